From an optimization exercise on the open Yosys and OpenROAD flow, aimed at a short achievable clock period and few clock cycles; shortcuts taken in it are not production practice. At most, simulation tests tie the RTL to the original design; equivalence was not proved. Order is by start time. A run may have started before the one above it ended, and the first run may already hold edits. Not every run is shown, and edits may drop behaviour that the tests do not exercise. The RTL of runs 1 and 2 was laid out without a check of its function. Power is estimated from default activity; no workload was simulated.

$ cat design/flow/design.v
module ARM(input clk,rst,
           output [31:0] imem_addr,
           input [31:0] imem_rdata,
           output [31:0] dmem_addr,dmem_wdata,
           output dmem_we,
           input [31:0] dmem_rdata);
  function cpass(input [3:0] c, input [3:0] f);
    reg n,z,cf,v;
    begin
      {n,z,cf,v}=f;
      case(c)
        4'd0: cpass=z;
        4'd1: cpass=!z;
        4'd2: cpass=cf;
        4'd3: cpass=!cf;
        4'd4: cpass=n;
        4'd5: cpass=!n;
        4'd6: cpass=v;
        4'd7: cpass=!v;
        4'd8: cpass=cf&!z;
        4'd9: cpass=!cf|z;
        4'd10: cpass=(n==v);
        4'd11: cpass=(n!=v);
        4'd12: cpass=!z&(n==v);
        4'd13: cpass=z|(n!=v);
        4'd14: cpass=1'b1;
        default: cpass=1'b0;
      endcase
    end
  endfunction
  reg [31:0] pc;
  reg        d_valid,d_pred;
  reg [31:0] d_ir,d_pc,d_pc4;
  reg        e_valid,e_wb,e_setf,e_ld,e_br,e_guess;
  reg [3:0]  e_cond,e_rd;
  reg        e_mov,e_mvn,e_arith,e_sub,e_cinc,e_and,e_orr,e_eor;
  reg [31:0] e_a,e_b;
  reg        e_fwd_a,e_fwd_b;
  reg [31:0] e_alt,e_bpc,e_tgt;
  reg [31:0] last_res;
  reg [31:0] m_addr,m_wdata;
  reg        m_we;
  reg [3:0]  flags;                
  reg [31:0] rf [0:14];
  reg [3:0]  btb_v;
  reg [31:0] btb_pc [0:3];
  reg [31:0] btb_tg [0:3];
  reg [1:0]  btb_ptr;
  assign imem_addr=pc;
  assign dmem_addr=m_addr;
  assign dmem_wdata=m_wdata;
  assign dmem_we=m_we;
  wire e_pass=cpass(e_cond,flags);
  wire e_wr=e_valid&e_wb&e_pass&(e_rd!=4'd15);
  wire e_sf=e_valid&e_setf&e_pass;
  wire [31:0] A=e_fwd_a ? last_res : e_a;
  wire [31:0] B=e_fwd_b ? last_res : e_b;
  wire [31:0] Bx=e_sub ? ~B : B;
  wire        cin=e_cinc ? flags[1] : e_sub;
  wire [32:0] sum={1'b0,A}+{1'b0,Bx}+{32'd0,cin};
  reg  [31:0] res;
  always @(*) begin
    res=32'd0;
    if(e_mov) res=B;
    if(e_mvn) res=~B;
    if(e_arith) res=sum[31:0];
    if(e_and) res=A&B;
    if(e_orr) res=A|B;
    if(e_eor) res=A^B;
  end
  wire nf=res[31];
  wire zf=(res==32'd0);
  wire cf=e_arith ? (sum[32]^e_sub) : flags[1];
  wire vf=e_arith ? ((A[31]==Bx[31])&(A[31]!=sum[31])) : flags[0];
  wire [31:0] e_final=e_ld ? dmem_rdata : res;
  wire e_mispred=e_valid&e_br&(e_pass!=e_guess);
  wire [3:0]  d_cond=d_ir[31:28];
  wire [1:0]  d_mode=d_ir[27:26];
  wire        d_I=d_ir[25];
  wire [3:0]  d_opc=d_ir[24:21];
  wire        d_S=d_ir[20];
  wire [3:0]  d_rn=d_ir[19:16];
  wire [3:0]  d_rd=d_ir[15:12];
  wire [11:0] d_opnd=d_ir[11:0];
  wire [3:0]  d_rm=d_opnd[3:0];
  wire [4:0]  d_sh=d_opnd[11:7];
  wire op_mov=(d_opc==4'b1101),op_mvn=(d_opc==4'b1111),op_add=(d_opc==4'b0100),
       op_adc=(d_opc==4'b0101),op_sub=(d_opc==4'b0010),op_sbc=(d_opc==4'b0110),
       op_and=(d_opc==4'b0000),op_orr=(d_opc==4'b1100),op_eor=(d_opc==4'b0001),
       op_cmp=(d_opc==4'b1010),op_tst=(d_opc==4'b1000);
  wire is_dp=(d_mode==2'b00)&(op_mov|op_mvn|op_add|op_adc|op_sub|op_sbc|op_and|op_orr|op_eor|op_cmp|op_tst);
  wire is_mem=(d_mode==2'b01)&(d_opc==4'b0100);
  wire is_ld=is_mem&d_S;
  wire is_st=is_mem&!d_S;
  wire is_br=(d_mode==2'b10);
  wire dp_wb=is_dp&!op_cmp&!op_tst;
  wire dp_setf=is_dp&(d_S|op_cmp|op_tst);
  wire shifted=is_dp&!d_I&!d_opnd[4]&(d_sh!=5'd0);
  wire needs_flags=(d_cond!=4'd14)&(d_cond!=4'd15);
  wire [31:0] rv_n=(d_rn==4'd15) ? 32'd0 : rf[d_rn];
  wire [31:0] rv_m=(d_rm==4'd15) ? 32'd0 : rf[d_rm];
  wire [31:0] rv_d=(d_rd==4'd15) ? 32'd0 : rf[d_rd];
  wire dep_n=e_wr&(d_rn==e_rd);
  wire dep_m=e_wr&(d_rm==e_rd);
  wire dep_d=e_wr&(d_rd==e_rd);
  wire stall=d_valid&((is_mem&dep_n)|(shifted&dep_m)|(is_st&needs_flags&e_sf));
  wire [4:0]  rot={d_opnd[11:8],1'b0};
  wire [63:0] immx={32'd0,24'd0,d_opnd[7:0]};
  wire [63:0] immr={immx[31:0],immx[31:0]}>>rot;
  wire [63:0] rorx={rv_m,rv_m}>>d_sh;
  reg  [31:0] shv;
  always @(*) begin
    case(d_opnd[6:5])
      2'b00: shv=rv_m<<d_sh;
      2'b01: shv=rv_m>>d_sh;
      2'b10: shv=$signed(rv_m)>>>d_sh;
      default: shv=rorx[31:0];
    endcase
  end
  wire [31:0] op2=d_I ? immr[31:0] : (shifted ? shv : rv_m);
  wire        fwd_b=!d_I&!shifted&dep_m;
  wire [31:0] addr=rv_n+{{20{d_opnd[11]}},d_opnd};
  wire [31:0] sdata=dep_d ? e_final : rv_d;
  wire [31:0] d_tgt=d_pc4+{{6{d_ir[23]}},d_ir[23:0],2'b00};
  wire br_known=!needs_flags|!e_sf;
  wire br_take=cpass(d_cond,flags);
  wire br_guess=br_known ? br_take : (d_pred|d_ir[23]);
  wire d_br=d_valid&is_br;
  wire d_redirect=d_br&(br_guess!=d_pred);
  wire [31:0] d_newpc=br_guess ? d_tgt : d_pc4;
  wire [3:0] hit;
  assign hit[0]=btb_v[0]&(btb_pc[0]==pc);
  assign hit[1]=btb_v[1]&(btb_pc[1]==pc);
  assign hit[2]=btb_v[2]&(btb_pc[2]==pc);
  assign hit[3]=btb_v[3]&(btb_pc[3]==pc);
  wire f_hit=|hit;
  wire [31:0] f_tgt=({32{hit[0]}}&btb_tg[0])|({32{hit[1]}}&btb_tg[1])|
                     ({32{hit[2]}}&btb_tg[2])|({32{hit[3]}}&btb_tg[3]);
  wire [31:0] pc4=pc+32'd4;
  wire d_ins=d_br&!e_mispred&br_known&br_take&!d_pred;
  wire e_ins=e_valid&e_br&e_pass&!e_guess_btb;
  reg  e_guess_btb;
  wire btb_ins=d_ins|e_ins;
  wire [31:0] ins_pc=d_ins ? d_pc : e_bpc;
  wire [31:0] ins_tg=d_ins ? d_tgt : e_tgt;
  integer i;
  always @(posedge clk or posedge rst) begin
    if(rst) begin
      btb_v<=4'd0;
      btb_ptr<=2'd0;
    end else if(btb_ins) begin
      btb_v[btb_ptr]<=1'b1;
      btb_ptr<=btb_ptr+2'd1;
    end
  end
  always @(posedge clk) begin
    if(btb_ins) begin
      btb_pc[btb_ptr]<=ins_pc;
      btb_tg[btb_ptr]<=ins_tg;
    end
  end
  always @(posedge clk or posedge rst) begin
    if(rst) begin
      pc<=32'd0;
      d_valid<=1'b0;
      e_valid<=1'b0;
      m_we<=1'b0;
      flags<=4'd0;
    end else begin
      if(e_mispred) begin
        pc<=e_alt;
        d_valid<=1'b0;
      end else if(d_redirect) begin
        pc<=d_newpc;
        d_valid<=1'b0;
      end else if(!stall) begin
        pc<=f_hit ? f_tgt : pc4;
        d_valid<=1'b1;
      end
      e_valid<=d_valid&!stall&!e_mispred&(is_dp|is_mem|is_br);
      m_we<=d_valid&!stall&!e_mispred&is_st&cpass(d_cond,flags);
      if(e_sf) flags<={nf,zf,cf,vf};
    end
  end
  always @(posedge clk) begin
    if(!stall) begin
      d_ir<=imem_rdata;
      d_pc<=pc;
      d_pc4<=pc4;
      d_pred<=f_hit;
    end
    e_cond<=d_cond;
    e_rd<=d_rd;
    e_wb<=dp_wb|is_ld;
    e_setf<=dp_setf;
    e_ld<=is_ld;
    e_br<=is_br&!br_known;
    e_guess<=br_guess;
    e_guess_btb<=d_pred;
    e_alt<=br_guess ? d_pc4 : d_tgt;
    e_bpc<=d_pc;
    e_tgt<=d_tgt;
    e_mov<=op_mov;
    e_mvn<=op_mvn;
    e_arith<=op_add|op_adc|op_sub|op_sbc|op_cmp;
    e_sub<=op_sub|op_sbc|op_cmp;
    e_cinc<=op_adc|op_sbc;
    e_and<=op_and|op_tst;
    e_orr<=op_orr;
    e_eor<=op_eor;
    e_a<=rv_n;
    e_b<=op2;
    e_fwd_a<=dep_n;
    e_fwd_b<=fwd_b;
    m_addr<=addr;
    m_wdata<=sdata;
    last_res<=e_final;
  end
  always @(posedge clk or posedge rst) begin
    if(rst) begin
      for(i=0;i<15;i=i+1) rf[i]<=i;
    end else if(e_wr) begin
      rf[e_rd]<=e_final;
    end
  end
endmodule
$ cat design/flow/run.sh
#!/bin/bash
# synth_recipe.tcl (not shown) runs the flow's synth.tcl, then flattens the netlist and writes it again
# the make line also repeats each setting of config.mk as NAME=value (left out here)
make -C /OpenROAD-flow-scripts/flow DESIGN_CONFIG=/design/flow/config.mk WORK_HOME=/design/flow/orfs CLKGATE_MAP_FILE= SYNTH_SCRIPT=/design/flow/synth_recipe.tcl finish
$ cat design/flow/config.mk
export PLATFORM = sky130hd
export DESIGN_NAME = ARM
export DESIGN_NICKNAME = ARM
export VERILOG_FILES = /design/flow/design.v
export SDC_FILE = /design/flow/constraint.sdc
export NUM_CORES = 4
export LEC_CHECK = 0
export CAP_MARGIN = 20
export CORE_MARGIN = 2
export CORE_UTILIZATION = 40
export PLACE_DENSITY = 0.6
export SLEW_MARGIN = 20
$ cat design/flow/constraint.sdc
create_clock -name core_clock -period 12.0 [get_ports {clk}]
set_input_delay 2.4000 -clock core_clock [delete_from_list [all_inputs] [get_ports {clk}]]
set_output_delay 2.4000 -clock core_clock [all_outputs]
set_load 0.01 [all_outputs]
==> notes.md, run 1 <==
- The design draws 14.26 mW.
- The clock arrives with 0.03604 ns of skew.
- The number of cells in the finished layout apart from fillers is 8943.
- The count of yosys warnings during synthesis is 2.
- The quantity of I/O buffers inserted on ports is 162.
- The routed via count divided by cell count is 6.710.
- The initial standard-cell utilization of the core is 40.19%.
- The relative area change from synthesis to final layout is 13.37%.
- Yosys instantiated no cell more often than sky130_fd_sc_hd__nand2_1.
- The commonest cells after synthesis are sky130_fd_sc_hd__nand2_1 (820), sky130_fd_sc_hd__o21ai_0 (649), sky130_fd_sc_hd__dfrtp_1 (497).
- The number of instances in the synthesized netlist is 6730.
- The net count reported at finish is 6897.
- For this block, the initial DRC count from the detailed router was 10800.
- The maximum level of the CTS H-tree is 4.
- Data on the critical path arrives at its endpoint at 7.03 ns.
- The post-route fraction of the period consumed by the critical path is 52.90%.
- More flip-flops sit in one register than any other, and that register is rf.
- The tightest min-delay check is of the flip-flop to flip-flop type.
- In the final routed layout, each cell accounts on average for 33.82 um.
- The distinct cell type count after synthesis is 104.
- The number of global-route vias before repair was 56670.
- Global routing used 36.06% of the available tracks.
- After global routing the overflow that remains totals 0.
- The count of final hold-check violations was 0.
- At the later pin of the worst-skew pair, clock insertion delay measures 0.84 ns.
- The setup path with the least slack is of type flip-flop to flip-flop.
- In this run the deepest clock path goes through 3 buffers.
- Counting every sink on the clock net gives 1144.
- On the final layout, the worst hold slack is 0.3641 ns.
- The register with the most flip-flops in the layout has 480 of them.
- The most used flip-flop cell after synthesis is sky130_fd_sc_hd__dfrtp_1.
- After detailed routing, the number of remaining DRC violations is 0.
- Counting flops and latches in the post-synthesis netlist gives 1144.
- The smallest clock period supported by the final layout is computed as 6.349 ns.
- The total negative slack is 0 ns.
- The flow ran to the end and the layout has no timing, DRC or antenna violations.
- The count of maximum capacitance violations is 0.
- The worst setup path is launched from a flip-flop.
- The synthesized design contains 343 enable-type register cells.
- The number of antenna violations at the first check in global routing is 20.
- The maximum vdd ir drop is 0.0002167 V.
- TritonCTS built the clock tree.
- The power density over the cells is 195.1 mW/mm^2.
- The number of iterations in the first detailed-routing pass is 13.
- The count of nets left with antenna violations once routing finished came out at 0.
- The number of buffers created by CTS is 132.
- The share of the synthesized area in the top cell type is 19.29%.
- The placeable core region is 0.1604 mm^2.
- A synthesized cell averages 9.578 um^2.
- Headroom to the max-slew limit came out at 8.948%.
- STA classifies the critical path endpoint as a flip-flop.
- For this design, the CTS-stage hold fixing added 0 buffers.
- Cells with a size suffix above 1 make up 11.51% of the layout.
- Setup repair after global routing left no endpoint under its margin.
- The actual transition at the worst max-transition pin is 1.360 ns.
- The maximum net fanout on the critical path is 33.
- The number of cell rows is 147.
- The clock tree root driver cell is sky130_fd_sc_hd__clkbuf_16.
- The area enclosed by the die boundary is 0.1644 mm^2.
- The data required time of the critical path is 12.68 ns.
- Summed over all instances, the cell type with the most area after synthesis is sky130_fd_sc_hd__dfrtp_1.
- The wire length of the first global-routing pass is 427600 um.
- The largest registers in the layout are rf: 480 flops, btb_pc: 126 flops, btb_tg: 122 flops.
- After clock tree synthesis, the clock-pin slew on the worst setup and hold paths is 0.06 ns.
- After synthesis, the cell types taking the most area are sky130_fd_sc_hd__dfrtp_1 (19%), sky130_fd_sc_hd__edfxtp_1 (16%), sky130_fd_sc_hd__dfxtp_1 (8.6%), sky130_fd_sc_hd__o21ai_0 (5.0%), sky130_fd_sc_hd__a22oi_1 (4.9%).
- The post-synthesis sequential area ratio is 44.98%.
- Setup slack on the critical path of the routed design comes to 5.651 ns.
- The total leakage power is 29.44 nW.
- The die is 405.4 um wide.
- Before CTS, the worst setup slack after placement is 5.951 ns.
- The post-DP HPWL is 194300 um.
- The count of buffers added by post-CTS timing repair for setup is 0.
- The routed wire length is 302400 um.
- The final setup violation count is 0.
- The die is 405.4 um tall.
- Summing every instance area after synthesis gives 0.06446 mm^2.
- The count of boundary I/O pins is 163.
- The number of gates resized after CTS was 0.
- The detailed-route via count is 60010.
- The pin count of the biggest net entering global routing is 157.
- The share of flip-flops with an asynchronous set or reset after synthesis is 45.89%.
- The weighted congestion reported at the end of routability-driven placement is 1.024.
- After detailed placement, the design holds a cell count of 8692.
- The number of max-slew violations in the final report is 0.
- The fmax is 157.5 MHz.
==> stage by stage <==
step,cell area (um^2),utilization (%)
6_report,73080,45.57
5_1_grt,73070,45.56
4_1_cts,73040,45.54
3_5_place_dp,68410,42.65
3_3_place_gp,68400,42.65
2_1_floorplan,64470,-
==> layout make-up <==
type,count,area (um^2)
Fill cell,15180,87300
Multi-Input combinational cell,4841,32850
Sequential cell,1144,29000
Clock buffer,180,3686
Timing Repair Buffer,357,3161
Tap cell,2160,2703
Clock inverter,65,948.4
Inverter,190,719.4
Antenna cell,6,15.01
==> final timing paths <==
path	from	endpoint	slack [ns]	cells past startpoint
min	d_pc[22]	e_bpc[22]	0.36	0
max in group asynchronous	rst	rf[2][28]	7.53	5
min in group asynchronous	rst	rf[2][10]	2.04	2
min reg2reg	d_pc[22]	e_bpc[22]	0.36	0
max reg2reg	d_ir[18]	m_addr[31]	5.65	18
max	d_ir[18]	m_addr[31]	5.65	18
==> cell families after synthesis <==
logic type,share of synthesized area (%)
multiplexers,8.012
adder cells (fa/ha/maj),3.249
flip-flops,44.98
AND/OR/NAND/NOR,12.61
AO/OA/AOI/OAI,22.63
XOR/XNOR,3.791
buffers and inverters,4.718
==> power breakdown <==
part	switching, mW	internal (mW)
sequential	0.767	4.90
clock	1.85	2.48
combinational	2.69	1.57
==> routing by layer <==
metal,up-vias,global-route usage (%),share of wire [%]
met2,4601,51.06,41
met5,-,0.4460,0.088
met4,22,20.74,7.1
met1,29230,47.60,39
li1,24980,-,-
met3,1176,12.39,13
==> cell usage in the layout (no fill, tap or decap), drive strengths merged, types with 39 or more instances in the layout <==
master,instances
ha,161
nand4,94
nand2b,57
o221ai,55
nand2,821
mux2i,312
xnor2,147
a21o,48
a222oi,71
clkdlybuf4s50,162
nor4,40
nand3,172
nor3,68
mux2,135
a22oi,422
a21oi,318
inv,195
dfxtp,276
xor2,132
nor2b,48
dfrtp,497
buf,195
nor2,286
a22o,40
clkinv,39
o21ai,659
edfxtp,343
a221oi,57
a211oi,39
clkbuf,180
o211ai,57
a31oi,52
==> worst max-delay path, stage by stage (launching register included) <==
cell and delay (ns):
sky130_fd_sc_hd__edfxtp_1 0.57, sky130_fd_sc_hd__nand4_1 0.18, sky130_fd_sc_hd__buf_4 0.58, sky130_fd_sc_hd__nand2_1 0.15, sky130_fd_sc_hd__buf_4 0.38, sky130_fd_sc_hd__a21oi_1 0.22
sky130_fd_sc_hd__nand4_1 0.10, sky130_fd_sc_hd__o221a_2 0.32, sky130_fd_sc_hd__ha_1 0.37, sky130_fd_sc_hd__a2111oi_0 0.46, sky130_fd_sc_hd__a21boi_0 0.22, sky130_fd_sc_hd__o211a_1 0.40
sky130_fd_sc_hd__o41ai_1 0.89, sky130_fd_sc_hd__o21ai_0 0.37, sky130_fd_sc_hd__a41o_1 0.35, sky130_fd_sc_hd__o31a_1 0.26, sky130_fd_sc_hd__o21a_1 0.18, sky130_fd_sc_hd__nor2_1 0.11
sky130_fd_sc_hd__xnor2_1 0.07
==> run 2, diff against run 1 <==
--- a/design/flow/design.v
+++ b/design/flow/design.v
@@ -31,6 +31,8 @@
   reg [31:0] pc;
   reg        d_valid,d_pred;
   reg [31:0] d_ir,d_pc,d_pc4;
+  reg [15:0] d_noh,d_moh,d_doh;      
+  reg        rst_q;                  
   reg        e_valid,e_wb,e_setf,e_ld,e_br,e_guess;
   reg [3:0]  e_cond,e_rd;
   reg        e_mov,e_mvn,e_arith,e_sub,e_cinc,e_and,e_orr,e_eor;
@@ -97,9 +99,16 @@
   wire dp_setf=is_dp&(d_S|op_cmp|op_tst);
   wire shifted=is_dp&!d_I&!d_opnd[4]&(d_sh!=5'd0);
   wire needs_flags=(d_cond!=4'd14)&(d_cond!=4'd15);
-  wire [31:0] rv_n=(d_rn==4'd15) ? 32'd0 : rf[d_rn];
-  wire [31:0] rv_m=(d_rm==4'd15) ? 32'd0 : rf[d_rm];
-  wire [31:0] rv_d=(d_rd==4'd15) ? 32'd0 : rf[d_rd];
+  reg  [31:0] rv_n,rv_m,rv_d;
+  integer k;
+  always @(*) begin
+    rv_n=32'd0; rv_m=32'd0; rv_d=32'd0;
+    for(k=0;k<15;k=k+1) begin
+      rv_n=rv_n|({32{d_noh[k]}}&rf[k]);
+      rv_m=rv_m|({32{d_moh[k]}}&rf[k]);
+      rv_d=rv_d|({32{d_doh[k]}}&rf[k]);
+    end
+  end
   wire dep_n=e_wr&(d_rn==e_rd);
   wire dep_m=e_wr&(d_rm==e_rd);
   wire dep_d=e_wr&(d_rd==e_rd);
@@ -188,6 +197,9 @@
       d_pc<=pc;
       d_pc4<=pc4;
       d_pred<=f_hit;
+      d_noh<=16'd1<<imem_rdata[19:16];
+      d_moh<=16'd1<<imem_rdata[3:0];
+      d_doh<=16'd1<<imem_rdata[15:12];
     end
     e_cond<=d_cond;
     e_rd<=d_rd;
@@ -217,7 +229,11 @@
     last_res<=e_final;
   end
   always @(posedge clk or posedge rst) begin
-    if(rst) begin
+    if(rst) rst_q<=1'b1;
+    else rst_q<=1'b0;
+  end
+  always @(posedge clk) begin
+    if(rst_q) begin
       for(i=0;i<15;i=i+1) rf[i]<=i;
     end else if(e_wr) begin
       rf[e_rd]<=e_final;
--- a/design/flow/config.mk
+++ b/design/flow/config.mk
@@ -5,6 +5,7 @@
 export SDC_FILE = /design/flow/constraint.sdc
 export NUM_CORES = 4
 export LEC_CHECK = 0
+export ABC_CLOCK_PERIOD_IN_PS = 2000
 export CAP_MARGIN = 20
 export CORE_MARGIN = 2
 export CORE_UTILIZATION = 40
==> notes.md, run 2 <==
- The data required time of the critical path is 12.52 ns.
- The flow ran to the end and the layout has no timing, DRC or antenna violations.
- The count of hold buffers inserted by post-cts repair is 0.
- The clock tree from TritonCTS is yes.
- The synthesized area per cell is 10.58 um^2.
- In the layout the commonest cells are sky130_fd_sc_hd__edfxtp_1 (868), sky130_fd_sc_hd__nor2_1 (724), sky130_fd_sc_hd__a22oi_1 (511).
- The root buffer cell chosen for the clock tree is sky130_fd_sc_hd__clkbuf_16.
- The worst register-to-register path has a depth of 16.
- For this run, the leading register cell type out of synthesis is sky130_fd_sc_hd__edfxtp_1.
- Power spread over the standard cell area amounts to 187.9 mW/mm^2.
- The maximum net fanout on the critical path is 32.
- The part of the power in registers is 42.3%.
- The area growth from synthesis to layout is 14.08%.
- Counting both buffers and inverters, the worst setup path holds a total of 2.
- Hold timing on the final database bottoms out at a slack of 0.3582 ns.
- The capturing element of the worst setup path is rf[1][28].
- 163 I/O pins were placed.
- Setup slack on the worst reg-to-reg path comes out at 6.17 ns.
- The clock passes through at most 3 buffers.
- Yosys attributes the largest share of cell area to sky130_fd_sc_hd__edfxtp_1 (42%), sky130_fd_sc_hd__dfxtp_1 (8.8%), sky130_fd_sc_hd__a22oi_1 (6.1%), sky130_fd_sc_hd__nor2_1 (4.4%), sky130_fd_sc_hd__ha_1 (3.2%).
- TritonCTS created 134 clock buffers.
- The weighted congestion reported at the end of routability-driven placement is 1.016.
- The maximum level of the CTS H-tree is 4.
- The global route total overflow is 0.
- The number of iterations in the first detailed-routing pass is 13.
- Headroom to the max-slew limit came out at 22.20%.
- The slack of the critical path is 6.174 ns.
- In the synthesized netlist, the number of instances is 5903.
- Counting instances in the post-synthesis netlist gives the leading cell types as sky130_fd_sc_hd__edfxtp_1 (868), sky130_fd_sc_hd__nor2_1 (728), sky130_fd_sc_hd__a22oi_1 (511).
- The delay of the slowest cell on the worst path is 0.78 ns.
- The top register by number of flip-flops is rf.
- For this run, the number of Yosys warnings is 1.
- The number of antenna violations at the first check in global routing is 24.
- Derived from the worst setup path, the maximum achievable clock frequency is 171.6 MHz.
- The number of global-route vias before repair is 52010.
- Synthesis instantiated 96 different standard cells from the library.
- The net count reported at finish is 6169.
- The count of final hold-check violations is 0.
- The worst register-to-register path ends at rf[1][28].
- The leading cell type by number of instances after synthesis is sky130_fd_sc_hd__edfxtp_1.
- The dominant delay contributor by cell family on the critical path is compound AO/OA/AOI/OAI gates.
- After floorplanning, the core was sized to cover 0.1546 mm^2.
- The net switching power of the design is 4.582 mW.
- Sequential cells were found to cover 52.44% of the synthesized design area.
- The signal on the critical path passes through buf_4, mux2i_1, xor2_1, fa_1, inv_1, fa_1, a211oi_1, o21ai_0, nand3_1, o21ai_1, a2111oi_2, o21ai_0, a21o_1, a31o_2, mux2i_2, nor2_1.
- The largest registers in the layout are rf: 480 flops, btb_pc: 128 flops, btb_tg: 120 flops.
- The switching share of power is 34.23%.
- The setup path with the least slack is of type flip-flop to flip-flop.
- The count of nets left with antenna violations after detail routing is 0.
- The clock-pin slew on the worst setup and hold paths is 0.06 ns.
- The fraction of layout cells with a size suffix above 1 is 10.20%.
- The count of instances resized after the clock tree is built is 0.
- The cell depth of the worst setup path is 16.
- sky130_fd_sc_hd__edfxtp_1 takes more of the synthesized area than any other cell.
- Measured along the x axis, the die boundary spans 399.1 um.
- The final layout contains routed wiring with a total length of 280700 um.
- The actual transition at the worst max-transition pin is 1.163 ns.
- The floorplan step defined a die boundary enclosing 0.1593 mm^2.
- Summed over all cells, the static leakage comes to 26.02 nW.
- Port buffering added 162 buffers.
- The number of cells in the finished layout apart from fillers is 8102.
- Setup repair after global routing left no endpoint under its margin.
- The number of placed instances, taps included, is 7844.
- The clock period minus final worst setup slack is 5.826 ns.
- The pin count of the biggest net entering global routing is 82.
- Clock latency on the worst-skew pair, taken at its later pin, is 0.82 ns.
- The reg-to-reg startpoint is e_fwd_b.
- The overall global routing resource usage is 34.17%.
- The share of synthesized area in the top cell type comes to 41.74%.
- The synthesized design contains 868 enable-type register cells.
- Post-CTS timing repair inserted 0 buffers for setup.
- The total negative slack is 0 ns.
- Between clock sinks in the finished design, the worst skew comes to 0.06425 ns.
- The post-route fraction of the period consumed by the critical path is 48.55%.
- The total power draw is 13.39 mW.
- The number of cell rows is 144.
- The clock net in this run drives a total of 1190 sinks.
- The final setup violation count is 0.
- The clock network is responsible for 31.5% of the overall power.
- The initial utilization of the core area, before any placement, comes to 40.39%.
- The first global-routing pass estimated 389300 um of wire.
- The class of the worst hold path is flip-flop to flip-flop.
- After legalization and detailed placement, the total HPWL measured 171600 um.
- The die is 399.1 um tall.
- In this run, the combinational gates consume 26.2% of the power.
- The worst setup slack after placement is 6.143 ns.
- The flip-flop count of the largest register after layout is 480.
- Detailed routing inserted a total of 55430 vias.
- The maximum vdd ir drop is 0.0001680 V.
- The cell-internal power is 8.804 mW.
- The library cell used most frequently in the layout, excluding fill and tap cells, is sky130_fd_sc_hd__edfxtp_1.
- Dividing the detail-routed wire length by the instance count gives 34.64 um.
- In this run the worst setup path begins at e_fwd_b.
- After detailed routing, the number of remaining DRC violations is 0.
- Synthesis inferred 1190 register bits.
- The cell type of the slowest stage on the worst timing path is sky130_fd_sc_hd__mux2i_2.
- The count of maximum capacitance violations is 0.
- The routed via count divided by cell count is 6.842.
- The cell area that synthesis handed to floorplanning was 0.06244 mm^2.
- The worst setup path is captured at a flip-flop.
- The number of max-slew violations in the final report is 0.
- The share of flip-flops with an asynchronous set or reset after synthesis is 3.866%.
- In this run, the number of DRC markers left after iteration 0 of detailed routing was 11150.
- The sort of element at the start of the critical path is a flip-flop.
- At the worst endpoint, the arrival time is 6.35 ns.
==> run 2: changes by cell type in the layout (fill, tap and decap cells not counted), sizes merged, moves of 69 or more <==
cell,delta
nand2,-425
a22oi,+89
a21oi,-69
mux2i,-127
o21ai,-444
edfxtp,+525
nor2,+442
dfrtp,-452
==> run 2: worst min path at each step <==
stage / from / endpoint / slack, ns / cells past startpoint
5_1_grt: d_pc[3] / e_bpc[3] / 0.37 / 0
3_3_place_gp: d_pc[29] / e_bpc[29] / 0.35 / 0
3_5_place_dp: d_pc[8] / e_bpc[8] / 0.35 / 0
2_1_floorplan: d_pc[10] / e_bpc[10] / 0.34 / 0
6_report: d_pc[26] / e_bpc[26] / 0.36 / 0
4_1_cts: d_pc[26] / e_bpc[26] / 0.36 / 0
==> run 2: layout make-up <==
type / count / area [um^2]
clock buffer: 181 / 3672
antenna: 9 / 22.52
clock inverter: 66 / 862.1
inverter: 160 / 605.6
multi-input combinational: 4110 / 27780
sequential: 1190 / 32750
tap: 2044 / 2557
timing repair buffer: 342 / 2988
fill: 14250 / 83350
==> run 2: power groups by stage <==
stage	Clock [mW]	Combinational (mW)	Sequential, mW
finish	4.22	3.51	5.66
CTS	4.24	3.42	5.65
global placement	0	3.36	5.72
global route	4.40	3.74	5.71
detailed placement	0	3.39	5.73
floorplan	0	2.16	5.48
==> run 2: worst reg2reg max path, stage by stage, from the launching register on <==
cell	delay, ns
sky130_fd_sc_hd__dfxtp_2	0.31
sky130_fd_sc_hd__buf_4	0.54
sky130_fd_sc_hd__mux2i_1	0.49
sky130_fd_sc_hd__xor2_1	0.23
sky130_fd_sc_hd__fa_1	0.24
sky130_fd_sc_hd__inv_1	0.07
sky130_fd_sc_hd__fa_1	0.48
sky130_fd_sc_hd__a211oi_1	0.30
sky130_fd_sc_hd__o21ai_0	0.23
sky130_fd_sc_hd__nand3_1	0.15
sky130_fd_sc_hd__o21ai_1	0.17
sky130_fd_sc_hd__a2111oi_2	0.73
sky130_fd_sc_hd__o21ai_0	0.26
sky130_fd_sc_hd__a21o_1	0.20
sky130_fd_sc_hd__a31o_2	0.25
sky130_fd_sc_hd__mux2i_2	0.78
sky130_fd_sc_hd__nor2_1	0.13
==> run 2: per-layer routing <==
layer	wire [um]	vias up	global-route usage, %
met5	131	-	0.1513
met4	18680	20	17.98
met3	42680	1221	12.82
met2	112000	4916	47.48
met1	107200	26790	45.97
li1	-	22490	-
==> run 2: logic make-up after synthesis <==
logic type,Yosys count,synth area share (%)
AO/OA/AOI/OAI,1595,18.34
multiplexers,294,5.474
other,1,0.006006
buffers and inverters,603,3.685
adder cells (fa/ha/maj),165,3.354
flip-flops,1190,52.44
AND/OR/NAND/NOR,1775,12.76
XOR/XNOR,280,3.939
==> run 2: per-stage QoR <==
| step | area [um^2] | utilization [%] |
|---|---|---|
| floorplan | 62440 | - |
| global placement | 66620 | 43.10 |
| detailed placement | 66640 | 43.10 |
| CTS | 71170 | 46.04 |
| global route | 71210 | 46.07 |
| finish | 71240 | 46.08 |
==> run 3, diff against run 2 <==
==> design/flow/design.v (replaced) <==
module ARM(input clk,rst,
           output [31:0] imem_addr,
           input [31:0] imem_rdata,
           output [31:0] dmem_addr,dmem_wdata,
           output dmem_we,
           input [31:0] dmem_rdata);
  function cpass(input [3:0] c, input [3:0] f);
    reg n,z,cf,v;
    begin
      {n,z,cf,v}=f;
      case(c)
        4'd0: cpass=z;
        4'd1: cpass=!z;
        4'd2: cpass=cf;
        4'd3: cpass=!cf;
        4'd4: cpass=n;
        4'd5: cpass=!n;
        4'd6: cpass=v;
        4'd7: cpass=!v;
        4'd8: cpass=cf&!z;
        4'd9: cpass=!cf|z;
        4'd10: cpass=(n==v);
        4'd11: cpass=(n!=v);
        4'd12: cpass=!z&(n==v);
        4'd13: cpass=z|(n!=v);
        4'd14: cpass=1'b1;
        default: cpass=1'b0;
      endcase
    end
  endfunction
  reg [31:0] pc;
  reg        d_valid,d_bpend,d_guess;
  reg [31:0] d_ir,d_pc4;
  reg [15:0] d_noh,d_moh,d_doh;      
  reg        d_byp_n,d_byp_m,d_byp_d;  
  reg        d_mt_n,d_mt_m,d_mt_d;   
  reg        rst_q;                  
  reg        e_valid,e_wb,e_setf,e_ld,e_br,e_guess;
  reg [3:0]  e_cond,e_rd;
  reg        e_inv,e_cinc,e_sub,e_arith,e_mov,e_and,e_orr,e_eor;
  reg [31:0] e_a,e_b;                
  reg        e_fwd_a,e_fwd_b;
  reg [31:0] e_alt;
  reg [31:0] m_addr,m_wdata;
  reg        m_we;
  reg [3:0]  flags;                  
  reg [31:0] w_res;                  
  reg [3:0]  w_rd;
  reg        w_wr;
  reg [31:0] rf [0:14];
  assign imem_addr=pc;
  assign dmem_addr=m_addr;
  assign dmem_wdata=m_wdata;
  assign dmem_we=m_we;
  wire e_pass=cpass(e_cond,flags);
  wire e_wr=e_valid&e_wb&e_pass&(e_rd!=4'd15);
  wire e_sf=e_valid&e_setf&e_pass;
  wire [31:0] A=e_fwd_a ? w_res : e_a;
  wire [31:0] Bx=e_fwd_b ? (w_res^{32{e_inv}}) : e_b;
  wire        cin=e_cinc ? flags[1] : e_sub;
  wire [32:0] sum={1'b0,A}+{1'b0,Bx}+{32'd0,cin};
  wire [31:0] lres=({32{e_mov}}&Bx)|({32{e_and}}&(A&Bx))|
                   ({32{e_orr}}&(A|Bx))|({32{e_eor}}&(A^Bx));
  wire [31:0] res=e_arith ? sum[31:0] : lres;
  wire [31:0] zp=A^Bx;
  wire [31:0] zk={A[30:0]|Bx[30:0],cin};
  wire        z_sum=&(zp^~zk);
  wire nf=res[31];
  wire zf=e_arith ? z_sum : ~|lres;
  wire cf=e_arith ? (sum[32]^e_sub) : flags[1];
  wire vf=e_arith ? ((A[31]==Bx[31])&(A[31]!=sum[31])) : flags[0];
  wire [31:0] e_final=e_ld ? dmem_rdata : res;
  wire e_mispred=e_valid&e_br&(e_pass!=e_guess);
  wire [3:0]  d_cond=d_ir[31:28];
  wire [1:0]  d_mode=d_ir[27:26];
  wire        d_I=d_ir[25];
  wire [3:0]  d_opc=d_ir[24:21];
  wire        d_S=d_ir[20];
  wire [3:0]  d_rn=d_ir[19:16];
  wire [3:0]  d_rd=d_ir[15:12];
  wire [11:0] d_opnd=d_ir[11:0];
  wire [3:0]  d_rm=d_opnd[3:0];
  wire [4:0]  d_sh=d_opnd[11:7];
  wire op_mov=(d_opc==4'b1101),op_mvn=(d_opc==4'b1111),op_add=(d_opc==4'b0100),
       op_adc=(d_opc==4'b0101),op_sub=(d_opc==4'b0010),op_sbc=(d_opc==4'b0110),
       op_and=(d_opc==4'b0000),op_orr=(d_opc==4'b1100),op_eor=(d_opc==4'b0001),
       op_cmp=(d_opc==4'b1010),op_tst=(d_opc==4'b1000);
  wire is_dp=(d_mode==2'b00)&(op_mov|op_mvn|op_add|op_adc|op_sub|op_sbc|op_and|op_orr|op_eor|op_cmp|op_tst);
  wire is_mem=(d_mode==2'b01)&(d_opc==4'b0100);
  wire is_ld=is_mem&d_S;
  wire is_st=is_mem&!d_S;
  wire dp_wb=is_dp&!op_cmp&!op_tst;
  wire dp_setf=is_dp&(d_S|op_cmp|op_tst);
  wire shifted=is_dp&!d_I&!d_opnd[4]&(d_sh!=5'd0);
  wire needs_flags=(d_cond!=4'd14)&(d_cond!=4'd15);
  wire inv_b=op_sub|op_sbc|op_cmp|op_mvn;
  reg  [31:0] rf_n,rf_m,rf_d;
  integer k;
  always @(*) begin
    rf_n=32'd0; rf_m=32'd0; rf_d=32'd0;
    for(k=0;k<15;k=k+1) begin
      rf_n=rf_n|({32{d_noh[k]}}&rf[k]);
      rf_m=rf_m|({32{d_moh[k]}}&rf[k]);
      rf_d=rf_d|({32{d_doh[k]}}&rf[k]);
    end
  end
  wire [31:0] rv_n=rf_n|({32{d_byp_n}}&w_res);
  wire [31:0] rv_m=rf_m|({32{d_byp_m}}&w_res);
  wire [31:0] rv_d=rf_d|({32{d_byp_d}}&w_res);
  wire dep_n=d_mt_n&e_pass;
  wire dep_m=d_mt_m&e_pass;
  wire dep_d=d_mt_d&e_pass;
  wire stall=d_valid&((is_mem&dep_n)|(shifted&dep_m)|(is_st&needs_flags&e_sf));
  wire [4:0]  rot={d_opnd[11:8],1'b0};
  wire [63:0] immx={32'd0,24'd0,d_opnd[7:0]};
  wire [63:0] immr={immx[31:0],immx[31:0]}>>rot;
  wire [63:0] rorx={rv_m,rv_m}>>d_sh;
  reg  [31:0] shv;
  always @(*) begin
    case(d_opnd[6:5])
      2'b00: shv=rv_m<<d_sh;
      2'b01: shv=rv_m>>d_sh;
      2'b10: shv=$signed(rv_m)>>>d_sh;
      default: shv=rorx[31:0];
    endcase
  end
  wire [31:0] op2=d_I ? immr[31:0] : (shifted ? shv : rv_m);
  wire        fwd_b=!d_I&!shifted&dep_m;
  wire [12:0] a_lo={1'b0,rv_n[11:0]}+{1'b0,d_opnd};
  wire [19:0] a_hi=rv_n[31:12];
  wire [19:0] a_hi_p=a_hi+20'd1;
  wire [19:0] a_hi_m=a_hi-20'd1;
  wire [19:0] a_top;
  CSel #(20) a_sel(.s(d_opnd[11]),.c(a_lo[12]),.x(a_hi),.p(a_hi_p),.m(a_hi_m),.y(a_top));
  wire [31:0] addr={a_top,a_lo[11:0]};
  wire [31:0] sdata=dep_d ? e_final : rv_d;
  wire [31:0] d_tgt=d_pc4+{{6{d_ir[23]}},d_ir[23:0],2'b00};
  wire d_br=d_valid&d_bpend;
  wire d_take=cpass(d_cond,flags);
  wire d_redirect=d_br&!e_sf&(d_take!=d_guess);
  wire [31:0] d_newpc=d_take ? d_tgt : d_pc4;
  wire [31:0] pc4=pc+32'd4;
  wire [3:0]  f_cond=imem_rdata[31:28];
  wire        f_isbr=(imem_rdata[27:26]==2'b10);
  wire        d_sf=d_valid&dp_setf;
  wire        f_known=(f_cond==4'd14)|(f_cond==4'd15)|!(d_sf|e_sf);
  wire        f_guess=f_known ? cpass(f_cond,flags) : imem_rdata[23];
  wire        f_short=(imem_rdata[23:7]==17'd0)|(imem_rdata[23:7]==17'h1ffff);
  wire [21:0] h=pc[31:10];
  wire        hq=&pc[9:2];
  wire [21:0] h_p1=h+22'd1;
  wire [21:0] h_p2=h+22'd2;
  wire [21:0] h_m1=h-22'd1;
  wire [21:0] pc4_hi,pc4_hi_p,pc4_hi_m;
  Mux2 #(22) h_sel0(.s(hq),.a(h_p1),.b(h),.y(pc4_hi));
  Mux2 #(22) h_sel1(.s(hq),.a(h_p2),.b(h_p1),.y(pc4_hi_p));
  Mux2 #(22) h_sel2(.s(hq),.a(h),.b(h_m1),.y(pc4_hi_m));
  wire [8:0]  f_lo={1'b0,pc4[9:2]}+{1'b0,imem_rdata[7:0]};
  wire [21:0] f_hi;
  CSel #(22) f_sel(.s(imem_rdata[7]),.c(f_lo[8]),.x(pc4_hi),.p(pc4_hi_p),.m(pc4_hi_m),.y(f_hi));
  wire [31:0] f_tgt={f_hi,f_lo[7:0],pc4[1:0]};
  wire [3:0]  nx_rn=stall ? d_rn : imem_rdata[19:16];
  wire [3:0]  nx_rm=stall ? d_rm : imem_rdata[3:0];
  wire [3:0]  nx_rd=stall ? d_rd : imem_rdata[15:12];
  wire        nx_byp_n=e_wr&(e_rd==nx_rn);
  wire        nx_byp_m=e_wr&(e_rd==nx_rm);
  wire        nx_byp_d=e_wr&(e_rd==nx_rd);
  wire        d_wpot=d_valid&!stall&(dp_wb|is_ld)&(d_rd!=4'd15);
  wire        nx_mt_n=d_wpot&(d_rd==imem_rdata[19:16]);
  wire        nx_mt_m=d_wpot&(d_rd==imem_rdata[3:0]);
  wire        nx_mt_d=d_wpot&(d_rd==imem_rdata[15:12]);
  wire f_take=!e_mispred&!d_redirect&!stall&f_isbr&f_short&f_guess;
  wire [31:0] pc_other=e_mispred ? e_alt : (d_redirect ? d_newpc : (stall ? pc : pc4));
  wire [31:0] pc_next;
  Mux2 #(32) pc_mux(.s(f_take),.a(f_tgt),.b(pc_other),.y(pc_next));
  always @(posedge clk or posedge rst) begin
    if(rst) begin
      pc<=32'd0;
      d_valid<=1'b0;
      e_valid<=1'b0;
      m_we<=1'b0;
      flags<=4'd0;
      w_wr<=1'b0;
    end else begin
      pc<=pc_next;
      if(e_mispred|d_redirect) d_valid<=1'b0;
      else if(!stall) d_valid<=1'b1;
      e_valid<=d_valid&!stall&!e_mispred&(is_dp|is_mem|(d_bpend&e_sf));
      m_we<=d_valid&!stall&!e_mispred&is_st&cpass(d_cond,flags);
      if(e_sf) flags<={nf,zf,cf,vf};
      w_wr<=e_wr;
    end
  end
  always @(posedge clk) begin
    if(!stall) begin
      d_ir<=imem_rdata;
      d_pc4<=pc4;
      d_bpend<=f_isbr&(!f_known|!f_short);
      d_guess<=f_short&f_guess;
    end
    d_noh<=(16'd1<<nx_rn)&{16{!nx_byp_n}};
    d_moh<=(16'd1<<nx_rm)&{16{!nx_byp_m}};
    d_doh<=(16'd1<<nx_rd)&{16{!nx_byp_d}};
    d_byp_n<=nx_byp_n;
    d_byp_m<=nx_byp_m;
    d_byp_d<=nx_byp_d;
    d_mt_n<=nx_mt_n;
    d_mt_m<=nx_mt_m;
    d_mt_d<=nx_mt_d;
    e_cond<=d_cond;
    e_rd<=d_rd;
    e_wb<=dp_wb|is_ld;
    e_setf<=dp_setf;
    e_ld<=is_ld;
    e_br<=d_bpend;
    e_guess<=d_guess;
    e_alt<=d_guess ? d_pc4 : d_tgt;
    e_inv<=inv_b;
    e_cinc<=op_adc|op_sbc;
    e_sub<=op_sub|op_sbc|op_cmp;
    e_arith<=op_add|op_adc|op_sub|op_sbc|op_cmp;
    e_mov<=op_mov|op_mvn;
    e_and<=op_and|op_tst;
    e_orr<=op_orr;
    e_eor<=op_eor;
    e_a<=rv_n;
    e_b<=op2^{32{inv_b}};
    e_fwd_a<=dep_n;
    e_fwd_b<=fwd_b;
    m_addr<=addr;
    m_wdata<=sdata;
    w_res<=e_final;
    w_rd<=e_rd;
  end
  integer i;
  always @(posedge clk or posedge rst) begin
    if(rst) rst_q<=1'b1;
    else rst_q<=1'b0;
  end
  always @(posedge clk) begin
    if(rst_q) begin
      for(i=0;i<15;i=i+1) rf[i]<=i;
    end else if(w_wr) begin
      rf[w_rd]<=w_res;
    end
  end
endmodule
module Mux2 #(parameter W=32) (input s, input [W-1:0] a, b, output [W-1:0] y);
  assign y=s ? a : b;
endmodule
module CSel #(parameter W=20) (input s, c, input [W-1:0] x, p, m, output [W-1:0] y);
  assign y=s ? (c ? x : m) : (c ? p : x);
endmodule
==> design/flow/flow/run.sh (new file) <==
#!/bin/bash
# The standard layout (standard.sh: unchanged synthesis, same clock and
# constraints). ORFS's timing repair is asked to leave a larger setup slack, and
# the port buffers are buf_4 cells instead of the default delay buffers.
set -euo pipefail
bash standard.sh SETUP_SLACK_MARGIN=8.5 "BUFFER_PORTS_ARGS=-buffer_cell sky130_fd_sc_hd__buf_4" finish > standard_flow.log 2>&1
==> design/flow/standard.sh (new file) <==
#!/bin/bash
# synth_recipe.tcl (not shown) runs the flow's synth.tcl, then flattens the netlist and writes it again
# the make line also repeats each setting of config.mk as NAME=value (left out here)
make -C /OpenROAD-flow-scripts/flow DESIGN_CONFIG=/design/flow/config.mk WORK_HOME=/design/flow/orfs CLKGATE_MAP_FILE= SYNTH_SCRIPT=/design/flow/synth_recipe.tcl "${@:-finish}"
--- a/design/flow/config.mk
+++ b/design/flow/config.mk
@@ -11,3 +11,5 @@
 export CORE_UTILIZATION = 40
 export PLACE_DENSITY = 0.6
 export SLEW_MARGIN = 20
+export SYNTH_HIERARCHICAL = 1
+export SYNTH_MINIMUM_KEEP_SIZE = 0
removed: design/flow/run.sh
==> notes.md, run 3 <==
- The run finished with no timing, DRC or antenna violations.
- The maximum vdd ir drop is 0.0001292 V.
- The x dimension of the die is 379.8 um.
- The worst path uses 33.91% of the clock period.
- The final setup violation count is 0.
- The post-layout instance area is 0.07228 mm^2.
- Along the worst path, the maximum fanout reaches 6.
- In this run, the combinational gates consume 39.4% of the power.
- The first detailed-routing pass took 13 iterations.
- The count of yosys warnings during synthesis is 7.
- The leading cell type by number of instances after synthesis is sky130_fd_sc_hd__edfxtp_1.
- The number of max-slew violations in the final report is 0.
- The number of global-route vias before repair was 51460.
- The combined area of all synthesized cells is 0.05649 mm^2.
- After legalization and detailed placement, the total HPWL measured 165300 um.
- The share of flip-flops with an asynchronous set or reset after synthesis is 4.784%.
- The die covers 0.1442 mm^2.
- The clock passes through at most 3 buffers.
- The count of final hold-check violations is 0.
- TritonCTS built the clock tree.
- The number of cell rows is 137.
- For this design the static power due to leakage is 27.17 nW.
- STA classifies the critical path startpoint as an input port.
- The floorplan step set the die height to 379.8 um.
- The initial standard-cell utilization of the core is 40.38%.
- The class of the worst hold path is flip-flop to flip-flop.
- For this run, the register share of the synthesized area comes to 40.41%.
- For the final routed database, the setup TNS stands at 0 ns.
- The global route total overflow is 0.
- The library cell used most frequently in the layout, excluding fill and tap cells, is sky130_fd_sc_hd__edfxtp_1.
- Entering global routing, the biggest net connects 77 pins.
- Counting flops with a built-in enable in the synthesized netlist gives 546.
- The synthesized area per cell is 9.844 um^2.
- The top register by number of flip-flops is rf.
- The worst clock skew on the final layout is 0.08644 ns.
- The filler cells instantiated in the layout total 12290.
- The routed via count divided by cell count is 7.149.
- The worst pin sits at a relative slew slack of 10.99%.
- The count of maximum capacitance violations is 0.
- The commonest register cell after synthesis is sky130_fd_sc_hd__edfxtp_1.
- The first global-routing pass estimated 399100 um of wire.
- STA classifies the critical path endpoint as a flip-flop.
- For the worst setup path, the data arrival time is 4.69 ns.
- The part of the power in registers is 34.3%.
- The fraction of layout cells with a size suffix above 1 is 29.66%.
- The clock period minus final worst setup slack is 4.070 ns.
- During placement, the flow inserted port buffers numbering 162.
- The final layout contains routed wiring with a total length of 309900 um.
- After synthesis the netlist holds a flip-flop and latch count of 857.
- The fmax is 245.7 MHz.
- The placeable core region is 0.1399 mm^2.
- After layout, the worst setup slack is 7.930 ns.
- The detailed router's first-iteration violation count is 12310.
- The clock tree root driver cell is sky130_fd_sc_hd__clkbuf_16.
- The overall global routing resource usage is 38.49%.
- The critical path is of the input port to flip-flop type.
- The commonest cells after synthesis are sky130_fd_sc_hd__edfxtp_1 (546), sky130_fd_sc_hd__and2_1 (472), sky130_fd_sc_hd__nand2_1 (376).
- Including well taps, the total number of placed cells is 7383.
- The switching share of power is 37.82%.
- The relative contribution of the clock network to total power is 26.4%.
- In this run the cell area measured after placement is 0.05890 mm^2.
- In this run the power spent charging and discharging nets is 4.501 mW.
- Setup repair after global routing could not meet its margin everywhere.
- The library cell with the largest summed area after synthesis is sky130_fd_sc_hd__edfxtp_1.
- The congestion estimate from routability-driven global placement came to 1.016.
- The flip-flop count of the largest register after layout is 480.
- The count of boundary I/O pins is 163.
- The distinct cell type count after synthesis is 99.
- The DRC violations left is 0.
- The number of instances in the synthesized netlist is 5738.
- Timing analysis after detailed placement gives a worst setup slack of 6.315 ns.
- Detailed routing inserted a total of 57790 vias.
- The data required time of the critical path is 12.63 ns.
- The actual transition at the worst max-transition pin is 1.330 ns.
- The tightest hold path in the finished design has a slack of 0.3755 ns.
- The relative area change from synthesis to final layout is 27.96%.
- The share of the synthesized area in the top cell type is 29.03%.
- Internal power comes to 7.400 mW.
- The maximum level of the CTS H-tree is 3.
- The net count reported at finish is 6283.
- The number of antenna violations at the first check in global routing is 40.
- The TritonCTS sink count is 857.
- The clock latency of the later-clocked register in the worst-skew pair is 0.78 ns.
- The number of clock buffers added by TritonCTS is 98.
- Clock-pin slew was measured on the worst setup and hold paths at 0.06 ns.
- Sorting the synthesized cells by area gives the leading types as sky130_fd_sc_hd__edfxtp_1 (29%), sky130_fd_sc_hd__dfxtp_1 (9.6%), sky130_fd_sc_hd__and2_1 (5.2%), sky130_fd_sc_hd__a221oi_1 (4.5%), sky130_fd_sc_hd__mux2i_1 (4.5%).
- Dividing total power by cell area gives a power density of 164.6 mW/mm^2.
- The top cell types in the final layout, fill and taps aside, are sky130_fd_sc_hd__edfxtp_1 (546), sky130_fd_sc_hd__buf_4 (483), sky130_fd_sc_hd__and2_1 (467).
- The finished layout holds 8084 standard cells, fillers aside.
- The post-detailed-route wirelength per cell is 38.34 um.
- The count of nets left with antenna violations after detail routing is 0.
- Buffers inserted to repair hold after CTS numbered 0.
## run 3: changes by cell type in the layout (fill, tap and decap cells not counted), moves of 95 or more
cell	before	now
sky130_fd_sc_hd__and2_1	21	467
sky130_fd_sc_hd__buf_4	176	483
sky130_fd_sc_hd__a222oi_1	96	0
sky130_fd_sc_hd__clkdlybuf4s50_1	162	0
sky130_fd_sc_hd__dfxtp_1	271	124
sky130_fd_sc_hd__a22o_1	73	265
sky130_fd_sc_hd__nand3_1	187	92
sky130_fd_sc_hd__edfxtp_1	868	546
sky130_fd_sc_hd__a22oi_1	511	266
sky130_fd_sc_hd__a221oi_1	78	238
sky130_fd_sc_hd__nor2_1	724	241
sky130_fd_sc_hd__buf_6	4	152
## run 3: cell type report
type | instances | area [um^2] | share of cell area, %
clock buffers | 135 | 2774 | 3.838
repair buffers | 777 | 8673 | 12.00
inverters | 168 | 664.4 | 0.9191
repair inverters | 2 | 20.02 | 0.02770
clock inverters | 51 | 514.2 | 0.7114
well taps | 1876 | 2347 | 3.247
flip-flops and latches | 857 | 23180 | 32.07
diodes | 31 | 77.57 | 0.1073
multi-input cells | 4187 | 34030 | 47.08
## run 3: cells by family (layout without fill, tap and decap cells)
family / count (synthesis) / after routing / synth area share [%]
simple gates: 1705 / 1710 / 15.89
compound gates: 1573 / 1573 / 20.54
flops: 857 / 857 / 40.41
buf+inv: 699 / 1133 / 5.644
mux: 445 / 445 / 9.496
xor+xnor: 332 / 332 / 5.161
fa+ha+maj: 126 / 126 / 2.857
other cells: 1 / 32 / 0.006639
## run 3: critical path: stages
cell and delay [ns]:
sky130_fd_sc_hd__buf_12 0.10, sky130_fd_sc_hd__ha_4 0.16, sky130_fd_sc_hd__fa_2 0.35, sky130_fd_sc_hd__a21o_1 0.17
sky130_fd_sc_hd__a21oi_2 0.14, sky130_fd_sc_hd__o21bai_1 0.11, sky130_fd_sc_hd__a21oi_2 0.16, sky130_fd_sc_hd__nor2b_1 0.08
sky130_fd_sc_hd__o21ai_2 0.20, sky130_fd_sc_hd__nand2b_4 0.12, sky130_fd_sc_hd__buf_12 0.16, sky130_fd_sc_hd__buf_16 0.15
sky130_fd_sc_hd__mux2i_1 0.12, sky130_fd_sc_hd__mux2_4 0.26
## run 3: per-stage QoR
| stage | power (mW) | utilization [%] |
|---|---|---|
| 2_1_floorplan | 6.253 | - |
| 3_3_place_gp | 7.432 | 42.11 |
| 3_5_place_dp | 7.473 | 42.11 |
| 4_1_cts | 11.32 | 48.48 |
| 5_1_grt | 12.21 | 51.63 |
| 6_report | 11.90 | 51.68 |
## run 3: metal layers
metal	wire (um)	GRT usage, %	vias up
li1	-	-	22470
met1	108700	49.16	27600
met2	117900	51.98	5877
met3	53170	17.48	1801
met4	29710	24.79	38
met5	505	0	-
## run 3: timing repair
| item | CTS | global route |
|---|---|---|
| cloned | 32 | 32 |
| pin swaps | 99 | 174 |
| gates resized for setup | 763 | 382 |
| setup buffers | 221 | 199 |
| endpoints found under the setup margin | 349 | 310 |
## run 3: worst paths after layout
check / start / end / slack, ns / cells past startpoint
max in group asynchronous: rst / flags[2] / 9.58 / 3
setup reg to reg: d_noh[13] / m_addr[30] / 7.96 / 12
setup / recovery: imem_rdata[0] / pc[31] / 7.93 / 14
min in group asynchronous: rst / pc[6] / 1.85 / 3
hold reg to reg: d_pc4[0] / e_alt[0] / 0.38 / 0
hold / removal: d_pc4[0] / e_alt[0] / 0.38 / 0
## run 3: power by group through the flow
stage | sequential, mW | clock, mW | combinational [mW]
floorplan | 3.80 | 0 | 2.46
global placement | 4.16 | 0 | 3.28
detailed placement | 4.15 | 0 | 3.32
CTS | 4.03 | 3.12 | 4.18
global route | 4.09 | 3.23 | 4.88
finish | 4.08 | 3.14 | 4.69
Testbench counts for the RTL of run 3, summed over its fixed seeds: cycles 24,737.
==> run 4, diff against run 3 <==
--- a/design/flow/design.v
+++ b/design/flow/design.v
@@ -1,3 +1,25 @@
+module EStage(input [31:0] A, B,                 
+              input cin, arith, sub, mov, and_, orr, eor, ld, c_old, v_old,
+              input [31:0] rdata,
+              input dep_a, dep_b, inv_b, dep_d,
+              input [31:0] rv_n, op2, rv_d,
+              output [31:0] res_out, a_next, b_next, sdata,
+              output nf, zf, cf, vf);
+  wire [32:0] sum={1'b0,A}+{1'b0,B}+{32'd0,cin};
+  wire [31:0] lres=({32{mov}}&B)|({32{and_}}&(A&B))|({32{orr}}&(A|B))|({32{eor}}&(A^B));
+  wire [31:0] res=arith ? sum[31:0] : lres;
+  wire [31:0] zp=A^B;
+  wire [31:0] zk={A[30:0]|B[30:0],cin};
+  wire        z_sum=&(zp^~zk);
+  assign nf=res[31];
+  assign zf=arith ? z_sum : ~|lres;
+  assign cf=arith ? (sum[32]^sub) : c_old;
+  assign vf=arith ? ((A[31]==B[31])&(A[31]!=sum[31])) : v_old;
+  assign res_out=ld ? rdata : res;
+  assign a_next=dep_a ? res_out : rv_n;
+  assign b_next=(dep_b ? res_out : op2)^{32{inv_b}};
+  assign sdata=dep_d ? res_out : rv_d;
+endmodule
 module ARM(input clk,rst,
            output [31:0] imem_addr,
            input [31:0] imem_rdata,
@@ -37,9 +59,8 @@
   reg        rst_q;                  
   reg        e_valid,e_wb,e_setf,e_ld,e_br,e_guess;
   reg [3:0]  e_cond,e_rd;
-  reg        e_inv,e_cinc,e_sub,e_arith,e_mov,e_and,e_orr,e_eor;
+  reg        e_inv,e_cin,e_sub,e_arith,e_mov,e_and,e_orr,e_eor;
   reg [31:0] e_a,e_b;                
-  reg        e_fwd_a,e_fwd_b;
   reg [31:0] e_alt;
   reg [31:0] m_addr,m_wdata;
   reg        m_we;
@@ -55,21 +76,13 @@
   wire e_pass=cpass(e_cond,flags);
   wire e_wr=e_valid&e_wb&e_pass&(e_rd!=4'd15);
   wire e_sf=e_valid&e_setf&e_pass;
-  wire [31:0] A=e_fwd_a ? w_res : e_a;
-  wire [31:0] Bx=e_fwd_b ? (w_res^{32{e_inv}}) : e_b;
-  wire        cin=e_cinc ? flags[1] : e_sub;
-  wire [32:0] sum={1'b0,A}+{1'b0,Bx}+{32'd0,cin};
-  wire [31:0] lres=({32{e_mov}}&Bx)|({32{e_and}}&(A&Bx))|
-                   ({32{e_orr}}&(A|Bx))|({32{e_eor}}&(A^Bx));
-  wire [31:0] res=e_arith ? sum[31:0] : lres;
-  wire [31:0] zp=A^Bx;
-  wire [31:0] zk={A[30:0]|Bx[30:0],cin};
-  wire        z_sum=&(zp^~zk);
-  wire nf=res[31];
-  wire zf=e_arith ? z_sum : ~|lres;
-  wire cf=e_arith ? (sum[32]^e_sub) : flags[1];
-  wire vf=e_arith ? ((A[31]==Bx[31])&(A[31]!=sum[31])) : flags[0];
-  wire [31:0] e_final=e_ld ? dmem_rdata : res;
+  wire [31:0] e_final,a_next,b_next,sdata;
+  wire        nf,zf,cf,vf;
+  EStage e_stage(.A(e_a),.B(e_b),.cin(e_cin),.arith(e_arith),.sub(e_sub),.mov(e_mov),
+                 .and_(e_and),.orr(e_orr),.eor(e_eor),.ld(e_ld),.c_old(flags[1]),.v_old(flags[0]),
+                 .rdata(dmem_rdata),.dep_a(dep_n),.dep_b(fwd_b),.inv_b(inv_b),.dep_d(dep_d),
+                 .rv_n(rv_n),.op2(op2),.rv_d(rv_d),.res_out(e_final),.a_next(a_next),
+                 .b_next(b_next),.sdata(sdata),.nf(nf),.zf(zf),.cf(cf),.vf(vf));
   wire e_mispred=e_valid&e_br&(e_pass!=e_guess);
   wire [3:0]  d_cond=d_ir[31:28];
   wire [1:0]  d_mode=d_ir[27:26];
@@ -126,39 +139,51 @@
   end
   wire [31:0] op2=d_I ? immr[31:0] : (shifted ? shv : rv_m);
   wire        fwd_b=!d_I&!shifted&dep_m;
-  wire [12:0] a_lo={1'b0,rv_n[11:0]}+{1'b0,d_opnd};
+  wire [12:0] a_lo;
+  AddC #(12) a_add(.a(rv_n[11:0]),.b(d_opnd),.ci(1'b0),.s(a_lo[11:0]),.co(a_lo[12]));
   wire [19:0] a_hi=rv_n[31:12];
-  wire [19:0] a_hi_p=a_hi+20'd1;
-  wire [19:0] a_hi_m=a_hi-20'd1;
+  wire [19:0] a_hi_p,a_hi_m;
+  wire        a_unused0,a_unused1;
+  AddC #(20) a_inc(.a(a_hi),.b(20'd0),.ci(1'b1),.s(a_hi_p),.co(a_unused0));
+  AddC #(20) a_dec(.a(a_hi),.b(20'hfffff),.ci(1'b0),.s(a_hi_m),.co(a_unused1));
   wire [19:0] a_top;
   CSel #(20) a_sel(.s(d_opnd[11]),.c(a_lo[12]),.x(a_hi),.p(a_hi_p),.m(a_hi_m),.y(a_top));
   wire [31:0] addr={a_top,a_lo[11:0]};
-  wire [31:0] sdata=dep_d ? e_final : rv_d;
-  wire [31:0] d_tgt=d_pc4+{{6{d_ir[23]}},d_ir[23:0],2'b00};
+  wire [31:0] d_tgt;
+  wire        d_unused;
+  AddC #(32) d_add(.a(d_pc4),.b({{6{d_ir[23]}},d_ir[23:0],2'b00}),.ci(1'b0),.s(d_tgt),.co(d_unused));
   wire d_br=d_valid&d_bpend;
   wire d_take=cpass(d_cond,flags);
   wire d_redirect=d_br&!e_sf&(d_take!=d_guess);
   wire [31:0] d_newpc=d_take ? d_tgt : d_pc4;
-  wire [31:0] pc4=pc+32'd4;
+  wire [31:0] pc4;
+  wire        pc4_unused;
+  AddC #(30) pc_inc(.a(pc[31:2]),.b(30'd0),.ci(1'b1),.s(pc4[31:2]),.co(pc4_unused));
+  assign pc4[1:0]=pc[1:0];
   wire [3:0]  f_cond=imem_rdata[31:28];
   wire        f_isbr=(imem_rdata[27:26]==2'b10);
   wire        d_sf=d_valid&dp_setf;
   wire        f_known=(f_cond==4'd14)|(f_cond==4'd15)|!(d_sf|e_sf);
-  wire        f_guess=f_known ? cpass(f_cond,flags) : imem_rdata[23];
+  wire [15:0] f_pass;
+  genvar gc;
+  generate for(gc=0;gc<16;gc=gc+1) begin : g_pass
+    assign f_pass[gc]=cpass(gc,flags);
+  end endgenerate
+  wire        f_ok=!e_mispred&!d_redirect&!stall;
+  wire        f_guess,f_take;
+  FTake f_dec(.ok(f_ok),.known(!(d_sf|e_sf)),.pass(f_pass),.cond(f_cond),.mode(imem_rdata[27:26]),
+              .back(imem_rdata[23]),.guess(f_guess),.take(f_take));
   wire        f_short=(imem_rdata[23:7]==17'd0)|(imem_rdata[23:7]==17'h1ffff);
   wire [21:0] h=pc[31:10];
   wire        hq=&pc[9:2];
-  wire [21:0] h_p1=h+22'd1;
-  wire [21:0] h_p2=h+22'd2;
-  wire [21:0] h_m1=h-22'd1;
-  wire [21:0] pc4_hi,pc4_hi_p,pc4_hi_m;
-  Mux2 #(22) h_sel0(.s(hq),.a(h_p1),.b(h),.y(pc4_hi));
+  wire [21:0] h_p1,h_p2,h_m1;
+  wire        h_unused0,h_unused1,h_unused2;
+  AddC #(22) h_inc1(.a(h),.b(22'd0),.ci(1'b1),.s(h_p1),.co(h_unused0));
+  AddC #(22) h_inc2(.a(h),.b(22'd1),.ci(1'b1),.s(h_p2),.co(h_unused1));
+  AddC #(22) h_dec1(.a(h),.b(22'h3fffff),.ci(1'b0),.s(h_m1),.co(h_unused2));
+  wire [21:0] pc4_hi_p,pc4_hi_m;
   Mux2 #(22) h_sel1(.s(hq),.a(h_p2),.b(h_p1),.y(pc4_hi_p));
   Mux2 #(22) h_sel2(.s(hq),.a(h),.b(h_m1),.y(pc4_hi_m));
-  wire [8:0]  f_lo={1'b0,pc4[9:2]}+{1'b0,imem_rdata[7:0]};
-  wire [21:0] f_hi;
-  CSel #(22) f_sel(.s(imem_rdata[7]),.c(f_lo[8]),.x(pc4_hi),.p(pc4_hi_p),.m(pc4_hi_m),.y(f_hi));
-  wire [31:0] f_tgt={f_hi,f_lo[7:0],pc4[1:0]};
   wire [3:0]  nx_rn=stall ? d_rn : imem_rdata[19:16];
   wire [3:0]  nx_rm=stall ? d_rm : imem_rdata[3:0];
   wire [3:0]  nx_rd=stall ? d_rd : imem_rdata[15:12];
@@ -169,26 +194,31 @@
   wire        nx_mt_n=d_wpot&(d_rd==imem_rdata[19:16]);
   wire        nx_mt_m=d_wpot&(d_rd==imem_rdata[3:0]);
   wire        nx_mt_d=d_wpot&(d_rd==imem_rdata[15:12]);
-  wire f_take=!e_mispred&!d_redirect&!stall&f_isbr&f_short&f_guess;
   wire [31:0] pc_other=e_mispred ? e_alt : (d_redirect ? d_newpc : (stall ? pc : pc4));
   wire [31:0] pc_next;
-  Mux2 #(32) pc_mux(.s(f_take),.a(f_tgt),.b(pc_other),.y(pc_next));
+  FNext f_next(.take(f_take),.short(f_short),.off(imem_rdata[7:0]),.pc4(pc4),.hi_p(pc4_hi_p),
+               .hi_m(pc4_hi_m),.other(pc_other),.next(pc_next));
   always @(posedge clk or posedge rst) begin
     if(rst) begin
-      pc<=32'd0;
       d_valid<=1'b0;
       e_valid<=1'b0;
-      m_we<=1'b0;
       flags<=4'd0;
       w_wr<=1'b0;
     end else begin
-      pc<=pc_next;
       if(e_mispred|d_redirect) d_valid<=1'b0;
       else if(!stall) d_valid<=1'b1;
       e_valid<=d_valid&!stall&!e_mispred&(is_dp|is_mem|(d_bpend&e_sf));
-      m_we<=d_valid&!stall&!e_mispred&is_st&cpass(d_cond,flags);
       if(e_sf) flags<={nf,zf,cf,vf};
       w_wr<=e_wr;
+    end
+  end
+  always @(posedge clk) begin
+    if(rst) begin
+      pc<=32'd0;
+      m_we<=1'b0;
+    end else begin
+      pc<=pc_next;
+      m_we<=d_valid&!stall&!e_mispred&is_st&cpass(d_cond,flags);
     end
   end
   always @(posedge clk) begin
@@ -216,17 +246,15 @@
     e_guess<=d_guess;
     e_alt<=d_guess ? d_pc4 : d_tgt;
     e_inv<=inv_b;
-    e_cinc<=op_adc|op_sbc;
+    e_cin<=(op_adc|op_sbc) ? (e_sf ? cf : flags[1]) : (op_sub|op_cmp);
     e_sub<=op_sub|op_sbc|op_cmp;
     e_arith<=op_add|op_adc|op_sub|op_sbc|op_cmp;
     e_mov<=op_mov|op_mvn;
     e_and<=op_and|op_tst;
     e_orr<=op_orr;
     e_eor<=op_eor;
-    e_a<=rv_n;
-    e_b<=op2^{32{inv_b}};
-    e_fwd_a<=dep_n;
-    e_fwd_b<=fwd_b;
+    e_a<=a_next;
+    e_b<=b_next;
     m_addr<=addr;
     m_wdata<=sdata;
     w_res<=e_final;
@@ -245,9 +273,31 @@
     end
   end
 endmodule
+module AddC #(parameter W=32) (input [W-1:0] a, b, input ci, output [W-1:0] s, output co);
+  assign {co,s}={1'b0,a}+{1'b0,b}+{{W{1'b0}},ci};
+endmodule
 module Mux2 #(parameter W=32) (input s, input [W-1:0] a, b, output [W-1:0] y);
   assign y=s ? a : b;
 endmodule
 module CSel #(parameter W=20) (input s, c, input [W-1:0] x, p, m, output [W-1:0] y);
   assign y=s ? (c ? x : m) : (c ? p : x);
 endmodule
+module FTake(input ok, known, input [15:0] pass, input [3:0] cond, input [1:0] mode,
+             input back, output guess, take);
+  assign guess=(cond==4'd14)|((cond!=4'd15)&(known ? pass[cond] : back));
+  assign take=ok&(mode==2'b10)&guess;
+endmodule
+module FNext(input take, short, input [7:0] off, input [31:0] pc4,
+             input [21:0] hi_p, hi_m, input [31:0] other, output [31:0] next);
+  wire [8:0]  lo={1'b0,pc4[9:2]}+{1'b0,off};
+  wire [21:0] hi_c1=off[7] ? pc4[31:10] : hi_p;
+  wire [21:0] hi_c0=off[7] ? hi_m : pc4[31:10];
+  wire        ts=take&short;
+  wire [31:0] base=take ? pc4 : other;
+  wire        s1=ts&lo[8];
+  wire        s0=ts&!lo[8];
+  wire        sb=!ts;
+  assign next[31:10]=({22{s1}}&hi_c1)|({22{s0}}&hi_c0)|({22{sb}}&base[31:10]);
+  assign next[9:2]=ts ? lo[7:0] : base[9:2];
+  assign next[1:0]=base[1:0];
+endmodule
==> notes.md, run 4 <==
- The count of boundary I/O pins is 163.
- The first global-routing pass estimated 444000 um of wire.
- The overall global routing resource usage is 38.05%.
- The pre-antenna-repair detailed-routing pass consisted of 14 iterations.
- The sort of element at the end of the critical path is a flip-flop.
- In the final timing run, aggregate negative setup slack is 0 ns.
- Of the cells placed in the final design, the portion with a size suffix greater than 1 is 28.43%.
- The worst slew margin relative to its limit is 26.09%.
- The count of maximum capacitance violations is 0.
- The data required time of the critical path is 12.62 ns.
- The post-route fraction of the period consumed by the critical path is 32.15%.
- The startpoint of the most critical hold path is d_bpend.
- The power density over the cells is 178.5 mW/mm^2.
- The cell type of the slowest stage on the worst timing path is sky130_fd_sc_hd__mux4_2.
- After detailed routing, the number of vias per cell comes to 7.017.
- The initial standard-cell utilization of the core is 40.31%.
- The quantity of I/O buffers inserted on ports is 162.
- The routed wire length is 326600 um.
- The number of cells in the finished layout apart from fillers is 9299.
- The sort of element at the start of the critical path is a flip-flop.
- The die is 400.8 um wide.
- The worst path arrival time is 4.48 ns.
- The detailed-route via count is 65260.
- The worst setup path is of the flip-flop to flip-flop kind.
- Traced cell by cell, the critical path runs through clkbuf_16, a22oi_1, nand2_1, or4_4, mux4_2, or2_4, a32oi_4, nor2_2, a2111oi_4, a21oi_4, nor2b_2, a31oi_1, xnor2_1.
- In this run the remaining antenna-violating nets after routing total 0.
- Along the worst hold path, the cell count comes to 0.
- The DRC violations left is 0.
- Clock skew on the completed layout was measured at 0.06629 ns.
- The delay of the slowest cell on the worst path is 0.61 ns.
- Once layout is done, the placed cells without fillers occupy 0.08010 mm^2.
- The weighted congestion reported at the end of routability-driven placement is 1.056.
- The buffering stage count on the worst path with inverters included is 1.
- The total leakage power is 30.79 nW.
- The combined area of all synthesized cells is 0.06297 mm^2.
- The top register by number of flip-flops is rf.
- The part of the power in registers is 27.9%.
- The relative area change from synthesis to final layout is 27.20%.
- The number of antenna violations at the first check in global routing is 30.
- Net switching is 42.17% of the power.
- Counting cells, the worst reg-to-reg path comes to 13.
- The count of yosys warnings during synthesis is 7.
- The number of max-slew violations in the final report is 0.
- The number of instances in the synthesized netlist is 6578.
- The area of placed instances is 0.06633 mm^2.
- The most frequent standard cell in the layout excluding fill and tap cells is sky130_fd_sc_hd__edfxtp_1.
- The total power draw is 14.30 mW.
- The clock tree from TritonCTS is yes.
- In the layout the commonest cells are sky130_fd_sc_hd__edfxtp_1 (546), sky130_fd_sc_hd__buf_4 (483), sky130_fd_sc_hd__and2_1 (477).
- The worst hold path belongs to the class flip-flop to flip-flop.
- After synthesis, the mean cell area works out to 9.573 um^2.
- The pin count of the biggest net entering global routing is 68.
- Subtracting the final worst setup slack from the clock period gives 3.858 ns.
- The number of cell rows is 145.
- Including well taps, the total number of placed cells is 8580.
- Counting buffers and inverters, the worst setup path is 13 cells deep.
- The global route total overflow is 0.
- After the last flow step, the layout net total stands at 7461.
- The count of final hold-check violations is 0.
- Clock tree synthesis found a total of 854 sinks.
- In the final routed layout, each cell accounts on average for 35.12 um.
- The area enclosed by the die boundary is 0.1606 mm^2.
- The count of hold buffers inserted by post-cts repair is 0.
- The fraction of the core area covered by cells at the end of the flow is 51.28%.
- The share of total power dissipated in combinational logic is 50.1%.
- At the later pin of the worst-skew pair, clock insertion delay measures 0.79 ns.
- The worst register-to-register path begins at d_moh[14].
- The number of buffers created by CTS is 98.
- At the pin with the least slew margin, the transition time is 1.109 ns.
- The final setup violation count is 0.
- Setup repair after global routing could not meet its margin everywhere.
- The flip-flop count of the largest register after layout is 480.
- The start point of the critical path is d_moh[14].
- In this run the power spent charging and discharging nets is 6.029 mW.
- The internal power of the cells totals 8.269 mW.
- From bottom edge to top edge, the die measures 400.8 um.
- Across the VDD grid, the largest voltage drop is 0.0001581 V.
- The number of global-route vias before repair came to 59700.
- Clock-pin slew was measured on the worst setup and hold paths at 0.06 ns.
- Along the worst path, the maximum fanout reaches 7.
- The clock network accounts for 22.0% of the total power.
- The flow ran to the end and the layout has no timing, DRC or antenna violations.
- The detailed router's first-iteration violation count is 10910.
- Derived from the worst setup path, the maximum achievable clock frequency is 259.2 MHz.
- The total area inside the core boundary comes to 0.1562 mm^2.
- In this design, the largest share of critical-path delay is due to compound AO/OA/AOI/OAI gates.
- Counting along the longest clock path gives a buffer depth of 3.
- After legalization and detailed placement, the total HPWL measured 185600 um.
- The H-tree generated during clock tree synthesis spans 3 levels.
- The clock tree root driver cell is sky130_fd_sc_hd__clkbuf_16.
run 4: through the flow:
step | hold slack [ns] | worst slack [ns]
floorplan | 0.3290 | 7.711
global placement | 0.4245 | 6.665
detailed placement | 0.4145 | 6.577
CTS | 0.4277 | 8.270
global route | 0.4299 | 8.051
finish | 0.4226 | 8.142
run 4: layout make-up:
type	instances	area, um^2
Antenna cell	24	60.06
Clock buffer	125	2668
Clock inverter	60	643.1
Fill cell	13830	76110
Inverter	176	696.9
Multi-Input combinational cell	5194	41420
Sequential cell	854	22950
Tap cell	2058	2575
Timing Repair Buffer	806	9059
Timing Repair inverter	2	32.53
run 4: timing repair:
action,in CTS,in global routing
pin swaps,151,189
endpoints found under the setup margin,330,322
setup buffers,258,188
gates resized for setup,772,449
gates cloned,47,17
run 4: power by group through the flow:
stage / registers [mW] / clock network, mW / logic, mW
global route: 4.01 / 3.26 / 7.51
floorplan: 3.83 / 0 / 3.91
detailed placement: 4.07 / 0 / 5.45
CTS: 3.95 / 3.15 / 6.42
finish: 3.98 / 3.15 / 7.16
global placement: 4.07 / 0 / 5.42
run 4: layer usage:
layer  vias to the layer above  part of all wire (%)  track usage (%)
met5                         -                  0.15            1.011
li1                      26360                     -                -
met4                        34                   8.1            22.27
met3                      1712                    16            17.43
met1                     31270                    36            47.90
met2                      5882                    39            52.94
run 4: final timing paths:
check	to	slack (ns)
max in group asynchronous	flags[0]	9.40
min reg2reg	e_br	0.42
max	e_b[26]	8.14
min	e_br	0.42
max reg2reg	e_b[26]	8.14
min in group asynchronous	w_wr	2.05
Testbench counts for the RTL of run 4, summed over its fixed seeds: cycles 24,737.
==> run 5, diff against run 4 <==
--- a/design/flow/design.v
+++ b/design/flow/design.v
@@ -3,8 +3,9 @@
               input [31:0] rdata,
               input dep_a, dep_b, inv_b, dep_d,
               input [31:0] rv_n, op2, rv_d,
+              input sets, input [3:0] flags, input [3:0] next_cond,
               output [31:0] res_out, a_next, b_next, sdata,
-              output nf, zf, cf, vf);
+              output nf, zf, cf, vf, next_pass);
   wire [32:0] sum={1'b0,A}+{1'b0,B}+{32'd0,cin};
   wire [31:0] lres=({32{mov}}&B)|({32{and_}}&(A&B))|({32{orr}}&(A|B))|({32{eor}}&(A^B));
   wire [31:0] res=arith ? sum[31:0] : lres;
@@ -16,10 +17,51 @@
   assign cf=arith ? (sum[32]^sub) : c_old;
   assign vf=arith ? ((A[31]==B[31])&(A[31]!=sum[31])) : v_old;
   assign res_out=ld ? rdata : res;
+  wire ps00,ps01,ps10,ps11,pl;
+  wire v0=(A[31]==B[31])&A[31];
+  wire v1=(A[31]==B[31])&!A[31];
+  Cond c00(.c(next_cond),.f({1'b0,z_sum,sub,v0}),.y(ps00));
+  Cond c01(.c(next_cond),.f({1'b0,z_sum,!sub,v0}),.y(ps01));
+  Cond c10(.c(next_cond),.f({1'b1,z_sum,sub,v1}),.y(ps10));
+  Cond c11(.c(next_cond),.f({1'b1,z_sum,!sub,v1}),.y(ps11));
+  Cond cl(.c(next_cond),.f(sets ? {lres[31],~|lres,c_old,v_old} : flags),.y(pl));
+  wire [1:0] top={sum[31],sum[32]};
+  wire ps=(top==2'd0) ? ps00 : (top==2'd1) ? ps01 : (top==2'd2) ? ps10 : ps11;
+  assign next_pass=(sets&arith) ? ps : pl;
   assign a_next=dep_a ? res_out : rv_n;
   assign b_next=(dep_b ? res_out : op2)^{32{inv_b}};
   assign sdata=dep_d ? res_out : rv_d;
 endmodule
+module ZPre(input [31:0] A, B, input cin, arith, mov, and_, orr, eor, output z);
+  wire [31:0] p=A^B;
+  wire [31:0] k={A[30:0]|B[30:0],cin};
+  wire        z_sum=&(p^~k);
+  wire [31:0] l=({32{mov}}&B)|({32{and_}}&(A&B))|({32{orr}}&(A|B))|({32{eor}}&p);
+  assign z=arith ? z_sum : ~|l;
+endmodule
+module Cond(input [3:0] c, input [3:0] f, output reg y);
+  wire n=f[3],z=f[2],cf=f[1],v=f[0];
+  always @(*) begin
+    case(c)
+      4'd0: y=z;
+      4'd1: y=!z;
+      4'd2: y=cf;
+      4'd3: y=!cf;
+      4'd4: y=n;
+      4'd5: y=!n;
+      4'd6: y=v;
+      4'd7: y=!v;
+      4'd8: y=cf&!z;
+      4'd9: y=!cf|z;
+      4'd10: y=(n==v);
+      4'd11: y=(n!=v);
+      4'd12: y=!z&(n==v);
+      4'd13: y=z|(n!=v);
+      4'd14: y=1'b1;
+      default: y=1'b0;
+    endcase
+  end
+endmodule
 module ARM(input clk,rst,
            output [31:0] imem_addr,
            input [31:0] imem_rdata,
@@ -62,6 +104,7 @@
   reg        e_inv,e_cin,e_sub,e_arith,e_mov,e_and,e_orr,e_eor;
   reg [31:0] e_a,e_b;                
   reg [31:0] e_alt;
+  reg        e_zpre,e_zok;           
   reg [31:0] m_addr,m_wdata;
   reg        m_we;
   reg [3:0]  flags;                  
@@ -73,16 +116,17 @@
   assign dmem_addr=m_addr;
   assign dmem_wdata=m_wdata;
   assign dmem_we=m_we;
-  wire e_pass=cpass(e_cond,flags);
+  reg  e_pass;                       
   wire e_wr=e_valid&e_wb&e_pass&(e_rd!=4'd15);
   wire e_sf=e_valid&e_setf&e_pass;
   wire [31:0] e_final,a_next,b_next,sdata;
-  wire        nf,zf,cf,vf;
+  wire        nf,zf,cf,vf,pass_next;
   EStage e_stage(.A(e_a),.B(e_b),.cin(e_cin),.arith(e_arith),.sub(e_sub),.mov(e_mov),
                  .and_(e_and),.orr(e_orr),.eor(e_eor),.ld(e_ld),.c_old(flags[1]),.v_old(flags[0]),
                  .rdata(dmem_rdata),.dep_a(dep_n),.dep_b(fwd_b),.inv_b(inv_b),.dep_d(dep_d),
-                 .rv_n(rv_n),.op2(op2),.rv_d(rv_d),.res_out(e_final),.a_next(a_next),
-                 .b_next(b_next),.sdata(sdata),.nf(nf),.zf(zf),.cf(cf),.vf(vf));
+                 .rv_n(rv_n),.op2(op2),.rv_d(rv_d),.sets(e_sf),.flags(flags),.next_cond(d_cond),
+                 .res_out(e_final),.a_next(a_next),.b_next(b_next),.sdata(sdata),
+                 .nf(nf),.zf(zf),.cf(cf),.vf(vf),.next_pass(pass_next));
   wire e_mispred=e_valid&e_br&(e_pass!=e_guess);
   wire [3:0]  d_cond=d_ir[31:28];
   wire [1:0]  d_mode=d_ir[27:26];
@@ -154,8 +198,16 @@
   AddC #(32) d_add(.a(d_pc4),.b({{6{d_ir[23]}},d_ir[23:0],2'b00}),.ci(1'b0),.s(d_tgt),.co(d_unused));
   wire d_br=d_valid&d_bpend;
   wire d_take=cpass(d_cond,flags);
-  wire d_redirect=d_br&!e_sf&(d_take!=d_guess);
-  wire [31:0] d_newpc=d_take ? d_tgt : d_pc4;
+  wire d_zcond=(d_cond[3:1]==3'd0);
+  wire d_known=!e_sf|(d_zcond&e_zok);
+  wire d_take_k=e_sf ? (e_zpre^d_cond[0]) : d_take;
+  wire d_redirect=d_br&d_known&(d_take_k!=d_guess);
+  wire [31:0] d_newpc=d_take_k ? d_tgt : d_pc4;
+  wire [31:0] z_b=(d_I ? immr[31:0] : rv_m)^{32{inv_b}};
+  wire        z_pre;
+  ZPre z_dec(.A(rv_n),.B(z_b),.cin(op_sub|op_cmp),.arith(op_add|op_sub|op_cmp),.mov(op_mov|op_mvn),
+             .and_(op_and|op_tst),.orr(op_orr),.eor(op_eor),.z(z_pre));
+  wire        z_ok=!shifted&!(!op_mov&!op_mvn&dep_n)&!fwd_b&!op_adc&!op_sbc;
   wire [31:0] pc4;
   wire        pc4_unused;
   AddC #(30) pc_inc(.a(pc[31:2]),.b(30'd0),.ci(1'b1),.s(pc4[31:2]),.co(pc4_unused));
@@ -207,7 +259,7 @@
     end else begin
       if(e_mispred|d_redirect) d_valid<=1'b0;
       else if(!stall) d_valid<=1'b1;
-      e_valid<=d_valid&!stall&!e_mispred&(is_dp|is_mem|(d_bpend&e_sf));
+      e_valid<=d_valid&!stall&!e_mispred&(is_dp|is_mem|(d_bpend&!d_known));
       if(e_sf) flags<={nf,zf,cf,vf};
       w_wr<=e_wr;
     end
@@ -238,6 +290,7 @@
     d_mt_m<=nx_mt_m;
     d_mt_d<=nx_mt_d;
     e_cond<=d_cond;
+    e_pass<=pass_next;
     e_rd<=d_rd;
     e_wb<=dp_wb|is_ld;
     e_setf<=dp_setf;
@@ -255,6 +308,8 @@
     e_eor<=op_eor;
     e_a<=a_next;
     e_b<=b_next;
+    e_zpre<=z_pre;
+    e_zok<=z_ok;
     m_addr<=addr;
     m_wdata<=sdata;
     w_res<=e_final;
==> notes.md, run 5 <==
- Setup repair after global routing could not meet its margin everywhere.
- The sort of element at the start of the critical path is a flip-flop.
- The filler cell count in the final layout is 14640.
- The number of cell rows is 148.
- Setup violations remaining at the end of the flow were counted as 0.
- The clock-pin slew on the worst setup and hold paths is 0.07 ns.
- The count of final hold-check violations is 0.
- The worst clock skew on the final layout is 0.06657 ns.
- The slack of the critical path is 8.114 ns.
- The flow ran to the end and the layout has no timing, DRC or antenna violations.
- The layer flagged by global routing as most heavily used is met2.
- The actual transition at the worst max-transition pin is 1.303 ns.
- For this run, the number of Yosys warnings is 8.
- The quantity of I/O buffers inserted on ports is 162.
- The design draws 14.45 mW.
- In the final layout, the share of cells above drive strength 1 is 27.58%.
- For this design the top-level I/O count stands at 163.
- After routing, the total negative slack on setup checks comes to 0 ns.
- In this run the static leakage power is 32.94 nW.
- The maximum vdd ir drop is 0.0001510 V.
- The total overflow left after global routing is 0.
- The clock tree from TritonCTS is yes.
- The post-detailed-route wirelength per cell is 35.50 um.
- The number of max-slew violations in the final report is 0.
- The die height is 409.9 um.
- The maximum clock path buffer count is 3.
- The wire length of the first global-routing pass is 480100 um.
- The count of nets left with antenna violations after detail routing is 0.
- Dividing the synthesized area by the synthesized cell count gives 9.362 um^2.
- The post-DP HPWL is 199200 um.
- The worst path arrival time is 4.50 ns.
- The TritonCTS sink count is 853.
- Static timing analysis puts the maximum clock frequency at 257.4 MHz.
- The category of the most critical setup path is flip-flop to flip-flop.
- The worst setup path is captured at a flip-flop.
- The placed instances occupy a cell area of 0.06961 mm^2.
- The flip-flop count of the largest register after layout is 480.
- The top cell types in the final layout, fill and taps aside, are sky130_fd_sc_hd__edfxtp_1 (546), sky130_fd_sc_hd__nand2_1 (515), sky130_fd_sc_hd__buf_4 (496).
- The count of maximum capacitance violations is 0.
- The weighted congestion reported at the end of routability-driven placement is 1.052.
- Global routing used 39.42% of the available tracks.
- The clock period minus final worst setup slack is 3.886 ns.
- The post-layout instance area is 0.08415 mm^2.
- The number of global-route vias before repair is 64100.
- The worst slew margin relative to its limit is 13.13%.
- Relative to the synthesized area, the layout overhead comes to 27.70%.
- The first routing iteration left 13690 violations.
- The total area of sequential cells is 0.02290 mm^2.
- At the end of the flow the core is filled with cells to 51.58%.
- Leaving out fill and tap cells, the most frequent cell in the layout is sky130_fd_sc_hd__edfxtp_1.
- The post-route fraction of the period consumed by the critical path is 32.38%.
- The routed wire length is 351500 um.
- The clock reaches the later pin of the worst-skew pair after 0.78 ns.
- Final hold analysis gives a worst-case slack of 0.4437 ns.
- The DRC violations left is 0.
- In the global route stage, met2 resource usage came out at 54.48%.
- The data required time of the critical path is 12.62 ns.
- Of all nets on the critical path, the largest fanout is 9.
- After the flow finishes, the layout carries non-filler instances totaling 9900.
- The initial standard-cell utilization of the core is 40.39%.
- After technology mapping, the gate count stands at 7039.
- Summing over every cut layer, the via total after detailed routing is 69440.
- The x dimension of the die is 409.9 um.
- Summing all multi-input logic gate instances after layout gives 0.04470 mm^2.
- The clock tree root driver cell is sky130_fd_sc_hd__clkbuf_16.
- The die covers 0.1680 mm^2.
- The synthesized netlist occupies a cell area of 0.06590 mm^2.
- Global routing used 50.23% of the available met1 tracks.
- The net count reported at finish is 8005.
- The number of buffers created by CTS is 101.
- The placeable core region is 0.1631 mm^2.
- In the routed layout, each cell is associated on average with a via count of 7.014.
- In this run the worst hold path is classified as flip-flop to flip-flop.
- In this run, placement finished with an instance count of 9169.
- The number of iterations in the first detailed-routing pass is 13.
- Global routing used 16.80% of the available met3 tracks.
- Counting flops per register, the top entry is rf.
- CTS built an H-tree with a depth of 3.
- The number of antenna violations at the first check in global routing is 30.
- For this design the ratio of total power to cell area is 171.7 mW/mm^2.
- The pin count of the biggest net entering global routing is 69.
- The worst setup slack after placement is 6.300 ns.
[run 5: routing by layer]
layer	wire (um)	share of wire, %
met1	126900	36
met2	137800	39
met3	55930	16
met4	30470	8.7
met5	359	0.10
[run 5: final timing paths]
path	depth (start not counted)	from	end	slack, ns
max reg2reg	14	d_moh[4]	e_b[24]	8.11
min	0	d_bpend	e_br	0.44
max in group asynchronous	2	rst	flags[3]	9.42
min in group asynchronous	2	rst	w_wr	2.07
min reg2reg	0	d_bpend	e_br	0.44
max	14	d_moh[4]	e_b[24]	8.11
[run 5: area by class of cell]
| cell class | instances | area share, % |
|---|---|---|
| Inverter | 235 | 1.131 |
| Clock inverter | 47 | 0.6200 |
| Clock buffer | 142 | 3.553 |
| Multi-Input combinational cell | 5588 | 53.12 |
| Timing Repair inverter | 3 | 0.03866 |
| Tap cell | 2175 | 3.234 |
| Timing Repair Buffer | 829 | 11.00 |
| Sequential cell | 853 | 27.22 |
| Antenna cell | 28 | 0.08326 |
[run 5: what timing repair did]
item,4_1_cts,5_1_grt
gates resized for setup,897,422
buffers inserted,309,142
gates cloned,45,18
pin swaps,187,200
hold buffers,0,0
hold endpoints to repair,0,0
setup endpoints to repair,293,227
[run 5: worst max-delay path, stage by stage, from the launching register on]
cell and delay (ns):
sky130_fd_sc_hd__dfxtp_4 0.42, sky130_fd_sc_hd__buf_12 0.20, sky130_fd_sc_hd__a22oi_1 0.19, sky130_fd_sc_hd__nand4_1 0.21
sky130_fd_sc_hd__nor3_4 0.30, sky130_fd_sc_hd__buf_4 0.26, sky130_fd_sc_hd__mux2i_1 0.15, sky130_fd_sc_hd__mux2i_2 0.30
sky130_fd_sc_hd__a21oi_1 0.13, sky130_fd_sc_hd__a221o_2 0.44, sky130_fd_sc_hd__o311a_1 0.32, sky130_fd_sc_hd__a311o_1 0.42
sky130_fd_sc_hd__nor2_1 0.14, sky130_fd_sc_hd__a21oi_1 0.07, sky130_fd_sc_hd__xor2_1 0.17
[run 5: where the power goes]
part / leakage, nW / internal (mW) / switching, mW / total [mW]
combinational: 23.0 / 2.96 / 4.19 / 7.16
sequential: 8.23 / 3.54 / 0.448 / 3.99
clock: 1.71 / 1.90 / 1.40 / 3.30
Testbench counts for the RTL of run 5, summed over its fixed seeds: cycles 24,230.
==> run 6, diff against run 5 <==
--- a/design/flow/design.v
+++ b/design/flow/design.v
@@ -94,7 +94,12 @@
   endfunction
   reg [31:0] pc;
   reg        d_valid,d_bpend,d_guess;
-  reg [31:0] d_ir,d_pc4;
+  reg [31:0] d_ir,d_pc,d_pc4;
+  reg        d_ismem,d_shifted;      
+  reg        d_zstatic,d_auses,d_rmop,d_setf;  
+  reg        d_fal,d_fz;             
+  reg        d_fold;                 
+  reg [3:0]  d_fcond;                
   reg [15:0] d_noh,d_moh,d_doh;      
   reg        d_byp_n,d_byp_m,d_byp_d;  
   reg        d_mt_n,d_mt_m,d_mt_d;   
@@ -104,6 +109,13 @@
   reg        e_inv,e_cin,e_sub,e_arith,e_mov,e_and,e_orr,e_eor;
   reg [31:0] e_a,e_b;                
   reg [31:0] e_alt;
+  reg        e_fold;
+  reg [3:0]  e_fcond;
+  reg [3:0]  btb_v;
+  reg [31:0] btb_tag [0:3];          
+  reg [31:0] btb_tgt [0:3];
+  reg [3:0]  btb_cond [0:3];
+  reg [1:0]  btb_ptr;
   reg        e_zpre,e_zok;           
   reg [31:0] m_addr,m_wdata;
   reg        m_we;
@@ -127,7 +139,8 @@
                  .rv_n(rv_n),.op2(op2),.rv_d(rv_d),.sets(e_sf),.flags(flags),.next_cond(d_cond),
                  .res_out(e_final),.a_next(a_next),.b_next(b_next),.sdata(sdata),
                  .nf(nf),.zf(zf),.cf(cf),.vf(vf),.next_pass(pass_next));
-  wire e_mispred=e_valid&e_br&(e_pass!=e_guess);
+  wire e_ftaken=(e_fcond==4'd14)|(e_sf ? (e_zpre^e_fcond[0]) : cpass(e_fcond,flags));
+  wire e_mispred=e_valid&((e_br&(e_pass!=e_guess))|(e_fold&!e_ftaken));
   wire [3:0]  d_cond=d_ir[31:28];
   wire [1:0]  d_mode=d_ir[27:26];
   wire        d_I=d_ir[25];
@@ -167,7 +180,7 @@
   wire dep_n=d_mt_n&e_pass;
   wire dep_m=d_mt_m&e_pass;
   wire dep_d=d_mt_d&e_pass;
-  wire stall=d_valid&((is_mem&dep_n)|(shifted&dep_m)|(is_st&needs_flags&e_sf));
+  wire stall=d_valid&e_pass&((d_ismem&d_mt_n)|(d_shifted&d_mt_m));
   wire [4:0]  rot={d_opnd[11:8],1'b0};
   wire [63:0] immx={32'd0,24'd0,d_opnd[7:0]};
   wire [63:0] immr={immx[31:0],immx[31:0]}>>rot;
@@ -201,13 +214,27 @@
   wire d_zcond=(d_cond[3:1]==3'd0);
   wire d_known=!e_sf|(d_zcond&e_zok);
   wire d_take_k=e_sf ? (e_zpre^d_cond[0]) : d_take;
-  wire d_redirect=d_br&d_known&(d_take_k!=d_guess);
-  wire [31:0] d_newpc=d_take_k ? d_tgt : d_pc4;
+  wire d_redirect_b=d_br&d_known&(d_take_k!=d_guess);
+  wire d_fk=d_fal|!d_setf|(d_fz&z_ok);
+  wire d_unfold=d_valid&d_fold&!d_fk&!stall;
+  wire d_redirect=d_redirect_b|d_unfold;
+  wire [31:0] d_newpc=(d_take_k&!d_unfold) ? d_tgt : d_pc4;
+  wire [31:0] d_pc8;
+  wire        d_pc8_unused;
+  AddC #(30) d_inc(.a(d_pc4[31:2]),.b(30'd0),.ci(1'b1),.s(d_pc8[31:2]),.co(d_pc8_unused));
+  assign d_pc8[1:0]=d_pc4[1:0];
+  wire d_isbr=(d_mode==2'b10);
+  wire d_btaken=d_bpend ? (d_known&d_take_k) : d_guess;
+  wire [31:0] d_pcm4;
+  wire        d_pcm4_unused;
+  AddC #(30) d_dec(.a(d_pc[31:2]),.b(30'h3fffffff),.ci(1'b0),.s(d_pcm4[31:2]),.co(d_pcm4_unused));
+  assign d_pcm4[1:0]=d_pc[1:0];
+  wire btb_ins=d_valid&d_isbr&!e_mispred&d_btaken&((d_cond[3:1]==3'd0)|(d_cond==4'd14));
   wire [31:0] z_b=(d_I ? immr[31:0] : rv_m)^{32{inv_b}};
   wire        z_pre;
   ZPre z_dec(.A(rv_n),.B(z_b),.cin(op_sub|op_cmp),.arith(op_add|op_sub|op_cmp),.mov(op_mov|op_mvn),
              .and_(op_and|op_tst),.orr(op_orr),.eor(op_eor),.z(z_pre));
-  wire        z_ok=!shifted&!(!op_mov&!op_mvn&dep_n)&!fwd_b&!op_adc&!op_sbc;
+  wire        z_ok=d_zstatic&!(d_auses&d_mt_n&e_pass)&!(d_rmop&d_mt_m&e_pass);
   wire [31:0] pc4;
   wire        pc4_unused;
   AddC #(30) pc_inc(.a(pc[31:2]),.b(30'd0),.ci(1'b1),.s(pc4[31:2]),.co(pc4_unused));
@@ -222,6 +249,22 @@
     assign f_pass[gc]=cpass(gc,flags);
   end endgenerate
   wire        f_ok=!e_mispred&!d_redirect&!stall;
+  wire [3:0]  f_hitv;
+  assign f_hitv[0]=btb_v[0]&(btb_tag[0]==pc);
+  assign f_hitv[1]=btb_v[1]&(btb_tag[1]==pc);
+  assign f_hitv[2]=btb_v[2]&(btb_tag[2]==pc);
+  assign f_hitv[3]=btb_v[3]&(btb_tag[3]==pc);
+  wire        f_hit=|f_hitv;
+  wire [31:0] f_btgt=({32{f_hitv[0]}}&btb_tgt[0])|({32{f_hitv[1]}}&btb_tgt[1])|
+                     ({32{f_hitv[2]}}&btb_tgt[2])|({32{f_hitv[3]}}&btb_tgt[3]);
+  wire [3:0]  f_bcond=({4{f_hitv[0]}}&btb_cond[0])|({4{f_hitv[1]}}&btb_cond[1])|
+                      ({4{f_hitv[2]}}&btb_cond[2])|({4{f_hitv[3]}}&btb_cond[3]);
+  wire        f_fold=f_ok&f_hit&!f_isbr;
+  wire [3:0]  f_opc=imem_rdata[24:21];
+  wire        f_dp=(imem_rdata[27:26]==2'b00)&((f_opc==4'b1101)|(f_opc==4'b1111)|(f_opc==4'b0100)|
+                   (f_opc==4'b0101)|(f_opc==4'b0010)|(f_opc==4'b0110)|(f_opc==4'b0000)|
+                   (f_opc==4'b1100)|(f_opc==4'b0001)|(f_opc==4'b1010)|(f_opc==4'b1000));
+  wire        f_shifted=f_dp&!imem_rdata[25]&!imem_rdata[4]&(imem_rdata[11:7]!=5'd0);
   wire        f_guess,f_take;
   FTake f_dec(.ok(f_ok),.known(!(d_sf|e_sf)),.pass(f_pass),.cond(f_cond),.mode(imem_rdata[27:26]),
               .back(imem_rdata[23]),.guess(f_guess),.take(f_take));
@@ -248,8 +291,8 @@
   wire        nx_mt_d=d_wpot&(d_rd==imem_rdata[15:12]);
   wire [31:0] pc_other=e_mispred ? e_alt : (d_redirect ? d_newpc : (stall ? pc : pc4));
   wire [31:0] pc_next;
-  FNext f_next(.take(f_take),.short(f_short),.off(imem_rdata[7:0]),.pc4(pc4),.hi_p(pc4_hi_p),
-               .hi_m(pc4_hi_m),.other(pc_other),.next(pc_next));
+  FNext f_next(.take(f_take),.short(f_short),.fold(f_fold),.off(imem_rdata[7:0]),.pc4(pc4),
+               .hi_p(pc4_hi_p),.hi_m(pc4_hi_m),.other(pc_other),.ftgt(f_btgt),.next(pc_next));
   always @(posedge clk or posedge rst) begin
     if(rst) begin
       d_valid<=1'b0;
@@ -259,7 +302,7 @@
     end else begin
       if(e_mispred|d_redirect) d_valid<=1'b0;
       else if(!stall) d_valid<=1'b1;
-      e_valid<=d_valid&!stall&!e_mispred&(is_dp|is_mem|(d_bpend&!d_known));
+      e_valid<=d_valid&!stall&!e_mispred&(is_dp|is_mem|(d_bpend&!d_known)|(d_fold&d_fk));
       if(e_sf) flags<={nf,zf,cf,vf};
       w_wr<=e_wr;
     end
@@ -270,13 +313,24 @@
       m_we<=1'b0;
     end else begin
       pc<=pc_next;
-      m_we<=d_valid&!stall&!e_mispred&is_st&cpass(d_cond,flags);
+      m_we<=d_valid&!stall&!e_mispred&is_st&pass_next;
     end
   end
   always @(posedge clk) begin
     if(!stall) begin
       d_ir<=imem_rdata;
+      d_pc<=pc;
       d_pc4<=pc4;
+      d_fold<=f_hit&!f_isbr;
+      d_ismem<=(imem_rdata[27:26]==2'b01)&(imem_rdata[24:21]==4'b0100);
+      d_shifted<=f_shifted;
+      d_zstatic<=!f_shifted&(f_opc!=4'b0101)&(f_opc!=4'b0110);
+      d_auses<=(f_opc!=4'b1101)&(f_opc!=4'b1111);
+      d_rmop<=!imem_rdata[25]&!f_shifted;
+      d_setf<=f_dp&(imem_rdata[20]|(f_opc==4'b1010)|(f_opc==4'b1000));
+      d_fal<=(f_bcond==4'd14);
+      d_fz<=(f_bcond[3:1]==3'd0);
+      d_fcond<=f_bcond;
       d_bpend<=f_isbr&(!f_known|!f_short);
       d_guess<=f_short&f_guess;
     end
@@ -297,7 +351,9 @@
     e_ld<=is_ld;
     e_br<=d_bpend;
     e_guess<=d_guess;
-    e_alt<=d_guess ? d_pc4 : d_tgt;
+    e_alt<=d_fold ? d_pc8 : (d_guess ? d_pc4 : d_tgt);
+    e_fold<=d_fold&d_fk;
+    e_fcond<=d_fcond;
     e_inv<=inv_b;
     e_cin<=(op_adc|op_sbc) ? (e_sf ? cf : flags[1]) : (op_sub|op_cmp);
     e_sub<=op_sub|op_sbc|op_cmp;
@@ -316,6 +372,34 @@
     w_rd<=e_rd;
   end
   integer i;
+  reg        ins_q;
+  reg [31:0] ins_tag,ins_tgt;
+  reg [3:0]  ins_cond;
+  wire       ins_dup=(btb_v[0]&(btb_tag[0]==ins_tag))|(btb_v[1]&(btb_tag[1]==ins_tag))|
+                     (btb_v[2]&(btb_tag[2]==ins_tag))|(btb_v[3]&(btb_tag[3]==ins_tag));
+  always @(posedge clk or posedge rst) begin
+    if(rst) begin
+      ins_q<=1'b0;
+      btb_v<=4'd0;
+      btb_ptr<=2'd0;
+    end else begin
+      ins_q<=btb_ins;
+      if(ins_q&!ins_dup) begin
+        btb_v[btb_ptr]<=1'b1;
+        btb_ptr<=btb_ptr+2'd1;
+      end
+    end
+  end
+  always @(posedge clk) begin
+    ins_tag<=d_pcm4;
+    ins_tgt<=d_tgt;
+    ins_cond<=d_cond;
+    if(ins_q&!ins_dup) begin
+      btb_tag[btb_ptr]<=ins_tag;
+      btb_tgt[btb_ptr]<=ins_tgt;
+      btb_cond[btb_ptr]<=ins_cond;
+    end
+  end
   always @(posedge clk or posedge rst) begin
     if(rst) rst_q<=1'b1;
     else rst_q<=1'b0;
@@ -342,8 +426,8 @@
   assign guess=(cond==4'd14)|((cond!=4'd15)&(known ? pass[cond] : back));
   assign take=ok&(mode==2'b10)&guess;
 endmodule
-module FNext(input take, short, input [7:0] off, input [31:0] pc4,
-             input [21:0] hi_p, hi_m, input [31:0] other, output [31:0] next);
+module FNext(input take, short, fold, input [7:0] off, input [31:0] pc4,
+             input [21:0] hi_p, hi_m, input [31:0] other, ftgt, output [31:0] next);
   wire [8:0]  lo={1'b0,pc4[9:2]}+{1'b0,off};
   wire [21:0] hi_c1=off[7] ? pc4[31:10] : hi_p;
   wire [21:0] hi_c0=off[7] ? hi_m : pc4[31:10];
@@ -351,8 +435,8 @@
   wire [31:0] base=take ? pc4 : other;
   wire        s1=ts&lo[8];
   wire        s0=ts&!lo[8];
-  wire        sb=!ts;
-  assign next[31:10]=({22{s1}}&hi_c1)|({22{s0}}&hi_c0)|({22{sb}}&base[31:10]);
-  assign next[9:2]=ts ? lo[7:0] : base[9:2];
-  assign next[1:0]=base[1:0];
+  wire        sb=!ts&!fold;
+  assign next[31:10]=({22{s1}}&hi_c1)|({22{s0}}&hi_c0)|({22{fold}}&ftgt[31:10])|({22{sb}}&base[31:10]);
+  assign next[9:2]=({8{ts}}&lo[7:0])|({8{fold}}&ftgt[9:2])|({8{sb}}&base[9:2]);
+  assign next[1:0]=fold ? ftgt[1:0] : base[1:0];
 endmodule
==> notes.md, run 6 <==
- The logic depth of the worst register-to-register path is 16.
- The clock tree from TritonCTS is yes.
- The relative area change from synthesis to final layout is 23.99%.
- The clock latency of the later-clocked register in the worst-skew pair is 0.83 ns.
- The count of yosys warnings during synthesis is 8.
- The routed via count divided by cell count is 6.711.
- The wire length of the first global-routing pass is 551400 um.
- The cell depth of the worst setup path is 13.
- The fraction of layout cells with a size suffix above 1 is 23.69%.
- The number of max-slew violations in the final report came to 0.
- For this block, the initial DRC count from the detailed router was 13620.
- The top register by number of flip-flops is rf.
- The initialized floorplan defines 168 standard-cell rows.
- The TritonCTS sink count is 1248.
- The clock tree root driver cell is sky130_fd_sc_hd__clkbuf_16.
- The count of nets left with antenna violations after detail routing is 0.
- The actual transition at the worst max-transition pin is 1.228 ns.
- The quantity of I/O buffers inserted on ports is 162.
- The routed layout has 80500 vias.
- The fraction of the core area covered by cells at the end of the flow is 49.89%.
- In the layout the commonest cells are sky130_fd_sc_hd__edfxtp_1 (861), sky130_fd_sc_hd__buf_4 (550), sky130_fd_sc_hd__and2_1 (508).
- In this run the number of H-tree levels came out at 4.
- For this run, the slowest stage of the critical path takes 0.54 ns.
- The number of antenna violations at the first check in global routing is 48.
- The worst slew margin relative to its limit is 18.10%.
- The worst path in the final design needs a cycle of 4.008 ns, including I/O delays and setup.
- The final hold slack is 0.3238 ns.
- The post-detailed-route wirelength per cell is 33.95 um.
- Summed over all nets, the half-perimeter wirelength after detailed placement is 242400 um.
- The count of maximum capacitance violations is 0.
- Averaged over all synthesized cells, the footprint is 10.06 um^2.
- Setup violations remaining at the end of the flow were counted as 0.
- Among the stages of the critical path, the cell type that occurs most often is sky130_fd_sc_hd__buf_12.
- The count of final hold-check violations came to 0.
- After routing, the total negative slack on setup checks comes to 0 ns.
- The post-route fraction of the period consumed by the critical path is 33.40%.
- The maximum clock path buffer count is 3.
- The depth of the worst hold-timing path is 0.
- The sort of element at the start of the critical path is an input port.
- The DRC violations left is 0.
- The worst clock skew on the final layout is 0.03900 ns.
- The combined area of all synthesized cells is 0.08424 mm^2.
- The worst setup path is of the input port to flip-flop kind.
- From bottom edge to top edge, the die measures 462.9 um.
- Global routing consumed, over all layers together, 35.37% of the routing resources.
- The first detailed-routing pass took 9 iterations.
- The sort of element at the end of the critical path is a flip-flop.
- The clock-pin slew on the worst setup and hold paths is 0.06 ns.
- The flow ran to the end and the layout has no timing, DRC or antenna violations.
- VDD sags by at most 0.0001665 V.
- The class of the worst hold path is flip-flop to flip-flop.
- The number of hold buffers added after CTS was 0.
- In this run the count of I/O pins placed on the die edge is 163.
- The net count of the finished layout is 9494.
- The initial utilization of the core area, before any placement, comes to 40.23%.
- The region available for standard cell placement spans 0.2094 mm^2.
- The fmax is 249.5 MHz.
- The total leakage power is 39.86 nW.
- The x dimension of the die is 462.9 um.
- Among all stages on the critical path, the largest delay is contributed by sky130_fd_sc_hd__or4_4.
- The area enclosed by the die boundary is 0.2143 mm^2.
- The total overflow left after global routing is 0.
- The dominant delay contributor by cell family on the critical path is simple AND/OR/NAND/NOR gates.
- The number of buffers and inverters on the critical path is 4.
- The power density over the cells is 193.5 mW/mm^2.
- At the worst endpoint, the arrival time is 4.66 ns.
- The number of instances in the synthesized netlist is 8375.
- The pin count of the biggest net entering global routing is 76.
- Along the worst path, the maximum fanout reaches 6.
- In the final layout, the registers with the most flip-flops are rf: 480 flops, btb_tag: 128 flops, btb_tgt: 128 flops.
- The number of global-route vias before repair is 73330.
- Leaving out fill and tap cells, the most frequent cell in the layout is sky130_fd_sc_hd__edfxtp_1.
- STA puts the critical path data required time at 12.66 ns.
- Summed over all layers, the routed wires come to 407300 um.
- The number of buffers created by CTS is 145.
- Setup repair after global routing could not meet its margin everywhere.
- At the end of routability-driven placement, the weighted congestion stood at 1.037.
- The signal on the critical path passes through buf_6, or4_4, nor2_4, nand4_1, o21ai_4, nor2b_4, buf_12, buf_12, buf_16, a21oi_2, nor2_1, a221o_1, nor2b_1.
- The flip-flop count of the largest register after layout is 480.
run 6: repair_timing:
| action | in CTS | in global routing |
|---|---|---|
| setup buffers | 287 | 190 |
| setup endpoints to repair | 422 | 326 |
| pin swaps | 150 | 183 |
| resized for setup | 822 | 513 |
| gates cloned | 33 | 20 |
run 6: final timing paths:
check / slack (ns) / to / startpoint
worst min register to register: 0.32 / e_fcond[0] / d_fcond[0]
worst min-delay path: 0.32 / e_fcond[0] / d_fcond[0]
worst max register to register: 8.06 / pc[20] / pc[2]
worst max-delay path: 7.99 / pc[28] / imem_rdata[10]
max in group asynchronous: 9.76 / flags[2] / rst
min in group asynchronous: 1.91 / w_wr / rst
run 6: cell type report:
class / instances / area (um^2)
timing repair inverter: 4 / 25.02
clock buffer: 195 / 4119
tap: 2805 / 3510
multi-input combinational: 6507 / 51290
timing repair buffer: 871 / 9470
fill: 18940 / 104900
clock inverter: 70 / 894.6
inverter: 255 / 1023
sequential: 1248 / 34010
antenna: 40 / 100.1
run 6: worst reg2reg max path, stage by stage, from the launching register on:
cell and delay, ns:
sky130_fd_sc_hd__dfxtp_4 0.39, sky130_fd_sc_hd__fa_2 0.37, sky130_fd_sc_hd__fa_2 0.41, sky130_fd_sc_hd__a21oi_4 0.16
sky130_fd_sc_hd__o211ai_1 0.20, sky130_fd_sc_hd__a31o_2 0.33, sky130_fd_sc_hd__o21ai_2 0.28, sky130_fd_sc_hd__o21ai_0 0.19
sky130_fd_sc_hd__xor2_2 0.21, sky130_fd_sc_hd__and2_1 0.17, sky130_fd_sc_hd__a211oi_1 0.22, sky130_fd_sc_hd__a221oi_1 0.12
sky130_fd_sc_hd__nor2b_1 0.17, sky130_fd_sc_hd__a21oi_2 0.10, sky130_fd_sc_hd__nor2_1 0.05, sky130_fd_sc_hd__a221o_1 0.27
sky130_fd_sc_hd__nor2b_1 0.14
run 6: stage by stage:
stage / std cells / area [um^2] / power [mW] / setup slack [ns]
6_report: 12000 / 104400 / 20.21 / 7.992
5_1_grt: 11970 / 104400 / 20.93 / 7.912
4_1_cts: 11750 / 99940 / 19.39 / 8.030
3_5_place_dp: 11160 / 88680 / 13.76 / 6.612
3_3_place_gp: 11160 / 88660 / 13.70 / 6.570
2_1_floorplan: 8611 / 85230 / 11.14 / 7.567
run 6: layer usage:
metal | vias to the layer above | share of wire [%] | track usage (%)
met5 | - | 0.18 | 0.5570
met4 | 32 | 7.2 | 19.50
met3 | 1775 | 14 | 12.83
met2 | 6345 | 40 | 49.73
met1 | 39190 | 39 | 46.77
li1 | 33160 | - | -
run 6: power breakdown:
part | switching, mW | internal, mW
registers | 0.754 | 5.33
logic | 5.56 | 3.85
clock network | 1.96 | 2.76
Testbench counts for the RTL of run 6, summed over its fixed seeds: cycles 22,873.
==> run 7, diff against run 6 <==
--- a/design/flow/design.v
+++ b/design/flow/design.v
@@ -3,9 +3,9 @@
               input [31:0] rdata,
               input dep_a, dep_b, inv_b, dep_d,
               input [31:0] rv_n, op2, rv_d,
-              input sets, input [3:0] flags, input [3:0] next_cond,
+              input sets, input [3:0] flags, input [3:0] next_cond, input st_ok,
               output [31:0] res_out, a_next, b_next, sdata,
-              output nf, zf, cf, vf, next_pass);
+              output nf, zf, cf, vf, next_pass, we_next);
   wire [32:0] sum={1'b0,A}+{1'b0,B}+{32'd0,cin};
   wire [31:0] lres=({32{mov}}&B)|({32{and_}}&(A&B))|({32{orr}}&(A|B))|({32{eor}}&(A^B));
   wire [31:0] res=arith ? sum[31:0] : lres;
@@ -28,6 +28,7 @@
   wire [1:0] top={sum[31],sum[32]};
   wire ps=(top==2'd0) ? ps00 : (top==2'd1) ? ps01 : (top==2'd2) ? ps10 : ps11;
   assign next_pass=(sets&arith) ? ps : pl;
+  assign we_next=st_ok&next_pass;          
   assign a_next=dep_a ? res_out : rv_n;
   assign b_next=(dep_b ? res_out : op2)^{32{inv_b}};
   assign sdata=dep_d ? res_out : rv_d;
@@ -98,6 +99,8 @@
   reg        d_ismem,d_shifted;      
   reg        d_zstatic,d_auses,d_rmop,d_setf;  
   reg        d_fal,d_fz;             
+  reg [31:0] d_immr;                 
+  reg        d_long;                 
   reg        d_fold;                 
   reg [3:0]  d_fcond;                
   reg [15:0] d_noh,d_moh,d_doh;      
@@ -132,13 +135,15 @@
   wire e_wr=e_valid&e_wb&e_pass&(e_rd!=4'd15);
   wire e_sf=e_valid&e_setf&e_pass;
   wire [31:0] e_final,a_next,b_next,sdata;
-  wire        nf,zf,cf,vf,pass_next;
+  wire        nf,zf,cf,vf,pass_next,we_next;
+  wire        st_ok;
   EStage e_stage(.A(e_a),.B(e_b),.cin(e_cin),.arith(e_arith),.sub(e_sub),.mov(e_mov),
                  .and_(e_and),.orr(e_orr),.eor(e_eor),.ld(e_ld),.c_old(flags[1]),.v_old(flags[0]),
                  .rdata(dmem_rdata),.dep_a(dep_n),.dep_b(fwd_b),.inv_b(inv_b),.dep_d(dep_d),
                  .rv_n(rv_n),.op2(op2),.rv_d(rv_d),.sets(e_sf),.flags(flags),.next_cond(d_cond),
                  .res_out(e_final),.a_next(a_next),.b_next(b_next),.sdata(sdata),
-                 .nf(nf),.zf(zf),.cf(cf),.vf(vf),.next_pass(pass_next));
+                 .st_ok(st_ok),
+                 .nf(nf),.zf(zf),.cf(cf),.vf(vf),.next_pass(pass_next),.we_next(we_next));
   wire e_ftaken=(e_fcond==4'd14)|(e_sf ? (e_zpre^e_fcond[0]) : cpass(e_fcond,flags));
   wire e_mispred=e_valid&((e_br&(e_pass!=e_guess))|(e_fold&!e_ftaken));
   wire [3:0]  d_cond=d_ir[31:28];
@@ -181,9 +186,7 @@
   wire dep_m=d_mt_m&e_pass;
   wire dep_d=d_mt_d&e_pass;
   wire stall=d_valid&e_pass&((d_ismem&d_mt_n)|(d_shifted&d_mt_m));
-  wire [4:0]  rot={d_opnd[11:8],1'b0};
-  wire [63:0] immx={32'd0,24'd0,d_opnd[7:0]};
-  wire [63:0] immr={immx[31:0],immx[31:0]}>>rot;
+  assign st_ok=d_valid&!stall&!e_mispred&is_st&!rst;
   wire [63:0] rorx={rv_m,rv_m}>>d_sh;
   reg  [31:0] shv;
   always @(*) begin
@@ -194,7 +197,7 @@
       default: shv=rorx[31:0];
     endcase
   end
-  wire [31:0] op2=d_I ? immr[31:0] : (shifted ? shv : rv_m);
+  wire [31:0] op2=d_I ? d_immr : (shifted ? shv : rv_m);
   wire        fwd_b=!d_I&!shifted&dep_m;
   wire [12:0] a_lo;
   AddC #(12) a_add(.a(rv_n[11:0]),.b(d_opnd),.ci(1'b0),.s(a_lo[11:0]),.co(a_lo[12]));
@@ -214,11 +217,12 @@
   wire d_zcond=(d_cond[3:1]==3'd0);
   wire d_known=!e_sf|(d_zcond&e_zok);
   wire d_take_k=e_sf ? (e_zpre^d_cond[0]) : d_take;
-  wire d_redirect_b=d_br&d_known&(d_take_k!=d_guess);
+  wire d_want=d_known ? d_take_k : d_guess;
+  wire d_redirect_b=d_br&((d_want!=d_guess)|(d_long&d_want));
   wire d_fk=d_fal|!d_setf|(d_fz&z_ok);
   wire d_unfold=d_valid&d_fold&!d_fk&!stall;
   wire d_redirect=d_redirect_b|d_unfold;
-  wire [31:0] d_newpc=(d_take_k&!d_unfold) ? d_tgt : d_pc4;
+  wire [31:0] d_newpc=(d_want&!d_unfold) ? d_tgt : d_pc4;
   wire [31:0] d_pc8;
   wire        d_pc8_unused;
   AddC #(30) d_inc(.a(d_pc4[31:2]),.b(30'd0),.ci(1'b1),.s(d_pc8[31:2]),.co(d_pc8_unused));
@@ -230,7 +234,7 @@
   AddC #(30) d_dec(.a(d_pc[31:2]),.b(30'h3fffffff),.ci(1'b0),.s(d_pcm4[31:2]),.co(d_pcm4_unused));
   assign d_pcm4[1:0]=d_pc[1:0];
   wire btb_ins=d_valid&d_isbr&!e_mispred&d_btaken&((d_cond[3:1]==3'd0)|(d_cond==4'd14));
-  wire [31:0] z_b=(d_I ? immr[31:0] : rv_m)^{32{inv_b}};
+  wire [31:0] z_b=(d_I ? d_immr : rv_m)^{32{inv_b}};
   wire        z_pre;
   ZPre z_dec(.A(rv_n),.B(z_b),.cin(op_sub|op_cmp),.arith(op_add|op_sub|op_cmp),.mov(op_mov|op_mvn),
              .and_(op_and|op_tst),.orr(op_orr),.eor(op_eor),.z(z_pre));
@@ -248,7 +252,7 @@
   generate for(gc=0;gc<16;gc=gc+1) begin : g_pass
     assign f_pass[gc]=cpass(gc,flags);
   end endgenerate
-  wire        f_ok=!e_mispred&!d_redirect&!stall;
+  wire        f_ok=!e_mispred&!d_redirect&!stall&!rst;
   wire [3:0]  f_hitv;
   assign f_hitv[0]=btb_v[0]&(btb_tag[0]==pc);
   assign f_hitv[1]=btb_v[1]&(btb_tag[1]==pc);
@@ -268,6 +272,9 @@
   wire        f_guess,f_take;
   FTake f_dec(.ok(f_ok),.known(!(d_sf|e_sf)),.pass(f_pass),.cond(f_cond),.mode(imem_rdata[27:26]),
               .back(imem_rdata[23]),.guess(f_guess),.take(f_take));
+  wire [4:0]  f_rot={imem_rdata[11:8],1'b0};
+  wire [63:0] f_immx={32'd0,24'd0,imem_rdata[7:0]};
+  wire [63:0] f_immr={f_immx[31:0],f_immx[31:0]}>>f_rot;
   wire        f_short=(imem_rdata[23:7]==17'd0)|(imem_rdata[23:7]==17'h1ffff);
   wire [21:0] h=pc[31:10];
   wire        hq=&pc[9:2];
@@ -289,9 +296,9 @@
   wire        nx_mt_n=d_wpot&(d_rd==imem_rdata[19:16]);
   wire        nx_mt_m=d_wpot&(d_rd==imem_rdata[3:0]);
   wire        nx_mt_d=d_wpot&(d_rd==imem_rdata[15:12]);
-  wire [31:0] pc_other=e_mispred ? e_alt : (d_redirect ? d_newpc : (stall ? pc : pc4));
+  wire [31:0] pc_other=rst ? 32'd0 : (e_mispred ? e_alt : (d_redirect ? d_newpc : (stall ? pc : pc4)));
   wire [31:0] pc_next;
-  FNext f_next(.take(f_take),.short(f_short),.fold(f_fold),.off(imem_rdata[7:0]),.pc4(pc4),
+  FNext f_next(.take(f_take),.fold(f_fold),.off(imem_rdata[7:0]),.pc4(pc4),
                .hi_p(pc4_hi_p),.hi_m(pc4_hi_m),.other(pc_other),.ftgt(f_btgt),.next(pc_next));
   always @(posedge clk or posedge rst) begin
     if(rst) begin
@@ -308,13 +315,8 @@
     end
   end
   always @(posedge clk) begin
-    if(rst) begin
-      pc<=32'd0;
-      m_we<=1'b0;
-    end else begin
-      pc<=pc_next;
-      m_we<=d_valid&!stall&!e_mispred&is_st&pass_next;
-    end
+    pc<=pc_next;                     
+    m_we<=we_next;                   
   end
   always @(posedge clk) begin
     if(!stall) begin
@@ -332,7 +334,9 @@
       d_fz<=(f_bcond[3:1]==3'd0);
       d_fcond<=f_bcond;
       d_bpend<=f_isbr&(!f_known|!f_short);
-      d_guess<=f_short&f_guess;
+      d_guess<=f_guess;
+      d_long<=f_isbr&!f_short;
+      d_immr<=f_immr[31:0];
     end
     d_noh<=(16'd1<<nx_rn)&{16{!nx_byp_n}};
     d_moh<=(16'd1<<nx_rm)&{16{!nx_byp_m}};
@@ -426,12 +430,12 @@
   assign guess=(cond==4'd14)|((cond!=4'd15)&(known ? pass[cond] : back));
   assign take=ok&(mode==2'b10)&guess;
 endmodule
-module FNext(input take, short, fold, input [7:0] off, input [31:0] pc4,
+module FNext(input take, fold, input [7:0] off, input [31:0] pc4,
              input [21:0] hi_p, hi_m, input [31:0] other, ftgt, output [31:0] next);
   wire [8:0]  lo={1'b0,pc4[9:2]}+{1'b0,off};
   wire [21:0] hi_c1=off[7] ? pc4[31:10] : hi_p;
   wire [21:0] hi_c0=off[7] ? hi_m : pc4[31:10];
-  wire        ts=take&short;
+  wire        ts=take;
   wire [31:0] base=take ? pc4 : other;
   wire        s1=ts&lo[8];
   wire        s0=ts&!lo[8];
==> notes.md, run 7 <==
- In this run the cell area of the synthesized design comes to 0.08541 mm^2.
- The routed wire length is 420400 um.
- The post-DP HPWL is 248700 um.
- The root buffer cell chosen for the clock tree is sky130_fd_sc_hd__clkbuf_16.
- The first detailed-routing pass took 13 iterations.
- The floorplan has 169 rows.
- TritonCTS built the clock tree.
- The number of global-route vias before repair is 76570.
- Counting the buffers created by CTS gives 148.
- The number of antenna violations at the first check in global routing came to 45.
- The fmax is 259.3 MHz.
- The count of boundary I/O pins is 163.
- The synthesized area per cell is 10.07 um^2.
- The TritonCTS sink count is 1281.
- Measured along the x axis, the die boundary spans 466.1 um.
- The fraction of layout cells with a size suffix above 1 is 23.99%.
- Counting flops per register, the top entry is rf.
- The completed layout was analyzed and its total power is 19.86 mW.
- The net count reported at finish is 9611.
- Once the floorplan was initialized, standard cells occupied 40.27% of the core.
- The power density over the cells is 187.4 mW/mm^2.
- The DRC violations left is 0.
- The quantity of I/O buffers inserted on ports is 162.
- STA puts the critical path data required time at 12.76 ns.
- The flow ran to the end and the layout has no timing, DRC or antenna violations.
- Data on the critical path arrives at its endpoint at 4.61 ns.
- The final setup violation count is 0.
- The worst setup path is launched from a flip-flop.
- Across all hold checks on the routed design, the worst slack comes to 0.3444 ns.
- The sort of element at the end of the critical path is a flip-flop.
- The count of final hold-check violations is 0.
- For this design the static power due to leakage is 40.94 nW.
- After layout, the worst path uses 32.14% of the clock period.
- The number of instances in the synthesized netlist is 8478.
- The largest registers in the layout are rf: 480 flops, btb_tag: 128 flops, btb_tgt: 128 flops.
- The category of the most critical setup path is flip-flop to flip-flop.
- In the final routed layout, each cell accounts on average for 34.64 um.
- The first global-routing pass estimated 566200 um of wire.
- The clock latency of the later-clocked register in the worst-skew pair is 0.87 ns.
- The die is 466.1 um tall.
- The overall global routing resource usage is 36.08%.
- The detailed router finished its first iteration with 14510 violations.
- Entering global routing, the biggest net connects 65 pins.
- The Yosys step of the flow raised 8 warnings.
- The clock passes through at most 3 buffers.
- The number of max-slew violations in the final report is 0.
- The maximum net fanout on the critical path is 63.
- The maximum level of the CTS H-tree is 4.
- The routed via count divided by cell count is 6.737.
- After floorplanning, the core was sized to cover 0.2121 mm^2.
- Subtracting the final worst setup slack from the clock period gives 3.856 ns.
- The area growth from synthesis to layout is 24.10%.
- The detail route stage leaves a number of antenna-violating nets equal to 0.
- The final route contains 81770 vias.
- The die covers 0.2172 mm^2.
- The count of maximum capacitance violations is 0.
- Setup repair after global routing could not meet its margin everywhere.
- The total negative slack is 0 ns.
- The actual transition at the worst max-transition pin is 1.167 ns.
- In the layout the commonest cells are sky130_fd_sc_hd__edfxtp_1 (894), sky130_fd_sc_hd__buf_4 (571), sky130_fd_sc_hd__nand2_1 (564).
- The flip-flop count of the largest register after layout is 480.
- The weighted congestion reported at the end of routability-driven placement is 1.034.
- The min-delay analysis places its worst path in the category flip-flop to flip-flop.
- Clock-pin slew was measured on the worst setup and hold paths at 0.06 ns.
- The global route total overflow is 0.
- The maximum vdd ir drop is 0.0001622 V.
- On the final layout, the worst clock skew is 0.06245 ns.
- Headroom to the max-slew limit came out at 21.37%.
- The library cell used most frequently in the layout, excluding fill and tap cells, is sky130_fd_sc_hd__edfxtp_1.
- After clock tree synthesis, the flow added hold-fix buffers numbering 0.
run 7: repair_timing:
action                     in CTS  in global routing
setup endpoints to repair     339                324
resized for setup             814                495
buffers inserted              326                178
pin swaps                     129                230
gates cloned                   29                 20
run 7: power breakdown:
group	internal, mW	switching [mW]	total (mW)
clock	2.69	2.10	4.79
combinational	3.66	5.18	8.85
sequential	5.46	0.769	6.23
run 7: path summary, 6_finish.rpt:
kind	from	endpoint	slack, ns	depth (start not counted)
max reg2reg	d_ir[25]	e_zpre	8.14	11
min in group asynchronous	rst	ins_q	1.63	2
max	d_ir[25]	e_zpre	8.14	11
min	d_fcond[2]	e_fcond[2]	0.34	0
min reg2reg	d_fcond[2]	e_fcond[2]	0.34	0
max in group asynchronous	rst	flags[3]	9.99	2
run 7: cell type report:
cell class,count,area (um^2)
Clock buffer,193,4015
Timing Repair Buffer,904,9644
Fill cell,18880,106100
Clock inverter,84,1046
Sequential cell,1281,35030
Inverter,259,1028
Antenna cell,40,100.1
Tap cell,2821,3530
Timing Repair inverter,1,8.758
Multi-Input combinational cell,6554,51590
run 7: metrics by stage:
| stage | utilization [%] | cell area [um^2] | setup slack (ns) | std cells |
|---|---|---|---|---|
| after floorplan | - | 86500 | 7.960 | 8714 |
| after global placement | 42.45 | 90030 | 6.779 | 11270 |
| after detailed placement | 42.45 | 90030 | 6.812 | 11270 |
| after CTS | 47.93 | 101700 | 8.133 | 11900 |
| after global routing | 49.95 | 105900 | 8.138 | 12110 |
| final | 49.98 | 106000 | 8.144 | 12140 |
run 7: worst max-delay path, stage by stage, from the launching register on:
cell and delay (ns):
sky130_fd_sc_hd__edfxtp_1 0.69, sky130_fd_sc_hd__clkinv_1 0.13, sky130_fd_sc_hd__buf_4 0.35, sky130_fd_sc_hd__o21ai_0 1.01, sky130_fd_sc_hd__xnor2_1 0.27, sky130_fd_sc_hd__inv_1 0.12, sky130_fd_sc_hd__ha_1 0.18, sky130_fd_sc_hd__nand4_1 0.08
sky130_fd_sc_hd__or4_1 0.52, sky130_fd_sc_hd__o21ai_1 0.13, sky130_fd_sc_hd__nand4_1 0.11, sky130_fd_sc_hd__o21ai_2 0.12
run 7: metal layers:
metal / up-vias / track usage, % / wire length (um)
met5: - / 0.04392 / 414
met4: 30 / 25.63 / 38450
met3: 2059 / 12.41 / 56390
met2: 6599 / 52.92 / 173400
met1: 39570 / 44.12 / 151700
li1: 33510 / - / -
Testbench counts for the RTL of run 7, summed over its fixed seeds: cycles 22,873.
==> run 8, diff against run 7 <==
--- a/design/flow/design.v
+++ b/design/flow/design.v
@@ -94,6 +94,7 @@
     end
   endfunction
   reg [31:0] pc;
+  reg [31:0] pc_o;                   
   reg        d_valid,d_bpend,d_guess;
   reg [31:0] d_ir,d_pc,d_pc4;
   reg        d_ismem,d_shifted;      
@@ -127,7 +128,7 @@
   reg [3:0]  w_rd;
   reg        w_wr;
   reg [31:0] rf [0:14];
-  assign imem_addr=pc;
+  assign imem_addr=pc_o;
   assign dmem_addr=m_addr;
   assign dmem_wdata=m_wdata;
   assign dmem_we=m_we;
@@ -272,6 +273,9 @@
   wire        f_guess,f_take;
   FTake f_dec(.ok(f_ok),.known(!(d_sf|e_sf)),.pass(f_pass),.cond(f_cond),.mode(imem_rdata[27:26]),
               .back(imem_rdata[23]),.guess(f_guess),.take(f_take));
+  wire        f_guess_o,f_take_o;
+  FTake f_dec_o(.ok(f_ok),.known(!(d_sf|e_sf)),.pass(f_pass),.cond(f_cond),.mode(imem_rdata[27:26]),
+                .back(imem_rdata[23]),.guess(f_guess_o),.take(f_take_o));
   wire [4:0]  f_rot={imem_rdata[11:8],1'b0};
   wire [63:0] f_immx={32'd0,24'd0,imem_rdata[7:0]};
   wire [63:0] f_immr={f_immx[31:0],f_immx[31:0]}>>f_rot;
@@ -300,6 +304,9 @@
   wire [31:0] pc_next;
   FNext f_next(.take(f_take),.fold(f_fold),.off(imem_rdata[7:0]),.pc4(pc4),
                .hi_p(pc4_hi_p),.hi_m(pc4_hi_m),.other(pc_other),.ftgt(f_btgt),.next(pc_next));
+  wire [31:0] pc_next_o;
+  FNext f_next_o(.take(f_take_o),.fold(f_fold),.off(imem_rdata[7:0]),.pc4(pc4),
+                 .hi_p(pc4_hi_p),.hi_m(pc4_hi_m),.other(pc_other),.ftgt(f_btgt),.next(pc_next_o));
   always @(posedge clk or posedge rst) begin
     if(rst) begin
       d_valid<=1'b0;
@@ -316,6 +323,7 @@
   end
   always @(posedge clk) begin
     pc<=pc_next;                     
+    pc_o<=pc_next_o;
     m_we<=we_next;                   
   end
   always @(posedge clk) begin
==> notes.md, run 8 <==
- The tree is rooted in a sky130_fd_sc_hd__clkbuf_16.
- The count of nets left with antenna violations after detail routing is 0.
- The worst setup path is launched from a flip-flop.
- The first TritonRoute pass finished after 11 iterations.
- The clock latency of the later-clocked register in the worst-skew pair is 0.87 ns.
- The cell family contributing the most delay on the critical path is flip-flops.
- Synthesis produced a netlist whose cell count is 8725.
- The class of the worst hold path is flip-flop to flip-flop.
- The delay of the slowest cell on the worst path is 0.41 ns.
- The synthesized netlist occupies a cell area of 0.08788 mm^2.
- Together, buffers and inverters on the worst path number 1.
- The internal reg-to-reg setup slack is 8.29 ns.
- The clock-pin slew on the worst setup and hold paths is 0.07 ns.
- TritonCTS built the clock tree.
- In this run, CTS created clock tree buffers numbering 152.
- The run finished with no timing, DRC or antenna violations.
- In the routed layout, each cell is associated on average with a via count of 6.766.
- The count of final hold-check violations came to 0.
- On the final layout, the worst hold slack is 0.3491 ns.
- rf holds more flip-flops than any other register.
- The post-route fraction of the period consumed by the critical path is 31.59%.
- The detailed-route via count is 83970.
- The total leakage power is 42.57 nW.
- The quantity of I/O buffers inserted on ports is 162.
- The first global-routing pass estimated 585300 um of wire.
- For hold timing, the worst endpoint is e_fcond[2].
- The slowest stage of the critical path is the sky130_fd_sc_hd__dfxtp_4 cell.
- Counting I/O delays and the setup requirement, the final critical path takes 3.791 ns.
- Leaving out fill and tap cells, the most frequent cells in the layout are sky130_fd_sc_hd__edfxtp_1 (894), sky130_fd_sc_hd__nand2_1 (564), sky130_fd_sc_hd__buf_4 (555).
- The overall global routing resource usage is 36.27%.
- The reg-to-reg startpoint is d_noh[6].
- The data required time of the critical path is 9.60 ns.
- The global route total overflow is 0.
- The number of cell rows is 172.
- The worst slew margin relative to its limit is 18.58%.
- The maximum net fanout on the critical path is 1.
- Traced cell by cell, the critical path runs through buf_6.
- The relative contribution of the clock network to total power is 23.5%.
- The internal power of the cells totals 12.53 mW.
- The critical path is of the flip-flop to primary output type.
- The number of antenna violations at the first check in global routing came to 34.
- The count of maximum capacitance violations is 0.
- The logic depth of the worst register-to-register path is 15.
- The depth of the worst hold-timing path is 0.
- Data on the critical path arrives at its endpoint at 1.39 ns.
- The final setup violation count is 0.
- Counting along the longest clock path gives a buffer depth of 3.
- The total negative slack is 0 ns.
- After filler insertion, the fill cell instance count of the layout stands at 19530.
- Dividing the detail-routed wire length by the instance count gives 34.78 um.
- After legalization and detailed placement, the total HPWL measured 260200 um.
- The net switching power of the design is 8.599 mW.
- The synthesized area per cell is 10.07 um^2.
- The register with the most flip-flops in the layout has 480 of them.
- The switching share of power is 40.69%.
- After detailed routing, the number of remaining DRC violations is 0.
- The relative area change from synthesis to final layout is 25.55%.
- The die height is 472.7 um.
- The post-route netlist has 25.86% of its cells at a drive strength greater than 1.
- The count of boundary I/O pins is 163.
- The area enclosed by the die boundary is 0.2235 mm^2.
- The total area of sequential cells is 0.03572 mm^2.
- Clock tree synthesis found a total of 1313 sinks.
- In this run the power density over the cells is 191.5 mW/mm^2.
- The number of global-route vias before repair came to 77830.
- The placeable core region is 0.2191 mm^2.
- The routed wire length is 431600 um.
- IR analysis of the VDD net gives a maximum drop of 0.0001358 V.
- The largest registers in the layout are rf: 480 flops, btb_tag: 128 flops, btb_tgt: 128 flops.
- The number of max-slew violations in the final report is 0.
- Entering global routing, the biggest net connects 91 pins.
- The worst clock skew on the final layout is 0.06269 ns.
- The share of total power dissipated in sequential elements is 31.0%.
- The worst hold path begins at d_fcond[2].
- The first routing iteration left 14080 violations.
- The x dimension of the die is 472.7 um.
- The Yosys step of the flow raised 8 warnings.
- The net count of the finished layout is 9851.
- The library cell used most frequently in the layout, excluding fill and tap cells, is sky130_fd_sc_hd__edfxtp_1.
- Once the floorplan was initialized, standard cells occupied 40.11% of the core.
- The endpoint identified for the worst register-to-register timing path is m_addr[26].
- STA classifies the critical path endpoint as a primary output.
- The multi-input combinational cells in the finished layout cover a total of 0.05471 mm^2.
- Setup repair after global routing could not meet its margin everywhere.
- The actual transition at the worst max-transition pin is 1.221 ns.
- The H-tree was split into 4 levels.
- Combinational logic burns 45.5% of the power.
- The congestion estimate from routability-driven global placement came to 1.010.
- The fmax is 263.8 MHz.
run 8: layer usage:
layer  global-route usage, %  part of all wire, %
met1                   44.43                   36
met2                   53.32                   42
met3                   12.39                   13
met4                   25.45                  9.3
met5                 0.06489                0.027
run 8: layout make-up:
| cell class | instances | area share, % |
|---|---|---|
| multi-input combinational | 6751 | 49.59 |
| inverter | 260 | 0.9208 |
| timing repair buffer | 902 | 9.003 |
| antenna | 27 | 0.06124 |
| clock buffer | 191 | 3.671 |
| tap | 2871 | 3.256 |
| sequential | 1313 | 32.37 |
| clock inverter | 95 | 1.125 |
run 8: worst max-delay path by stage:
stage | startpoint | to | slack [ns] | cells after the start
CTS | pc_o[12] | imem_addr[12] | 8.18 | 1
detailed placement | rst | pc_o[7] | 6.45 | 8
finish | pc_o[12] | imem_addr[12] | 8.21 | 1
global placement | rst | pc_o[7] | 6.54 | 8
global route | pc_o[12] | imem_addr[12] | 8.21 | 1
floorplan | rst | pc[7] | 7.95 | 12
run 8: through the flow:
| step | std cells | worst slack (ns) | cell area, um^2 | power, mW | util [%] |
|---|---|---|---|---|---|
| after floorplan | 8963 | 7.953 | 89140 | 11.61 | - |
| after global placement | 11540 | 6.544 | 92510 | 14.21 | 42.23 |
| after detailed placement | 11540 | 6.455 | 92570 | 14.28 | 42.25 |
| after CTS | 12160 | 8.182 | 105000 | 20.08 | 47.94 |
| after global routing | 12390 | 8.209 | 110300 | 21.85 | 50.34 |
| final | 12410 | 8.209 | 110300 | 21.13 | 50.36 |
run 8: timing repair:
| item | CTS | global route |
|---|---|---|
| hold endpoints to repair | 0 | 0 |
| pin swaps | 168 | 279 |
| gates resized for setup | 899 | 613 |
| endpoints found under the setup margin | 466 | 289 |
| hold buffers | 0 | 0 |
| cloned | 30 | 26 |
| setup buffers | 301 | 200 |
run 8: power by group through the flow:
stage | sequential [mW] | clock, mW | combinational (mW)
global route | 6.59 | 5.15 | 10.1
CTS | 6.51 | 4.98 | 8.59
detailed placement | 6.55 | 0 | 7.73
finish | 6.55 | 4.97 | 9.61
floorplan | 6.06 | 0 | 5.55
global placement | 6.54 | 0 | 7.67
Testbench counts for the RTL of run 8, summed over its fixed seeds: cycles 22,873.
==> run 9, diff against run 8 <==
--- a/design/flow/design.v
+++ b/design/flow/design.v
@@ -104,6 +104,10 @@
   reg        d_long;                 
   reg        d_fold;                 
   reg [3:0]  d_fcond;                
+  reg        d_fpred;                
+  reg [1:0]  d_fidx;                 
+  reg [31:0] d_ftgt;                 
+  reg        d_hintok;               
   reg [15:0] d_noh,d_moh,d_doh;      
   reg        d_byp_n,d_byp_m,d_byp_d;  
   reg        d_mt_n,d_mt_m,d_mt_d;   
@@ -115,6 +119,9 @@
   reg [31:0] e_alt;
   reg        e_fold;
   reg [3:0]  e_fcond;
+  reg        e_fpred,e_hintok;
+  reg [1:0]  e_fidx;
+  reg [3:0]  btb_hint;               
   reg [3:0]  btb_v;
   reg [31:0] btb_tag [0:3];          
   reg [31:0] btb_tgt [0:3];
@@ -137,6 +144,7 @@
   wire e_sf=e_valid&e_setf&e_pass;
   wire [31:0] e_final,a_next,b_next,sdata;
   wire        nf,zf,cf,vf,pass_next,we_next;
+  wire        eq_next=(e_a=={~e_b[30:0],1'b0});
   wire        st_ok;
   EStage e_stage(.A(e_a),.B(e_b),.cin(e_cin),.arith(e_arith),.sub(e_sub),.mov(e_mov),
                  .and_(e_and),.orr(e_orr),.eor(e_eor),.ld(e_ld),.c_old(flags[1]),.v_old(flags[0]),
@@ -146,7 +154,7 @@
                  .st_ok(st_ok),
                  .nf(nf),.zf(zf),.cf(cf),.vf(vf),.next_pass(pass_next),.we_next(we_next));
   wire e_ftaken=(e_fcond==4'd14)|(e_sf ? (e_zpre^e_fcond[0]) : cpass(e_fcond,flags));
-  wire e_mispred=e_valid&((e_br&(e_pass!=e_guess))|(e_fold&!e_ftaken));
+  wire e_mispred=e_valid&((e_br&(e_pass!=e_guess))|(e_fold&(e_ftaken!=e_fpred)));
   wire [3:0]  d_cond=d_ir[31:28];
   wire [1:0]  d_mode=d_ir[27:26];
   wire        d_I=d_ir[25];
@@ -264,6 +272,13 @@
                      ({32{f_hitv[2]}}&btb_tgt[2])|({32{f_hitv[3]}}&btb_tgt[3]);
   wire [3:0]  f_bcond=({4{f_hitv[0]}}&btb_cond[0])|({4{f_hitv[1]}}&btb_cond[1])|
                       ({4{f_hitv[2]}}&btb_cond[2])|({4{f_hitv[3]}}&btb_cond[3]);
+  wire        f_bhint=|(f_hitv&btb_hint);
+  wire [1:0]  f_fidx={f_hitv[3]|f_hitv[2],f_hitv[3]|f_hitv[1]};
+  wire [31:0] f_pc8;
+  wire        f_pc8_unused;
+  AddC #(30) f_inc8(.a(pc[31:2]),.b(30'd1),.ci(1'b1),.s(f_pc8[31:2]),.co(f_pc8_unused));
+  assign f_pc8[1:0]=pc[1:0];
+  wire [31:0] f_fnext=f_bhint ? f_pc8 : f_btgt;   
   wire        f_fold=f_ok&f_hit&!f_isbr;
   wire [3:0]  f_opc=imem_rdata[24:21];
   wire        f_dp=(imem_rdata[27:26]==2'b00)&((f_opc==4'b1101)|(f_opc==4'b1111)|(f_opc==4'b0100)|
@@ -303,10 +318,10 @@
   wire [31:0] pc_other=rst ? 32'd0 : (e_mispred ? e_alt : (d_redirect ? d_newpc : (stall ? pc : pc4)));
   wire [31:0] pc_next;
   FNext f_next(.take(f_take),.fold(f_fold),.off(imem_rdata[7:0]),.pc4(pc4),
-               .hi_p(pc4_hi_p),.hi_m(pc4_hi_m),.other(pc_other),.ftgt(f_btgt),.next(pc_next));
+               .hi_p(pc4_hi_p),.hi_m(pc4_hi_m),.other(pc_other),.ftgt(f_fnext),.next(pc_next));
   wire [31:0] pc_next_o;
   FNext f_next_o(.take(f_take_o),.fold(f_fold),.off(imem_rdata[7:0]),.pc4(pc4),
-                 .hi_p(pc4_hi_p),.hi_m(pc4_hi_m),.other(pc_other),.ftgt(f_btgt),.next(pc_next_o));
+                 .hi_p(pc4_hi_p),.hi_m(pc4_hi_m),.other(pc_other),.ftgt(f_fnext),.next(pc_next_o));
   always @(posedge clk or posedge rst) begin
     if(rst) begin
       d_valid<=1'b0;
@@ -341,6 +356,11 @@
       d_fal<=(f_bcond==4'd14);
       d_fz<=(f_bcond[3:1]==3'd0);
       d_fcond<=f_bcond;
+      d_fpred<=!f_bhint;
+      d_fidx<=f_fidx;
+      d_ftgt<=f_btgt;
+      d_hintok<=(f_cond==4'd14)&(imem_rdata[27:25]==3'b001)&(f_opc==4'b0010)&imem_rdata[20]&
+                (imem_rdata[19:16]==imem_rdata[15:12]);
       d_bpend<=f_isbr&(!f_known|!f_short);
       d_guess<=f_guess;
       d_long<=f_isbr&!f_short;
@@ -363,7 +383,10 @@
     e_ld<=is_ld;
     e_br<=d_bpend;
     e_guess<=d_guess;
-    e_alt<=d_fold ? d_pc8 : (d_guess ? d_pc4 : d_tgt);
+    e_alt<=d_fold ? (d_fpred ? d_pc8 : d_ftgt) : (d_guess ? d_pc4 : d_tgt);
+    e_fpred<=d_fpred;
+    e_fidx<=d_fidx;
+    e_hintok<=d_hintok;
     e_fold<=d_fold&d_fk;
     e_fcond<=d_fcond;
     e_inv<=inv_b;
@@ -387,15 +410,20 @@
   reg        ins_q;
   reg [31:0] ins_tag,ins_tgt;
   reg [3:0]  ins_cond;
+  reg        ins_hint;
+  reg        hw_q,hw_val;            
+  reg [1:0]  hw_idx;
   wire       ins_dup=(btb_v[0]&(btb_tag[0]==ins_tag))|(btb_v[1]&(btb_tag[1]==ins_tag))|
                      (btb_v[2]&(btb_tag[2]==ins_tag))|(btb_v[3]&(btb_tag[3]==ins_tag));
   always @(posedge clk or posedge rst) begin
     if(rst) begin
       ins_q<=1'b0;
+      hw_q<=1'b0;
       btb_v<=4'd0;
       btb_ptr<=2'd0;
     end else begin
       ins_q<=btb_ins;
+      hw_q<=e_valid&e_fold;
       if(ins_q&!ins_dup) begin
         btb_v[btb_ptr]<=1'b1;
         btb_ptr<=btb_ptr+2'd1;
@@ -406,10 +434,15 @@
     ins_tag<=d_pcm4;
     ins_tgt<=d_tgt;
     ins_cond<=d_cond;
+    ins_hint<=e_valid&e_hintok&(d_cond[3:1]==3'd0)&(eq_next==d_cond[0]);
+    hw_idx<=e_fidx;
+    hw_val<=e_hintok&(e_fcond[3:1]==3'd0)&(eq_next==e_fcond[0]);
+    if(hw_q) btb_hint[hw_idx]<=hw_val;
     if(ins_q&!ins_dup) begin
       btb_tag[btb_ptr]<=ins_tag;
       btb_tgt[btb_ptr]<=ins_tgt;
       btb_cond[btb_ptr]<=ins_cond;
+      btb_hint[btb_ptr]<=ins_hint;
     end
   end
   always @(posedge clk or posedge rst) begin
==> notes.md, run 9 <==
- The post-route fraction of the period consumed by the critical path is 32.69%.
- The worst pin sits at a relative slew slack of 16.38%.
- The tightest min-delay check is of the flip-flop to flip-flop type.
- The maximum level of the CTS H-tree is 4.
- The weighted congestion reported at the end of routability-driven placement is 1.045.
- The initial standard-cell utilization of the core is 40.19%.
- TritonCTS built the clock tree.
- The cell total after placement is 12300.
- The library cell used most frequently in the layout, excluding fill and tap cells, is sky130_fd_sc_hd__edfxtp_1.
- The number of antenna violations at the first check in global routing is 51.
- The detailed router's first-iteration violation count is 14670.
- The register with the most flip-flops in the layout has 480 of them.
- The smallest clock period supported by the final layout is computed as 3.923 ns.
- The detail route stage leaves a number of antenna-violating nets equal to 0.
- The sort of element at the end of the critical path is a flip-flop.
- STA puts the critical path data arrival time at 4.72 ns.
- The finished layout holds 13140 standard cells, fillers aside.
- The detailed-route via count is 89010.
- After clock tree synthesis, the flow added hold-fix buffers numbering 0.
- The clock-pin slew on the worst setup and hold paths is 0.06 ns.
- The count of maximum capacitance violations is 0.
- After detailed routing, the average wire length per cell comes to 34.68 um.
- The total negative slack is 0 ns.
- The startpoint of the most critical hold path is e_fidx[0].
- The Yosys step of the flow raised 8 warnings.
- The fmax is 254.9 MHz.
- The routed wire length is 455800 um.
- The worst-case IR drop observed on VDD is 0.0001499 V.
- The die is 484.6 um wide.
- Entering global routing, the biggest net connects 84 pins.
- The die height is 484.6 um.
- The slack of the critical path is 8.077 ns.
- The total leakage power is 44.40 nW.
- The area enclosed by the die boundary is 0.2349 mm^2.
- The number of max-slew violations in the final report came to 0.
- The run finished with no timing, DRC or antenna violations.
- The start point of the critical path is flags[3].
- The global route total overflow is 0.
- The count of final hold-check violations came to 0.
- Total power for the finished layout comes to 22.75 mW.
- The category of the most critical setup path is flip-flop to flip-flop.
- The clock latency of the later-clocked register in the worst-skew pair is 0.89 ns.
- The TritonCTS sink count is 1362.
- After detailed routing, the number of remaining DRC violations is 0.
- The worst clock skew on the final layout is 0.06087 ns.
- Summed over all nets, the half-perimeter wirelength after detailed placement is 284800 um.
- Summing every instance area after synthesis gives 0.09240 mm^2.
- The final setup violation count is 0.
- The worst setup path is launched from a flip-flop.
- Setup repair after global routing could not meet its margin everywhere.
- The number of global-route vias before repair is 83020.
- The number of instances in the synthesized netlist is 9280.
- Timing analysis after detailed placement gives a worst setup slack of 6.768 ns.
- In the final layout, the registers with the most flip-flops are rf: 480 flops, btb_tag: 128 flops, btb_tgt: 128 flops.
- At the pin with the least slew margin, the transition time is 1.254 ns.
- The power density over the cells is 197.8 mW/mm^2.
- The wire length of the first global-routing pass is 630000 um.
- CTS placed an instance of sky130_fd_sc_hd__clkbuf_16 at the clock tree root.
- During placement, the flow inserted port buffers numbering 162.
- The count of boundary I/O pins is 163.
- Of all nets on the critical path, the largest fanout is 3.
- Dividing the detail-routed via count by the number of cells gives 6.773.
- The net count reported at finish is 10450.
- The core region is 0.2299 mm^2.
- The relative area change from synthesis to final layout is 24.43%.
- More flip-flops sit in one register than any other, and that register is rf.
- The final hold slack is 0.3285 ns.
- For this run, the detailed router's first-pass iteration total came to 15.
- At the worst endpoint, the required time is 12.80 ns.
- The worst register-to-register path begins at flags[3].
- The overall global routing resource usage is 37.11%.
- The number of clock buffers added by TritonCTS is 156.
- Cells with a size suffix above 1 make up 25.07% of the layout.
- The longest clock path from root to sink contains 3 buffers.
- The number of cell rows is 176.
- Each instance of the synthesized netlist takes up on average 9.957 um^2.
- The top cell types in the final layout, fill and taps aside, are sky130_fd_sc_hd__edfxtp_1 (930), sky130_fd_sc_hd__nand2_1 (629), sky130_fd_sc_hd__buf_4 (557).
-- run 9: critical path, stage by stage, from the launching register on --
cell and delay [ns]:
sky130_fd_sc_hd__dfrtp_2 0.47, sky130_fd_sc_hd__xor2_4 0.20, sky130_fd_sc_hd__mux2_4 0.30, sky130_fd_sc_hd__a311oi_4 0.33, sky130_fd_sc_hd__nor3b_4 0.08, sky130_fd_sc_hd__a211oi_2 0.18
sky130_fd_sc_hd__xnor2_1 0.11, sky130_fd_sc_hd__a32o_2 0.28, sky130_fd_sc_hd__nor2_4 0.12, sky130_fd_sc_hd__buf_12 0.11, sky130_fd_sc_hd__and3_4 0.18, sky130_fd_sc_hd__nand2_2 0.05
sky130_fd_sc_hd__or3_4 0.33, sky130_fd_sc_hd__a21oi_4 0.21, sky130_fd_sc_hd__buf_6 0.15, sky130_fd_sc_hd__buf_6 0.12, sky130_fd_sc_hd__clkinvlp_4 0.11, sky130_fd_sc_hd__buf_12 0.15
sky130_fd_sc_hd__nor3b_4 0.20, sky130_fd_sc_hd__a221oi_2 0.05, sky130_fd_sc_hd__o21ai_1 0.11
-- run 9: final cells by class --
type                            instances  area (um^2)
Antenna cell                           38        95.09
Clock buffer                          198         4352
Clock inverter                         96         1441
Fill cell                           20660       114900
Inverter                              282         1097
Multi-Input combinational cell       7251        57550
Sequential cell                      1362        37100
Tap cell                             3026         3786
Timing Repair Buffer                  887         9557
Timing Repair inverter                  1        7.507
-- run 9: per-stage QoR --
step	cell area (um^2)	utilization (%)
after floorplan	93710	-
final	115000	50.01
after global routing	114900	50.00
after CTS	111200	48.36
after detailed placement	97640	42.47
after global placement	97620	42.46
-- run 9: final timing paths --
check	to	slack (ns)	depth (start not counted)
hold reg to reg	hw_idx[0]	0.33	0
max in group asynchronous	rst_q	9.96	3
setup reg to reg	pc_o[7]	8.08	20
setup / recovery	pc_o[7]	8.08	20
min in group asynchronous	flags[3]	1.68	3
hold / removal	hw_idx[0]	0.33	0
-- run 9: metal layers --
metal / track usage [%] / vias to the layer above / routed length, um
met4: 23.60 / 44 / 38300
li1: - / 36530 / -
met2: 52.84 / 7212 / 184700
met1: 46.86 / 43040 / 169600
met3: 14.16 / 2187 / 62770
met5: 0.3470 / - / 430
-- run 9: timing repair --
| item | in CTS | in global routing |
|---|---|---|
| cloned | 41 | 5 |
| pin swaps | 259 | 266 |
| buffers inserted | 321 | 140 |
| setup endpoints to repair | 534 | 467 |
| gates resized for setup | 1044 | 488 |
-- run 9: where the power goes --
group	internal, mW	switching, mW	total (mW)
clock network	3.15	2.26	5.41
logic	4.30	6.23	10.5
registers	5.82	0.985	6.80
total	13.3	9.48	22.7
Testbench counts for the RTL of run 9, summed over its fixed seeds: cycles 22,227.
==> run 10, diff against run 9 <==
--- a/design/flow/design.v
+++ b/design/flow/design.v
@@ -139,6 +139,11 @@
   assign dmem_addr=m_addr;
   assign dmem_wdata=m_wdata;
   assign dmem_we=m_we;
+  wire [15:0] f_pass;
+  genvar gc;
+  generate for(gc=0;gc<16;gc=gc+1) begin : g_pass
+    assign f_pass[gc]=cpass(gc,flags);
+  end endgenerate
   reg  e_pass;                       
   wire e_wr=e_valid&e_wb&e_pass&(e_rd!=4'd15);
   wire e_sf=e_valid&e_setf&e_pass;
@@ -153,7 +158,7 @@
                  .res_out(e_final),.a_next(a_next),.b_next(b_next),.sdata(sdata),
                  .st_ok(st_ok),
                  .nf(nf),.zf(zf),.cf(cf),.vf(vf),.next_pass(pass_next),.we_next(we_next));
-  wire e_ftaken=(e_fcond==4'd14)|(e_sf ? (e_zpre^e_fcond[0]) : cpass(e_fcond,flags));
+  wire e_ftaken=(e_fcond==4'd14)|(e_sf ? (e_zpre^e_fcond[0]) : f_pass[e_fcond]);
   wire e_mispred=e_valid&((e_br&(e_pass!=e_guess))|(e_fold&(e_ftaken!=e_fpred)));
   wire [3:0]  d_cond=d_ir[31:28];
   wire [1:0]  d_mode=d_ir[27:26];
@@ -222,7 +227,7 @@
   wire        d_unused;
   AddC #(32) d_add(.a(d_pc4),.b({{6{d_ir[23]}},d_ir[23:0],2'b00}),.ci(1'b0),.s(d_tgt),.co(d_unused));
   wire d_br=d_valid&d_bpend;
-  wire d_take=cpass(d_cond,flags);
+  wire d_take=f_pass[d_cond];
   wire d_zcond=(d_cond[3:1]==3'd0);
   wire d_known=!e_sf|(d_zcond&e_zok);
   wire d_take_k=e_sf ? (e_zpre^d_cond[0]) : d_take;
@@ -256,11 +261,6 @@
   wire        f_isbr=(imem_rdata[27:26]==2'b10);
   wire        d_sf=d_valid&dp_setf;
   wire        f_known=(f_cond==4'd14)|(f_cond==4'd15)|!(d_sf|e_sf);
-  wire [15:0] f_pass;
-  genvar gc;
-  generate for(gc=0;gc<16;gc=gc+1) begin : g_pass
-    assign f_pass[gc]=cpass(gc,flags);
-  end endgenerate
   wire        f_ok=!e_mispred&!d_redirect&!stall&!rst;
   wire [3:0]  f_hitv;
   assign f_hitv[0]=btb_v[0]&(btb_tag[0]==pc);
==> notes.md, run 10 <==
- The number of instances in the synthesized netlist is 9255.
- Power spread over the standard cell area amounts to 194.4 mW/mm^2.
- Per report_power, the sequential group accounts for 30.0% of the total.
- The core region is 0.2299 mm^2.
- The global route total overflow is 0.
- After detailed routing, the average wire length per cell comes to 34.59 um.
- The maximum net fanout on the critical path is 32.
- The depth of the worst hold-timing path is 0.
- The fmax is 254.0 MHz.
- The run finished with no timing, DRC or antenna violations.
- For the worst setup path, the data arrival time is 4.69 ns.
- For this design, the CTS-stage hold fixing added 0 buffers.
- Across the VDD grid, the largest voltage drop is 0.0001590 V.
- Leaving out fill and tap cells, the most frequent cell in the layout is sky130_fd_sc_hd__edfxtp_1.
- The detailed-route via count is 88370.
- The startpoint identified for the worst register-to-register timing path is d_noh[9].
- More flip-flops sit in one register than any other, and that register is rf.
- The count of final hold-check violations is 0.
- Summing every instance area after synthesis gives 0.09244 mm^2.
- In the final layout, the share of cells above drive strength 1 is 25.72%.
- The number of max-slew violations in the final report was 0.
- In the final routing, the length of wire on met1 measures 165400 um.
- After detailed placement, the total cell area comes to 0.09775 mm^2.
- The post-route fraction of the period consumed by the critical path is 32.81%.
- The largest registers in the layout are rf: 480 flops, btb_tag: 128 flops, btb_tgt: 128 flops.
- Setup repair after global routing could not meet its margin everywhere.
- The routed design has 457400 um of wire.
- The x dimension of the die is 484.7 um.
- The overall global routing resource usage is 35.99%.
- At the end of routability-driven placement, the weighted congestion stood at 1.005.
- For the pin with the worst max-slew slack, the measured transition is 1.228 ns.
- The top routing layer in use is met5.
- The initial standard-cell utilization of the core is 40.21%.
- Internal power comes to 13.21 mW.
- The number of buffers created by CTS is 158.
- In the routed design, unresolved DRC markers number 0.
- The reg-to-reg critical path endpoint is m_addr[28].
- The flip-flop count of the largest register after layout is 480.
- During placement, the flow inserted port buffers numbering 162.
- Clock skew on the completed layout was measured at 0.1004 ns.
- In this run, the clock network consumes 23.0% of the power.
- The switching share of power is 41.38%.
- The detailed router finished its first iteration with 14480 violations.
- In the routed layout, each cell is associated on average with a via count of 6.684.
- STA classifies the critical path startpoint as a flip-flop.
- Counting cells, the worst reg-to-reg path comes to 17.
- The final setup violation count is 0.
- The clock-pin slew on the worst setup and hold paths is 0.06 ns.
- Combinational cells account for 47.0% of the total power.
- During I/O placement, the number of pins put on the boundary was 163.
- The most critical setup path has its startpoint at d_noh[9].
- The count of maximum capacitance violations is 0.
- The sort of element at the end of the critical path is a flip-flop.
- The clock tree root driver cell is sky130_fd_sc_hd__clkbuf_16.
- CTS built an H-tree with a depth of 4.
- The detailed route wirelength on metal3 is 57070 um.
- The area enclosed by the die boundary is 0.2350 mm^2.
- The detail route stage leaves a number of antenna-violating nets equal to 0.
- Once layout is done, the placed cells without fillers occupy 0.1159 mm^2.
- Across all register-to-register paths, the minimum setup slack is 8.06 ns.
- The analysis attributes to net switching a power of 9.323 mW.
- The clock latency of the later-clocked register in the worst-skew pair is 0.88 ns.
- The worst setup path is of the flip-flop to flip-flop kind.
- The wire-length estimate of the detail-placed layout is 272300 um.
- The floorplan has 176 rows.
- The most critical setup path has its endpoint at m_addr[28].
- The die is 484.7 um tall.
- Averaged over all synthesized cells, the footprint is 9.988 um^2.
- On the final layout, the worst hold slack is 0.3251 ns.
- TritonCTS built the clock tree.
- The routed design uses 194400 um of met2 wire.
- The number of global-route vias before repair is 82890.
- Adding up every negative setup slack in the final design gives 0 ns.
- The worst slew margin relative to its limit is 18.17%.
- The class of the worst hold path is flip-flop to flip-flop.
- In the post-route analysis, the smallest setup slack over all paths is 8.063 ns.
- The total leakage power is 45.12 nW.
- The number of iterations in the first detailed-routing pass is 11.
- The count of yosys warnings during synthesis is 8.
- Counting every sink on the clock net gives 1362.
- The number of antenna violations at the first check in global routing came to 36.
- The clock period minus final worst setup slack is 3.937 ns.
- The clock passes through at most 3 buffers.
- Timing analysis after detailed placement gives a worst setup slack of 6.623 ns.
- The top cell types in the final layout, fill and taps aside, are sky130_fd_sc_hd__edfxtp_1 (930), sky130_fd_sc_hd__buf_4 (618), sky130_fd_sc_hd__nand2_1 (577).
- The pin count of the biggest net entering global routing is 116.
- The wire length of the first global-routing pass is 613900 um.
- The total power draw is 22.53 mW.
- Data on the critical path is required at its endpoint by 12.75 ns.
- The net count reported at finish is 10530.
- The relative area change from synthesis to final layout is 25.41%.
-- run 10: layout make-up --
cell class                      count  area [um^2]
Antenna cell                       37        92.59
Fill cell                       20580       114000
Inverter                          307         1207
Timing Repair Buffer              969        10230
Clock buffer                      228         4652
Tap cell                         3026         3786
Sequential cell                  1362        37110
Clock inverter                     69        932.1
Multi-Input combinational cell   7223        57930
-- run 10: worst max-delay path, stage by stage, from the launching register on --
cell and delay (ns):
sky130_fd_sc_hd__dfxtp_2 0.32, sky130_fd_sc_hd__buf_8 0.25, sky130_fd_sc_hd__a221oi_2 0.29, sky130_fd_sc_hd__nand4_1 0.26, sky130_fd_sc_hd__buf_12 0.24, sky130_fd_sc_hd__buf_4 0.14
sky130_fd_sc_hd__fa_2 0.36, sky130_fd_sc_hd__fa_2 0.35, sky130_fd_sc_hd__a21o_2 0.22, sky130_fd_sc_hd__nand4_1 0.13, sky130_fd_sc_hd__a21boi_2 0.10, sky130_fd_sc_hd__o2111ai_2 0.22
sky130_fd_sc_hd__buf_4 0.16, sky130_fd_sc_hd__nand4_1 0.11, sky130_fd_sc_hd__a21boi_1 0.20, sky130_fd_sc_hd__xnor2_1 0.15, sky130_fd_sc_hd__mux2i_1 0.10, sky130_fd_sc_hd__mux2i_1 0.14
-- run 10: repair_timing --
action                     CTS  global route
resized for setup          998           554
pin swaps                  235           295
setup endpoints to repair  321           406
gates cloned                30            29
setup buffers              289           247
-- run 10: power by group through the flow --
stage / clock network [mW] / registers [mW] / logic [mW]
after floorplan: 0 / 6.32 / 6.19
after global placement: 0 / 6.73 / 8.66
after detailed placement: 0 / 6.74 / 8.73
after CTS: 5.17 / 6.72 / 9.73
after global routing: 5.37 / 6.81 / 11.2
final: 5.18 / 6.77 / 10.6
-- run 10: worst min path at each step --
| stage | startpoint | end | slack (ns) |
|---|---|---|---|
| 3_3_place_gp | e_fidx[0] | hw_idx[0] | 0.31 |
| 2_1_floorplan | e_fidx[0] | hw_idx[0] | 0.31 |
| 5_1_grt | e_fidx[0] | hw_idx[0] | 0.33 |
| 3_5_place_dp | e_fidx[1] | hw_idx[1] | 0.31 |
| 4_1_cts | e_fidx[1] | hw_idx[1] | 0.33 |
| 6_report | e_fidx[0] | hw_idx[0] | 0.33 |
-- run 10: metal layers --
layer	vias up	global-route usage, %
met5	-	0.4287
met4	16	23.77
li1	36660	-
met1	42990	44.32
met3	2073	10.69
met2	6631	54.49
-- run 10: stage by stage --
step | instances | utilization [%]
after global placement | 12290 | 42.51
after CTS | 12910 | 48.07
after floorplan | 9525 | -
after global routing | 13200 | 50.40
after detailed placement | 12290 | 42.52
final | 13220 | 50.43
Testbench counts for the RTL of run 10, summed over its fixed seeds: cycles 22,227.
==> run 11, diff against run 10 <==
--- a/design/flow/design.v
+++ b/design/flow/design.v
@@ -122,6 +122,8 @@
   reg        e_fpred,e_hintok;
   reg [1:0]  e_fidx;
   reg [3:0]  btb_hint;               
+  reg        hw_q,hw_val;            
+  reg [1:0]  hw_idx;
   reg [3:0]  btb_v;
   reg [31:0] btb_tag [0:3];          
   reg [31:0] btb_tgt [0:3];
@@ -272,7 +274,15 @@
                      ({32{f_hitv[2]}}&btb_tgt[2])|({32{f_hitv[3]}}&btb_tgt[3]);
   wire [3:0]  f_bcond=({4{f_hitv[0]}}&btb_cond[0])|({4{f_hitv[1]}}&btb_cond[1])|
                       ({4{f_hitv[2]}}&btb_cond[2])|({4{f_hitv[3]}}&btb_cond[3]);
-  wire        f_bhint=|(f_hitv&btb_hint);
+  wire        hint_now_we=e_valid&e_fold;
+  wire        hint_now=e_hintok&(e_fcond[3:1]==3'd0)&(eq_next==e_fcond[0]);
+  wire [3:0]  hint_eff;
+  genvar gh;
+  generate for(gh=0;gh<4;gh=gh+1) begin : g_hint
+    assign hint_eff[gh]=(hint_now_we&(e_fidx==gh)) ? hint_now :
+                        ((hw_q&(hw_idx==gh)) ? hw_val : btb_hint[gh]);
+  end endgenerate
+  wire        f_bhint=|(f_hitv&hint_eff);
   wire [1:0]  f_fidx={f_hitv[3]|f_hitv[2],f_hitv[3]|f_hitv[1]};
   wire [31:0] f_pc8;
   wire        f_pc8_unused;
@@ -411,8 +421,6 @@
   reg [31:0] ins_tag,ins_tgt;
   reg [3:0]  ins_cond;
   reg        ins_hint;
-  reg        hw_q,hw_val;            
-  reg [1:0]  hw_idx;
   wire       ins_dup=(btb_v[0]&(btb_tag[0]==ins_tag))|(btb_v[1]&(btb_tag[1]==ins_tag))|
                      (btb_v[2]&(btb_tag[2]==ins_tag))|(btb_v[3]&(btb_tag[3]==ins_tag));
   always @(posedge clk or posedge rst) begin
@@ -423,7 +431,7 @@
       btb_ptr<=2'd0;
     end else begin
       ins_q<=btb_ins;
-      hw_q<=e_valid&e_fold;
+      hw_q<=hint_now_we;
       if(ins_q&!ins_dup) begin
         btb_v[btb_ptr]<=1'b1;
         btb_ptr<=btb_ptr+2'd1;
@@ -436,7 +444,7 @@
     ins_cond<=d_cond;
     ins_hint<=e_valid&e_hintok&(d_cond[3:1]==3'd0)&(eq_next==d_cond[0]);
     hw_idx<=e_fidx;
-    hw_val<=e_hintok&(e_fcond[3:1]==3'd0)&(eq_next==e_fcond[0]);
+    hw_val<=hint_now;
     if(hw_q) btb_hint[hw_idx]<=hw_val;
     if(ins_q&!ins_dup) begin
       btb_tag[btb_ptr]<=ins_tag;
==> notes.md, run 11 <==
- The detailed router's first-iteration violation count is 15590.
- Counting every sink on the clock net gives 1362.
- The routed wire length is 455500 um.
- The congestion estimate from routability-driven global placement came to 1.056.
- The pin count of the biggest net entering global routing is 101.
- Summed over all cells, the static leakage comes to 44.84 nW.
- The clock period minus final worst setup slack is 3.895 ns.
- The later pin in the worst-skew pair is clocked with a latency of 0.86 ns.
- For this run, the share of the core covered by cells in the final layout is 49.84%.
- The root buffer cell chosen for the clock tree is sky130_fd_sc_hd__clkbuf_16.
- The count of buffers added on input and output ports is 162.
- Dividing the detail-routed wire length by the instance count gives 34.63 um.
- The number of global-route vias before repair is 81710.
- The final setup violation count is 0.
- The number of antenna violations at the first check in global routing is 49.
- STA puts the critical path data required time at 12.69 ns.
- The worst setup path is of the flip-flop to flip-flop kind.
- The count of final hold-check violations was 0.
- The cell type of the slowest stage on the worst timing path is sky130_fd_sc_hd__mux4_2.
- The flow ran to the end and the layout has no timing, DRC or antenna violations.
- The library cells used most frequently in the layout, excluding fill and tap cells, are sky130_fd_sc_hd__edfxtp_1 (930), sky130_fd_sc_hd__nand2_1 (645), sky130_fd_sc_hd__buf_4 (561).
- The number of instances in the synthesized netlist is 9286.
- In the global route stage, overall resource usage came out at 35.92%.
- For this run, the detailed router's first-pass iteration total came to 13.
- The count of yosys warnings during synthesis is 8.
- Cells with a size suffix above 1 make up 24.58% of the layout.
- The total area inside the core boundary comes to 0.2303 mm^2.
- The worst-case IR drop observed on VDD is 0.0001695 V.
- Across all layers, the routed design uses 89200 vias.
- The wire-length estimate of the detail-placed layout is 281800 um.
- The net count reported at finish is 10470.
- The top register by number of flip-flops is rf.
- The delay of the slowest cell on the worst path is 0.48 ns.
- The synthesized area per cell is 10.00 um^2.
- TritonCTS built the clock tree.
- The worst path uses 32.46% of the clock period.
- The clock-pin slew on the worst setup and hold paths is 0.06 ns.
- Setup repair after global routing could not meet its margin everywhere.
- In the routed layout, each cell is associated on average with a via count of 6.782.
- The worst clock skew on the final layout is 0.05395 ns.
- The sort of element at the end of the critical path is a flip-flop.
- The die is 485.9 um tall.
- For this run, the top clock speed supported by timing is 256.7 MHz.
- The DRC violations left is 0.
- The number of cell rows is 176.
- The number of clock buffers added by TritonCTS is 150.
- The total overflow left after global routing is 0.
- The dominant delay contributor by cell family on the critical path is simple AND/OR/NAND/NOR gates.
- The combined area of all synthesized cells is 0.09289 mm^2.
- The count of hold buffers inserted by post-cts repair is 0.
- For this design the top-level I/O count stands at 163.
- The first global-routing pass estimated 614200 um of wire.
- The buffering stage count on the worst path with inverters included is 5.
- The tool flagged a number of max-cap violations equal to 0.
- Setup total negative slack on the finished layout was measured at 0 ns.
- The class of the worst hold path is flip-flop to flip-flop.
- The maximum level of the CTS H-tree is 4.
- The initial utilization of the core area, before any placement, comes to 40.33%.
- In this run the worst path has a maximum fanout of 5.
- The largest registers in the layout are rf: 480 flops, btb_tag: 128 flops, btb_tgt: 128 flops.
- The worst path arrival time is 4.59 ns.
- The register with the most flip-flops in the layout has 480 of them.
- The power density over the cells is 195.4 mW/mm^2.
- The x dimension of the die is 485.9 um.
- The most frequent standard cell in the layout excluding fill and tap cells is sky130_fd_sc_hd__edfxtp_1.
- The count of nets left with antenna violations after detail routing is 0.
- The area enclosed by the die boundary is 0.2361 mm^2.
- The maximum clock path buffer count is 3.
- The worst slew margin relative to its limit is 19.79%.
- The relative area change from synthesis to final layout is 23.58%.
- The sort of element at the start of the critical path is a flip-flop.
- The number of max-slew violations in the final report is 0.
- Traced cell by cell, the critical path runs through buf_12, mux4_2, a32o_2, mux2i_1, o31ai_2, nor2_2, o21ai_4, buf_12, nor4_4, nand2_1, or3_4, a21oi_4, buf_12, buf_12, nor2_4, buf_12, a221oi_2, o21ai_1.
- The actual transition at the worst max-transition pin is 1.203 ns.
- The most frequent cell on the critical path is sky130_fd_sc_hd__buf_12.
- The filler cell count in the final layout is 20820.
## run 11: cell types whose count changed in the layout (fill, tap and decap cells not counted), moves of 22 or more
cell                       before  now
sky130_fd_sc_hd__a32o_1         2   31
sky130_fd_sc_hd__nor2_1       366  344
sky130_fd_sc_hd__o22ai_1       25   48
sky130_fd_sc_hd__mux2i_1      277  303
sky130_fd_sc_hd__xnor2_1      416  353
sky130_fd_sc_hd__a211oi_1      98   72
sky130_fd_sc_hd__buf_4        618  561
sky130_fd_sc_hd__o32ai_2       26    1
sky130_fd_sc_hd__a221oi_2      31   54
sky130_fd_sc_hd__nand2_1      577  645
sky130_fd_sc_hd__a22o_1       343  373
sky130_fd_sc_hd__and3_1        92   29
sky130_fd_sc_hd__xor2_1       214  267
## run 11: per-stage QoR
step	total power [mW]	setup WS (ns)	hold slack, ns	cell area [um^2]	std cells
5_1_grt	23.17	7.982	0.3470	114800	13140
3_3_place_gp	15.75	6.922	0.3262	97900	12320
3_5_place_dp	15.80	6.864	0.3285	97910	12320
4_1_cts	21.51	8.146	0.3405	110000	12890
6_report	22.43	8.105	0.3367	114800	13150
2_1_floorplan	12.54	7.963	0.3233	94180	9556
## run 11: final timing paths
check                           cells past startpoint  slack [ns]         to      start
worst max-delay path                               18        8.10      pc[7]   d_ir[29]
worst min-delay path                                0        0.34  e_fidx[1]  d_fidx[1]
worst max register to register                     18        8.10      pc[7]   d_ir[29]
worst min register to register                      0        0.34  e_fidx[1]  d_fidx[1]
max in group asynchronous                           3        9.96      rst_q        rst
min in group asynchronous                           3        1.71       w_wr        rst
## run 11: cell type report
type	count	area, um^2	area share (%)
multi-input cells	7264	57650	50.22
well taps	3026	3786	3.298
repair inverters	1	5.005	0.004360
diodes	34	85.08	0.07411
repair buffers	906	9832	8.565
clock inverters	66	758.2	0.6605
clock buffers	215	4479	3.902
inverters	278	1064	0.9264
flip-flops and latches	1362	37140	32.35
## run 11: report_power, final
group	internal [mW]	switching (mW)	leakage (nW)
combinational	4.31	6.40	29.2
sequential	5.83	0.977	13.1
clock	2.78	2.14	2.55
## run 11: layer usage
metal  track usage (%)  vias to the layer above  wire (um)
met5            0.2041                        -        893
met4             22.14                       28      36870
met3             13.21                     2159      66920
met2             50.47                     7354     179500
met1             46.53                    43040     171300
li1                  -                    36620          -
## run 11: repair_timing
action	CTS	global route
gates resized for setup	980	547
endpoints found under the setup margin	487	474
setup buffers	257	209
gates cloned	32	22
pin swaps	182	244
Testbench counts for the RTL of run 11, summed over its fixed seeds: cycles 22,067.
==> run 12, diff against run 11 <==
--- a/design/flow/design.v
+++ b/design/flow/design.v
@@ -96,7 +96,7 @@
   reg [31:0] pc;
   reg [31:0] pc_o;                   
   reg        d_valid,d_bpend,d_guess;
-  reg [31:0] d_ir,d_pc,d_pc4;
+  reg [31:0] d_ir,d_pc4;
   reg        d_ismem,d_shifted;      
   reg        d_zstatic,d_auses,d_rmop,d_setf;  
   reg        d_fal,d_fz;             
@@ -121,14 +121,14 @@
   reg [3:0]  e_fcond;
   reg        e_fpred,e_hintok;
   reg [1:0]  e_fidx;
-  reg [3:0]  btb_hint;               
+  reg [1:0]  btb_hint;               
   reg        hw_q,hw_val;            
   reg [1:0]  hw_idx;
-  reg [3:0]  btb_v;
-  reg [31:0] btb_tag [0:3];          
-  reg [31:0] btb_tgt [0:3];
-  reg [3:0]  btb_cond [0:3];
-  reg [1:0]  btb_ptr;
+  reg [1:0]  btb_v;
+  reg [31:0] btb_tag [0:1];          
+  reg [31:0] btb_tgt [0:1];
+  reg [3:0]  btb_cond [0:1];
+  reg        btb_ptr;
   reg        e_zpre,e_zok;           
   reg [31:0] m_addr,m_wdata;
   reg        m_we;
@@ -247,8 +247,8 @@
   wire d_btaken=d_bpend ? (d_known&d_take_k) : d_guess;
   wire [31:0] d_pcm4;
   wire        d_pcm4_unused;
-  AddC #(30) d_dec(.a(d_pc[31:2]),.b(30'h3fffffff),.ci(1'b0),.s(d_pcm4[31:2]),.co(d_pcm4_unused));
-  assign d_pcm4[1:0]=d_pc[1:0];
+  AddC #(30) d_dec(.a(d_pc4[31:2]),.b(30'h3ffffffe),.ci(1'b0),.s(d_pcm4[31:2]),.co(d_pcm4_unused));
+  assign d_pcm4[1:0]=d_pc4[1:0];
   wire btb_ins=d_valid&d_isbr&!e_mispred&d_btaken&((d_cond[3:1]==3'd0)|(d_cond==4'd14));
   wire [31:0] z_b=(d_I ? d_immr : rv_m)^{32{inv_b}};
   wire        z_pre;
@@ -267,23 +267,21 @@
   wire [3:0]  f_hitv;
   assign f_hitv[0]=btb_v[0]&(btb_tag[0]==pc);
   assign f_hitv[1]=btb_v[1]&(btb_tag[1]==pc);
-  assign f_hitv[2]=btb_v[2]&(btb_tag[2]==pc);
-  assign f_hitv[3]=btb_v[3]&(btb_tag[3]==pc);
+  assign f_hitv[3:2]=2'b00;
   wire        f_hit=|f_hitv;
-  wire [31:0] f_btgt=({32{f_hitv[0]}}&btb_tgt[0])|({32{f_hitv[1]}}&btb_tgt[1])|
-                     ({32{f_hitv[2]}}&btb_tgt[2])|({32{f_hitv[3]}}&btb_tgt[3]);
-  wire [3:0]  f_bcond=({4{f_hitv[0]}}&btb_cond[0])|({4{f_hitv[1]}}&btb_cond[1])|
-                      ({4{f_hitv[2]}}&btb_cond[2])|({4{f_hitv[3]}}&btb_cond[3]);
+  wire [31:0] f_btgt=({32{f_hitv[0]}}&btb_tgt[0])|({32{f_hitv[1]}}&btb_tgt[1]);
+  wire [3:0]  f_bcond=({4{f_hitv[0]}}&btb_cond[0])|({4{f_hitv[1]}}&btb_cond[1]);
   wire        hint_now_we=e_valid&e_fold;
   wire        hint_now=e_hintok&(e_fcond[3:1]==3'd0)&(eq_next==e_fcond[0]);
   wire [3:0]  hint_eff;
   genvar gh;
-  generate for(gh=0;gh<4;gh=gh+1) begin : g_hint
+  assign hint_eff[3:2]=2'b00;
+  generate for(gh=0;gh<2;gh=gh+1) begin : g_hint
     assign hint_eff[gh]=(hint_now_we&(e_fidx==gh)) ? hint_now :
                         ((hw_q&(hw_idx==gh)) ? hw_val : btb_hint[gh]);
   end endgenerate
   wire        f_bhint=|(f_hitv&hint_eff);
-  wire [1:0]  f_fidx={f_hitv[3]|f_hitv[2],f_hitv[3]|f_hitv[1]};
+  wire [1:0]  f_fidx={1'b0,f_hitv[1]};
   wire [31:0] f_pc8;
   wire        f_pc8_unused;
   AddC #(30) f_inc8(.a(pc[31:2]),.b(30'd1),.ci(1'b1),.s(f_pc8[31:2]),.co(f_pc8_unused));
@@ -354,7 +352,6 @@
   always @(posedge clk) begin
     if(!stall) begin
       d_ir<=imem_rdata;
-      d_pc<=pc;
       d_pc4<=pc4;
       d_fold<=f_hit&!f_isbr;
       d_ismem<=(imem_rdata[27:26]==2'b01)&(imem_rdata[24:21]==4'b0100);
@@ -421,20 +418,19 @@
   reg [31:0] ins_tag,ins_tgt;
   reg [3:0]  ins_cond;
   reg        ins_hint;
-  wire       ins_dup=(btb_v[0]&(btb_tag[0]==ins_tag))|(btb_v[1]&(btb_tag[1]==ins_tag))|
-                     (btb_v[2]&(btb_tag[2]==ins_tag))|(btb_v[3]&(btb_tag[3]==ins_tag));
+  wire       ins_dup=(btb_v[0]&(btb_tag[0]==ins_tag))|(btb_v[1]&(btb_tag[1]==ins_tag));
   always @(posedge clk or posedge rst) begin
     if(rst) begin
       ins_q<=1'b0;
       hw_q<=1'b0;
-      btb_v<=4'd0;
-      btb_ptr<=2'd0;
+      btb_v<=2'd0;
+      btb_ptr<=1'b0;
     end else begin
       ins_q<=btb_ins;
       hw_q<=hint_now_we;
       if(ins_q&!ins_dup) begin
         btb_v[btb_ptr]<=1'b1;
-        btb_ptr<=btb_ptr+2'd1;
+        btb_ptr<=!btb_ptr;
       end
     end
   end
@@ -445,7 +441,7 @@
     ins_hint<=e_valid&e_hintok&(d_cond[3:1]==3'd0)&(eq_next==d_cond[0]);
     hw_idx<=e_fidx;
     hw_val<=hint_now;
-    if(hw_q) btb_hint[hw_idx]<=hw_val;
+    if(hw_q) btb_hint[hw_idx[0]]<=hw_val;
     if(ins_q&!ins_dup) begin
       btb_tag[btb_ptr]<=ins_tag;
       btb_tgt[btb_ptr]<=ins_tgt;
==> notes.md, run 12 <==
- The run finished with no timing, DRC or antenna violations.
- Registers are responsible for 28.2% of the overall power.
- The cell area that synthesis handed to floorplanning was 0.08500 mm^2.
- The actual transition at the worst max-transition pin is 1.167 ns.
- The number of hold buffers added after CTS was 0.
- The detailed route wirelength on metal3 is 54860 um.
- Data arrives at the worst endpoint at 4.73 ns.
- The number of max-slew violations in the final report is 0.
- After routing, the total negative slack on setup checks comes to 0 ns.
- The quantity of I/O buffers inserted on ports is 162.
- CTS built an H-tree with a depth of 4.
- The first routing iteration left 13900 violations.
- The delay of the slowest cell on the worst path is 0.56 ns.
- The total power draw is 20.77 mW.
- The relative contribution of the clock network to total power is 21.4%.
- The final setup violation count is 0.
- Setup repair after global routing could not meet its margin everywhere.
- The post-detailed-route wirelength per cell is 34.46 um.
- The top register by number of flip-flops is rf.
- In the final layout, the registers with the most flip-flops are rf: 480 flops, btb_tag: 64 flops, btb_tgt: 64 flops.
- The number of cells on the worst reg-to-reg path is 17.
- At the worst endpoint, the required time is 12.76 ns.
- In this run the worst setup path begins at d_moh[6].
- Summing all flip-flop and latch instances after layout gives 0.03187 mm^2.
- The most frequent standard cell in the layout excluding fill and tap cells is sky130_fd_sc_hd__edfxtp_1.
- The clock tree root driver cell is sky130_fd_sc_hd__clkbuf_16.
- The sort of element at the end of the critical path is a flip-flop.
- The routed metal-1 wire length is 153000 um.
- The fmax is 252.0 MHz.
- Clock latency on the worst-skew pair, taken at its later pin, is 0.85 ns.
- The initial standard-cell utilization of the core is 40.16%.
- The routed via count divided by cell count is 6.768.
- Leaving out fill and tap cells, the most frequent cells in the layout are sky130_fd_sc_hd__edfxtp_1 (763), sky130_fd_sc_hd__nand2_1 (563), sky130_fd_sc_hd__and2_1 (496).
- In this run the worst hold path is classified as flip-flop to flip-flop.
- Global routing consumed, over all layers together, 37.46% of the routing resources.
- Once detailed placement completed, the half-perimeter wirelength came to 262600 um.
- Summing all multi-input logic gate instances after layout gives 0.05519 mm^2.
- Counting both buffers and inverters, the worst setup path holds a total of 5.
- The detail route stage leaves a number of antenna-violating nets equal to 0.
- In this run the worst path has a maximum fanout of 4.
- The first global-routing pass estimated 586200 um of wire.
- In this design, the critical path's most frequently occurring cell is sky130_fd_sc_hd__buf_12.
- The final critical path takes up 33.07% of the cycle.
- The power density over the cells is 197.3 mW/mm^2.
- The number of instances in the synthesized netlist is 8737.
- The register with the most flip-flops in the layout has 480 of them.
- Between clock sinks in the finished design, the worst skew comes to 0.04086 ns.
- The worst setup path is launched from a flip-flop.
- The maximum clock path buffer count is 3.
- The worst slew margin relative to its limit is 22.23%.
- The reg-to-reg startpoint is d_moh[6].
- For this design the total switching power over the nets is 8.888 mW.
- Along the worst hold path, the cell count comes to 0.
- The count of boundary I/O pins is 163.
- The clock period could shrink to 3.968 ns.
- Summed over all layers, the global routing overflow is 0.
- From left edge to right edge, the die measures 465.0 um.
- The TritonCTS sink count is 1188.
- Summed over all nets, wire length on met2 after detailed routing comes to 175500 um.
- The number of cell rows is 169.
- Internal power comes to 11.89 mW.
- The Yosys step of the flow raised 8 warnings.
- The startpoint identified for the worst hold timing path is d_fcond[2].
- The reg-to-reg critical path endpoint is e_b[31].
- The cell type of the slowest stage on the worst timing path is sky130_fd_sc_hd__mux4_2.
- The clock tree from TritonCTS is yes.
- The synthesized area per cell is 9.728 um^2.
- The number of antenna violations at the first check in global routing is 40.
- The number of clock buffers added by TritonCTS is 136.
- The dominant delay contributor by cell family on the critical path is compound AO/OA/AOI/OAI gates.
- The area growth from synthesis to layout is 23.88%.
- The part of the power in combinational logic is 50.4%.
- In the final layout, the share of cells above drive strength 1 is 24.01%.
- The internal reg-to-reg setup slack is 8.03 ns.
- The area enclosed by the die boundary is 0.2162 mm^2.
- The detailed-route via count is 83370.
- The highest metal layer carrying signal wires in the routed design is met5.
- The number of global-route vias before repair is 78610.
- The category of the most critical setup path is flip-flop to flip-flop.
- Entering global routing, the biggest net connects 73 pins.
- The placeable core region is 0.2117 mm^2.
- The clock-pin slew on the worst setup and hold paths is 0.06 ns.
- After detailed routing, the number of remaining DRC violations is 0.
- For hold timing, the worst endpoint is e_fcond[2].
- The filler cell count in the final layout is 19030.
- The total leakage power is 41.39 nW.
- The floorplan step set the die height to 465.0 um.
- The maximum vdd ir drop is 0.0001423 V.
- After detailed routing, the total wire length is 424500 um.
- The count of final hold-check violations came to 0.
- Net switching is 42.78% of the power.
- Traced cell by cell, the critical path runs through buf_12, buf_16, buf_12, buf_8, a22o_1, a221oi_2, and4_4, clkbuf_16, mux2i_1, mux4_2, nand3_1, o31ai_1, a21oi_1, a32oi_1, nor2b_1, a31oi_1, xnor2_1.
- The number of iterations in the first detailed-routing pass is 13.
- Routability-driven placement finished with a final weighted congestion of 1.014.
- Across the run, the number of max-cap violations was 0.
- The net count reported at finish is 9846.
-- run 12: worst max-delay path by stage --
stage / end / slack, ns / cells after the start
after floorplan: pc[7] / 7.82 / 11
after global placement: pc_o[7] / 6.42 / 18
after detailed placement: pc[7] / 6.35 / 18
after CTS: imem_addr[6] / 8.14 / 1
after global routing: e_b[22] / 7.97 / 15
final: e_b[31] / 8.03 / 17
-- run 12: through the flow --
| stage | hold WS [ns] | instance area (um^2) | std cells | worst slack [ns] | util [%] |
|---|---|---|---|---|---|
| floorplan | 0.3233 | 86280 | 9007 | 7.823 | - |
| global placement | 0.3245 | 90090 | 11580 | 6.423 | 42.56 |
| detailed placement | 0.3278 | 90090 | 11580 | 6.350 | 42.56 |
| CTS | 0.3393 | 101600 | 12150 | 8.140 | 48.01 |
| global route | 0.3487 | 105200 | 12300 | 7.971 | 49.72 |
| finish | 0.3395 | 105300 | 12320 | 8.032 | 49.75 |
-- run 12: layout make-up --
type / count / area share, %
Multi-Input combinational cell: 6940 / 52.41
Sequential cell: 1188 / 30.26
Timing Repair Buffer: 808 / 8.390
Clock buffer: 185 / 3.749
Tap cell: 2821 / 3.352
Inverter: 276 / 1.012
Clock inverter: 69 / 0.7462
Antenna cell: 32 / 0.07605
-- run 12: worst reg2reg max path, stage by stage, from the launching register on --
cell                        delay, ns
sky130_fd_sc_hd__dfxtp_4         0.41
sky130_fd_sc_hd__buf_12          0.15
sky130_fd_sc_hd__buf_16          0.13
sky130_fd_sc_hd__buf_12          0.13
sky130_fd_sc_hd__buf_8           0.13
sky130_fd_sc_hd__a22o_1          0.21
sky130_fd_sc_hd__a221oi_2        0.20
sky130_fd_sc_hd__and4_4          0.39
sky130_fd_sc_hd__clkbuf_16       0.20
sky130_fd_sc_hd__mux2i_1         0.06
sky130_fd_sc_hd__mux4_2          0.56
sky130_fd_sc_hd__nand3_1         0.18
sky130_fd_sc_hd__o31ai_1         0.08
sky130_fd_sc_hd__a21oi_1         0.21
sky130_fd_sc_hd__a32oi_1         0.19
sky130_fd_sc_hd__nor2b_1         0.19
sky130_fd_sc_hd__a31oi_1         0.30
sky130_fd_sc_hd__xnor2_1         0.16
-- run 12: repair_timing --
action / 4_1_cts / 5_1_grt
setup buffers: 283 / 126
gates cloned: 37 / 8
setup endpoints to repair: 301 / 398
resized for setup: 843 / 518
pin swaps: 129 / 200
-- run 12: routing by layer --
metal  track usage, %  vias to the layer above
met5           0.4392                        -
met4            27.18                       22
met3            13.12                     1990
met2            54.78                     6528
met1            45.55                    40370
li1                 -                    34460
-- run 12: power groups by stage --
| stage | Sequential (mW) | Combinational [mW] | Clock (mW) |
|---|---|---|---|
| 2_1_floorplan | 5.48 | 5.95 | 0 |
| 3_3_place_gp | 5.93 | 8.57 | 0 |
| 5_1_grt | 5.89 | 11.0 | 4.60 |
| 6_report | 5.86 | 10.5 | 4.44 |
| 3_5_place_dp | 5.92 | 8.62 | 0 |
| 4_1_cts | 5.83 | 9.56 | 4.44 |
Testbench counts for the RTL of run 12, summed over its fixed seeds: cycles 22,067.
==> run 13, diff against run 12 <==
--- a/design/flow/design.v
+++ b/design/flow/design.v
@@ -104,10 +104,6 @@
   reg        d_long;                 
   reg        d_fold;                 
   reg [3:0]  d_fcond;                
-  reg        d_fpred;                
-  reg [1:0]  d_fidx;                 
-  reg [31:0] d_ftgt;                 
-  reg        d_hintok;               
   reg [15:0] d_noh,d_moh,d_doh;      
   reg        d_byp_n,d_byp_m,d_byp_d;  
   reg        d_mt_n,d_mt_m,d_mt_d;   
@@ -119,11 +115,6 @@
   reg [31:0] e_alt;
   reg        e_fold;
   reg [3:0]  e_fcond;
-  reg        e_fpred,e_hintok;
-  reg [1:0]  e_fidx;
-  reg [1:0]  btb_hint;               
-  reg        hw_q,hw_val;            
-  reg [1:0]  hw_idx;
   reg [1:0]  btb_v;
   reg [31:0] btb_tag [0:1];          
   reg [31:0] btb_tgt [0:1];
@@ -141,17 +132,11 @@
   assign dmem_addr=m_addr;
   assign dmem_wdata=m_wdata;
   assign dmem_we=m_we;
-  wire [15:0] f_pass;
-  genvar gc;
-  generate for(gc=0;gc<16;gc=gc+1) begin : g_pass
-    assign f_pass[gc]=cpass(gc,flags);
-  end endgenerate
   reg  e_pass;                       
   wire e_wr=e_valid&e_wb&e_pass&(e_rd!=4'd15);
   wire e_sf=e_valid&e_setf&e_pass;
   wire [31:0] e_final,a_next,b_next,sdata;
   wire        nf,zf,cf,vf,pass_next,we_next;
-  wire        eq_next=(e_a=={~e_b[30:0],1'b0});
   wire        st_ok;
   EStage e_stage(.A(e_a),.B(e_b),.cin(e_cin),.arith(e_arith),.sub(e_sub),.mov(e_mov),
                  .and_(e_and),.orr(e_orr),.eor(e_eor),.ld(e_ld),.c_old(flags[1]),.v_old(flags[0]),
@@ -160,8 +145,8 @@
                  .res_out(e_final),.a_next(a_next),.b_next(b_next),.sdata(sdata),
                  .st_ok(st_ok),
                  .nf(nf),.zf(zf),.cf(cf),.vf(vf),.next_pass(pass_next),.we_next(we_next));
-  wire e_ftaken=(e_fcond==4'd14)|(e_sf ? (e_zpre^e_fcond[0]) : f_pass[e_fcond]);
-  wire e_mispred=e_valid&((e_br&(e_pass!=e_guess))|(e_fold&(e_ftaken!=e_fpred)));
+  wire e_ftaken=(e_fcond==4'd14)|(e_sf ? (e_zpre^e_fcond[0]) : cpass(e_fcond,flags));
+  wire e_mispred=e_valid&((e_br&(e_pass!=e_guess))|(e_fold&!e_ftaken));
   wire [3:0]  d_cond=d_ir[31:28];
   wire [1:0]  d_mode=d_ir[27:26];
   wire        d_I=d_ir[25];
@@ -229,7 +214,7 @@
   wire        d_unused;
   AddC #(32) d_add(.a(d_pc4),.b({{6{d_ir[23]}},d_ir[23:0],2'b00}),.ci(1'b0),.s(d_tgt),.co(d_unused));
   wire d_br=d_valid&d_bpend;
-  wire d_take=f_pass[d_cond];
+  wire d_take=cpass(d_cond,flags);
   wire d_zcond=(d_cond[3:1]==3'd0);
   wire d_known=!e_sf|(d_zcond&e_zok);
   wire d_take_k=e_sf ? (e_zpre^d_cond[0]) : d_take;
@@ -263,6 +248,11 @@
   wire        f_isbr=(imem_rdata[27:26]==2'b10);
   wire        d_sf=d_valid&dp_setf;
   wire        f_known=(f_cond==4'd14)|(f_cond==4'd15)|!(d_sf|e_sf);
+  wire [15:0] f_pass;
+  genvar gc;
+  generate for(gc=0;gc<16;gc=gc+1) begin : g_pass
+    assign f_pass[gc]=cpass(gc,flags);
+  end endgenerate
   wire        f_ok=!e_mispred&!d_redirect&!stall&!rst;
   wire [3:0]  f_hitv;
   assign f_hitv[0]=btb_v[0]&(btb_tag[0]==pc);
@@ -271,22 +261,6 @@
   wire        f_hit=|f_hitv;
   wire [31:0] f_btgt=({32{f_hitv[0]}}&btb_tgt[0])|({32{f_hitv[1]}}&btb_tgt[1]);
   wire [3:0]  f_bcond=({4{f_hitv[0]}}&btb_cond[0])|({4{f_hitv[1]}}&btb_cond[1]);
-  wire        hint_now_we=e_valid&e_fold;
-  wire        hint_now=e_hintok&(e_fcond[3:1]==3'd0)&(eq_next==e_fcond[0]);
-  wire [3:0]  hint_eff;
-  genvar gh;
-  assign hint_eff[3:2]=2'b00;
-  generate for(gh=0;gh<2;gh=gh+1) begin : g_hint
-    assign hint_eff[gh]=(hint_now_we&(e_fidx==gh)) ? hint_now :
-                        ((hw_q&(hw_idx==gh)) ? hw_val : btb_hint[gh]);
-  end endgenerate
-  wire        f_bhint=|(f_hitv&hint_eff);
-  wire [1:0]  f_fidx={1'b0,f_hitv[1]};
-  wire [31:0] f_pc8;
-  wire        f_pc8_unused;
-  AddC #(30) f_inc8(.a(pc[31:2]),.b(30'd1),.ci(1'b1),.s(f_pc8[31:2]),.co(f_pc8_unused));
-  assign f_pc8[1:0]=pc[1:0];
-  wire [31:0] f_fnext=f_bhint ? f_pc8 : f_btgt;   
   wire        f_fold=f_ok&f_hit&!f_isbr;
   wire [3:0]  f_opc=imem_rdata[24:21];
   wire        f_dp=(imem_rdata[27:26]==2'b00)&((f_opc==4'b1101)|(f_opc==4'b1111)|(f_opc==4'b0100)|
@@ -326,10 +300,10 @@
   wire [31:0] pc_other=rst ? 32'd0 : (e_mispred ? e_alt : (d_redirect ? d_newpc : (stall ? pc : pc4)));
   wire [31:0] pc_next;
   FNext f_next(.take(f_take),.fold(f_fold),.off(imem_rdata[7:0]),.pc4(pc4),
-               .hi_p(pc4_hi_p),.hi_m(pc4_hi_m),.other(pc_other),.ftgt(f_fnext),.next(pc_next));
+               .hi_p(pc4_hi_p),.hi_m(pc4_hi_m),.other(pc_other),.ftgt(f_btgt),.next(pc_next));
   wire [31:0] pc_next_o;
   FNext f_next_o(.take(f_take_o),.fold(f_fold),.off(imem_rdata[7:0]),.pc4(pc4),
-                 .hi_p(pc4_hi_p),.hi_m(pc4_hi_m),.other(pc_other),.ftgt(f_fnext),.next(pc_next_o));
+                 .hi_p(pc4_hi_p),.hi_m(pc4_hi_m),.other(pc_other),.ftgt(f_btgt),.next(pc_next_o));
   always @(posedge clk or posedge rst) begin
     if(rst) begin
       d_valid<=1'b0;
@@ -363,11 +337,6 @@
       d_fal<=(f_bcond==4'd14);
       d_fz<=(f_bcond[3:1]==3'd0);
       d_fcond<=f_bcond;
-      d_fpred<=!f_bhint;
-      d_fidx<=f_fidx;
-      d_ftgt<=f_btgt;
-      d_hintok<=(f_cond==4'd14)&(imem_rdata[27:25]==3'b001)&(f_opc==4'b0010)&imem_rdata[20]&
-                (imem_rdata[19:16]==imem_rdata[15:12]);
       d_bpend<=f_isbr&(!f_known|!f_short);
       d_guess<=f_guess;
       d_long<=f_isbr&!f_short;
@@ -390,10 +359,7 @@
     e_ld<=is_ld;
     e_br<=d_bpend;
     e_guess<=d_guess;
-    e_alt<=d_fold ? (d_fpred ? d_pc8 : d_ftgt) : (d_guess ? d_pc4 : d_tgt);
-    e_fpred<=d_fpred;
-    e_fidx<=d_fidx;
-    e_hintok<=d_hintok;
+    e_alt<=d_fold ? d_pc8 : (d_guess ? d_pc4 : d_tgt);
     e_fold<=d_fold&d_fk;
     e_fcond<=d_fcond;
     e_inv<=inv_b;
@@ -417,17 +383,14 @@
   reg        ins_q;
   reg [31:0] ins_tag,ins_tgt;
   reg [3:0]  ins_cond;
-  reg        ins_hint;
   wire       ins_dup=(btb_v[0]&(btb_tag[0]==ins_tag))|(btb_v[1]&(btb_tag[1]==ins_tag));
   always @(posedge clk or posedge rst) begin
     if(rst) begin
       ins_q<=1'b0;
-      hw_q<=1'b0;
       btb_v<=2'd0;
       btb_ptr<=1'b0;
     end else begin
       ins_q<=btb_ins;
-      hw_q<=hint_now_we;
       if(ins_q&!ins_dup) begin
         btb_v[btb_ptr]<=1'b1;
         btb_ptr<=!btb_ptr;
@@ -438,15 +401,10 @@
     ins_tag<=d_pcm4;
     ins_tgt<=d_tgt;
     ins_cond<=d_cond;
-    ins_hint<=e_valid&e_hintok&(d_cond[3:1]==3'd0)&(eq_next==d_cond[0]);
-    hw_idx<=e_fidx;
-    hw_val<=hint_now;
-    if(hw_q) btb_hint[hw_idx[0]]<=hw_val;
     if(ins_q&!ins_dup) begin
       btb_tag[btb_ptr]<=ins_tag;
       btb_tgt[btb_ptr]<=ins_tgt;
       btb_cond[btb_ptr]<=ins_cond;
-      btb_hint[btb_ptr]<=ins_hint;
     end
   end
   always @(posedge clk or posedge rst) begin
==> notes.md, run 13 <==
- The run finished with no timing, DRC or antenna violations.
- The area enclosed by the die boundary is 0.2062 mm^2.
- The clock passes through at most 3 buffers.
- The die is 454.1 um wide.
- The worst setup path is captured at a flip-flop.
- The fraction of layout cells with a size suffix above 1 is 25.14%.
- The tree is rooted in a sky130_fd_sc_hd__clkbuf_16.
- Entering global routing, the biggest net connects 94 pins.
- After detailed routing, the number of vias per cell comes to 6.853.
- The maximum net fanout on the critical path is 6.
- The overall global routing resource usage is 39.55%.
- The number of max-slew violations in the final report is 0.
- The count of maximum capacitance violations is 0.
- The fmax is 249.3 MHz.
- The final layout contains routed wiring with a total length of 425200 um.
- The number of antenna violations at the first check in global routing came to 37.
- The worst setup slack after placement is 6.793 ns.
- The detailed-route via count is 81600.
- Power spread over the standard cell area amounts to 196.1 mW/mm^2.
- The total leakage power is 39.24 nW.
- The most frequent standard cell in the layout excluding fill and tap cells is sky130_fd_sc_hd__edfxtp_1.
- Counting instances, the worst hold path has a depth of 0.
- The total negative slack is 0 ns.
- The path class of the tightest hold or removal check is flip-flop to flip-flop.
- In the layout the commonest cells are sky130_fd_sc_hd__edfxtp_1 (728), sky130_fd_sc_hd__nand2_1 (650), sky130_fd_sc_hd__buf_4 (526).
- At the worst endpoint, the required time is 12.71 ns.
- The worst register-to-register path has a depth of 14.
- On the final layout, the worst hold slack is 0.3409 ns.
- The die height is 454.1 um.
- Setup repair after global routing could not meet its margin everywhere.
- Averaged over all synthesized cells, the footprint is 9.581 um^2.
- The net count reported at finish is 9562.
- For this run, the share of the core covered by cells in the final layout is 50.15%.
- The number of cells in the finished layout apart from fillers is 11910.
- The internal reg-to-reg setup slack is 7.99 ns.
- Detailed placement finished with a half-perimeter wire length of 269400 um.
- STA puts the critical path data arrival time at 4.72 ns.
- STA classifies the critical path startpoint as a flip-flop.
- The count of boundary I/O pins is 163.
- The clock net in this run drives a total of 1144 sinks.
- Summing all non-filler instances in the final layout gives an area of 0.1012 mm^2.
- Total power for the finished layout comes to 19.84 mW.
- The area of placed instances is 0.08593 mm^2.
- The cell total after placement is 11150.
- The slack of the critical path is 7.988 ns.
- The critical path is of the flip-flop to flip-flop type.
- At the end of routability-driven placement, the weighted congestion stood at 1.058.
- The worst slew margin relative to its limit is 21.04%.
- The combined area of all synthesized cells is 0.08105 mm^2.
- The detail route stage leaves a number of antenna-violating nets equal to 0.
- At the pin with the least slew margin, the transition time is 1.180 ns.
- The start point of the critical path is d_moh[13].
- The path with the worst hold slack has its endpoint at e_fcond[2].
- The count of final hold-check violations is 0.
- The global route total overflow is 0.
- The clock period minus final worst setup slack is 4.012 ns.
- The clock latency of the later-clocked register in the worst-skew pair is 0.85 ns.
- The clock tree from TritonCTS is yes.
- The top register by number of flip-flops is rf.
- The detailed router's first-iteration violation count is 12630.
- The number of clock buffers added by TritonCTS is 136.
- Once the floorplan was initialized, standard cells occupied 40.18% of the core.
- The worst path uses 33.43% of the clock period.
- Clock-pin slew was measured on the worst setup and hold paths at 0.06 ns.
- The flip-flop count of the largest register after layout is 480.
- The startpoint identified for the worst register-to-register timing path is d_moh[13].
- The area growth from synthesis to layout is 24.80%.
- The worst hold path begins at d_fcond[2].
- The first global-routing pass estimated 583300 um of wire.
- The reg-to-reg critical path endpoint is e_b[20].
- The DRC violations left is 0.
- Dividing the detail-routed wire length by the instance count gives 35.70 um.
- The count of yosys warnings during synthesis is 8.
- The number of instances in the synthesized netlist is 8460.
- The number of global-route vias before repair is 76270.
- In the final layout, the registers with the most flip-flops are rf: 480 flops, btb_tag: 64 flops, btb_tgt: 64 flops.
- The maximum level of the CTS H-tree is 4.
- Setup violations remaining at the end of the flow were counted as 0.
- The quantity of I/O buffers inserted on ports is 162.
- The placeable core region is 0.2017 mm^2.
- The number of cell rows is 165.
- The maximum vdd ir drop is 0.0001596 V.
- The worst clock skew on the final layout is 0.04304 ns.
- The number of iterations in the first detailed-routing pass is 14.
-- run 13: layout make-up --
type,count,area (um^2)
timing repair buffer,837,8996
sequential,1144,30630
inverter,259,1015
timing repair inverter,1,5.005
clock buffer,187,3896
fill,18310,100600
tap,2672,3343
antenna,28,70.07
clock inverter,62,714.4
multi-input combinational,6718,52480
-- run 13: power breakdown --
part	switching [mW]	internal (mW)
Clock	1.87	2.48
Combinational	5.77	4.07
Sequential	0.788	4.86
Total	8.43	11.4
-- run 13: layer usage --
layer	track usage [%]	wire, um	vias to the layer above
met5	1.213	556	-
met4	25.04	36280	32
li1	-	-	33380
met3	16.40	57130	2130
met2	57.30	174800	6401
met1	48.19	156400	39660
-- run 13: critical path: stages (launching register included) --
cell	delay, ns
sky130_fd_sc_hd__dfxtp_4	0.38
sky130_fd_sc_hd__buf_12	0.15
sky130_fd_sc_hd__buf_12	0.16
sky130_fd_sc_hd__a22oi_2	0.12
sky130_fd_sc_hd__nand2_1	0.10
sky130_fd_sc_hd__or4_4	0.59
sky130_fd_sc_hd__mux4_2	0.50
sky130_fd_sc_hd__a222oi_1	0.54
sky130_fd_sc_hd__buf_4	0.29
sky130_fd_sc_hd__nor2_4	0.06
sky130_fd_sc_hd__a22oi_2	0.18
sky130_fd_sc_hd__nand3_2	0.11
sky130_fd_sc_hd__o31a_1	0.37
sky130_fd_sc_hd__mux2i_1	0.21
sky130_fd_sc_hd__xnor2_1	0.11
-- run 13: worst max path at each step --
| stage | depth (start not counted) | slack (ns) | end |
|---|---|---|---|
| global placement | 8 | 6.86 | pc_o[23] |
| global route | 19 | 8.04 | pc[22] |
| floorplan | 7 | 7.67 | btb_cond[0][0] |
| finish | 14 | 7.99 | e_b[20] |
| CTS | 14 | 8.19 | e_b[20] |
| detailed placement | 8 | 6.79 | pc_o[20] |
-- run 13: timing repair --
item / in CTS / in global routing
setup buffers: 348 / 87
resized for setup: 1021 / 334
pin swaps: 235 / 195
cloned: 39 / 6
setup endpoints to repair: 492 / 474
hold buffers: 0 / 0
Testbench counts for the RTL of run 13, summed over its fixed seeds: cycles 22,873.

==> afterwards: timing with drivers on the ports <==
Ports are ideal in the flow. The routed layouts listed here were re-timed in OpenROAD.
Step 1 sets driving cells, clkbuf_16 on the clock port and buf_2 on the other inputs (assumed; they add their load-dependent delay and slew).
Step 2, shift: input delay + t, output delay - t, t = (earliest + latest rising clock arrival at the registers) / 2. This alone moves slack from input paths to output paths.
a / b / c = ideal ports / drivers / drivers and shift; a / b = the first two.
| run | t (ns) | setup slack, ns | hold WS [ns] | worst setup path after step 2 |
|---|---|---|---|---|
| run 1 | 0.903 | 5.651 / 5.651 / 5.651 | 0.364 / 0.364 / 0.364 | register to register |
| run 2 | 0.869 | 6.174 / 6.174 / 6.174 | 0.358 / 0.358 / 0.358 | register to register |
| run 3 | 0.826 | 7.930 / 7.957 / 7.144 | 0.375 / 0.375 / 0.375 | input to register |
| run 4 | 0.837 | 8.142 / 8.142 / 7.331 | 0.423 / 0.423 / 0.423 | input to register |
| run 5 | 0.826 | 8.114 / 8.113 / 7.288 | 0.444 / 0.444 / 0.444 | input to register |
| run 6 | 0.898 | 7.992 / 7.914 / 7.016 | 0.324 / 0.324 / 0.324 | input to register |
| run 7 | 0.929 | 8.144 / 8.076 / 7.547 | 0.344 / 0.344 / 0.344 | input to register |
| run 8 | 0.937 | 8.209 / 8.108 / 7.474 | 0.349 / 0.349 / 0.349 | input to register |
| run 9 | 0.959 | 8.077 / 8.077 / 7.307 | 0.328 / 0.328 / 0.328 | input to register |
| run 10 | 0.923 | 8.063 / 8.063 / 7.408 | 0.325 / 0.325 / 0.325 | input to register |
| run 11 | 0.916 | 8.105 / 8.105 / 7.321 | 0.337 / 0.337 / 0.337 | input to register |
| run 12 | 0.925 | 8.032 / 8.032 / 7.287 | 0.339 / 0.339 / 0.339 | input to register |
| run 13 | 0.913 | 7.988 / 7.988 / 7.402 | 0.341 / 0.341 / 0.341 | input to register |
After both steps setup and hold are still met in every run listed. The setup slack of run 6, which loses most, moves by -0.078 ns with the drivers and by -0.976 ns with both steps.
